What follows belongs to an exercise in optimizing a design on an open flow for small area, a short achievable clock period and few clock cycles; a production flow would make more cautious choices.
In this exercise RTL edits were held to simulation tests only and were not proved equivalent to the original.
Runs are listed by start time; runs that overlapped did not see each other's results, and the first one shown may already differ from the original design.
Some runs may be left out. An edit can pass the tests and still lose a function that they never use.
No activity file was given, so power comes from the tool's default toggle rates.

$ cat flow/run.sh
#!/bin/bash
# synth_recipe.tcl (not shown) runs the flow's synth.tcl, then flattens the netlist and writes it again
# the make line also repeats each setting of config.mk as NAME=value (left out here)
make -C /OpenROAD-flow-scripts/flow DESIGN_CONFIG=/design/flow/config.mk WORK_HOME=/design/flow/orfs CLKGATE_MAP_FILE= SYNTH_SCRIPT=/design/flow/synth_recipe.tcl finish
$ cat flow/config.mk
export PLATFORM = sky130hd
export DESIGN_NAME = cpu_cache
export DESIGN_NICKNAME = cpu_cache
export VERILOG_FILES = /design/flow/design.v
export SDC_FILE = /design/flow/constraint.sdc
export NUM_CORES = 8
export LEC_CHECK = 0
export CAP_MARGIN = 20
export CORE_MARGIN = 2
export CORE_UTILIZATION = 40
export SLEW_MARGIN = 20
$ cat flow/constraint.sdc
create_clock -name core_clock -period 11.0 [get_ports {clk}]
set_input_delay 2.2000 -clock core_clock [delete_from_list [all_inputs] [get_ports {clk}]]
set_output_delay 2.2000 -clock core_clock [all_outputs]
set_load 0.01 [all_outputs]
$ cat flow/design.v
module alu (Opcode, read1, ALUinput, FuncCode, Bcond, ALUresult, Reset_N);
	input [16-1:0] read1;
	input [16-1:0] ALUinput;
	input [5:0] FuncCode;
    input [3:0] Opcode;
    input Reset_N;
	output [16-1:0] ALUresult;
    output Bcond;
	reg [16-1:0] ALUresult;
    reg Bcond;
    reg [16-1:0] zeroextended;
	always @(*) begin
        ALUresult = 0;
        Bcond = 0;
        zeroextended = 0;
        case(Opcode)
            4'd15:
            begin
                case (FuncCode)
                    3'b000: ALUresult = read1+ALUinput;
                    3'b001: ALUresult = read1-ALUinput;                      	
                    3'b100: ALUresult = ~read1;  
                    3'b010: ALUresult = (read1&ALUinput);  
                    3'b011: ALUresult = read1|ALUinput;  
                    3'b110: ALUresult = read1<<1;  
                    3'b111: ALUresult = $signed(read1)>>>1;  
                    3'b101: ALUresult = ~read1+1;  
                    default: ALUresult=-1;
                endcase
            end
            4'd4: begin
                ALUresult = read1+ALUinput;
            end
            4'd5: begin
                zeroextended[7:0] = ALUinput[7:0];
                ALUresult = read1|zeroextended;
            end
            4'd6: ALUresult = ALUinput<<8;
            4'd7: ALUresult = read1+ALUinput;		  
            4'd8: ALUresult = read1+ALUinput;		
            4'd0: Bcond = (read1 != ALUinput)? 1 : 0;
            4'd1: Bcond = (read1 == ALUinput)? 1 : 0;
            4'd2: Bcond = ($signed(read1) > 0)? 1: 0;
            4'd3: Bcond = ($signed(read1) < 0)? 1: 0;
        endcase
    end
endmodule
module control (Instruction, Reset_N, Opcode, RegDst, Jump, Branch, MemRead, MemtoReg, MemWrite, ALUSrc, RegWrite, FuncCode, isStall,isFlush,isFlushID,isHalted,cacheHit1,cacheHit2,writeToData);
    input [16-1:0] Instruction;
    input Reset_N;
    input isStall;
    input [1:0]isFlush;
	output [3:0] Opcode;
    output RegDst;
    output Jump;
    output MemRead;
    output MemtoReg;
    output MemWrite;
    output ALUSrc;
    output RegWrite;
    output [5:0] FuncCode;
    input [1:0] isFlushID;
    output reg isHalted;
    output reg Branch;
    input cacheHit1;
    input cacheHit2;
    input writeToData;
    wire [3:0] Opcode;
    reg RegDst;
    reg Jump;
    reg MemRead;
    reg MemtoReg;
    reg MemWrite; 
    reg ALUSrc;
    reg RegWrite;
    wire [5:0] FuncCode;
    assign Opcode = Instruction[15:12];
    assign FuncCode = Instruction[5:0];
    always @(*) begin
        RegDst=0;
        Jump=0;
        Branch=0;
        MemRead=0;
        MemtoReg=0;
        MemWrite=0;
        ALUSrc=0;
        RegWrite=0;
        isHalted=0;
        if(Reset_N && !isFlushID && cacheHit1!=0 && cacheHit2!=0&&writeToData==0) begin
            if(Opcode == 4'd15) begin
                if(FuncCode==6'd29) isHalted=1;
                if((FuncCode != 6'd28) &&(FuncCode != 6'd29) && (FuncCode != 6'd25)) begin
                RegDst = 1;
                if(isStall==0) RegWrite = 1;
                end
            end
            if((Opcode == 4'd4)||(Opcode == 4'd5)||(Opcode == 4'd6)) begin
                ALUSrc = 1;
                if(isStall==0) RegWrite = 1;
            end
            if(Opcode ==4'd7) begin
                MemRead = 1;
                ALUSrc = 1;
                if(isStall==0) RegWrite = 1;
                MemtoReg = 1;
            end
            if(Opcode ==4'd8) begin
                if(isStall==0) MemWrite = 1;
                ALUSrc = 1;
            end
            if((Opcode == 4'd0)||(Opcode == 4'd1)||(Opcode == 4'd2)||(Opcode == 4'd3)) begin
                Branch = 1;
            end
            if(Opcode == 4'd9) begin
                Jump = 1;
            end
            if(Opcode == 4'd10) begin
                Jump = 1;
                if(isStall==0) RegWrite = 1;
            end
        end
    end    
endmodule
module datapath(Instruction, Opcode, RegDst, Jump, Branch, MemRead, MemtoReg, MemWrite, ALUSrc, RegWrite, Reset_N,PC,PC_EX,clk,forwardBMEM,realData,FuncCode,
isStall,isFlush,PC_NEXT,MemReadMEM,MemWriteMEM,ALUresultMEM,output_port_reg,PC_PRED_EX,num_inst_reg,isFlushID,is_halted_reg,isHalted,BranchEX,BcondEX,JumpEX,cacheHit1,cacheHit2,writeToData);
input clk;
input [15:0] Instruction;
input [3:0] Opcode;
input RegDst;
input Jump;
input Branch;
input MemRead;
input MemtoReg;
input MemWrite;
input ALUSrc;  
input RegWrite;
input Reset_N;
input [15:0] realData;
input [5:0] FuncCode;
input [15:0] PC;
input [15:0] PC_EX;
input [15:0] PC_PRED_EX;
output reg [1:0] isFlushID;
output reg [15:0] forwardBMEM;
output reg isStall;
output reg [1:0] isFlush;
output reg [15:0] PC_NEXT;
output MemReadMEM;
output MemWriteMEM;
output [15:0] ALUresultMEM;
output reg [15:0] output_port_reg;
output reg [15:0] num_inst_reg;
output reg is_halted_reg;
input isHalted;
output reg BranchEX;
output BcondEX;
output JumpEX;
input cacheHit1;
input cacheHit2;
input writeToData;
wire [16-1:0] writedata;
wire [1:0] rs;
wire [1:0] rt;
wire [1:0] rd;
wire [7:0] imm;
wire [11:0] target;
wire [16-1:0] read1;
wire [16-1:0] read2;
wire [16-1:0] forwardA;
wire [16-1:0] forwardB;
wire [16-1:0] ALUresultEX;
wire [16-1:0] ALUinput2;
wire [15:0] realData;
wire [15:0] extended;
wire BcondEX;
wire isJRL;
wire isJPR;
wire isJAL;
reg [1:0] rsEX;
reg [1:0] rtEX;
reg [1:0] rdEX;
reg RegWriteEX;
reg RegDstEX;
reg MemReadEX;
reg MemWriteEX;
reg MemtoRegEX;
reg isJRLEX;
reg isJPREX;
reg isJALEX;
reg ALUSrcEX;
reg [7:0] immEX;
reg JumpEX;
reg [3:0] OpcodeEX;
reg [11:0]targetEX;
reg [5:0] FuncCodeEX;
reg [1:0] isFlushEX;
reg isHaltedEX;
reg [15:0] read1EX;
reg [15:0] read2EX;
reg wasStallEX;
reg [1:0] rsMEM;
reg [1:0] rtMEM;
reg [1:0] rdMEM;
reg RegWriteMEM;
reg RegDstMEM;
reg MemReadMEM;
reg MemWriteMEM;
reg MemtoRegMEM;
reg [15:0] ALUresultMEM;
reg isJRLMEM;
reg isJPRMEM;
reg isJALMEM;
reg [15:0] PC_MEM;
reg [1:0] isFlushMEM;
reg wasStallMEM;
reg isHaltedMEM;
reg wwdMEM;
reg [15:0]wwdDataMEM;
reg [1:0] rsWB;
reg [1:0] rtWB;
reg [1:0] rdWB;
reg RegWriteWB;
reg RegDstWB;
reg MemtoRegWB;
reg [15:0] ALUresultWB;
reg isJRLWB;
reg isJPRWB;
reg isJALWB;
reg [15:0] PC_WB;
reg [1:0] isFlushWB;
reg wwdWB;
reg wasStallWB;
reg isHaltedWB;
reg [15:0] wwdDataWB;
assign rs = Instruction[11:10];
assign rt = Instruction[9:8];
assign rd = (isJRL||isJAL)? 2: Instruction[7:6];
assign imm = Instruction[7:0];
assign extended = {{8{immEX[7]}},immEX[7:0]};  
assign target = Instruction[11:0];
assign writedata = MemtoRegWB? realData: ((isJRLWB||isJALWB)? PC_WB+1: ALUresultWB);
assign isJRL = ((Opcode==4'd15)&&(FuncCode == 6'd26))? 1:0;
assign isJPR = ((Opcode==4'd15)&&(FuncCode == 6'd25))? 1:0;
assign isJAL = (Opcode==4'd10)? 1:0;
assign ALUinput2 = (ALUSrcEX==1)? extended: forwardB;
Forwarding forwardunitA(rsEX, rdMEM, rdWB, read1EX, ALUresultMEM, writedata, RegWriteMEM, RegWriteWB, forwardA,isFlushMEM,isFlushWB,isJALMEM,isJRLMEM,PC_MEM);
Forwarding forwardunitB(rtEX, rdMEM, rdWB, read2EX, ALUresultMEM, writedata, RegWriteMEM, RegWriteWB, forwardB,isFlushMEM,isFlushWB,isJALMEM,isJRLMEM,PC_MEM);
register Register(rs,rt,rtWB,rdWB, writedata, RegWriteWB, read1, read2, Reset_N, RegDstWB,clk,isJPRWB,isJRLWB,isJALWB);
alu Alu(OpcodeEX, forwardA, ALUinput2, FuncCodeEX, BcondEX, ALUresultEX, Reset_N);
always @(posedge clk) begin 
    if(!Reset_N) begin
        read1EX<=0;
        read2EX<=0;
        num_inst_reg<=0;
        output_port_reg<=0;
        is_halted_reg<=0;
        isFlushID<=2;
        rsEX<=0;
        rtEX<=0;
        rdEX<=0;
        RegWriteEX<=0;
        RegDstEX<=0;
        MemReadEX<=0;
        MemWriteEX<=0;
        MemtoRegEX<=0;
        isJRLEX<=0;
        isJPREX<=0;
        isJALEX<=0;
        ALUSrcEX<=0;
        immEX<=0;
        targetEX<=0;
        FuncCodeEX<=0;
        JumpEX<=0;
        OpcodeEX<=0;
        isFlushEX<=2;
        isHaltedEX<=0;
        wasStallEX<=0;
        BranchEX<=0;
        wwdMEM<=0;
        rsMEM<=0;
        rtMEM<=0;
        rdMEM<=0;
        RegWriteMEM<=0;
        RegDstMEM<=0;
        MemReadMEM<=0;
        MemWriteMEM<=0;
        MemtoRegMEM<=0;
        ALUresultMEM<=0;
        isJRLMEM<=0;
        isJPRMEM<=0;
        isJALMEM<=0;
        PC_MEM<=0;
        forwardBMEM<=0;
        isFlushMEM<=2;
        wasStallMEM<=0;
        isHaltedMEM<=0;
        wwdDataMEM<=0;
        rsWB<=0;
        rtWB<=0;
        rdWB<=0;
        RegWriteWB<=0;
        RegDstWB<=0;
        MemtoRegWB<=0;
        ALUresultWB<=0;
        isJRLWB<=0;
        isJPRWB<=0;
        isJALWB<=0;
        PC_WB<=0;
        isFlushWB<=2;
        wwdWB<=0;
        wasStallWB<=0;
        isHaltedWB<=0;
        wwdDataWB<=0;
    end
    else begin
    if(cacheHit1!=0&&cacheHit2!=0&&writeToData==0) begin
        if(isFlush) begin
        read1EX<=0;
        read2EX<=0;
        rsEX<=0;
        rtEX<=0;
        rdEX<=0;
        RegWriteEX<=0;
        RegDstEX<=0;
        MemReadEX<=0;
        MemWriteEX<=0;
        MemtoRegEX<=0;
        isJRLEX<=0;
        isJPREX<=0;
        isJALEX<=0;
        ALUSrcEX<=0;
        immEX<=0;
        targetEX<=0;
        FuncCodeEX<=0;
        JumpEX<=0;
        OpcodeEX<=0;
        isFlushEX<=1;
        isFlushID<=1;
        isHaltedEX<=0;
        BranchEX<=0;
        end
        else begin
        read1EX<=read1;
        read2EX<=read2;
        rsEX<=rs;
        rtEX<=rt;
        if(RegDst==1) rdEX<=rd;
        else if (isJAL||isJRL) rdEX<=2;
        else rdEX<=rt;
        if(isStall) wasStallEX<=1;
        else wasStallEX<=0;
        RegWriteEX<=RegWrite;
        RegDstEX<=RegDst;
        MemReadEX<=MemRead;
        MemWriteEX<=MemWrite;
        MemtoRegEX<=MemtoReg;
        isJRLEX<=isJRL;
        isJPREX<=isJPR;
        isJALEX<=isJAL;
        ALUSrcEX<=ALUSrc;
        immEX<=imm;
        targetEX<=target;
        FuncCodeEX<=FuncCode;
        OpcodeEX<=Opcode;
        JumpEX<=Jump && !isStall;
        isFlushEX<=isFlushID;
        isFlushID<=isFlush;
        isHaltedEX<=isHalted;
        BranchEX<=Branch && !isStall;
        end
        if(OpcodeEX == 4'd15 && FuncCodeEX==6'd28)begin
            wwdMEM<=1;
            wwdDataMEM<=forwardA;
        end
        else wwdMEM<=0;
        rsMEM<=rsEX;
        rtMEM<=rtEX;
        rdMEM<=rdEX;
        RegWriteMEM<=RegWriteEX;
        RegDstMEM<=RegDstEX;
        MemReadMEM<=MemReadEX;
        MemWriteMEM<=MemWriteEX;
        MemtoRegMEM<=MemtoRegEX;
        ALUresultMEM<=ALUresultEX;
        isJRLMEM<=isJRLEX;
        isJPRMEM<=isJPREX;
        isJALMEM<=isJALEX;
        PC_MEM<=PC_EX;
        forwardBMEM<=forwardB;
        isFlushMEM<=isFlushEX;
        isHaltedMEM<=isHaltedEX;
        wasStallMEM<=wasStallEX;
        rsWB<=rsMEM;
        rtWB<=rtMEM;
        rdWB<=rdMEM;
        RegWriteWB<=RegWriteMEM;
        RegDstWB<=RegDstMEM;
        MemtoRegWB<=MemtoRegMEM;
        ALUresultWB<=ALUresultMEM;
        isJRLWB<=isJRLMEM;
        isJPRWB<=isJPRMEM;
        isJALWB<=isJALMEM;
        PC_WB<=PC_MEM;
        isFlushWB<=isFlushMEM;
        wwdWB<=wwdMEM;
        wasStallWB<=wasStallMEM;
        isHaltedWB<=isHaltedMEM;
        wwdDataWB<=wwdDataMEM;
        if(isFlushWB==0 && wasStallWB==0) begin
        num_inst_reg<=num_inst_reg+1;
        if(isHaltedWB) is_halted_reg<=1;
        if(wwdWB) output_port_reg<=wwdDataWB;
        end
    end
    end
end
always @(*) begin
    isStall = 0;
    if(!Reset_N) begin
    PC_NEXT = 0;
    isFlush = 2;
    end
    else begin
    if(JumpEX) begin
    PC_NEXT = targetEX;    
    end
    else if (BcondEX) begin
    PC_NEXT = PC_EX + (extended+1);
    end
    else if (isJRLEX||isJPREX) PC_NEXT = forwardA;
    else PC_NEXT = PC_EX+1;
    end
    if(PC_NEXT!=PC_PRED_EX && isFlushID!=2 && isFlushEX==0 && wasStallEX==0) isFlush = 1;
    else isFlush = 0;
    if((wasStallEX==0) && (isFlushEX==0))begin
        if((rs==rdEX)&&(MemReadEX==1)) isStall = 1;
        if(Opcode==4'd15) begin
            if((FuncCode==6'd0)||(FuncCode==6'd1)||(FuncCode==6'd2)||(FuncCode==6'd3))begin
                if((rt==rdEX)&&(MemReadEX==1)) isStall = 1;    
            end
        end
        else if((Opcode!=4'd2) && (Opcode!=4'd3) && (Opcode!=4'd9) && (Opcode!=4'd10)) begin
                if((rt==rdEX)&&(MemReadEX==1)) isStall = 1;  
        end
        else if((Opcode==4'd9) || (Opcode==4'd10)) isStall = 0;
    end
    else isStall = 0;
end
endmodule
module Forwarding (rs, rdMEM, rdWB, read, ALUresultMEM, writedata,RegWriteMEM,RegWriteWB,out,isFlushMEM,isFlushWB,isJALMEM,isJRLMEM,PC_MEM);
    input [1:0] rs;
    input [1:0] rdMEM;
    input [1:0] rdWB;
    input [15:0] read;
    input [15:0] ALUresultMEM;
    input [15:0] writedata;
    input RegWriteMEM;
    input RegWriteWB;
    input [1:0]isFlushMEM;
    input [1:0]isFlushWB;
    input isJALMEM;
    input isJRLMEM;
    input [15:0] PC_MEM;
    output reg [15:0] out;
    always @(*) begin
        if((rs==rdMEM) && (RegWriteMEM==1) && (isFlushMEM==0))begin
           if(isJALMEM||isJRLMEM) out = PC_MEM+1;
           else out = ALUresultMEM;
        end
        else if((rs==rdWB) && (RegWriteWB==1) && (isFlushWB==0)) out = writedata;
        else out =read;
    end
endmodule
module MUX (in0, in1, in2, in3, sel, out);
    input [16-1:0] in0;
    input [16-1:0] in1;
    input [16-1:0] in2;
    input [16-1:0] in3;
    input [1:0] sel;
    output reg [16-1:0] out;
    always @(*) begin
        case (sel)
            0: out = in0;
            1: out = in1;
            2: out = in2;
            3: out = in3;
        endcase
    end
endmodule
module register(rs,rt,rtWB,rdWB, writedata, RegWrite, read1, read2, Reset_N, RegDst,clk, isJPR,isJRL,isJAL);
    input clk;
    input [1:0] rs;
    input [1:0] rt;
    input [1:0] rdWB;
    input [1:0] rtWB;
    input [16-1:0]writedata;
    input Reset_N;
    input RegWrite;
    input RegDst;
    input isJPR;
    input isJRL;
    input isJAL;
    output [16-1:0] read1;
    output [16-1:0] read2;
    reg [16-1:0] innerReg0;
    reg [16-1:0] innerReg1;
    reg [16-1:0] innerReg2;
    reg [16-1:0] innerReg3;
    wire [16-1:0] read1;
    wire [16-1:0] read2;
    always @(negedge clk) begin
        if(!Reset_N) begin
            innerReg0 <= 0;
            innerReg1 <= 0;
            innerReg2 <= 0;
            innerReg3 <= 0;
        end
        if((RegWrite==1) && (RegDst==1)) begin
            if(isJRL==1) innerReg2 <= writedata;
            else begin
            case (rdWB)
                0: innerReg0 <= writedata;
                1: innerReg1 <= writedata;
                2: innerReg2 <= writedata;
                3: innerReg3 <= writedata; 
            endcase
            end
        end
        if((RegWrite==1) && (RegDst==0)) begin
            if(isJAL==1) innerReg2 <= writedata;
            else begin
            case (rtWB)
                0: innerReg0 <= writedata;
                1: innerReg1 <= writedata;
                2: innerReg2 <= writedata;
                3: innerReg3 <= writedata; 
            endcase
            end
        end
    end
    MUX muxRS (innerReg0, innerReg1, innerReg2, innerReg3, rs, read1);
    MUX muxRT (innerReg0, innerReg1, innerReg2, innerReg3, rt, read2);
endmodule
module cpu(Clk, Reset_N, readC1, address1, cacheData1, readC2, writeC2, address2, cacheData2, num_inst, output_port, is_halted, cacheHit1,cacheHit2, writeCacheData,writeToData);
	input Clk;
	wire Clk;
	input Reset_N;
	wire Reset_N;
	output readC1;
	wire readC1;
	output [16-1:0] address1;
	wire [16-1:0] address1;
	output readC2;
	wire readC2;
	output writeC2;
	wire writeC2;
	output [16-1:0] address2;
	wire [16-1:0] address2;
	input [16-1:0] cacheData1;
	wire [16-1:0] cacheData1;
	input [16-1:0] cacheData2;
	wire [16-1:0] cacheData2;
	output wire [15:0] writeCacheData;
	output [16-1:0] num_inst;
	wire [16-1:0] num_inst;
	output [16-1:0] output_port;
	wire [16-1:0] output_port;
	output is_halted;
	wire is_halted;
	input cacheHit1;
	input cacheHit2;
	input writeToData;
	reg [15:0] Instruction;
	reg [15:0] realData;
	wire [15:0] num_inst_reg;
	wire [15:0] PC_PRED;
	reg [15:0] PC;
	reg [15:0] PC_EX;
	reg [15:0] PC_ID;
	reg [15:0] PC_PRED_EX;
	reg [15:0] PC_PRED_ID;
	wire [3:0]Opcode;
	wire RegDst;
	wire Jump;
	wire Branch;
	wire MemRead;
	wire MemtoReg;
	wire MemWrite;
	wire ALUSrc;
	wire RegWrite;
	wire [15:0] forwardBMEM;
	wire [5:0]FuncCode;
	wire isStall;
	wire [1:0] isFlush;
	wire [15:0]PC_NEXT;
	wire MemReadMEM;
	wire MemWriteMEM;
	wire [15:0] ALUresultMEM;
	wire [15:0] forwardA;
	wire is_halted_reg;
	wire [15:0]output_port_reg;
	reg [15:0] address1_reg;
	wire [1:0] isFlushID;
	wire isHalted;
	wire BranchEX;
	wire BcondEX;
	wire JumpEX;
	PCPred pcpred(PC,PC_PRED,Reset_N,PC_EX,PC_NEXT,BcondEX,JumpEX,BranchEX,Clk);
	datapath datapathA (Instruction, Opcode, RegDst, Jump, Branch, MemRead, MemtoReg, MemWrite, ALUSrc, RegWrite, Reset_N,PC,PC_EX,Clk,forwardBMEM,realData,FuncCode,
	isStall,isFlush,PC_NEXT,MemReadMEM,MemWriteMEM,ALUresultMEM,output_port_reg,PC_PRED_EX,num_inst_reg,isFlushID,is_halted_reg,isHalted,BranchEX,BcondEX,JumpEX,cacheHit1,cacheHit2,writeToData);
	control controlA (Instruction, Reset_N, Opcode, RegDst, Jump, Branch, MemRead, MemtoReg, MemWrite, ALUSrc, RegWrite, FuncCode, isStall,isFlush,isFlushID,isHalted,cacheHit1,cacheHit2,writeToData);
	assign num_inst = num_inst_reg;
	assign readC1 = (!isStall&&cacheHit1!=0&&cacheHit2!=0&&writeToData==0);
	assign readC2 = (MemReadMEM);
	assign writeC2 = (MemWriteMEM);
	assign address2 = ALUresultMEM;
	assign writeCacheData = MemWriteMEM? forwardBMEM:0;
	assign address1 = address1_reg;
	assign is_halted = is_halted_reg;
	assign output_port = output_port_reg;
	always @(posedge Clk) begin
		if(Reset_N==0) begin
			Instruction <=0;
			realData <=0;
			PC<=0;
			PC_EX<=0;
			PC_PRED_EX<=0;
			address1_reg<=0;
		end
		else begin
			if(isStall==0 && cacheHit1!=0&&cacheHit2!=0&&writeToData==0) begin		
				Instruction <= cacheData1;
				if(isFlush!=1) begin
					address1_reg <= PC_PRED;
					PC <= PC_PRED;
				end
				else begin
					address1_reg<=PC_NEXT;
					PC <= PC_NEXT;
				end
				PC_ID<=PC;
				PC_EX<=PC_ID;
				PC_PRED_ID<=PC_PRED;
				PC_PRED_EX<=PC_PRED_ID;
			end
			if(MemReadMEM==1&&cacheHit1!=0&&cacheHit2!=0&&writeToData==0) realData <= cacheData2;
		end
	end
endmodule
module PCPred(PC,out,Reset_N,UpdatePC,UpdatePred,Bcond,Jump,Branch,clk);
	input [15:0] PC;
	input Reset_N;
	input [15:0] UpdatePC;
	input [15:0] UpdatePred;
	input Bcond;
	input Jump;
	input Branch;
	input clk;
	output reg [15:0] out;
	reg [2:0] State;
	reg [15:0] PCentry[0:7];
	reg [15:0] Predentry[0:7];
	reg valid[0:7];
	integer i;
	always @(*) begin
		if(!Reset_N) out = 0;
		else if(PCentry[PC[2:0]]==PC && valid[PC[2:0]] && (State==2 || State==3)) out = Predentry[PC[2:0]];
		else out = PC+1;
	end
	always @(posedge clk) begin
		if(!Reset_N) begin
			for(i=0;i<8;i=i+1) begin
				PCentry[i] <= 0;
				Predentry[i] <= 0;
				valid[i] <= 0;
			end
			State <= 3;
		end
		else if(Jump||Branch) begin
			if(Branch) begin
			case (State) 
				0: begin
					if(Bcond) State <= 1;
					else State <= 0; 
				end
				1: begin
					if(Bcond) State <= 3;
					else State <= 0; 	
				end
				2: begin
					if(Bcond) State <= 3;
					else State <= 0; 
				end
				3: begin
					if(Bcond) State <= 3;
					else State <= 2; 
				end				
			endcase
			end
			PCentry[UpdatePC[2:0]] <= UpdatePC;
			Predentry[UpdatePC[2:0]] <= UpdatePred;
			valid[UpdatePC[2:0]] <= 1;
		end	
	end
endmodule
module cache (Clk,Reset_N,readC1,readC2,writeC2, address1, address2, writeCacheData,
instData00, instData01, instData10, instData11, memData00, memData01, memData10, memData11, instReady, memReadReady, memWriteReady,
cacheHit1, cacheHit2, cacheData1, cacheData2, readM1, readM2, writeM2, writeToData,
evicted2_00, evicted2_01, evicted2_10, evicted2_11,evicted2_address);
input Clk;
input Reset_N;
input readC1;
input readC2;
input writeC2;
input [15:0] address1;
input [15:0] address2;
input [15:0] writeCacheData;
input [15:0] instData00;
input [15:0] instData01;
input [15:0] instData10;
input [15:0] instData11;
input [15:0] memData00;
input [15:0] memData01;
input [15:0] memData10;
input [15:0] memData11;
input [1:0] instReady;
input [1:0] memReadReady;
input [1:0] memWriteReady;
output reg cacheHit1;
output reg cacheHit2;
output reg [15:0] cacheData1;
output reg [15:0] cacheData2;
output reg writeToData;
output reg readM1;
output reg readM2;
output reg writeM2;
output reg[15:0] evicted2_00;
output reg[15:0] evicted2_01;
output reg[15:0] evicted2_10;
output reg[15:0] evicted2_11;
output reg [15:0] evicted2_address;
reg [15:0] Iway0_data[0:1][0:3];
reg [15:0] Iway1_data[0:1][0:3];
reg [15:0] Dway0_data[0:1][0:3];
reg [15:0] Dway1_data[0:1][0:3];
reg [12:0] Iway0_tag[0:1];
reg [12:0] Iway1_tag[0:1];
reg [12:0] Dway0_tag[0:1];
reg [12:0] Dway1_tag[0:1];
reg Iway0_valid[0:1];
reg Iway1_valid[0:1];
reg ILRU[0:1];
reg Dway0_valid[0:1];
reg Dway1_valid[0:1];
reg Dway0_dirty[0:1];
reg Dway1_dirty[0:1];
reg DLRU[0:1];
reg fill2_way; 
integer i,j;
always @(negedge Clk) begin
    if(!Reset_N) begin
        for(i=0;i<2;i=i+1) begin
            for(j=0;j<4;j=j+1)begin
                Iway0_data[i][j] <= 0;
                Iway1_data[i][j] <= 0;
                Dway0_data[i][j] <= 0;
                Dway1_data[i][j] <= 0;
            end
            Iway0_tag[i] <= 0;
            Iway1_tag[i] <= 0;
            Iway0_valid[i] <= 0;
            Iway1_valid[i] <= 0;
            ILRU[i] <= 0;
            Dway0_tag[i] <= 0;
            Dway1_tag[i] <= 0;
            Dway0_valid[i] <= 0;
            Dway1_valid[i] <= 0;
            Dway0_dirty[i] <= 0;
            Dway1_dirty[i] <= 0;
            DLRU[i] <= 0;
        end
        cacheData1<=0;
        cacheData2<=0;
        evicted2_address<=0;
        cacheHit1<=1;
        cacheHit2<=1;
        readM1<=0;
        readM2<=0;
        writeM2<=0;
        evicted2_00<=0;
        evicted2_01<=0;
        evicted2_10<=0;
        evicted2_11<=0;
        writeToData<=0;
        fill2_way<=0;
    end
    else begin
        if(readC1) begin
            if(Iway0_tag[address1[2]] == address1[15:3] && Iway0_valid[address1[2]]) begin
                cacheHit1 <=1;
                cacheData1 <= Iway0_data[address1[2]][address1[1:0]];
                ILRU[address1[2]] <= 1;
            end
            else if(Iway1_tag[address1[2]] == address1[15:3] && Iway1_valid[address1[2]])begin
                cacheHit1 <=1;
                cacheData1 <= Iway1_data[address1[2]][address1[1:0]];
                ILRU[address1[2]] <= 0;
            end
            else begin  
                cacheHit1<=0;
                readM1<=1;
            end
        end
        if(readC2 && cacheHit2 && !writeToData) begin
            if(Dway0_tag[address2[2]] == address2[15:3] && Dway0_valid[address2[2]]) begin
                cacheHit2 <= 1;
                cacheData2 <= Dway0_data[address2[2]][address2[1:0]];
                DLRU[address2[2]] <= 1;
            end
            else if(Dway1_tag[address2[2]] == address2[15:3] && Dway1_valid[address2[2]])begin
                cacheHit2 <=1;
                cacheData2 <= Dway1_data[address2[2]][address2[1:0]];
                DLRU[address2[2]] <= 0;
            end
            else begin  
                cacheHit2<=0;
                fill2_way <= !Dway0_valid[address2[2]] ? 1'b0 : !Dway1_valid[address2[2]] ? 1'b1 : DLRU[address2[2]];
                if(DLRU[address2[2]]==0 && Dway0_dirty[address2[2]] && Dway0_valid[address2[2]]) begin  
                   evicted2_00 <= Dway0_data[address2[2]][0];
                   evicted2_01 <= Dway0_data[address2[2]][1];
                   evicted2_10 <= Dway0_data[address2[2]][2];
                   evicted2_11 <= Dway0_data[address2[2]][3];
                   writeM2<=1;
                   evicted2_address <= {Dway0_tag[address2[2]], address2[2], 2'b00};
                   writeToData<=1;
                   fill2_way<=0;
                   DLRU[address2[2]] <=1;                   
                end
                else if(DLRU[address2[2]]==1 && Dway1_dirty[address2[2]] && Dway1_valid[address2[2]]) begin  
                   evicted2_00 <= Dway1_data[address2[2]][0];
                   evicted2_01 <= Dway1_data[address2[2]][1];
                   evicted2_10 <= Dway1_data[address2[2]][2];
                   evicted2_11 <= Dway1_data[address2[2]][3];
                   writeM2<=1;
                   evicted2_address <= {Dway1_tag[address2[2]], address2[2], 2'b00};
                   writeToData<=1;
                   fill2_way<=1;
                   DLRU[address2[2]] <=0;                       
                end
                readM2 <= 1;
            end    
        end
        else if (writeC2 && cacheHit2 && !writeToData) begin
            if(Dway0_tag[address2[2]] == address2[15:3] && Dway0_valid[address2[2]]) begin
                cacheHit2 <= 1;
                Dway0_data[address2[2]][address2[1:0]] <= writeCacheData;
                DLRU[address2[2]] <= 1;
                Dway0_dirty[address2[2]]<=1;
            end
            else if(Dway1_tag[address2[2]] == address2[15:3] && Dway1_valid[address2[2]])begin
                cacheHit2 <=1;
                Dway1_data[address2[2]][address2[1:0]] <= writeCacheData;
                DLRU[address2[2]] <= 0;
                Dway1_dirty[address2[2]]<=1;
            end
            else begin
                cacheHit2<=0;
                fill2_way <= !Dway0_valid[address2[2]] ? 1'b0 : !Dway1_valid[address2[2]] ? 1'b1 : DLRU[address2[2]];
                if(DLRU[address2[2]]==0 && Dway0_dirty[address2[2]] && Dway0_valid[address2[2]]) begin  
                   evicted2_00 <= Dway0_data[address2[2]][0];
                   evicted2_01 <= Dway0_data[address2[2]][1];
                   evicted2_10 <= Dway0_data[address2[2]][2];
                   evicted2_11 <= Dway0_data[address2[2]][3];
                   evicted2_address <= {Dway0_tag[address2[2]], address2[2], 2'b00};                   
                   writeM2<=1;
                   writeToData<=1;
                   fill2_way<=0;
                   DLRU[address2[2]]<=1;                   
                end
                else if(DLRU[address2[2]]==1 && Dway1_dirty[address2[2]] && Dway1_valid[address2[2]]) begin  
                   evicted2_00 <= Dway1_data[address2[2]][0];
                   evicted2_01 <= Dway1_data[address2[2]][1];
                   evicted2_10 <= Dway1_data[address2[2]][2];
                   evicted2_11 <= Dway1_data[address2[2]][3];
                   evicted2_address <= {Dway1_tag[address2[2]], address2[2], 2'b00};                   
                   writeM2<=1;
                   writeToData<=1;
                   fill2_way<=1;
                   DLRU[address2[2]]<=0;                   
                end
                readM2<=1;
            end
        end
        if(instReady==1) begin
            if(Iway0_valid[address1[2]]==0) begin
                Iway0_data[address1[2]][0] <= instData00;
                Iway0_data[address1[2]][1] <= instData01;
                Iway0_data[address1[2]][2] <= instData10;
                Iway0_data[address1[2]][3] <= instData11;
                Iway0_tag[address1[2]] <= address1[15:3];
                Iway0_valid[address1[2]] <=1;
            end
            else begin
                Iway1_data[address1[2]][0] <= instData00;
                Iway1_data[address1[2]][1] <= instData01;
                Iway1_data[address1[2]][2] <= instData10;
                Iway1_data[address1[2]][3] <= instData11;
                Iway1_tag[address1[2]] <= address1[15:3];
                Iway1_valid[address1[2]] <=1;
            end
            case (address1[1:0])
                0:cacheData1<=instData00; 
                1:cacheData1<=instData01;
                2:cacheData1<=instData10;
                3:cacheData1<=instData11;
            endcase
            cacheHit1<=1;
            readM1<=0;
        end
        if(memReadReady==1) begin
            if(fill2_way==0) begin
                Dway0_data[address2[2]][0] <= memData00;
                Dway0_data[address2[2]][1] <= memData01;
                Dway0_data[address2[2]][2] <= memData10;
                Dway0_data[address2[2]][3] <= memData11;
                Dway0_tag[address2[2]] <= address2[15:3];
                Dway0_valid[address2[2]] <=1;
                Dway0_dirty[address2[2]] <=0;
            end
            else begin
                Dway1_data[address2[2]][0] <= memData00;
                Dway1_data[address2[2]][1] <= memData01;
                Dway1_data[address2[2]][2] <= memData10;
                Dway1_data[address2[2]][3] <= memData11;
                Dway1_tag[address2[2]] <= address2[15:3];
                Dway1_valid[address2[2]] <=1;
                Dway1_dirty[address2[2]] <=0;
            end
            if(readC2) begin
                case (address2[1:0])
                    0:cacheData2<=memData00; 
                    1:cacheData2<=memData01;
                    2:cacheData2<=memData10;
                    3:cacheData2<=memData11;
                endcase
            end
            else if(writeC2) begin
                if(fill2_way==0) begin
                    Dway0_data[address2[2]][address2[1:0]] <= writeCacheData;
                    Dway0_dirty[address2[2]] <= 1;
                end
                else begin
                    Dway1_data[address2[2]][address2[1:0]] <= writeCacheData;
                    Dway1_dirty[address2[2]] <= 1;
                end
            end
            cacheHit2<=1;
            readM2<=0;
        end
        if(memWriteReady==1) begin
            writeM2<=0;
            writeToData<=0;
        end
    end
end
endmodule
module cpu_cache (
	input clk,
	input reset_n,
	output readM1,
	output [15:0] address1,
	input [15:0] instData00,
	input [15:0] instData01,
	input [15:0] instData10,
	input [15:0] instData11,
	input [1:0] instReady,
	output readM2,
	output writeM2,
	output [15:0] address2,
	input [15:0] memData00,
	input [15:0] memData01,
	input [15:0] memData10,
	input [15:0] memData11,
	input [1:0] memReadReady,
	input [1:0] memWriteReady,
	output [15:0] evicted2_address,
	output [15:0] evicted2_00,
	output [15:0] evicted2_01,
	output [15:0] evicted2_10,
	output [15:0] evicted2_11,
	output [15:0] num_inst,
	output [15:0] output_port,
	output is_halted
);
	wire readC1, readC2, writeC2;
	wire [15:0] cacheData1, cacheData2, writeCacheData;
	wire cacheHit1, cacheHit2, writeToData;
	cpu UUT (clk, reset_n, readC1, address1, cacheData1, readC2, writeC2, address2, cacheData2,
		num_inst, output_port, is_halted, cacheHit1, cacheHit2, writeCacheData, writeToData);
	cache cacheA (clk, reset_n, readC1, readC2, writeC2, address1, address2, writeCacheData,
		instData00, instData01, instData10, instData11, memData00, memData01, memData10, memData11,
		instReady, memReadReady, memWriteReady,
		cacheHit1, cacheHit2, cacheData1, cacheData2, readM1, readM2, writeM2, writeToData,
		evicted2_00, evicted2_01, evicted2_10, evicted2_11, evicted2_address);
endmodule
==> out/metrics.cfg, run 1 <==
[synth]
ys_top_cells_by_area = edfxtp_1, dfxtp_1, mux4_2
synth.most_common_cell = nand2_1
synth_warnings = 9
yosys.area.top_type = edfxtp_1
synth_flop_cell = edfxtp_1
netlist_area_um2 = 71500
async_flop_share_pct = 0
synth_top_family_by_area = simple AND/OR/NAND/NOR gates
synth_fa_ha_area_share_pct = 1.36
ys_seq_area_share_pct = 52.8
syn_area_per_cell_um2 = 10.9
ys_seq_elements = 1432
synth.area.mux_share_pct = 13.2
synthSimpleGateAreaFrac_pct = 15.5
synth_cell_type_count = 99
synth-compound-area-share_pct = 11.4
synth_xor_area_share_pct = 2.23
synth-edff-count = 904
synthCells = 6531
synthTopCellsByCount = nand2_1, edfxtp_1, dfxtp_1, clkbuf_1, nor2_1
netlist.area_leader.share_pct = 38.0

[die]
fp.dieH_um = 427
start_util_pct = 40.1
num_io_pins = 284
coreArea_um2 = 178000
die_w_um = 427
num_rows = 155
dieArea_um2 = 182000

[global_routing]
overflow = 0
grt_use_total_pct = 26.1
grt_pass1_vias = 56600
grt_pass1_wl_mm = 358
antenna_found_initial = 0
grt_max_degree = 164

[timing]
slew_viol_final = 0
slew_headroom_pct = 19.4
hold_viol = 0
setup_tns_ps = 0
clock_skew_ps = 67.5
setup_viol = 0
worstMarginPinSlew_ps = 1190
rsz0062_at_grt = false

[power]
ir_drop_mv = 0.133
power.density_nw_per_um2 = 165
total_power_w = 0.0141
p_leak_nw = 32.8

[setup_path]
path_max_fanout = 58
worstSetupStartpoint = UUT.datapathA.ALUresultMEM[2]$_SDFFE_PN0P_
r2r-start = UUT.datapathA.ALUresultMEM[2]$_SDFFE_PN0P_
crit_path_start_kind = register
path_cells = mux2i_1 -> xnor2_1 -> nor4_1 -> nand4_1 -> nand2b_1 -> buf_4 -> o21a_1 -> nor2_1 -> nand2_1 -> nand3b_1 -> buf_4
crit_arrival_ps = 4810
path_delay_family = simple AND/OR/NAND/NOR gates
slowest_delay_ps = 880
crit_path_frequent_cell = buf_4
end_kind = register
crit_type = register to register
worstPathRequired_ps = 5970
path_buf_inv = 2
critPathSlowestCell = dfxtp_4

[flow_run]
cap_violations = 0

[cts]
clk_path_buf_depth = 3
path_clk_slew_ps = 50
h-tree-depth = 4
hold_buffers = 0
cts_setup_buffers = 0
cts.sinks = 1432
cts-buffers-inserted = 163
cts_resized = 0
clockRootBuffer = clkbuf_16
clock_latency_ps = 840
cts_tree = built

[outcome]
status = complete, no violations

[finish]
utilization_pct = 48.0
area_delta_synth_final_pct = 19.6
drive_gt1_share_pct = 11.8
nNetsFinal = 7659

[placement]
place.gp.congestion = 0.977
port_buffers = 281
post-dp-hpwl_mm = 164

[detailed_routing]
wl_per_cell_um = 24.3
drc = 0
dr.pass1.iters = 8
drtAntennaViolNets = 0
drtIter0Drc = 6460
viasPerCell = 5.76
totalWireLength_mm = 241
vias = 57300

[worst_hold_path]
hold_class = register to register
hold_start = cacheA.evicted2_00[12]$_SDFFE_NN0P_

final cells by class:
| cell class | instances | area [um2] |
|---|---|---|
| Clock inverter | 917 | 4060 |
| Fill cell | 16300 | 92600 |
| Timing Repair Buffer | 479 | 4400 |
| Multi-Input combinational cell | 4451 | 31500 |
| Antenna cell | 1 | 2.50 |
| Clock buffer | 196 | 4420 |
| Tap cell | 2355 | 2950 |
| Sequential cell | 1432 | 37700 |
| Inverter | 109 | 417 |
worst register-to-register path, stage by stage (launching register included):
cell      delay, ps
dfxtp_4         880
mux2i_1         450
xnor2_1         130
nor4_1          340
nand4_1         270
nand2b_1        240
buf_4           230
o21a_1          230
nor2_1          500
nand2_1         200
nand3b_1        240
buf_4           290
report_power, final:
group | internal [W] | switching [W]
Combinational | 0.000499 | 0.000752
Sequential | 0.00593 | 0.000186
Clock | 0.00360 | 0.00312
Total | 0.0100 | 0.00405
layer usage:
metal  GRT usage [%]  vias to the layer above  part of all wire (%)  wire length (um)
li1                -                    25700                     -                 -
met1            33.4                    28200                    40             95700
met2            41.4                     2849                    47            113000
met3            6.04                      479                   8.6             20800
met4            13.2                        0                   4.7             11500
met5               0                        -                     0                 0
cell families (layout without fill, tap and decap cells):
group,Yosys count,count (layout)
XOR/XNOR,182,182
AO/OA/AOI/OAI,1298,1298
AND/OR/NAND/NOR,2360,2360
buffers and inverters,661,1701
other,1,15
adder cells (fa/ha/maj),76,76
flip-flops,1432,1432
multiplexers,521,521
per-stage QoR:
| step | hold WS [ps] | cell area [um2] | worst slack (ps) | instances |
|---|---|---|---|---|
| 2_1_floorplan | 418 | 71500 | 187 | 6544 |
| 3_3_place_gp | 433 | 76900 | 569 | 8825 |
| 3_5_place_dp | 432 | 77000 | 509 | 8825 |
| 4_1_cts | 449 | 85400 | 1270 | 9937 |
| 5_1_grt | 463 | 85400 | 889 | 9939 |
| 6_report | 446 | 85400 | 1170 | 9940 |
worst paths after layout:
kind	depth (start not counted)	slack, ps	to
max reg2reg	11	1170	cacheA.Dway1_data[7][11]$_DFFE_NP_
min	2	450	cacheA.evicted2_00[12]$_SDFFE_NN0P_
min reg2reg	2	450	cacheA.evicted2_00[12]$_SDFFE_NN0P_
max	11	1170	cacheA.Dway1_data[7][11]$_DFFE_NP_
cell usage in the layout, fill, tap and decap left out, drive strengths merged, types with 28 or more instances in the layout:
cell	n
a2bb2oi	53
xnor2	121
inv	949
nand2	991
o21ai	416
buf	197
nand3	121
dfxtp	528
and2	375
o22ai	31
clkinv	35
mux2i	170
nor2	441
a22oi	34
a21oi	397
mux4	336
clkbuf	198
clkdlybuf4s50	280
ha	73
nor4	39
nor3	76
a211oi	90
nand2b	29
edfxtp	904
and3	135
a32o	32
clkinvlp	28
xor2	61
nand4	41
Testbench counts, summed over its fixed seeds: cycles 393,617.
==> inputs of run 2 (changes only) <==
==> flow/design.v (replaced) <==
module cpu_cache (
	input clk,
	input reset_n,
	output readM1,
	output [15:0] address1,
	input [15:0] instData00,
	input [15:0] instData01,
	input [15:0] instData10,
	input [15:0] instData11,
	input [1:0] instReady,
	output readM2,
	output writeM2,
	output [15:0] address2,
	input [15:0] memData00,
	input [15:0] memData01,
	input [15:0] memData10,
	input [15:0] memData11,
	input [1:0] memReadReady,
	input [1:0] memWriteReady,
	output [15:0] evicted2_address,
	output [15:0] evicted2_00,
	output [15:0] evicted2_01,
	output [15:0] evicted2_10,
	output [15:0] evicted2_11,
	output reg [15:0] num_inst,
	output reg [15:0] output_port,
	output reg is_halted
);
	reg [1:0] st1, st2r, st2w;
	always @(posedge clk) begin
		st1 <= instReady;
		st2r <= memReadReady;
		st2w <= memWriteReady;
	end
	wire idle1 = (st1 == 2'd2);
	wire idle2r = (st2r == 2'd2);
	wire idle2w = (st2w == 2'd2);
	wire wbusy = (st2w == 2'd0);
	wire rdy1 = (instReady == 2'd1);
	wire rdy2 = (memReadReady == 2'd1);
	reg [15:0] pc;
	reg id_v;
	reg [15:0] id_ins;
	reg [15:0] id_pcn;
	reg mem_v, mem_wen, mem_ld, mem_st, mem_wwd, mem_hlt;
	reg [1:0] mem_rd;
	reg [15:0] mem_res;
	reg [15:0] mem_sd;
	reg [15:0] rf0, rf1, rf2, rf3;
	reg [13:0] tagI;      
	reg hasI;             
	reg vI;               
	reg [13:0] tagS;
	reg vS;
	reg [15:0] iS0, iS1, iS2, iS3;
	wire [13:0] pcb = pc[15:2];
	wire mS = vS & (tagS == pcb);
	wire mI = hasI & (tagI == pcb);
	wire ihit = mS | (mI & (vI | rdy1));
	reg [15:0] wS, wI;
	always @(*) begin
		case (pc[1:0])
			2'd0: begin wS = iS0; wI = instData00; end
			2'd1: begin wS = iS1; wI = instData01; end
			2'd2: begin wS = iS2; wI = instData10; end
			default: begin wS = iS3; wI = instData11; end
		endcase
	end
	wire [15:0] fetched = mS ? wS : wI;
	wire [3:0] id_op = id_ins[15:12];
	wire [5:0] id_fn = id_ins[5:0];
	wire id_flow = id_v & ((id_op == 4'd9) | (id_op == 4'd10) |
		((id_op == 4'd15) & ((id_fn == 6'd25) | (id_fn == 6'd26) | (id_fn == 6'd29))) |
		((id_op[3:2] == 2'b00) & id_ins[7]));
	wire [13:0] pfb = pcb + 14'd1;
	wire demand = ~mS & ~mI & ~id_flow;
	wire pf = ~demand & ~id_flow & (mS | (mI & vI)) &
		~(vS & (tagS == pfb)) & ~(hasI & (tagI == pfb));
	assign readM1 = demand | pf;
	assign address1 = demand ? pc : {pfb, 2'b00};
	wire take1 = readM1 & idle1;
	always @(posedge clk) begin
		if (!reset_n) begin
			hasI <= 1'b0;
			vI <= 1'b0;
			vS <= 1'b0;
		end else if (take1) begin
			tagI <= address1[15:2];
			hasI <= 1'b1;
			vI <= 1'b0;
			if (vI & ~mS) begin
				vS <= 1'b1;
				tagS <= tagI;
				iS0 <= instData00;
				iS1 <= instData01;
				iS2 <= instData10;
				iS3 <= instData11;
			end
		end else if (hasI & rdy1) begin
			vI <= 1'b1;
		end
	end
	wire [3:0] op = id_op;
	wire [1:0] rs = id_ins[11:10];
	wire [1:0] rt = id_ins[9:8];
	wire [1:0] rd = id_ins[7:6];
	wire [5:0] fn = id_fn;
	wire [7:0] imm = id_ins[7:0];
	wire [15:0] simm = {{8{imm[7]}}, imm};
	wire isR = (op == 4'd15);
	wire isAlu = isR & (fn[5:3] == 3'd0);
	wire isJPR = isR & (fn == 6'd25);
	wire isJRL = isR & (fn == 6'd26);
	wire isWWD = isR & (fn == 6'd28);
	wire isHLT = isR & (fn == 6'd29);
	wire isADI = (op == 4'd4);
	wire isORI = (op == 4'd5);
	wire isLHI = (op == 4'd6);
	wire isLWD = (op == 4'd7);
	wire isSWD = (op == 4'd8);
	wire isBr = (op[3:2] == 2'b00);
	wire isJMP = (op == 4'd9);
	wire isJAL = (op == 4'd10);
	wire uses_rs = ~(isLHI | isJMP | isJAL | (op == 4'd11) | (op == 4'd12) | (op == 4'd13) | (op == 4'd14));
	wire uses_rt = (isAlu & (fn[2:1] == 2'b00)) | (isAlu & (fn[2:1] == 2'b01)) | isSWD | (op == 4'd0) | (op == 4'd1);
	reg [15:0] rfa, rfb;
	always @(*) begin
		case (rs)
			2'd0: rfa = rf0;
			2'd1: rfa = rf1;
			2'd2: rfa = rf2;
			default: rfa = rf3;
		endcase
		case (rt)
			2'd0: rfb = rf0;
			2'd1: rfb = rf1;
			2'd2: rfb = rf2;
			default: rfb = rf3;
		endcase
	end
	wire fwd_ok = mem_v & mem_wen & ~mem_ld;
	wire [15:0] a = (fwd_ok & (mem_rd == rs)) ? mem_res : rfa;
	wire [15:0] b = (fwd_ok & (mem_rd == rt)) ? mem_res : rfb;
	wire luse = mem_v & mem_ld & ((uses_rs & (mem_rd == rs)) | (uses_rt & (mem_rd == rt)));
	wire aSub = isAlu & (fn[2:0] == 3'd1);
	wire aTcp = isAlu & (fn[2:0] == 3'd5);
	wire useImm = ~isR;
	wire [15:0] ax = aTcp ? ~a : a;
	wire [15:0] ay = useImm ? simm : (aSub ? ~b : (aTcp ? 16'd0 : b));
	wire [15:0] sum = ax + ay + {15'd0, aSub | aTcp};
	reg [15:0] res;
	always @(*) begin
		if (isAlu) begin
			case (fn[2:0])
				3'd2: res = a & b;
				3'd3: res = a | b;
				3'd4: res = ~a;
				3'd6: res = {a[14:0], 1'b0};
				3'd7: res = {a[15], a[15:1]};
				default: res = sum;
			endcase
		end else if (isORI) res = a | {8'd0, imm};
		else if (isLHI) res = {imm, 8'd0};
		else if (isJAL | isJRL) res = id_pcn;
		else if (isWWD) res = a;
		else res = sum;
	end
	wire a_eq_b = (a == b);
	wire a_zero = (a == 16'd0);
	reg bcond;
	always @(*) begin
		case (op[1:0])
			2'd0: bcond = ~a_eq_b;
			2'd1: bcond = a_eq_b;
			2'd2: bcond = ~a[15] & ~a_zero;
			default: bcond = a[15];
		endcase
	end
	wire [15:0] btarget = id_pcn + simm;
	wire taken = (isBr & bcond) | isJMP | isJAL | isJPR | isJRL;
	wire [15:0] target = isBr ? btarget : ((isJMP | isJAL) ? {4'd0, id_ins[11:0]} : a);
	wire wen = isAlu | isADI | isORI | isLHI | isLWD | isJAL | isJRL;
	wire [1:0] wrd = (isJAL | isJRL) ? 2'd2 : (isR ? rd : rt);
	reg [13:0] tagR;      
	reg hasR;
	reg vR;               
	reg [13:0] tagD;      
	reg vD, dirtyD;
	reg [15:0] dS0, dS1, dS2, dS3;
	wire [13:0] ab = mem_res[15:2];
	wire [1:0] aw = mem_res[1:0];
	wire hD = vD & (tagD == ab);
	wire mR = hasR & (tagR == ab);
	wire rok = vR | rdy2;
	wire memop = mem_v & (mem_ld | mem_st);
	wire st_wb = mem_v & mem_st & ~hD & vD & dirtyD;       
	assign writeM2 = st_wb & idle2w;
	assign evicted2_address = {tagD, 2'b00};
	assign evicted2_00 = dS0;
	assign evicted2_01 = dS1;
	assign evicted2_10 = dS2;
	assign evicted2_11 = dS3;
	wire st_alloc = mem_v & mem_st & ~hD & mR & rok & (~(vD & dirtyD) | idle2w);
	assign readM2 = memop & ~hD & ~mR & ~wbusy;
	assign address2 = mem_res;
	wire take2 = readM2 & idle2r;
	reg [15:0] wD, wR;
	always @(*) begin
		case (aw)
			2'd0: begin wD = dS0; wR = memData00; end
			2'd1: begin wD = dS1; wR = memData01; end
			2'd2: begin wD = dS2; wR = memData10; end
			default: begin wD = dS3; wR = memData11; end
		endcase
	end
	wire [15:0] ldata = hD ? wD : wR;
	wire mem_done = ~mem_v | (mem_ld ? (hD | (mR & rok)) : (mem_st ? (hD | st_alloc) : 1'b1));
	wire mem_stall = ~mem_done;
	wire retire = mem_v & mem_done & ~is_halted;
	always @(posedge clk) begin
		if (!reset_n) begin
			hasR <= 1'b0;
			vR <= 1'b0;
			vD <= 1'b0;
			dirtyD <= 1'b0;
		end else begin
			if (take2) begin
				tagR <= ab;
				hasR <= 1'b1;
				vR <= 1'b0;
			end else if (hasR & rdy2) begin
				vR <= 1'b1;
			end
			if (writeM2) dirtyD <= 1'b0;
			if (mem_v & mem_st & hD) begin
				dirtyD <= 1'b1;
				case (aw)
					2'd0: dS0 <= mem_sd;
					2'd1: dS1 <= mem_sd;
					2'd2: dS2 <= mem_sd;
					default: dS3 <= mem_sd;
				endcase
			end else if (st_alloc) begin
				vD <= 1'b1;
				dirtyD <= 1'b1;
				tagD <= ab;
				dS0 <= (aw == 2'd0) ? mem_sd : memData00;
				dS1 <= (aw == 2'd1) ? mem_sd : memData01;
				dS2 <= (aw == 2'd2) ? mem_sd : memData10;
				dS3 <= (aw == 2'd3) ? mem_sd : memData11;
			end
		end
	end
	wire ex_fire = id_v & ~mem_stall & ~luse;
	wire redirect = ex_fire & taken;
	wire id_free = ~id_v | ex_fire;
	always @(posedge clk) begin
		if (!reset_n) begin
			pc <= 16'd0;
			id_v <= 1'b0;
			mem_v <= 1'b0;
			num_inst <= 16'd0;
			output_port <= 16'd0;
			is_halted <= 1'b0;
			rf0 <= 16'd0;
			rf1 <= 16'd0;
			rf2 <= 16'd0;
			rf3 <= 16'd0;
		end else begin
			if (redirect) begin
				pc <= target;
				id_v <= 1'b0;
			end else if (id_free) begin
				id_v <= ihit;
				id_ins <= fetched;
				id_pcn <= pc + 16'd1;
				if (ihit) pc <= pc + 16'd1;
			end
			if (~mem_stall) begin
				mem_v <= ex_fire;
				mem_wen <= wen;
				mem_ld <= isLWD;
				mem_st <= isSWD;
				mem_wwd <= isWWD;
				mem_hlt <= isHLT;
				mem_rd <= wrd;
				mem_res <= res;
				mem_sd <= b;
			end
			if (retire) begin
				num_inst <= num_inst + 16'd1;
				if (mem_wwd) output_port <= mem_res;
				if (mem_hlt) is_halted <= 1'b1;
			end
			if (mem_v & mem_done & mem_wen) begin
				case (mem_rd)
					2'd0: rf0 <= mem_ld ? ldata : mem_res;
					2'd1: rf1 <= mem_ld ? ldata : mem_res;
					2'd2: rf2 <= mem_ld ? ldata : mem_res;
					default: rf3 <= mem_ld ? ldata : mem_res;
				endcase
			end
		end
	end
endmodule
==> run 2 against run 1 <==
- still clean
- power fell by 75%
- hold slack improved by 28 ps
- sequential power fell by 74%
- clock skew fell by 39 ps
- synthesized cell count fell by 69%
- utilization rose by 1.4 points
- highest routed layer unchanged
==> out/metrics.cfg, run 2 <==
[outcome]
status = complete, no violations

[setup_path]
rrSetupSlack_ps = 5200
path_delay_family = simple AND/OR/NAND/NOR gates
path_buf_inv = 1
path_max_fanout = 13
worstPathRequired_ps = 8800
r2r-end = mem_res[14]$_DFFE_PP_
worstSetupStartpoint = pc[3]$_SDFFE_PN0P_
r2r-start = id_ins[1]$_DFFE_PP_
path_cells = ha_1 -> nand3_1 -> nor4_1 -> xor2_1 -> nand4_1 -> a2111oi_0 -> a221o_2 -> nor2b_1 -> clkdlybuf4s50_1
crit_type = register to primary output
r2r_cells = 17
slowest_delay_ps = 950
crit_path_start_kind = register
crit_arrival_ps = 4700
critPathSlowestCell = nor4_1
end_kind = primary output

[finish]
area_delta_synth_final_pct = 22.3
nNetsFinal = 2465
final_area_um2 = 27800
layout_common_cells = clkdlybuf4s50_1, edfxtp_1, nor2_1
layout_commonest_cell = clkdlybuf4s50_1
antenna_cells = 0
drive_gt1_share_pct = 16.7
fin_cells = 3066

[die]
start_util_pct = 40.4
num_rows = 87
die_w_um = 242
dieArea_um2 = 58800
coreArea_um2 = 56300
num_io_pins = 284
fp.dieH_um = 242

[cts]
cts.sinks = 383
hold_buffers = 0
cts_resized = 0
cts_tree = built
path_clk_slew_ps = 60
cts_setup_buffers = 0
clockRootBuffer = clkbuf_16
cts-buffers-inserted = 44
h-tree-depth = 2
clock_latency_ps = 590
clk_path_buf_depth = 3

[synth]
yosys.area.top_type = edfxtp_1
synthSimpleGateAreaFrac_pct = 11.5
synth_flop_cell = edfxtp_1
synth.most_common_cell = edfxtp_1
synth_cell_type_count = 88
synth.area.mux_share_pct = 15.6
synth_warnings = 1
netlist.area_leader.share_pct = 33.7
netlist_area_um2 = 22700
synthCells = 2043
synth-edff-count = 255
syn_area_per_cell_um2 = 11.1
synth_fa_ha_area_share_pct = 3.12
synth_xor_area_share_pct = 6.28
synth_top_family_by_area = multiplexers
async_flop_share_pct = 0
ys_seq_area_share_pct = 44.9
synth-compound-area-share_pct = 14.3
synthTopCellsByCount = edfxtp_1, nor2_1, dfxtp_1, xnor2_1, nand2_1
ys_top_cells_by_area = edfxtp_1, dfxtp_1, mux4_2
ys_seq_elements = 383

[timing]
setup_tns_ps = 0
slew_headroom_pct = 20.9
slew_viol_final = 0
min_period_ps = 6900
worstMarginPinSlew_ps = 1180
fmax_mhz = 145
clock_skew_ps = 28.2
post-route-period-util_pct = 62.7
setup_viol = 0
rsz0062_at_grt = false
hold_viol = 0

[global_routing]
grt_pass1_wl_mm = 114
antenna_found_initial = 0
grt_pass1_vias = 18000
overflow = 0
grt_max_degree = 85
grt_use_total_pct = 25.2

[placement]
place_inst = 2981
place.gp.congestion = 1.02
port_buffers = 281
post-dp-hpwl_mm = 54.7
place_area_um2 = 26300

[detailed_routing]
totalWireLength_mm = 75.8
vias = 18300
drc = 0
wl_per_cell_um = 24.7
viasPerCell = 5.98
drtAntennaViolNets = 0
dr.pass1.iters = 9
drtIter0Drc = 1806

[power]
p_leak_nw = 10.1
ir_drop_mv = 0.112
power.density_nw_per_um2 = 125

[worst_hold_path]
hold_class = register to register
holdPathEnd = tagS[10]$_DFFE_PP_
hold_start = tagI[10]$_DFFE_PP_
hold_depth = 0

[flow_run]
cap_violations = 0

==> run 2: layout make-up <==
type | count | area (um2)
clock buffers | 61 | 1250
clock inverters | 21 | 244
fillers | 5133 | 28500
inverters | 75 | 282
multi-input cells | 1435 | 11600
flip-flops and latches | 383 | 10200
well taps | 756 | 946
repair buffers | 335 | 3240
==> run 2: report_power, final <==
group / total (W) / internal (W) / switching (W)
sequential: 0.00158 / 0.00156 / 0.0000227
combinational: 0.000380 / 0.000174 / 0.000206
clock: 0.00153 / 0.000913 / 0.000614
total: 0.00349 / 0.00264 / 0.000843
==> run 2: logic make-up (layout without fill, tap and decap cells) <==
kind of cell | after synthesis | in the layout
simple gates | 531 | 531
other cells | 1 | 2
fa+ha+maj | 55 | 55
mux | 239 | 239
xor+xnor | 163 | 163
buf+inv | 226 | 492
flops | 383 | 383
compound gates | 445 | 445
==> run 2: through the flow <==
stage                     hold WS [ps]  setup WS [ps]  utilization, %  power, W
after floorplan                    444           5540               -   0.00182
after global placement             452           4720            46.7   0.00198
after detailed placement           463           4640            46.7   0.00198
after CTS                          477           4000            49.3   0.00352
after global routing               482           3740            49.4   0.00360
final                              475           4100            49.4   0.00349
==> run 2: worst max-delay path by stage <==
stage                                     end  slack [ps]  cells past startpoint
after floorplan           id_ins[0]$_DFFE_PP_        5540                      9
after global placement                 readM1        4720                      9
after detailed placement               readM1        4640                      9
after CTS                              readM1        4000                      9
after global routing                   readM1        3740                      9
final                                  readM1        4100                      9
==> run 2: routing by layer <==
layer	vias to the layer above	share of wire, %	wire, um	track usage (%)
met4	0	3.2	2460	8.28
met1	9089	44	33100	34.8
met2	819	46	34900	40.6
li1	8287	-	-	-
met5	-	0	0	0
met3	125	7.0	5320	3.84
Testbench counts for the RTL of run 2, summed over its fixed seeds: cycles 259,322.
==> inputs of run 3 (changes only) <==
==> flow/design.v (replaced) <==
module cpu_cache (
	input clk,
	input reset_n,
	output readM1,
	output [15:0] address1,
	input [15:0] instData00,
	input [15:0] instData01,
	input [15:0] instData10,
	input [15:0] instData11,
	input [1:0] instReady,
	output readM2,
	output writeM2,
	output [15:0] address2,
	input [15:0] memData00,
	input [15:0] memData01,
	input [15:0] memData10,
	input [15:0] memData11,
	input [1:0] memReadReady,
	input [1:0] memWriteReady,
	output [15:0] evicted2_address,
	output [15:0] evicted2_00,
	output [15:0] evicted2_01,
	output [15:0] evicted2_10,
	output [15:0] evicted2_11,
	output reg [15:0] num_inst,
	output reg [15:0] output_port,
	output reg is_halted
);
	function flow;
		input [15:0] w;
		flow = (w[15:12] == 4'd9) | (w[15:12] == 4'd10) |
			((w[15:12] == 4'd15) & ((w[5:0] == 6'd25) | (w[5:0] == 6'd26) | (w[5:0] == 6'd29))) |
			((w[15:14] == 2'b00) & w[7]);
	endfunction
	function reads;
		input [15:0] w;
		input [1:0] r;
		reads = ((w[11:10] == r) & ~((w[15:12] == 4'd6) | (w[15:12] == 4'd9) | (w[15:12] == 4'd10) |
				(w[15:12] == 4'd11) | (w[15:12] == 4'd12) | (w[15:12] == 4'd13) | (w[15:12] == 4'd14))) |
			((w[9:8] == r) & (((w[15:12] == 4'd15) & (w[5:2] == 4'd0)) | (w[15:12] == 4'd8) |
				(w[15:12] == 4'd0) | (w[15:12] == 4'd1)));
	endfunction
	function sumeq;
		input [15:0] x, y;
		input [13:0] k;
		reg [14:0] r;
		reg c2;
		integer i;
		begin
			c2 = (x[1] & y[1]) | ((x[1] ^ y[1]) & x[0] & y[0]);
			r = {1'b0, x[15:2] ^ y[15:2] ^ k};
			sumeq = (r[0] == c2);
			for (i = 0; i < 13; i = i + 1)
				sumeq = sumeq & (r[i + 1] == ((x[i + 2] & y[i + 2]) | ((x[i + 2] ^ y[i + 2]) & r[i])));
		end
	endfunction
	reg [1:0] st1, st2r, st2w;
	always @(posedge clk) begin
		st1 <= instReady;
		st2r <= memReadReady;
		st2w <= memWriteReady;
	end
	wire idle1 = (st1 == 2'd2);
	wire idle2r = (st2r == 2'd2);
	wire rdy1 = (instReady == 2'd1);
	wire rdy2 = (memReadReady == 2'd1);
	reg [15:0] pc;
	reg id_v;
	reg [15:0] id_ins;
	reg fa, fb;           
	reg [3:0] ra, rb;     
	reg luse;             
	reg mem_v, mem_fw, mem_ld, mem_st, mem_wwd, mem_hlt;
	reg [1:0] mem_rd;
	reg [15:0] mem_res;
	reg [15:0] mem_sd;
	reg mem_hD, mem_mR;   
	reg [15:0] rf0, rf1, rf2, rf3;
	reg [13:0] tagI;      
	reg hasI;             
	reg vI;               
	reg [3:0] flI;        
	reg [13:0] tagS;
	reg vS;
	reg [15:0] iS0, iS1, iS2, iS3;
	reg [3:0] flS;
	reg rq1;              
	reg [15:0] a1;        
	reg rq2;              
	reg wq;               
	reg [13:0] tagR;      
	reg hasR;
	reg vR;               
	reg [13:0] tagD;      
	reg vD, dirtyD;
	reg [15:0] dS0, dS1, dS2, dS3;
	wire [13:0] pcb = pc[15:2];
	wire mS = vS & (tagS == pcb);
	wire mI = hasI & (tagI == pcb);
	wire ihit = mS | (mI & (vI | rdy1));
	reg [15:0] wS, wI;
	always @(*) begin
		case (pc[1:0])
			2'd0: begin wS = iS0; wI = instData00; end
			2'd1: begin wS = iS1; wI = instData01; end
			2'd2: begin wS = iS2; wI = instData10; end
			default: begin wS = iS3; wI = instData11; end
		endcase
	end
	wire [15:0] fetched = mS ? wS : wI;
	wire [3:0] flcur = mS ? flS : flI;
	wire fetched_fl = (mS | vI) & flcur[pc[1:0]];
	assign readM1 = rq1;
	assign address1 = a1;
	wire take1 = rq1 & idle1;
	wire copy = take1 & vI & ~mS;
	wire [3:0] op = id_ins[15:12];
	wire [1:0] rs = id_ins[11:10];
	wire [1:0] rt = id_ins[9:8];
	wire [1:0] rd = id_ins[7:6];
	wire [5:0] fn = id_ins[5:0];
	wire [7:0] imm = id_ins[7:0];
	wire [15:0] simm = {{8{imm[7]}}, imm};
	wire isR = (op == 4'd15);
	wire isAlu = isR & (fn[5:3] == 3'd0);
	wire isJPR = isR & (fn == 6'd25);
	wire isJRL = isR & (fn == 6'd26);
	wire isWWD = isR & (fn == 6'd28);
	wire isHLT = isR & (fn == 6'd29);
	wire isADI = (op == 4'd4);
	wire isORI = (op == 4'd5);
	wire isLHI = (op == 4'd6);
	wire isLWD = (op == 4'd7);
	wire isSWD = (op == 4'd8);
	wire isBr = (op[3:2] == 2'b00);
	wire isJMP = (op == 4'd9);
	wire isJAL = (op == 4'd10);
	wire [15:0] rfa = ({16{ra[3]}} & rf3) | ({16{ra[2]}} & rf2) | ({16{ra[1]}} & rf1) | ({16{ra[0]}} & rf0);
	wire [15:0] rfb = ({16{rb[3]}} & rf3) | ({16{rb[2]}} & rf2) | ({16{rb[1]}} & rf1) | ({16{rb[0]}} & rf0);
	wire [15:0] a = fa ? mem_res : rfa;
	wire [15:0] b = fb ? mem_res : rfb;
	wire [15:0] addr;
	add16 u_addr (.x(a), .y(simm), .ci(1'b0), .s(addr));
	wire aSub = fn[2:0] == 3'd1;
	wire aTcp = fn[2:0] == 3'd5;
	wire [15:0] ax = aTcp ? 16'd0 : a;
	wire [15:0] ay = aTcp ? a : b;
	wire [15:0] asum;
	add16 u_asum (.x(ax), .y((aSub | aTcp) ? ~ay : ay), .ci(aSub | aTcp), .s(asum));
	reg [15:0] other;
	always @(*) begin
		if (isAlu) begin
			case (fn[2:0])
				3'd2: other = a & b;
				3'd3: other = a | b;
				3'd4: other = ~a;
				3'd6: other = {a[14:0], 1'b0};
				default: other = {a[15], a[15:1]};
			endcase
		end else if (isORI) other = a | {8'd0, imm};
		else if (isLHI) other = {imm, 8'd0};
		else if (isWWD) other = a;
		else other = pc;     
	end
	wire selAddr = isADI | isLWD | isSWD;
	wire selSum = isAlu & ((fn[2:0] == 3'd0) | aSub | aTcp);
	wire [15:0] res = selAddr ? addr : (selSum ? asum : other);
	wire a_eq_b = (a == b);
	wire a_zero = (a == 16'd0);
	reg bcond;
	always @(*) begin
		case (op[1:0])
			2'd0: bcond = ~a_eq_b;
			2'd1: bcond = a_eq_b;
			2'd2: bcond = ~a[15] & ~a_zero;
			default: bcond = a[15];
		endcase
	end
	wire [15:0] btarget;
	add16 u_btarget (.x(pc), .y(simm), .ci(1'b0), .s(btarget));
	wire taken = (isBr & bcond) | isJMP | isJAL | isJPR | isJRL;
	wire [15:0] target = isBr ? btarget : ((isJMP | isJAL) ? {4'd0, id_ins[11:0]} : a);
	wire wen = isAlu | isADI | isORI | isLHI | isLWD | isJAL | isJRL;
	wire ex_fw = wen & ~isLWD;
	wire [1:0] wrd = (isJAL | isJRL) ? 2'd2 : (isR ? rd : rt);
	wire [13:0] ab = mem_res[15:2];
	wire [1:0] aw = mem_res[1:0];
	wire rok = vR | rdy2;
	assign readM2 = rq2;
	assign writeM2 = wq;
	assign address2 = mem_res;
	assign evicted2_address = {tagD, 2'b00};
	assign evicted2_00 = dS0;
	assign evicted2_01 = dS1;
	assign evicted2_10 = dS2;
	assign evicted2_11 = dS3;
	wire take2 = rq2 & idle2r;
	wire st_hit = mem_v & mem_st & mem_hD;
	wire st_alloc = mem_v & mem_st & ~mem_hD & mem_mR & rok & (~(vD & dirtyD) | wq);
	reg [15:0] wD, wR;
	always @(*) begin
		case (aw)
			2'd0: begin wD = dS0; wR = memData00; end
			2'd1: begin wD = dS1; wR = memData01; end
			2'd2: begin wD = dS2; wR = memData10; end
			default: begin wD = dS3; wR = memData11; end
		endcase
	end
	wire [15:0] ldata = mem_hD ? wD : wR;
	wire mem_done = ~mem_v | (mem_ld ? (mem_hD | (mem_mR & rok)) : (mem_st ? (mem_hD | st_alloc) : 1'b1));
	wire mem_stall = ~mem_done;
	wire retire = mem_v & mem_done & ~is_halted;
	wire wb_en = mem_v & mem_done & (mem_fw | mem_ld);
	wire [13:0] tagR_n = take2 ? ab : tagR;
	wire hasR_n = hasR | take2;
	wire dirtyD_n = st_hit | st_alloc | (dirtyD & ~wq);
	wire ex_go = id_v & ~luse;              
	wire ex_fire = ex_go & ~mem_stall;
	wire redirect = ex_fire & taken;
	wire hold = id_v & ~ex_fire;            
	wire adv = ihit & ~hold & ~redirect;    
	wire [15:0] pc_inc = pc + 16'd1;
	wire [15:0] pc_n = redirect ? target : (adv ? pc_inc : pc);
	wire id_v_n = hold | (ihit & ~redirect);
	wire [15:0] id_ins_n = adv ? fetched : id_ins;
	wire faS = mem_v & mem_fw & (mem_rd == (id_v ? rs : fetched[11:10]));
	wire fbS = mem_v & mem_fw & (mem_rd == (id_v ? rt : fetched[9:8]));
	wire luS = mem_v & mem_ld & (id_v ? reads(id_ins, mem_rd) : reads(fetched, mem_rd));
	wire faG = ex_go & ex_fw & (wrd == fetched[11:10]);
	wire fbG = ex_go & ex_fw & (wrd == fetched[9:8]);
	wire luG = ex_go & isLWD & reads(fetched, wrd);
	wire fa_n = mem_stall ? faS : faG;
	wire fb_n = mem_stall ? fbS : fbG;
	wire luse_n = mem_stall ? luS : luG;
	wire [3:0] ra_n = hold ? ra : (4'd1 << fetched[11:10]);
	wire [3:0] rb_n = hold ? rb : (4'd1 << fetched[9:8]);
	wire hDg_old = vD & sumeq(a, simm, tagD);
	wire mRg = hasR_n & sumeq(a, simm, tagR_n);
	wire hDg = st_alloc ? mRg : hDg_old;     
	wire memG = ex_go & (isLWD | isSWD);
	wire hD_n = mem_stall ? mem_hD : hDg;
	wire mR_n = mem_stall ? (mem_mR | take2) : mRg;
	wire rq2S = mem_v & (mem_ld | mem_st) & ~mem_hD & ~mem_mR & ~take2;
	wire rq2G = memG & ~hDg & ~mRg;
	wire rq2_n = (memWriteReady != 2'd0) & (mem_stall ? rq2S : rq2G);
	wire wqS = mem_v & mem_st & ~mem_hD & vD & dirtyD & ~wq;
	wire wqG = ex_go & isSWD & ~hDg & (vD | st_alloc) & dirtyD_n;
	wire wq_n = (memWriteReady == 2'd2) & (mem_stall ? wqS : wqG);
	wire [13:0] pfb = pcb + 14'd1;
	wire m_nxt = (vS & (tagS == pfb)) | (hasI & (tagI == pfb));
	wire m_cur = mS | mI;
	wire [13:0] tb = target[15:2];
	wire m_tgt = (vS & (tagS == tb)) | (hasI & (tagI == tb));
	wire demR = ~m_tgt;
	wire demA = ~((pc[1:0] == 2'd3) ? m_nxt : m_cur) & ~fetched_fl;
	wire demH = ~m_cur & ~(id_v & flow(id_ins));
	wire demE = ~m_cur;
	wire dem_n = redirect ? demR : (adv ? demA : (hold ? demH : demE));
	wire [3:0] ahead = {1'b1, pc[1:0] != 2'd3, ~pc[1], pc[1:0] == 2'd0};
	wire pf = ~take1 & ~(id_v & flow(id_ins)) & (mS | (mI & vI)) & ~|(flcur & ahead) & ~m_nxt;
	wire [15:0] pfa = {pfb, 2'b00};
	wire [15:0] a1R = demR ? target : pfa;
	wire [15:0] a1A = demA ? pc_inc : pfa;
	wire [15:0] a1H = (hold ? demH : demE) ? pc : pfa;
	wire [15:0] a1_n = redirect ? a1R : (adv ? a1A : a1H);
	always @(posedge clk) begin
		if (!reset_n) begin
			pc <= 16'd0;
			id_v <= 1'b0;
			fa <= 1'b0;
			fb <= 1'b0;
			ra <= 4'd0;
			rb <= 4'd0;
			luse <= 1'b0;
			mem_v <= 1'b0;
			num_inst <= 16'd0;
			output_port <= 16'd0;
			is_halted <= 1'b0;
			rf0 <= 16'd0;
			rf1 <= 16'd0;
			rf2 <= 16'd0;
			rf3 <= 16'd0;
			hasI <= 1'b0;
			vI <= 1'b0;
			vS <= 1'b0;
			rq1 <= 1'b1;
			a1 <= 16'd0;
			rq2 <= 1'b0;
			wq <= 1'b0;
			hasR <= 1'b0;
			vR <= 1'b0;
			vD <= 1'b0;
			dirtyD <= 1'b0;
			mem_hD <= 1'b0;
			mem_mR <= 1'b0;
		end else begin
			if (take1) begin
				tagI <= a1[15:2];
				hasI <= 1'b1;
				vI <= 1'b0;
			end else if (hasI & rdy1) begin
				vI <= 1'b1;
			end
			if (hasI & rdy1) flI <= {flow(instData11), flow(instData10), flow(instData01), flow(instData00)};
			if (copy) begin
				tagS <= tagI;
				vS <= 1'b1;
				flS <= flI;
				iS0 <= instData00;
				iS1 <= instData01;
				iS2 <= instData10;
				iS3 <= instData11;
			end
			rq1 <= dem_n | pf;
			a1 <= a1_n;
			pc <= pc_n;
			id_v <= id_v_n;
			id_ins <= id_ins_n;
			fa <= fa_n;
			fb <= fb_n;
			ra <= ra_n;
			rb <= rb_n;
			luse <= luse_n;
			if (~mem_stall) begin
				mem_v <= ex_fire;
				mem_fw <= ex_fw;
				mem_ld <= isLWD;
				mem_st <= isSWD;
				mem_wwd <= isWWD;
				mem_hlt <= isHLT;
				mem_rd <= wrd;
				mem_res <= res;
				mem_sd <= b;
			end
			mem_hD <= hD_n;
			mem_mR <= mR_n;
			rq2 <= rq2_n;
			wq <= wq_n;
			tagR <= tagR_n;
			hasR <= hasR_n;
			if (take2) vR <= 1'b0;
			else if (hasR & rdy2) vR <= 1'b1;
			dirtyD <= dirtyD_n;
			if (st_hit) begin
				case (aw)
					2'd0: dS0 <= mem_sd;
					2'd1: dS1 <= mem_sd;
					2'd2: dS2 <= mem_sd;
					default: dS3 <= mem_sd;
				endcase
			end else if (st_alloc) begin
				vD <= 1'b1;
				tagD <= ab;
				dS0 <= (aw == 2'd0) ? mem_sd : memData00;
				dS1 <= (aw == 2'd1) ? mem_sd : memData01;
				dS2 <= (aw == 2'd2) ? mem_sd : memData10;
				dS3 <= (aw == 2'd3) ? mem_sd : memData11;
			end
			if (retire) begin
				num_inst <= num_inst + 16'd1;
				if (mem_wwd) output_port <= mem_res;
				if (mem_hlt) is_halted <= 1'b1;
			end
			if (wb_en) begin
				case (mem_rd)
					2'd0: rf0 <= mem_ld ? ldata : mem_res;
					2'd1: rf1 <= mem_ld ? ldata : mem_res;
					2'd2: rf2 <= mem_ld ? ldata : mem_res;
					default: rf3 <= mem_ld ? ldata : mem_res;
				endcase
			end
		end
	end
endmodule
module add16 (
	input [15:0] x,
	input [15:0] y,
	input ci,
	output [15:0] s
);
	wire [15:0] p0 = x ^ y;
	wire [15:0] g0 = x & y;
	wire [15:0] g1, p1, g2, p2, g3, p3, g4;
	wire [15:0] gi = {g0[15:1], g0[0] | (p0[0] & ci)};
	genvar i;
	generate
		for (i = 0; i < 16; i = i + 1) begin : l1
			if (i >= 1) begin
				assign g1[i] = gi[i] | (p0[i] & gi[i - 1]);
				assign p1[i] = p0[i] & p0[i - 1];
			end else begin
				assign g1[i] = gi[i];
				assign p1[i] = p0[i];
			end
		end
		for (i = 0; i < 16; i = i + 1) begin : l2
			if (i >= 2) begin
				assign g2[i] = g1[i] | (p1[i] & g1[i - 2]);
				assign p2[i] = p1[i] & p1[i - 2];
			end else begin
				assign g2[i] = g1[i];
				assign p2[i] = p1[i];
			end
		end
		for (i = 0; i < 16; i = i + 1) begin : l3
			if (i >= 4) begin
				assign g3[i] = g2[i] | (p2[i] & g2[i - 4]);
				assign p3[i] = p2[i] & p2[i - 4];
			end else begin
				assign g3[i] = g2[i];
				assign p3[i] = p2[i];
			end
		end
		for (i = 0; i < 16; i = i + 1) begin : l4
			if (i >= 8) begin
				assign g4[i] = g3[i] | (p3[i] & g3[i - 8]);
			end else begin
				assign g4[i] = g3[i];
			end
		end
	endgenerate
	assign s = p0 ^ {g4[14:0], ci};
endmodule
==> flow/flow/run.sh (new file) <==
#!/bin/bash
# The standard layout (standard.sh), with three changes to how it is made:
#  - ports are buffered with sky130_fd_sc_hd__buf_1 instead of the delay buffer
#    that buffer_ports picks by default,
#  - timing repair aims for 7 ns of setup slack (the SDC is unchanged),
#  - the clock tree clusters up to 25 sinks within 80 um.
# The make output goes to flow.log in this folder; ORFS keeps each step's log
# under orfs/logs.
set -euo pipefail
bash standard.sh \
  "BUFFER_PORTS_ARGS=-buffer_cell sky130_fd_sc_hd__buf_1" \
  SETUP_SLACK_MARGIN=7 \
  CTS_CLUSTER_SIZE=25 \
  CTS_CLUSTER_DIAMETER=80 \
  finish > flow.log 2>&1
==> flow/standard.sh (new file) <==
#!/bin/bash
# synth_recipe.tcl (not shown) runs the flow's synth.tcl, then flattens the netlist and writes it again
# the make line also repeats each setting of config.mk as NAME=value (left out here)
make -C /OpenROAD-flow-scripts/flow DESIGN_CONFIG=/design/flow/config.mk WORK_HOME=/design/flow/orfs CLKGATE_MAP_FILE= SYNTH_SCRIPT=/design/flow/synth_recipe.tcl "${@:-finish}"
removed: flow/run.sh
==> run 3 against run 2 <==
- largest cell class unchanged
- critical path depth is 7 higher
- maximum frequency is 65% higher
- utilization is 0.33 points lower
- routed wire length is 52% higher
- critical path type is now register to register
- highest routed layer is now met5
==> out/metrics.cfg, run 3 <==
[finish]
nNetsFinal = 3461
layout_commonest_cell = nand2_1
regArea_um2 = 10600
drive_gt1_share_pct = 19.9
final_area_um2 = 32900
fillers = 6262
layout_common_cells = nand2_1, buf_1, edfxtp_1
utilization_pct = 49.1
multiInputGateArea_um2 = 16400
area_delta_synth_final_pct = 22.1

[timing]
slew_headroom_pct = 23.6
fmax_mhz = 240
hold_viol = 0
clock_skew_ps = 21.4
post-route-period-util_pct = 37.9
min_period_ps = 4170
worstMarginPinSlew_ps = 1140
hold_slack_ps = 454
setup_viol = 0
setup_tns_ps = 0
slew_viol_final = 0
rsz0062_at_grt = true

[power]
power.density_nw_per_um2 = 93.5
p_leak_nw = 11.6
ir_drop_mv = 0.106

[global_routing]
overflow = 0
grt_max_degree = 83
antenna_found_initial = 3
grt_pass1_vias = 24700
grt_use_total_pct = 31.8
grt_pass1_wl_mm = 166

[synth]
netlist_area_um2 = 26900
synth_warnings = 1
synth.most_common_cell = nand2_1
synthTopCellsByCount = nand2_1, a21oi_1, edfxtp_1, nor2_1, clkbuf_1
ys_top_cells_by_area = edfxtp_1, dfxtp_1, a21oi_1
synthCells = 2879
netlist.area_leader.share_pct = 27.6
syn_area_per_cell_um2 = 9.35
synth-edff-count = 247
synth_flop_cell = edfxtp_1
ys_seq_area_share_pct = 39.3
async_flop_share_pct = 0
ys_seq_elements = 405
yosys.area.top_type = edfxtp_1
synth_cell_type_count = 98

[die]
die_w_um = 263
num_rows = 95
fp.dieH_um = 263
dieArea_um2 = 69400
coreArea_um2 = 66900
num_io_pins = 284
start_util_pct = 40.2

[detailed_routing]
viasPerCell = 6.29
drc = 0
dr.pass1.iters = 7
wl_per_cell_um = 28.0
drtAntennaViolNets = 0
totalWireLength_mm = 115
vias = 25800
drtIter0Drc = 2968

[setup_path]
worstPathRequired_ps = 11550
crit_path_start_kind = register
crit_arrival_ps = 4720
path_max_fanout = 4
crit_type = register to register
end_kind = register

[placement]
port_buffers = 281
post-dp-hpwl_mm = 80.9
place_area_um2 = 28900
place.gp.congestion = 1.02

[cts]
path_clk_slew_ps = 90
clock_latency_ps = 630
clk_path_buf_depth = 3
hold_buffers = 0
clockRootBuffer = clkbuf_16
cts_tree = built
h-tree-depth = 1
cts-buffers-inserted = 30
cts.sinks = 405

[outcome]
status = complete, no violations

[worst_hold_path]
hold_class = register to register

[flow_run]
cap_violations = 0

## run 3: path summary, 6_finish.rpt
kind | from | end | slack, ps | cells after the start
setup reg to reg | id_ins[0]$_DFFE_PP_ | a1[7]$_SDFF_PN0_ | 6830 | 16
setup / recovery | id_ins[0]$_DFFE_PP_ | a1[7]$_SDFF_PN0_ | 6830 | 16
hold / removal | a1[10]$_SDFF_PN0_ | tagI[8]$_DFFE_PP_ | 450 | 0
hold reg to reg | a1[10]$_SDFF_PN0_ | tagI[8]$_DFFE_PP_ | 450 | 0
## run 3: cell families after synthesis
group	share of synthesized area [%]
other	0.0139
xor gates and xnor gates	6.92
muxes	7.95
adders and majority gates	6.34
buffers and inverters	4.76
DFF	39.3
and+or+nand+nor	16.1
AOI/OAI and AO/OA	18.6
## run 3: final cells by class
type                            instances  share of cell area [%]
Antenna cell                            3                  0.0228
Clock buffer                           30                    2.28
Clock inverter                         26                    1.06
Inverter                              108                    1.39
Multi-Input combinational cell       2160                    50.0
Sequential cell                       405                    32.3
Tap cell                              873                    3.32
Timing Repair Buffer                  501                    9.60
## run 3: per-stage QoR
stage          instances  power [W]  setup WS, ps
2_1_floorplan       2880    0.00176          6820
3_3_place_gp        3895    0.00184          5730
3_5_place_dp        3895    0.00184          5620
4_1_cts             4051    0.00309          6800
5_1_grt             4103    0.00316          6700
6_report            4106    0.00307          6830
## run 3: worst max-delay path, cell delays in order, from the launching register on
cell and delay, ps:
edfxtp_1 440, buf_12 160, ha_4 150, fa_2 390, a211o_4 380, o21ai_4 120, nor4_1 90, nand2b_1 200
a2111oi_4 230, o2111ai_2 180, or4_4 620, a2bb2oi_4 210, mux2i_4 220, buf_12 160, buf_12 120, mux2_4 310
o22ai_2 130
## run 3: metal layers
metal | share of wire [%] | GRT usage [%] | up-vias
li1 | - | - | 11300
met1 | 40 | 42.0 | 12700
met2 | 46 | 51.3 | 1482
met3 | 9.1 | 5.28 | 313
met4 | 5.3 | 14.5 | 2
met5 | 0.011 | 0 | -
## run 3: power by group
part / switching (W) / internal [W]
clock: 0.000692 / 0.000558
sequential: 0.0000203 / 0.00162
combinational: 0.000113 / 0.0000729
total: 0.000826 / 0.00225
## run 3: what timing repair did
item / in CTS / in global routing
endpoints found under the setup margin: 158 / 165
cloned: 10 / 1
gates resized for setup: 193 / 133
pin swaps: 61 / 59
setup buffers: 90 / 51
Testbench counts for the RTL of run 3, summed over its fixed seeds: cycles 251,425.
==> inputs of run 4 (changes only) <==
--- a/flow/design.v
+++ b/flow/design.v
@@ -142,11 +142,9 @@
 	wire [15:0] addr;
 	add16 u_addr (.x(a), .y(simm), .ci(1'b0), .s(addr));
 	wire aSub = fn[2:0] == 3'd1;
-	wire aTcp = fn[2:0] == 3'd5;
-	wire [15:0] ax = aTcp ? 16'd0 : a;
-	wire [15:0] ay = aTcp ? a : b;
 	wire [15:0] asum;
-	add16 u_asum (.x(ax), .y((aSub | aTcp) ? ~ay : ay), .ci(aSub | aTcp), .s(asum));
+	add16 u_asum (.x(a), .y(b ^ {16{aSub}}), .ci(aSub), .s(asum));
+	wire [15:0] neg = ~a + 16'd1;
 	reg [15:0] other;
 	always @(*) begin
 		if (isAlu) begin
@@ -154,6 +152,7 @@
 				3'd2: other = a & b;
 				3'd3: other = a | b;
 				3'd4: other = ~a;
+				3'd5: other = neg;
 				3'd6: other = {a[14:0], 1'b0};
 				default: other = {a[15], a[15:1]};
 			endcase
@@ -163,8 +162,9 @@
 		else other = pc;     
 	end
 	wire selAddr = isADI | isLWD | isSWD;
-	wire selSum = isAlu & ((fn[2:0] == 3'd0) | aSub | aTcp);
-	wire [15:0] res = selAddr ? addr : (selSum ? asum : other);
+	wire selSum = isAlu & ((fn[2:0] == 3'd0) | aSub);
+	wire selOther = ~selAddr & ~selSum;
+	wire [15:0] res = ({16{selAddr}} & addr) | ({16{selSum}} & asum) | ({16{selOther}} & other);
 	wire a_eq_b = (a == b);
 	wire a_zero = (a == 16'd0);
 	reg bcond;
@@ -196,7 +196,8 @@
 	assign evicted2_11 = dS3;
 	wire take2 = rq2 & idle2r;
 	wire st_hit = mem_v & mem_st & mem_hD;
-	wire st_alloc = mem_v & mem_st & ~mem_hD & mem_mR & rok & (~(vD & dirtyD) | wq);
+	wire st_fill = mem_v & mem_st & ~mem_hD & mem_mR & (~(vD & dirtyD) | wq);    
+	wire st_alloc = st_fill & rok;                                                 
 	reg [15:0] wD, wR;
 	always @(*) begin
 		case (aw)
@@ -210,7 +211,7 @@
 	wire mem_done = ~mem_v | (mem_ld ? (mem_hD | (mem_mR & rok)) : (mem_st ? (mem_hD | st_alloc) : 1'b1));
 	wire mem_stall = ~mem_done;
 	wire retire = mem_v & mem_done & ~is_halted;
-	wire wb_en = mem_v & mem_done & (mem_fw | mem_ld);
+	wire wb_en = mem_v & (mem_fw | mem_ld);
 	wire [13:0] tagR_n = take2 ? ab : tagR;
 	wire hasR_n = hasR | take2;
 	wire dirtyD_n = st_hit | st_alloc | (dirtyD & ~wq);
@@ -249,20 +250,18 @@
 	wire [13:0] pfb = pcb + 14'd1;
 	wire m_nxt = (vS & (tagS == pfb)) | (hasI & (tagI == pfb));
 	wire m_cur = mS | mI;
-	wire [13:0] tb = target[15:2];
-	wire m_tgt = (vS & (tagS == tb)) | (hasI & (tagI == tb));
+	wire [13:0] tk = (isJMP | isJAL) ? {4'd0, id_ins[11:2]} : a[15:2];
+	wire m_tgtS = vS & (isBr ? sumeq(pc, simm, tagS) : (tagS == tk));
+	wire m_tgtI = hasI & (isBr ? sumeq(pc, simm, tagI) : (tagI == tk));
+	wire m_tgt = m_tgtS | m_tgtI;
 	wire demR = ~m_tgt;
 	wire demA = ~((pc[1:0] == 2'd3) ? m_nxt : m_cur) & ~fetched_fl;
 	wire demH = ~m_cur & ~(id_v & flow(id_ins));
 	wire demE = ~m_cur;
 	wire dem_n = redirect ? demR : (adv ? demA : (hold ? demH : demE));
 	wire [3:0] ahead = {1'b1, pc[1:0] != 2'd3, ~pc[1], pc[1:0] == 2'd0};
-	wire pf = ~take1 & ~(id_v & flow(id_ins)) & (mS | (mI & vI)) & ~|(flcur & ahead) & ~m_nxt;
-	wire [15:0] pfa = {pfb, 2'b00};
-	wire [15:0] a1R = demR ? target : pfa;
-	wire [15:0] a1A = demA ? pc_inc : pfa;
-	wire [15:0] a1H = (hold ? demH : demE) ? pc : pfa;
-	wire [15:0] a1_n = redirect ? a1R : (adv ? a1A : a1H);
+	wire pf = ~take1 & ~(id_v & (flow(id_ins) | isBr)) & (mS | (mI & vI)) & ~|(flcur & ahead) & ~m_nxt;
+	wire [15:0] a1_n = pf ? {pfb, 2'b00} : pc_n;
 	always @(posedge clk) begin
 		if (!reset_n) begin
 			pc <= 16'd0;
@@ -341,6 +340,10 @@
 			if (take2) vR <= 1'b0;
 			else if (hasR & rdy2) vR <= 1'b1;
 			dirtyD <= dirtyD_n;
+			if (st_alloc) begin
+				vD <= 1'b1;
+				tagD <= ab;
+			end
 			if (st_hit) begin
 				case (aw)
 					2'd0: dS0 <= mem_sd;
@@ -348,9 +351,7 @@
 					2'd2: dS2 <= mem_sd;
 					default: dS3 <= mem_sd;
 				endcase
-			end else if (st_alloc) begin
-				vD <= 1'b1;
-				tagD <= ab;
+			end else if (st_fill) begin
 				dS0 <= (aw == 2'd0) ? mem_sd : memData00;
 				dS1 <= (aw == 2'd1) ? mem_sd : memData01;
 				dS2 <= (aw == 2'd2) ? mem_sd : memData10;
==> flow/flow/run.sh (replaced) <==
#!/bin/bash
# The standard layout (standard.sh), with three changes to how it is made:
#  - ports are buffered with sky130_fd_sc_hd__buf_1 instead of the delay buffer
#    that buffer_ports picks by default,
#  - timing repair aims for 7.5 ns of setup slack (the SDC is unchanged),
#  - the clock tree clusters up to 25 sinks within 80 um.
# The make output goes to flow.log in this folder; ORFS keeps each step's log
# under orfs/logs.
set -euo pipefail
bash standard.sh \
  "BUFFER_PORTS_ARGS=-buffer_cell sky130_fd_sc_hd__buf_1" \
  SETUP_SLACK_MARGIN=7.5 \
  CTS_CLUSTER_SIZE=25 \
  CTS_CLUSTER_DIAMETER=80 \
  finish > flow.log 2>&1
==> run 4 against run 3 <==
- routed wire length is 0.79% lower
- highest routed layer unchanged
- sequential power is essentially flat
- still clean on timing, DRC and antenna
- design area up 1.3%
- hold slack improved by 5.1 ps
- clock skew rose by 10 ps
- non-clock buffer count grew 37
- clock power barely moved
- first-iteration DRC count grew 20%
- power is 0.11% lower
- die area decreased by 0.55%
- via count fell by 0.43%
- register-to-register slack got worse by 90 ps
==> out/metrics.cfg, run 4 <==
[cts]
cts_tree = built
h-tree-depth = 1
cts-buffers-inserted = 29
clock_latency_ps = 640
hold_buffers = 0
clockRootBuffer = clkbuf_16
path_clk_slew_ps = 100
cts.sinks = 405
clk_path_buf_depth = 3

[timing]
hold_viol = 0
fmax_mhz = 235
rsz0062_at_grt = true
clock_skew_ps = 31.8
min_period_ps = 4260
slew_viol_final = 0
finalWorstSetupSlack_ps = 6740
slew_headroom_pct = 24.3
post-route-period-util_pct = 38.7
worstMarginPinSlew_ps = 1130
setup_viol = 0
setup_tns_ps = 0

[global_routing]
grt_pass1_wl_mm = 166
antenna_found_initial = 3
grt_pass1_vias = 24800
overflow = 0
grt_max_degree = 68
grt_use_total_pct = 31.7

[synth]
syn_area_per_cell_um2 = 9.63
async_flop_share_pct = 0
ys_top_cells_by_area = edfxtp_1, dfxtp_1, xnor2_1
netlist.area_leader.share_pct = 27.7
ys_seq_elements = 405
synthCells = 2778
synth.most_common_cell = nand2_1
synth_cell_type_count = 96
yosys.area.top_type = edfxtp_1
synth-edff-count = 247
ys_seq_area_share_pct = 39.5
synthTopCellsByCount = nand2_1, edfxtp_1, a21oi_1, nor2_1, xnor2_1
synth_warnings = 1
netlist_area_um2 = 26800
synth_flop_cell = edfxtp_1

[setup_path]
critical_path_depth = 18
crit_path_start_kind = register
worstPathRequired_ps = 11520
crit_type = register to register
path_cells = buf_8 -> a22o_1 -> nor2_2 -> a21boi_1 -> buf_4 -> ha_4 -> nor4_4 -> nand4_1 -> xor2_2 -> a21oi_2 -> or4b_4 -> o32ai_4 -> buf_12 -> nand2_8 -> buf_4 -> buf_6 -> o21a_1 -> o311a_1
slowest_delay_ps = 490
critPathSlowestCell = or4b_4
path_buf_inv = 5
path_max_fanout = 7
r2r_cells = 18
crit_arrival_ps = 4780
path_delay_family = simple AND/OR/NAND/NOR gates
crit_path_frequent_cell = buf_4
end_kind = register

[power]
power.density_nw_per_um2 = 92.2
p_leak_nw = 11.9
ir_drop_mv = 0.112

[placement]
place.gp.congestion = 0.998
post-dp-hpwl_mm = 78.5
pre_cts_ws_ps = 5400
port_buffers = 281

[flow_run]
cap_violations = 0

[finish]
layout_commonest_cell = nand2_1
layout_common_cells = nand2_1, buf_1, edfxtp_1
antenna_cells = 0
drive_gt1_share_pct = 22.1
fillers = 6065
area_delta_synth_final_pct = 24.4
nNetsFinal = 3459

[detailed_routing]
dr.pass1.iters = 7
drc = 0
vias = 25700
drtAntennaViolNets = 0
viasPerCell = 6.33
wl_per_cell_um = 28.1
drtIter0Drc = 3552
totalWireLength_mm = 114

[worst_hold_path]
hold_class = register to register
hold_depth = 0

[die]
fp.dieH_um = 263
num_io_pins = 284
coreArea_um2 = 66000
start_util_pct = 40.6
die_w_um = 263
num_rows = 94
dieArea_um2 = 69000

[outcome]
status = complete, no violations

## run 4: cell type report
| type | count | area [um2] | share of cell area, % |
|---|---|---|---|
| clock buffer | 32 | 737 | 2.21 |
| clock inverter | 21 | 299 | 0.898 |
| inverter | 118 | 542 | 1.63 |
| multi-input combinational | 2081 | 16400 | 49.2 |
| sequential | 405 | 10600 | 31.9 |
| tap | 864 | 1080 | 3.25 |
| timing repair buffer | 538 | 3580 | 10.8 |
| timing repair inverter | 4 | 42.5 | 0.128 |
## run 4: through the flow
step / hold WS, ps / utilization (%) / cell area [um2] / total power, W / cells
2_1_floorplan: 421 / - / 27100 / 0.00177 / 2779
3_3_place_gp: 437 / 43.6 / 28800 / 0.00184 / 3797
3_5_place_dp: 436 / 43.6 / 28800 / 0.00184 / 3797
4_1_cts: 459 / 49.0 / 32400 / 0.00307 / 4016
5_1_grt: 478 / 50.5 / 33300 / 0.00314 / 4063
6_report: 459 / 50.5 / 33300 / 0.00307 / 4063
## run 4: cell families (layout without fill, tap and decap cells)
| kind of cell | count (synthesis) | count (layout) | share of synthesized area, % |
|---|---|---|---|
| muxes | 151 | 151 | 7.62 |
| buffers and inverters | 297 | 713 | 4.49 |
| DFF | 405 | 405 | 39.5 |
| xor gates and xnor gates | 237 | 237 | 7.89 |
| adders and majority gates | 146 | 146 | 8.37 |
| other | 1 | 2 | 0.0140 |
| AOI/OAI and AO/OA | 692 | 692 | 17.2 |
| and+or+nand+nor | 849 | 853 | 14.9 |
## run 4: worst paths after layout
kind                                     endpoint          startpoint  slack (ps)
worst max-delay path            a1[11]$_SDFF_PN0_  ra[3]$_SDFFE_PN0N_        6740
worst min-delay path             flS[0]$_DFFE_PP_    flI[0]$_DFFE_PP_         460
worst max register to register  a1[11]$_SDFF_PN0_  ra[3]$_SDFFE_PN0N_        6740
worst min register to register   flS[0]$_DFFE_PP_    flI[0]$_DFFE_PP_         460
## run 4: layer usage
metal / vias up / routed length, um / track usage (%)
met5: - / 8 / 0
met4: 2 / 6610 / 14.0
met3: 361 / 11900 / 5.93
met2: 1697 / 50500 / 49.7
met1: 12600 / 45200 / 42.7
li1: 11000 / - / -
## run 4: report_power, final
group          switching [W]  leakage, nW  internal, W  total, W
sequential         0.0000218         3.58      0.00162   0.00164
combinational       0.000123         7.81    0.0000833  0.000206
clock               0.000687        0.492     0.000538   0.00123
## run 4: repair_timing
action	4_1_cts	5_1_grt
setup endpoints to repair	322	200
setup buffers	159	42
resized for setup	270	128
cloned	7	5
pin swaps	58	67
Testbench counts for the RTL of run 4, summed over its fixed seeds: cycles 252,199.
==> inputs of run 5 (changes only) <==
--- a/flow/design.v
+++ b/flow/design.v
@@ -94,6 +94,8 @@
 	reg [13:0] tagD;      
 	reg vD, dirtyD;
 	reg [15:0] dS0, dS1, dS2, dS3;
+	reg pk;               
+	reg [1:0] pk_w;       
 	wire [13:0] pcb = pc[15:2];
 	wire mS = vS & (tagS == pcb);
 	wire mI = hasI & (tagI == pcb);
@@ -195,9 +197,12 @@
 	assign evicted2_10 = dS2;
 	assign evicted2_11 = dS3;
 	wire take2 = rq2 & idle2r;
-	wire st_hit = mem_v & mem_st & mem_hD;
-	wire st_fill = mem_v & mem_st & ~mem_hD & mem_mR & (~(vD & dirtyD) | wq);    
-	wire st_alloc = st_fill & rok;                                                 
+	wire st_hit = mem_v & mem_st & mem_hD & ~pk;
+	wire okW = ~(vD & dirtyD) | wq;            
+	wire st_fill = mem_v & mem_st & ~mem_hD & mem_mR & okW & ~pk;    
+	wire st_alloc = st_fill & rok;                                   
+	wire park = mem_v & mem_st & ~mem_hD & ~pk & okW & (take2 | (mem_mR & ~rok));
+	wire pk_alloc = pk & rok;
 	reg [15:0] wD, wR;
 	always @(*) begin
 		case (aw)
@@ -208,13 +213,14 @@
 		endcase
 	end
 	wire [15:0] ldata = mem_hD ? wD : wR;
-	wire mem_done = ~mem_v | (mem_ld ? (mem_hD | (mem_mR & rok)) : (mem_st ? (mem_hD | st_alloc) : 1'b1));
+	wire mem_done = ~mem_v | (mem_ld ? (~pk & (mem_hD | (mem_mR & rok))) : (mem_st ? (~pk & (mem_hD | st_alloc | park)) : 1'b1));
 	wire mem_stall = ~mem_done;
 	wire retire = mem_v & mem_done & ~is_halted;
 	wire wb_en = mem_v & (mem_fw | mem_ld);
 	wire [13:0] tagR_n = take2 ? ab : tagR;
 	wire hasR_n = hasR | take2;
-	wire dirtyD_n = st_hit | st_alloc | (dirtyD & ~wq);
+	wire dirtyD_n = st_hit | st_alloc | pk_alloc | (dirtyD & ~wq);
+	wire pk_n = (pk & ~pk_alloc) | park;
 	wire ex_go = id_v & ~luse;              
 	wire ex_fire = ex_go & ~mem_stall;
 	wire redirect = ex_fire & taken;
@@ -237,13 +243,13 @@
 	wire [3:0] rb_n = hold ? rb : (4'd1 << fetched[9:8]);
 	wire hDg_old = vD & sumeq(a, simm, tagD);
 	wire mRg = hasR_n & sumeq(a, simm, tagR_n);
-	wire hDg = st_alloc ? mRg : hDg_old;     
+	wire hDg = (st_alloc | pk_alloc) ? mRg : hDg_old;     
 	wire memG = ex_go & (isLWD | isSWD);
-	wire hD_n = mem_stall ? mem_hD : hDg;
+	wire hD_n = mem_stall ? (pk_alloc ? mem_mR : mem_hD) : hDg;
 	wire mR_n = mem_stall ? (mem_mR | take2) : mRg;
 	wire rq2S = mem_v & (mem_ld | mem_st) & ~mem_hD & ~mem_mR & ~take2;
 	wire rq2G = memG & ~hDg & ~mRg;
-	wire rq2_n = (memWriteReady != 2'd0) & (mem_stall ? rq2S : rq2G);
+	wire rq2_n = (memWriteReady != 2'd0) & ~pk_n & (mem_stall ? rq2S : rq2G);
 	wire wqS = mem_v & mem_st & ~mem_hD & vD & dirtyD & ~wq;
 	wire wqG = ex_go & isSWD & ~hDg & (vD | st_alloc) & dirtyD_n;
 	wire wq_n = (memWriteReady == 2'd2) & (mem_stall ? wqS : wqG);
@@ -290,6 +296,7 @@
 			vR <= 1'b0;
 			vD <= 1'b0;
 			dirtyD <= 1'b0;
+			pk <= 1'b0;
 			mem_hD <= 1'b0;
 			mem_mR <= 1'b0;
 		end else begin
@@ -343,8 +350,13 @@
 			if (st_alloc) begin
 				vD <= 1'b1;
 				tagD <= ab;
+			end else if (pk_alloc) begin
+				vD <= 1'b1;
+				tagD <= tagR;
 			end
-			if (st_hit) begin
+			pk <= pk_n;
+			if (park) pk_w <= aw;
+			if (st_hit | park) begin
 				case (aw)
 					2'd0: dS0 <= mem_sd;
 					2'd1: dS1 <= mem_sd;
@@ -356,6 +368,11 @@
 				dS1 <= (aw == 2'd1) ? mem_sd : memData01;
 				dS2 <= (aw == 2'd2) ? mem_sd : memData10;
 				dS3 <= (aw == 2'd3) ? mem_sd : memData11;
+			end else if (pk) begin
+				if (pk_w != 2'd0) dS0 <= memData00;
+				if (pk_w != 2'd1) dS1 <= memData01;
+				if (pk_w != 2'd2) dS2 <= memData10;
+				if (pk_w != 2'd3) dS3 <= memData11;
 			end
 			if (retire) begin
 				num_inst <= num_inst + 16'd1;
==> run 5 against run 4 <==
- still clean on timing, DRC and antenna
- global-route usage fell by 1.0 points
- routed wire length barely moved
- maximum frequency rose by 6.1%
- count of clock-buffer cells in the layout did not move
- clock power barely moved
- clock skew rose by 7.0 ps
- power rose by 0.61%
- critical path type unchanged
- largest power group unchanged
- highest routed layer unchanged
==> out/metrics.cfg, run 5 <==
[synth]
netlist_area_um2 = 27600
async_flop_share_pct = 0
yosys.area.top_type = edfxtp_1
netlist.area_leader.share_pct = 27.1
ys_top_cells_by_area = edfxtp_1, dfxtp_1, xnor2_1
synthTopCellsByCount = nand2_1, edfxtp_1, nor2_1, a21oi_1, xnor2_1
ys_seq_elements = 408
synth_warnings = 1
synth_cell_type_count = 98
synth.most_common_cell = nand2_1
synth-edff-count = 249
synth_flop_cell = edfxtp_1
syn_area_per_cell_um2 = 9.63
ys_seq_area_share_pct = 38.6
synthCells = 2869

[die]
dieArea_um2 = 71200
coreArea_um2 = 68500
die_w_um = 267
fp.dieH_um = 267
num_rows = 96
start_util_pct = 40.4
num_io_pins = 284

[timing]
hold_viol = 0
setup_tns_ps = 0
clock_skew_ps = 38.8
slew_viol_final = 0
fmax_mhz = 249
hold_slack_ps = 461
slew_headroom_pct = 14.6
post-route-period-util_pct = 36.5
setup_viol = 0
rsz0062_at_grt = true
min_period_ps = 4020
worstMarginPinSlew_ps = 1280

[cts]
h-tree-depth = 1
cts.sinks = 408
path_clk_slew_ps = 100
cts-buffers-inserted = 28
cts_tree = built
clockRootBuffer = clkbuf_16
clk_path_buf_depth = 3
clock_latency_ps = 640
hold_buffers = 0

[setup_path]
crit_type = register to register
worstPathRequired_ps = 11510
path_max_fanout = 6
path_delay_family = simple AND/OR/NAND/NOR gates
path_buf_inv = 4
crit_path_frequent_cell = buf_8
crit_path_start_kind = register
critPathSlowestCell = fa_1
end_kind = register
slowest_delay_ps = 560
crit_arrival_ps = 4530
path_cells = buf_12 -> buf_8 -> a22o_1 -> o31a_1 -> buf_8 -> inv_1 -> fa_1 -> xnor2_1 -> nor4_1 -> nand3_1 -> or4_1 -> o21ai_1 -> nor3_1 -> a31oi_1 -> nor2_1

[flow_run]
cap_violations = 0

[global_routing]
overflow = 0
grt_use_total_pct = 30.7
grt_pass1_wl_mm = 165
antenna_found_initial = 3
grt_pass1_vias = 25200
grt_max_degree = 110

[placement]
post-dp-hpwl_mm = 78.1
place_area_um2 = 29700
place.gp.congestion = 0.962
port_buffers = 281

[finish]
area_delta_synth_final_pct = 26.8
layout_commonest_cell = nand2_1
layout_common_cells = nand2_1, buf_1, edfxtp_1
drive_gt1_share_pct = 23.4
regArea_um2 = 10700
fillers = 6199
multiInputGateArea_um2 = 17400
nNetsFinal = 3579
final_area_um2 = 35000

[detailed_routing]
drc = 0
dr.pass1.iters = 9
vias = 26100
drtAntennaViolNets = 0
totalWireLength_mm = 114
viasPerCell = 6.22
drtIter0Drc = 3042
wl_per_cell_um = 27.2

[power]
ir_drop_mv = 0.162
power.density_nw_per_um2 = 88.1
p_leak_nw = 12.9

[outcome]
status = complete, no violations

[worst_hold_path]
hold_class = register to register

## run 5: cell count changes after synthesis, sizes merged, moves of 14 or more
cell | previous run | this run
a21oi | 236 | 186
a22o | 9 | 23
o221ai | 25 | 11
clkbuf | 125 | 145
nand3 | 66 | 95
o211ai | 10 | 27
mux2 | 71 | 96
nor2 | 195 | 221
## run 5: power breakdown
group          leakage, nW  switching (W)  internal (W)
clock                0.495       0.000655      0.000564
combinational         8.78       0.000124     0.0000966
sequential            3.60      0.0000200       0.00163
total                 12.9       0.000800       0.00229
## run 5: metrics by stage
stage | total power [W] | util (%) | std cells | setup WS [ps]
finish | 0.00309 | 51.2 | 4203 | 6980
CTS | 0.00308 | 49.2 | 4142 | 7130
global placement | 0.00185 | 43.4 | 3890 | 5650
detailed placement | 0.00185 | 43.4 | 3890 | 5680
floorplan | 0.00178 | - | 2870 | 6860
global route | 0.00316 | 51.2 | 4203 | 6870
## run 5: per-layer routing
metal	vias up	global-route usage, %	wire length (um)
li1	11400	-	-
met1	12800	39.0	43500
met2	1559	50.2	53200
met3	391	4.36	9730
met4	2	17.2	7820
met5	-	0	12
## run 5: layout make-up
class	instances	area share [%]
Timing Repair inverter	1	0.0214
Multi-Input combinational cell	2160	49.7
Tap cell	882	3.15
Sequential cell	408	30.5
Antenna cell	2	0.0143
Timing Repair Buffer	585	12.4
Clock buffer	32	2.07
Inverter	113	1.31
Clock inverter	20	0.868
## run 5: kinds of logic after synthesis
family          Yosys count  share of synthesized area, %
other cells               1                        0.0136
fa+ha+maj               146                          8.11
buf+inv                 307                          4.42
flops                   408                          38.6
simple gates            906                          15.7
xor+xnor                249                          8.16
compound gates          665                          16.2
mux                     187                          8.87
## run 5: path summary, 6_finish.rpt
kind	startpoint	to	slack, ps	cells past startpoint
max	ra[3]$_SDFFE_PN0N_	rq2$_SDFF_PN0_	6980	15
min	output_port[13]$_SDFFE_PN0P_	output_port[13]$_SDFFE_PN0P_	460	2
max reg2reg	ra[3]$_SDFFE_PN0N_	rq2$_SDFF_PN0_	6980	15
min reg2reg	output_port[13]$_SDFFE_PN0P_	output_port[13]$_SDFFE_PN0P_	460	2
## run 5: what timing repair did
item / in CTS / in global routing
resized for setup: 275 / 195
cloned: 11 / 8
pin swaps: 86 / 82
hold endpoints to repair: 0 / 0
buffers inserted: 189 / 51
setup endpoints to repair: 369 / 297
## run 5: tightest hold or removal path, stage by stage, from the launching register on
cell and delay, ps:
dfxtp_1 330, nand2_2 60, a21oi_2 40
Testbench counts for the RTL of run 5, summed over its fixed seeds: cycles 243,786.
==> inputs of run 6 (changes only) <==
--- a/flow/design.v
+++ b/flow/design.v
@@ -40,20 +40,6 @@
 			((w[9:8] == r) & (((w[15:12] == 4'd15) & (w[5:2] == 4'd0)) | (w[15:12] == 4'd8) |
 				(w[15:12] == 4'd0) | (w[15:12] == 4'd1)));
 	endfunction
-	function sumeq;
-		input [15:0] x, y;
-		input [13:0] k;
-		reg [14:0] r;
-		reg c2;
-		integer i;
-		begin
-			c2 = (x[1] & y[1]) | ((x[1] ^ y[1]) & x[0] & y[0]);
-			r = {1'b0, x[15:2] ^ y[15:2] ^ k};
-			sumeq = (r[0] == c2);
-			for (i = 0; i < 13; i = i + 1)
-				sumeq = sumeq & (r[i + 1] == ((x[i + 2] & y[i + 2]) | ((x[i + 2] ^ y[i + 2]) & r[i])));
-		end
-	endfunction
 	reg [1:0] st1, st2r, st2w;
 	always @(posedge clk) begin
 		st1 <= instReady;
@@ -241,8 +227,8 @@
 	wire luse_n = mem_stall ? luS : luG;
 	wire [3:0] ra_n = hold ? ra : (4'd1 << fetched[11:10]);
 	wire [3:0] rb_n = hold ? rb : (4'd1 << fetched[9:8]);
-	wire hDg_old = vD & sumeq(a, simm, tagD);
-	wire mRg = hasR_n & sumeq(a, simm, tagR_n);
+	wire hDg_old = vD & (addr[15:2] == tagD);
+	wire mRg = hasR_n & (addr[15:2] == tagR_n);
 	wire hDg = (st_alloc | pk_alloc) ? mRg : hDg_old;     
 	wire memG = ex_go & (isLWD | isSWD);
 	wire hD_n = mem_stall ? (pk_alloc ? mem_mR : mem_hD) : hDg;
@@ -256,9 +242,9 @@
 	wire [13:0] pfb = pcb + 14'd1;
 	wire m_nxt = (vS & (tagS == pfb)) | (hasI & (tagI == pfb));
 	wire m_cur = mS | mI;
-	wire [13:0] tk = (isJMP | isJAL) ? {4'd0, id_ins[11:2]} : a[15:2];
-	wire m_tgtS = vS & (isBr ? sumeq(pc, simm, tagS) : (tagS == tk));
-	wire m_tgtI = hasI & (isBr ? sumeq(pc, simm, tagI) : (tagI == tk));
+	wire [13:0] tk = isBr ? btarget[15:2] : (isJMP | isJAL) ? {4'd0, id_ins[11:2]} : a[15:2];
+	wire m_tgtS = vS & (tagS == tk);
+	wire m_tgtI = hasI & (tagI == tk);
 	wire m_tgt = m_tgtS | m_tgtI;
 	wire demR = ~m_tgt;
 	wire demA = ~((pc[1:0] == 2'd3) ? m_nxt : m_cur) & ~fetched_fl;
==> flow/flow/run.sh (replaced) <==
#!/bin/bash
# The standard layout (standard.sh), with three changes to how it is made:
#  - ports are buffered with sky130_fd_sc_hd__buf_1 instead of the delay buffer
#    that buffer_ports picks by default,
#  - timing repair aims for 7 ns of setup slack (the SDC is unchanged),
#  - the clock tree clusters up to 25 sinks within 80 um.
# The make output goes to flow.log in this folder; ORFS keeps each step's log
# under orfs/logs.
set -euo pipefail
bash standard.sh \
  "BUFFER_PORTS_ARGS=-buffer_cell sky130_fd_sc_hd__buf_1" \
  SETUP_SLACK_MARGIN=7 \
  CTS_CLUSTER_SIZE=25 \
  CTS_CLUSTER_DIAMETER=80 \
  finish > flow.log 2>&1
==> run 6 against run 5 <==
- sequential share of layout area up 4.0 points
- hold slack worse by 23 ps
- first-iteration DRC count down 3.7%
- die area down 5.5%
- sequential power about the same
- power down 2.2%
- synthesized cell count down 1.8%
- count of clock-buffer cells in the layout unchanged
- largest power group unchanged
==> out/metrics.cfg, run 6 <==
[detailed_routing]
drtAntennaViolNets = 0
wl_per_cell_um = 25.8
dr_wl_met3_mm = 8.30
viasPerCell = 6.26
totalWireLength_mm = 102
top_layer_used = met4
dr.pass1.iters = 9
vias = 24800
drt-met1-wl_mm = 40.4
drtIter0Drc = 2930
wl_met2_mm = 48.1
drc = 0

[timing]
min_period_ps = 4190
slew_headroom_pct = 27.2
setup_tns_ps = 0
setup_viol = 0
fmax_mhz = 239
post-route-period-util_pct = 38.1
rsz0062_at_grt = true
worstMarginPinSlew_ps = 1090
slew_viol_final = 0
finalWorstSetupSlack_ps = 6810
hold_viol = 0
clock_skew_ps = 37.3

[setup_path]
slowest_delay_ps = 520
crit_type = register to register
critPathSlowestCell = or4_4
crit_path_start_kind = register
end_kind = register
worstPathRequired_ps = 11480
r2r-start = ra[0]$_SDFFE_PN0N_
path_max_fanout = 6
r2r-end = pc[15]$_SDFF_PN0_
path_cells = buf_6 -> a222oi_1 -> a2bb2oi_4 -> buf_12 -> buf_4 -> buf_4 -> or4_4 -> nor3_4 -> a41o_2 -> a31oi_4 -> or4_4 -> or3_4 -> xnor2_2 -> nand2_1 -> a21oi_2
crit_arrival_ps = 4670
worstSetupStartpoint = ra[0]$_SDFFE_PN0N_
r2r_cells = 15
crit_path_end = pc[15]$_SDFF_PN0_
rrSetupSlack_ps = 6810

[die]
coreArea_um2 = 64500
die_w_um = 259
start_util_pct = 40.5
fp.dieH_um = 259
dieArea_um2 = 67300
num_io_pins = 284
num_rows = 93

[synth]
ys_top_cells_by_area = edfxtp_1, dfxtp_1, nand2_1
netlist.area_leader.share_pct = 28.7
synth_flop_cell = edfxtp_1
synthCells = 2817
synthTopCellsByCount = nand2_1, edfxtp_1, a21oi_1, nor2_1, clkbuf_1
async_flop_share_pct = 0
synth_warnings = 1
yosys.area.top_type = edfxtp_1
ys_seq_area_share_pct = 40.9
synth-edff-count = 249
synth_cell_type_count = 90
ys_seq_elements = 408
netlist_area_um2 = 26100
syn_area_per_cell_um2 = 9.26
synth.most_common_cell = nand2_1

[global_routing]
overflow = 0
grt_pass1_vias = 24100
grt_max_degree = 131
grt_use_total_pct = 29.3
grt_pass1_wl_mm = 151
antenna_found_initial = 1

[cts]
path_clk_slew_ps = 90
cts-buffers-inserted = 28
clock_latency_ps = 630
clockRootBuffer = clkbuf_16
h-tree-depth = 1
cts.sinks = 408
hold_buffers = 0
cts_tree = built
clk_path_buf_depth = 3

[placement]
pre_cts_ws_ps = 5680
place.gp.congestion = 0.999
post-dp-hpwl_mm = 72.8
place_inst = 3809
port_buffers = 281
place_area_um2 = 28100

[flow_run]
cap_violations = 0

[finish]
drive_gt1_share_pct = 16.8
area_delta_synth_final_pct = 18.9
layout_commonest_cell = nand2_1
nNetsFinal = 3312
layout_common_cells = nand2_1, buf_1, edfxtp_1
utilization_pct = 48.1
fin_cells = 3960
final_area_um2 = 31000
fillers = 6195

[worst_hold_path]
hold_depth = 0
hold_start = a1[9]$_SDFF_PN0_
hold_class = register to register

[power]
ir_drop_mv = 0.116
power.density_nw_per_um2 = 97.3
p_leak_nw = 11.0

[outcome]
status = complete, no violations

-- run 6: cell count changes after synthesis, moves of 18 or more --
cell,previous run,this run
nand2_1,318,343
fa_1,55,3
a21oi_1,186,226
xnor2_1,173,139
nor3_1,44,63
a22oi_1,57,75
-- run 6: cells by family (layout without fill, tap and decap cells) --
kind of cell	after synthesis	in the layout	share of synthesized area, %
flip-flops	408	408	40.9
buffers and inverters	307	592	4.53
adder cells (fa/ha/maj)	94	94	4.59
AO/OA/AOI/OAI	735	735	18.6
multiplexers	161	161	7.98
AND/OR/NAND/NOR	907	908	16.3
XOR/XNOR	204	204	7.06
other	1	3	0.0144
-- run 6: layer usage --
layer | up-vias | track usage, %
li1 | 11000 | -
met1 | 12200 | 38.3
met2 | 1360 | 48.2
met3 | 259 | 3.57
met4 | 0 | 14.1
met5 | - | 0
-- run 6: through the flow --
stage / total power (W) / hold slack (ps)
3_5_place_dp: 0.00184 / 421
6_report: 0.00302 / 438
2_1_floorplan: 0.00177 / 424
5_1_grt: 0.00310 / 463
4_1_cts: 0.00303 / 446
3_3_place_gp: 0.00183 / 417
-- run 6: timing repair --
action	4_1_cts	5_1_grt
cloned	3	1
setup endpoints to repair	259	142
pin swaps	40	49
gates resized for setup	147	105
buffers inserted	62	32
-- run 6: worst min path at each step --
stage                     slack, ps                 to
after floorplan                 420  tagS[1]$_DFFE_PP_
after global placement          420  tagI[2]$_DFFE_PP_
after detailed placement        420  tagI[7]$_DFFE_PP_
after CTS                       450  tagI[7]$_DFFE_PP_
after global routing            460  tagI[4]$_DFFE_PP_
final                           440  tagI[7]$_DFFE_PP_
-- run 6: layout make-up --
cell class / instances / area, um2 / share of cell area (%)
diodes: 1 / 2.50 / 0.00806
clock buffers: 32 / 758 / 2.44
clock inverters: 20 / 250 / 0.806
inverters: 112 / 473 / 1.52
multi-input cells: 2104 / 15400 / 49.5
flip-flops and latches: 408 / 10700 / 34.5
well taps: 855 / 1070 / 3.45
repair buffers: 428 / 2420 / 7.79
-- run 6: report_power, final --
part | switching (W) | total (W) | leakage [nW] | internal, W
Sequential | 0.0000229 | 0.00165 | 3.60 | 0.00163
Combinational | 0.000101 | 0.000167 | 6.95 | 0.0000661
Clock | 0.000661 | 0.00120 | 0.495 | 0.000542
-- run 6: critical path, delay by kind of cell, from the launching register on --
kind | cells | cell delay (ps)
and+or+nand+nor | 5 | 1820
DFF | 1 | 380
AOI/OAI and AO/OA | 5 | 1160
xor gates and xnor gates | 1 | 140
buffers and inverters | 4 | 530
Testbench counts for the RTL of run 6, summed over its fixed seeds: cycles 243,786.
==> inputs of run 7 (changes only) <==
==> flow/flow/run.sh (replaced) <==
#!/bin/bash
# The standard layout (standard.sh), with three changes to how it is made:
#  - ports are buffered with sky130_fd_sc_hd__buf_1 instead of the delay buffer
#    that buffer_ports picks by default,
#  - timing repair aims for 7.5 ns of setup slack (the SDC is unchanged),
#  - the clock tree clusters up to 25 sinks within 80 um.
# The make output goes to flow.log in this folder; ORFS keeps each step's log
# under orfs/logs.
set -euo pipefail
bash standard.sh \
  "BUFFER_PORTS_ARGS=-buffer_cell sky130_fd_sc_hd__buf_1" \
  SETUP_SLACK_MARGIN=7.5 \
  CTS_CLUSTER_SIZE=25 \
  CTS_CLUSTER_DIAMETER=80 \
  finish > flow.log 2>&1
==> run 7 against run 6 <==
- utilization is 4.5 points higher
- sequential power hardly changed
- maximum frequency is 0.63% higher
- design area is 9.3% higher
- hold slack better by 9.4 ps
- critical path type unchanged
- cell count is 3.7% higher
- die area stayed put
==> out/metrics.cfg, run 7 <==
[synth]
netlist.area_leader.share_pct = 28.7
async_flop_share_pct = 0
synth.most_common_cell = nand2_1
ys_seq_area_share_pct = 40.9
synthCells = 2817
netlist_area_um2 = 26100
synth-edff-count = 249
synthTopCellsByCount = nand2_1, edfxtp_1, a21oi_1, nor2_1, clkbuf_1
syn_area_per_cell_um2 = 9.26
synth_cell_type_count = 90
synth_warnings = 1
synth_flop_cell = edfxtp_1
ys_seq_elements = 408
yosys.area.top_type = edfxtp_1
ys_top_cells_by_area = edfxtp_1, dfxtp_1, nand2_1

[timing]
slew_headroom_pct = 29.7
min_period_ps = 4170
post-route-period-util_pct = 37.9
clock_skew_ps = 29.3
fmax_mhz = 240
hold_viol = 0
slew_viol_final = 0
worstMarginPinSlew_ps = 1050
rsz0062_at_grt = true
hold_slack_ps = 447
setup_tns_ps = 0
setup_viol = 0

[setup_path]
end_kind = register
worstPathRequired_ps = 11530
crit_path_frequent_cell = buf_6
path_buf_inv = 5
path_cells = buf_8 -> a222oi_1 -> a2bb2oi_4 -> buf_6 -> buf_6 -> buf_6 -> or4_4 -> nor3_4 -> buf_4 -> a41o_4 -> a31oi_4 -> or4_4 -> or3_4 -> mux2i_1 -> o21a_1
path_max_fanout = 8
slowest_delay_ps = 510
crit_arrival_ps = 4690
crit_type = register to register
rrSetupSlack_ps = 6830
critPathSlowestCell = or4_4
crit_path_start_kind = register
path_delay_family = simple AND/OR/NAND/NOR gates

[global_routing]
grt_max_degree = 132
overflow = 0
grt_use_total_pct = 30.9
grt_pass1_wl_mm = 159
grt_pass1_vias = 24900
antenna_found_initial = 1

[placement]
place.gp.congestion = 1.02
port_buffers = 281
post-dp-hpwl_mm = 74.4

[die]
die_w_um = 259
dieArea_um2 = 67300
fp.dieH_um = 259
num_rows = 93
num_io_pins = 284
coreArea_um2 = 64500
start_util_pct = 40.5

[cts]
clk_path_buf_depth = 3
clock_latency_ps = 650
hold_buffers = 0
cts.sinks = 408
cts-buffers-inserted = 30
path_clk_slew_ps = 100
h-tree-depth = 1
clockRootBuffer = clkbuf_16
cts_tree = built

[power]
ir_drop_mv = 0.115
power.density_nw_per_um2 = 93.5
p_leak_nw = 12.5

[detailed_routing]
vias = 25900
dr.pass1.iters = 9
drtIter0Drc = 3201
totalWireLength_mm = 109
wl_per_cell_um = 26.6
drc = 0
drtAntennaViolNets = 0
viasPerCell = 6.30

[finish]
area_delta_synth_final_pct = 30.0
drive_gt1_share_pct = 24.1
layout_commonest_cell = nand2_1
nNetsFinal = 3458
antenna_cells = 0
layout_common_cells = nand2_1, buf_1, edfxtp_1

[outcome]
status = complete, no violations

[flow_run]
cap_violations = 0

[worst_hold_path]
hold_class = register to register

==> run 7: cell counts after synthesis <==
Identical to the previous run, type by type.
==> run 7: layout make-up <==
type,instances,area [um2]
multi-input cells,2107,16400
well taps,855,1070
repair buffers,569,4140
inverters,112,473
clock inverters,21,325
clock buffers,35,855
fillers,5746,30500
flip-flops and latches,408,10700
==> run 7: worst paths after layout <==
check / depth (start not counted) / startpoint / endpoint
max: 15 / ra[1]$_SDFFE_PN0N_ / a1[15]$_SDFF_PN0_
min: 0 / a1[13]$_SDFF_PN0_ / tagI[11]$_DFFE_PP_
max reg2reg: 15 / ra[1]$_SDFFE_PN0N_ / a1[15]$_SDFF_PN0_
min reg2reg: 0 / a1[13]$_SDFF_PN0_ / tagI[11]$_DFFE_PP_
==> run 7: repair_timing <==
action	4_1_cts	5_1_grt
pin swaps	75	68
gates cloned	13	4
setup endpoints to repair	370	359
setup buffers	149	69
gates resized for setup	268	211
==> run 7: through the flow <==
step                      worst slack [ps]  utilization (%)  std cells  total power (W)  cell area, um2
after detailed placement              5550             44.5       3816          0.00185           28700
after global placement                5750             44.5       3816          0.00185           28700
after global routing                  6760             52.6       4107          0.00325           33900
after floorplan                       5600                -       2818          0.00178           27100
final                                 6830             52.6       4107          0.00317           33900
after CTS                             6880             50.3       4034          0.00316           32500
==> run 7: power breakdown <==
part           switching, W  internal (W)
registers         0.0000166       0.00163
clock network      0.000687      0.000630
logic              0.000120     0.0000911
==> run 7: cells by family (layout without fill, tap and decap cells) <==
family / after synthesis / in the layout / synth area share (%)
AND/OR/NAND/NOR: 907 / 911 / 16.3
AO/OA/AOI/OAI: 735 / 735 / 18.6
flip-flops: 408 / 408 / 40.9
buffers and inverters: 307 / 737 / 4.53
XOR/XNOR: 204 / 204 / 7.06
multiplexers: 161 / 161 / 7.98
adder cells (fa/ha/maj): 94 / 94 / 4.59
other: 1 / 2 / 0.0144
==> run 7: per-layer routing <==
metal / global-route usage, % / up-vias / wire (um)
li1: - / 11300 / -
met1: 40.2 / 12700 / 42900
met2: 49.9 / 1521 / 50400
met3: 4.50 / 346 / 9350
met4: 15.7 / 2 / 6610
met5: 0 / - / 14
==> inputs of run 8 (changes only) <==
==> flow/flow/run.sh (replaced) <==
#!/bin/bash
# The standard layout (standard.sh), with three changes to how it is made:
#  - ports are buffered with sky130_fd_sc_hd__buf_1 instead of the delay buffer
#    that buffer_ports picks by default,
#  - timing repair aims for 6 ns of setup slack (the SDC is unchanged),
#  - the clock tree clusters up to 25 sinks within 80 um.
# The make output goes to flow.log in this folder; ORFS keeps each step's log
# under orfs/logs.
set -euo pipefail
bash standard.sh \
  "BUFFER_PORTS_ARGS=-buffer_cell sky130_fd_sc_hd__buf_1" \
  SETUP_SLACK_MARGIN=6 \
  CTS_CLUSTER_SIZE=25 \
  CTS_CLUSTER_DIAMETER=80 \
  finish > flow.log 2>&1
==> run 8 against run 7 <==
- still clean
- count of clock-buffer cells in the layout down 1
- die area unchanged
- hold slack worse by 6.3 ps
- clock skew up 1.1 ps
- sequential power about the same
==> out/metrics.cfg, run 8 <==
[timing]
post-route-period-util_pct = 43.3
worstMarginPinSlew_ps = 1080
rsz0062_at_grt = true
hold_slack_ps = 441
slew_viol_final = 0
fmax_mhz = 210
setup_tns_ps = 0
hold_viol = 0
clock_skew_ps = 30.4
slew_headroom_pct = 28.1
min_period_ps = 4760
setup_viol = 0

[synth]
async_flop_share_pct = 0
syn_area_per_cell_um2 = 9.26
yosys.area.top_type = edfxtp_1
synthTopCellsByCount = nand2_1, edfxtp_1, a21oi_1, nor2_1, clkbuf_1
synth-edff-count = 249
synth_flop_cell = edfxtp_1
synth.most_common_cell = nand2_1
synthCells = 2817
netlist_area_um2 = 26100
synth_warnings = 1
netlist.area_leader.share_pct = 28.7
ys_seq_elements = 408
ys_top_cells_by_area = edfxtp_1, dfxtp_1, nand2_1
ys_seq_area_share_pct = 40.9
synth_cell_type_count = 90

[detailed_routing]
top_layer_used = met5
vias = 24000
wl_per_cell_um = 25.5
dr_wl_met3_mm = 7.29
drtIter0Drc = 3041
drc = 0
dr.pass1.iters = 7
drtAntennaViolNets = 0
drt-met1-wl_mm = 40.7
totalWireLength_mm = 98.8
wl_met2_mm = 46.0
viasPerCell = 6.19

[cts]
clk_path_buf_depth = 3
clockRootBuffer = clkbuf_16
clock_latency_ps = 650
path_clk_slew_ps = 90
cts-buffers-inserted = 29
h-tree-depth = 1
cts.sinks = 408
cts_tree = built

[finish]
drive_gt1_share_pct = 9.71
nNetsFinal = 3225
area_delta_synth_final_pct = 12.0
multiInputGateArea_um2 = 14400
antenna_cells = 0
regArea_um2 = 10700
fillers = 6350
utilization_pct = 45.3
fin_cells = 3873
layout_common_cells = nand2_1, buf_1, edfxtp_1
layout_commonest_cell = nand2_1

[placement]
place.gp.congestion = 0.993
port_buffers = 281
place_inst = 3814
post-dp-hpwl_mm = 72.7

[setup_path]
crit_arrival_ps = 5090
rrSetupSlack_ps = 6240
crit_path_end = mem_res[14]$_DFFE_PP_
path_max_fanout = 39
end_kind = register
crit_path_start_kind = register
r2r-start = id_ins[0]$_DFFE_PP_
crit_type = register to register
r2r-end = mem_res[14]$_DFFE_PP_
r2r_cells = 17
worstPathRequired_ps = 11330
worstSetupStartpoint = id_ins[0]$_DFFE_PP_

[die]
num_io_pins = 284
dieArea_um2 = 67300
num_rows = 93
start_util_pct = 40.5
die_w_um = 259
fp.dieH_um = 259
coreArea_um2 = 64500

[global_routing]
overflow = 0
grt_pass1_vias = 23200
grt_use_total_pct = 28.5
grt_max_degree = 131
antenna_found_initial = 1
grt_pass1_wl_mm = 148

[flow_run]
cap_violations = 0

[outcome]
status = complete, no violations

[power]
p_leak_nw = 10.3
ir_drop_mv = 0.127
power.density_nw_per_um2 = 104

[worst_hold_path]
hold_class = register to register

run 8: cell counts after synthesis:
No cell type changed its count.
run 8: worst max-delay path, cell delays in order (launching register included):
cell and delay, ps:
edfxtp_1 360, buf_6 300, clkinvlp_4 180, nor3_2 180
buf_4 320, xnor2_1 160, fa_1 470, a21o_1 210
a21oi_1 230, o21bai_1 100, a21oi_1 270, nor2b_1 90
o21a_1 190, o31a_1 290, o41ai_2 290, o21ai_0 200
xnor2_1 320, o221ai_1 220
run 8: cell families after synthesis:
logic type / count (synthesis) / share of synthesized area, %
AOI/OAI and AO/OA: 735 / 18.6
xor gates and xnor gates: 204 / 7.06
adders and majority gates: 94 / 4.59
buffers and inverters: 307 / 4.53
DFF: 408 / 40.9
muxes: 161 / 7.98
other: 1 / 0.0144
and+or+nand+nor: 907 / 16.3
run 8: where the power goes:
part / leakage [nW] / total, W / switching, W / internal [W]
Combinational: 6.22 / 0.000152 / 0.0000936 / 0.0000587
Sequential: 3.59 / 0.00165 / 0.0000245 / 0.00163
Clock: 0.508 / 0.00123 / 0.000681 / 0.000549
run 8: worst min-delay path by stage:
stage	from	to	slack, ps	depth (start not counted)
finish	a1[9]$_SDFF_PN0_	tagI[7]$_DFFE_PP_	440	0
global route	a1[9]$_SDFF_PN0_	tagI[7]$_DFFE_PP_	460	0
CTS	a1[11]$_SDFF_PN0_	tagI[9]$_DFFE_PP_	450	0
detailed placement	a1[8]$_SDFF_PN0_	tagI[6]$_DFFE_PP_	420	0
global placement	a1[2]$_SDFF_PN0_	tagI[0]$_DFFE_PP_	420	0
floorplan	tagI[1]$_DFFE_PP_	tagS[1]$_DFFE_PP_	420	0
run 8: timing repair:
| action | CTS | global route |
|---|---|---|
| hold buffers | 0 | 0 |
| gates resized for setup | 20 | 21 |
| setup buffers | 2 | 3 |
| endpoints found under the setup margin | 22 | 15 |
run 8: per-layer routing:
metal	vias up	global-route usage [%]
li1	10800	-
met1	11700	37.8
met2	1226	47.1
met3	209	3.41
met4	2	11.9
met5	-	0
run 8: cell type report:
type | instances | area share, %
sequential | 408 | 36.5
clock buffer | 34 | 2.58
multi-input combinational | 2103 | 49.4
inverter | 112 | 1.53
timing repair buffer | 341 | 5.22
tap | 855 | 3.66
clock inverter | 20 | 1.08
run 8: through the flow:
stage                     setup slack, ps  power (W)  instance area [um2]
after floorplan                      5600    0.00176                26200
after global placement               5070    0.00183                28000
after detailed placement             4920    0.00184                28000
after CTS                            6030    0.00306                29100
after global routing                 5980    0.00312                29200
final                                6240    0.00304                29200
==> inputs of run 9 (changes only) <==
==> flow/flow/run.sh (replaced) <==
#!/bin/bash
# The standard layout (standard.sh), with three changes to how it is made:
#  - ports are buffered with sky130_fd_sc_hd__buf_1 instead of the delay buffer
#    that buffer_ports picks by default,
#  - timing repair aims for 6.5 ns of setup slack (the SDC is unchanged),
#  - the clock tree clusters up to 25 sinks within 80 um.
# The make output goes to flow.log in this folder; ORFS keeps each step's log
# under orfs/logs.
set -euo pipefail
bash standard.sh \
  "BUFFER_PORTS_ARGS=-buffer_cell sky130_fd_sc_hd__buf_1" \
  SETUP_SLACK_MARGIN=6.5 \
  CTS_CLUSTER_SIZE=25 \
  CTS_CLUSTER_DIAMETER=80 \
  finish > flow.log 2>&1
==> run 9 against run 8 <==
- register-to-register slack gained 350 ps
- first-iteration DRC count decreased by 13%
- utilization is 0.73 points higher
- global-route usage rose by 0.15 points
- still clean on timing, DRC and antenna
- die area unchanged
- synthesized cell count unchanged
- largest power group unchanged
- hold slack lost 3.0 ps
- clock skew is 6.3 ps lower
- sequential cell count is the same
- power fell by 1.6%
- highest routed layer is now met4
==> out/metrics.cfg, run 9 <==
[synth]
synth_warnings = 1
ys_top_cells_by_area = edfxtp_1, dfxtp_1, nand2_1
syn_area_per_cell_um2 = 9.26
synthCells = 2817
netlist.area_leader.share_pct = 28.7
ys_seq_area_share_pct = 40.9
async_flop_share_pct = 0
synth_top_family_by_area = compound AO/OA/AOI/OAI gates
synth.most_common_cell = nand2_1
synth-compound-area-share_pct = 18.6
synth-edff-count = 249
synth_cell_type_count = 90
netlist_area_um2 = 26100
synthSimpleGateAreaFrac_pct = 16.3
yosys.area.top_type = edfxtp_1
synth_fa_ha_area_share_pct = 4.59
ys_seq_elements = 408
synth_xor_area_share_pct = 7.06
synth.area.mux_share_pct = 7.98
synthTopCellsByCount = nand2_1, edfxtp_1, a21oi_1, nor2_1, clkbuf_1
synth_flop_cell = edfxtp_1

[global_routing]
grt_max_degree = 131
antenna_found_initial = 1
grt_use_total_pct = 28.7
overflow = 0
grt_pass1_vias = 23300
grt_pass1_wl_mm = 149

[timing]
slew_viol_final = 0
slew_headroom_pct = 28.3
min_period_ps = 4410
fmax_mhz = 227
worstMarginPinSlew_ps = 1070
post-route-period-util_pct = 40.0
setup_viol = 0
setup_tns_ps = 0
rsz0062_at_grt = true
hold_viol = 0
clock_skew_ps = 24.1

[setup_path]
worstPathRequired_ps = 11550
crit_path_end = pc[15]$_SDFF_PN0_
r2r_cells = 17
crit_arrival_ps = 4960
r2r-end = pc[15]$_SDFF_PN0_
r2r-start = ra[1]$_SDFFE_PN0N_
rrSetupSlack_ps = 6590
crit_type = register to register
end_kind = register
crit_path_start_kind = register
path_max_fanout = 17
worstSetupStartpoint = ra[1]$_SDFFE_PN0N_

[die]
die_w_um = 259
start_util_pct = 40.5
num_io_pins = 284
fp.dieH_um = 259
coreArea_um2 = 64500
num_rows = 93
dieArea_um2 = 67300

[detailed_routing]
totalWireLength_mm = 99.7
dr.pass1.iters = 6
dr_wl_met3_mm = 7.17
drt-met1-wl_mm = 41.0
viasPerCell = 6.20
drtAntennaViolNets = 0
wl_per_cell_um = 25.5
drtIter0Drc = 2645
top_layer_used = met4
vias = 24200
wl_met2_mm = 46.9
drc = 0

[finish]
drive_gt1_share_pct = 11.5
layout_common_cells = nand2_1, buf_1, edfxtp_1
layout_commonest_cell = nand2_1
multiInputGateArea_um2 = 14600
area_delta_synth_final_pct = 13.8
utilization_pct = 46.1
fin_cells = 3902
nNetsFinal = 3255
fillers = 6230
antenna_cells = 0
regArea_um2 = 10700

[power]
power.density_nw_per_um2 = 101
p_leak_nw = 10.5
ir_drop_mv = 0.136

[cts]
path_clk_slew_ps = 90
h-tree-depth = 1
cts_tree = built
clock_latency_ps = 630
clk_path_buf_depth = 3
cts.sinks = 408
cts-buffers-inserted = 28
clockRootBuffer = clkbuf_16
hold_buffers = 0

[worst_hold_path]
hold_class = register to register

[flow_run]
cap_violations = 0

[placement]
post-dp-hpwl_mm = 72.2
place.gp.congestion = 0.966
port_buffers = 281
place_inst = 3817

[outcome]
status = complete, no violations

-- run 9: cell types whose count changed in the layout (fill, tap and decap cells not counted), sizes merged --
cell	change
clkinv	-4
buf	+30
clkbuf	+1
clkinvlp	+2
-- run 9: critical path, stage by stage, from the launching register on --
cell	delay (ps)
dfxtp_4	440
a22oi_1	230
nand3_1	110
o21ai_1	120
buf_6	240
clkinvlp_4	230
ha_1	370
nor4_4	240
nand4_1	270
xnor2_1	220
o21ai_0	160
a21oi_1	230
a31oi_1	190
or4_4	560
or3_4	380
xnor2_1	140
nand2_1	80
a21oi_2	130
-- run 9: worst min-delay path by stage --
stage	startpoint	end	slack, ps	cells after the start
final	a1[13]$_SDFF_PN0_	tagI[11]$_DFFE_PP_	440	0
after global routing	a1[13]$_SDFF_PN0_	tagI[11]$_DFFE_PP_	450	0
after CTS	a1[7]$_SDFF_PN0_	tagI[5]$_DFFE_PP_	440	0
after detailed placement	a1[7]$_SDFF_PN0_	tagI[5]$_DFFE_PP_	410	0
after global placement	a1[7]$_SDFF_PN0_	tagI[5]$_DFFE_PP_	420	0
after floorplan	tagI[1]$_DFFE_PP_	tagS[1]$_DFFE_PP_	420	0
-- run 9: per-stage QoR --
stage	hold WS [ps]	area [um2]	setup slack [ps]	total power [W]
floorplan	424	26200	5600	0.00176
global placement	416	28000	5100	0.00184
detailed placement	413	28000	4890	0.00184
CTS	444	29300	6510	0.00300
global route	448	29700	6450	0.00307
finish	438	29700	6590	0.00299
-- run 9: area by class of cell --
cell class	instances	area share (%)
clock inverter	18	0.792
tap	855	3.60
inverter	112	1.55
sequential	408	36.0
timing repair buffer	372	6.23
clock buffer	34	2.54
multi-input combinational	2103	49.3
-- run 9: kinds of logic (layout without fill, tap and decap cells) --
group | after synthesis | after routing
flip-flops | 408 | 408
AND/OR/NAND/NOR | 907 | 907
multiplexers | 161 | 161
XOR/XNOR | 204 | 204
other | 1 | 2
buffers and inverters | 307 | 536
AO/OA/AOI/OAI | 735 | 735
adder cells (fa/ha/maj) | 94 | 94
-- run 9: power breakdown --
group | internal, W | switching, W | total [W]
clock | 0.000534 | 0.000643 | 0.00118
combinational | 0.0000615 | 0.000100 | 0.000161
sequential | 0.00163 | 0.0000219 | 0.00165
total | 0.00222 | 0.000764 | 0.00299
-- run 9: metal layers --
layer	up-vias	track usage, %
li1	10800	-
met1	11900	38.1
met2	1222	47.8
met3	189	2.81
met4	0	11.7
met5	-	0
-- run 9: repair_timing --
action	CTS	global route
gates resized for setup	49	52
buffers inserted	10	21
endpoints found under the setup margin	85	30
gates cloned	0	1
pin swaps	3	9
==> inputs of run 10 (changes only) <==
==> flow/flow/run.sh (replaced) <==
#!/bin/bash
# The standard layout (standard.sh), with three changes to how it is made:
#  - ports are buffered with sky130_fd_sc_hd__buf_1 instead of the delay buffer
#    that buffer_ports picks by default,
#  - timing repair aims for 7.25 ns of setup slack (the SDC is unchanged),
#  - the clock tree clusters up to 25 sinks within 80 um.
# The make output goes to flow.log in this folder; ORFS keeps each step's log
# under orfs/logs.
set -euo pipefail
bash standard.sh \
  "BUFFER_PORTS_ARGS=-buffer_cell sky130_fd_sc_hd__buf_1" \
  SETUP_SLACK_MARGIN=7.25 \
  CTS_CLUSTER_SIZE=25 \
  CTS_CLUSTER_DIAMETER=80 \
  finish > flow.log 2>&1
==> run 10 against run 9 <==
- count of clock-buffer cells in the layout down 4
- clock power about the same
- design area up 9.1%
- power increased by 2.0%
- routed wire length is 4.7% higher
- hold slack is essentially flat
- first-iteration DRC count increased by 18%
- combinational power rose by 17%
- largest cell class unchanged
- largest power group unchanged
==> out/metrics.cfg, run 10 <==
[outcome]
status = complete, no violations

[global_routing]
grt_use_total_pct = 29.6
overflow = 0
grt_max_degree = 131
grt_pass1_vias = 24000
grt_pass1_wl_mm = 153
antenna_found_initial = 0

[setup_path]
path_cells = buf_12 -> buf_8 -> a22o_1 -> o31a_1 -> buf_6 -> ha_4 -> nor4_4 -> nand4_1 -> xnor2_1 -> o21ai_2 -> a21oi_2 -> a31oi_4 -> or4_4 -> or3_4 -> xnor2_1 -> nand2_1 -> a21oi_2
r2r-start = ra[0]$_SDFFE_PN0N_
worstPathRequired_ps = 11560
slowest_delay_ps = 480
critPathSlowestCell = or4_4
rrSetupSlack_ps = 6840
r2r-end = pc[15]$_SDFF_PN0_
crit_arrival_ps = 4730
crit_type = register to register
crit_path_start_kind = register
end_kind = register
path_max_fanout = 9
r2r_cells = 17

[finish]
layout_commonest_cell = nand2_1
drive_gt1_share_pct = 20.4
multiInputGateArea_um2 = 16000
regArea_um2 = 10700
antenna_cells = 0
fillers = 6000
nNetsFinal = 3377
layout_common_cells = nand2_1, buf_1, edfxtp_1
fin_cells = 4024
area_delta_synth_final_pct = 24.2

[detailed_routing]
viasPerCell = 6.23
dr.pass1.iters = 8
drc = 0
totalWireLength_mm = 104
vias = 25100
wl_per_cell_um = 25.9
drtIter0Drc = 3122
drtAntennaViolNets = 0

[cts]
h-tree-depth = 1
clock_latency_ps = 660
path_clk_slew_ps = 90
clk_path_buf_depth = 3
clockRootBuffer = clkbuf_16
cts.sinks = 408
cts_tree = built
cts-buffers-inserted = 29

[power]
comb_power_share_pct = 6.2
p_leak_nw = 11.8
switching_share_pct = 26.5
p_int_w = 0.00224
total_power_w = 0.00305
p_sw_w = 0.000806
clkPwrFrac_pct = 39.8
power.density_nw_per_um2 = 94.0
ir_drop_mv = 0.125
pwr-share-seq_pct = 54.0

[timing]
setup_viol = 0
min_period_ps = 4160
slew_viol_final = 0
clock_skew_ps = 42.8
worstMarginPinSlew_ps = 1160
fmax_mhz = 240
hold_viol = 0
slew_headroom_pct = 22.6
setup_tns_ps = 0
hold_slack_ps = 438
rsz0062_at_grt = true
post-route-period-util_pct = 37.9

[synth]
synth_cell_type_count = 90
synth.most_common_cell = nand2_1
synth_flop_cell = edfxtp_1
synthTopCellsByCount = nand2_1, edfxtp_1, a21oi_1, nor2_1, clkbuf_1
ys_top_cells_by_area = edfxtp_1, dfxtp_1, nand2_1
netlist.area_leader.share_pct = 28.7
syn_area_per_cell_um2 = 9.26
ys_seq_area_share_pct = 40.9
synth_warnings = 1
async_flop_share_pct = 0
synthCells = 2817
yosys.area.top_type = edfxtp_1
ys_seq_elements = 408
synth-edff-count = 249
netlist_area_um2 = 26100

[die]
num_rows = 93
num_io_pins = 284
dieArea_um2 = 67300
die_w_um = 259
coreArea_um2 = 64500
fp.dieH_um = 259
start_util_pct = 40.5

[placement]
post-dp-hpwl_mm = 73.5
place.gp.congestion = 0.983
place_inst = 3815
port_buffers = 281

[worst_hold_path]
hold_depth = 0
hold_class = register to register
holdPathEnd = tagI[6]$_DFFE_PP_
hold_start = a1[8]$_SDFF_PN0_

[flow_run]
cap_violations = 0

run 10: repair_timing:
item | 4_1_cts | 5_1_grt
hold buffers | 0 | 0
pin swaps | 53 | 58
endpoints found under the setup margin | 311 | 183
gates resized for setup | 207 | 133
buffers inserted | 88 | 57
cloned | 8 | 3
run 10: cell families (layout without fill, tap and decap cells):
logic type,Yosys count,count (layout),synth area share (%)
AOI/OAI and AO/OA,735,735,18.6
xor gates and xnor gates,204,204,7.06
adders and majority gates,94,94,4.59
buffers and inverters,307,655,4.53
DFF,408,408,40.9
muxes,161,161,7.98
other,1,2,0.0144
and+or+nand+nor,907,910,16.3
run 10: worst max-delay path by stage:
stage                                     from                 to
after floorplan                        reset_n   flS[0]$_DFFE_PP_
after global placement    mem_res[1]$_DFFE_PP_  pc[15]$_SDFF_PN0_
after detailed placement  mem_res[1]$_DFFE_PP_  pc[15]$_SDFF_PN0_
after CTS                      memReadReady[1]  pc[15]$_SDFF_PN0_
after global routing        ra[0]$_SDFFE_PN0N_  pc[15]$_SDFF_PN0_
final                       ra[0]$_SDFFE_PN0N_  pc[15]$_SDFF_PN0_
run 10: power groups by stage:
stage	registers (W)	logic [W]	clock network (W)
after global routing	0.00165	0.000200	0.00128
after global placement	0.00168	0.000163	0
after CTS	0.00165	0.000183	0.00123
after detailed placement	0.00168	0.000167	0
final	0.00165	0.000189	0.00121
after floorplan	0.00167	0.000101	0
run 10: layout make-up:
cell class | instances | area share, %
clock inverter | 23 | 1.00
clock buffer | 30 | 2.25
inverter | 112 | 1.46
multi-input combinational | 2106 | 49.3
timing repair buffer | 490 | 9.68
tap | 855 | 3.30
sequential | 408 | 33.0
run 10: critical path: cells and delay by family (launching register included):
family,cells,cell delay [ps]
simple gates,5,1590
compound gates,6,1070
buf+inv,3,440
xor+xnor,2,420
flops,1,340
fa+ha+maj,1,220
run 10: metal layers:
metal	share of wire (%)	GRT usage [%]	vias up
li1	-	-	11100
met1	40	38.9	12200
met2	46	48.4	1419
met3	8.3	3.52	295
met4	6.0	14.4	0
met5	0	0	-
run 10: stage by stage:
step | cell area, um2 | setup WS, ps | utilization, %
6_report | 32400 | 6840 | 50.3
3_5_place_dp | 28500 | 5680 | 44.2
3_3_place_gp | 28500 | 5610 | 44.2
5_1_grt | 32400 | 6790 | 50.3
2_1_floorplan | 27000 | 5600 | -
4_1_cts | 31400 | 6950 | 48.7
==> inputs of run 11 (changes only) <==
==> flow/flow/run.sh (replaced) <==
#!/bin/bash
# The standard layout (standard.sh), with three changes to how it is made:
#  - ports are buffered with sky130_fd_sc_hd__buf_1 instead of the delay buffer
#    that buffer_ports picks by default,
#  - timing repair aims for 7 ns of setup slack (the SDC is unchanged),
#  - the clock tree clusters up to 25 sinks within 80 um,
#  - the core is sized for 50% utilization.
# The make output goes to flow.log in this folder; ORFS keeps each step's log
# under orfs/logs.
set -euo pipefail
bash standard.sh \
  "BUFFER_PORTS_ARGS=-buffer_cell sky130_fd_sc_hd__buf_1" \
  SETUP_SLACK_MARGIN=7 \
  CTS_CLUSTER_SIZE=25 \
  CORE_UTILIZATION=50 \
  CTS_CLUSTER_DIAMETER=80 \
  finish > flow.log 2>&1
==> run 11 against run 10 <==
- synthesized area unchanged
- utilization increased by 11 points
- hold slack worse by 2.8 ps
- worst setup slack worse by 150 ps
- power rose by 0.78%
- cell count is 4.9% lower
- via count fell by 0.78%
- sequential cell count is the same
- register-to-register slack worse by 150 ps
- die area is 20% lower
- clock power increased by 4%
- non-clock buffer count shrank 27
- critical path type unchanged
- largest cell class unchanged
==> out/metrics.cfg, run 11 <==
[timing]
clock_skew_ps = 29.2
worstMarginPinSlew_ps = 1060
slew_viol_final = 0
setup_viol = 0
setup_tns_ps = 0
slew_headroom_pct = 29.4
fmax_mhz = 232
post-route-period-util_pct = 39.2
hold_viol = 0
min_period_ps = 4310
rsz0062_at_grt = true

[detailed_routing]
drc = 0
drtAntennaViolNets = 0
vias = 24900
viasPerCell = 6.50
totalWireLength_mm = 98.6
drtIter0Drc = 2942
dr.pass1.iters = 6
wl_per_cell_um = 25.8

[setup_path]
path_delay_family = simple AND/OR/NAND/NOR gates
critical_path_depth = 18
r2r-start = ra[1]$_SDFFE_PN0N_
path_max_fanout = 8
crit_arrival_ps = 4880
worstPathRequired_ps = 11570
slowest_delay_ps = 490
path_buf_inv = 4
critPathSlowestCell = or4_4
path_cells = buf_6 -> buf_6 -> buf_12 -> a22oi_1 -> a31oi_1 -> buf_4 -> ha_1 -> nor4_4 -> nand4_1 -> xnor2_1 -> o21ai_2 -> a21oi_2 -> a31oi_4 -> or4_4 -> or3_4 -> xnor2_2 -> nand2_1 -> a21oi_2
end_kind = register
crit_type = register to register
crit_path_start_kind = register
r2r_cells = 18
worstSetupStartpoint = ra[1]$_SDFFE_PN0N_

[finish]
nNetsFinal = 3351
layout_common_cells = nand2_1, buf_1, edfxtp_1
antenna_cells = 0
fillers = 4461
area_delta_synth_final_pct = 20.2
layout_commonest_cell = nand2_1
drive_gt1_share_pct = 18.1

[global_routing]
overflow = 0
grt_pass1_wl_mm = 145
grt_max_degree = 80
antenna_found_initial = 0
grt_use_total_pct = 35.0
grt_pass1_vias = 23600

[synth]
netlist.area_leader.share_pct = 28.7
yosys.area.top_type = edfxtp_1
synthCells = 2817
synthTopCellsByCount = nand2_1, edfxtp_1, a21oi_1, nor2_1, clkbuf_1
ys_seq_area_share_pct = 40.9
synth.most_common_cell = nand2_1
syn_area_per_cell_um2 = 9.26
synth_warnings = 1
async_flop_share_pct = 0
ys_top_cells_by_area = edfxtp_1, dfxtp_1, nand2_1
ys_seq_elements = 408
synth_cell_type_count = 90
synth_flop_cell = edfxtp_1
synth-edff-count = 249
netlist_area_um2 = 26100

[cts]
hold_buffers = 0
cts-buffers-inserted = 30
cts_tree = built
clockRootBuffer = clkbuf_16
path_clk_slew_ps = 100
clock_latency_ps = 630
clk_path_buf_depth = 3
h-tree-depth = 1
cts.sinks = 408

[die]
start_util_pct = 50.8
coreArea_um2 = 51400
die_w_um = 232
num_io_pins = 284
fp.dieH_um = 232
dieArea_um2 = 54000
num_rows = 83

[placement]
place.gp.congestion = 0.991
post-dp-hpwl_mm = 69.3
port_buffers = 281

[worst_hold_path]
hold_depth = 0
hold_start = a1[14]$_SDFF_PN0_
hold_class = register to register

[flow_run]
cap_violations = 0

[power]
ir_drop_mv = 0.134
total_power_w = 0.00307
p_leak_nw = 11.3
power.density_nw_per_um2 = 97.9

[outcome]
status = complete, no violations

-- run 11: cell types whose count changed in the layout (fill, tap and decap cells not counted), moves of 6 or more --
cell / change
mux2_2: +52
mux2_4: -52
buf_6: -20
buf_4: -7
a21oi_1: +6
inv_12: +6
-- run 11: through the flow --
| stage | utilization, % | worst slack (ps) | hold slack (ps) | instance area [um2] | cells |
|---|---|---|---|---|---|
| after floorplan | - | 5600 | 424 | 26500 | 2818 |
| after global placement | 54.4 | 5800 | 414 | 27900 | 3637 |
| after detailed placement | 54.4 | 5730 | 413 | 28000 | 3637 |
| after CTS | 58.4 | 6750 | 436 | 30000 | 3747 |
| after global routing | 61.0 | 6640 | 443 | 31400 | 3825 |
| final | 61.0 | 6690 | 435 | 31400 | 3825 |
-- run 11: what timing repair did --
item,4_1_cts,5_1_grt
cloned,3,5
setup endpoints to repair,261,146
pin swaps,25,74
setup buffers,51,73
gates resized for setup,129,136
-- run 11: cell families after synthesis --
kind of cell	after synthesis	synth area share, %
AOI/OAI and AO/OA	735	18.6
other	1	0.0144
adders and majority gates	94	4.59
and+or+nand+nor	907	16.3
muxes	161	7.98
buffers and inverters	307	4.53
xor gates and xnor gates	204	7.06
DFF	408	40.9
-- run 11: final timing paths --
| check | end | slack, ps |
|---|---|---|
| worst min-delay path | tagI[12]$_DFFE_PP_ | 440 |
| worst min register to register | tagI[12]$_DFFE_PP_ | 440 |
| worst max register to register | pc[15]$_SDFF_PN0_ | 6690 |
| worst max-delay path | pc[15]$_SDFF_PN0_ | 6690 |
-- run 11: report_power, final --
| group | internal (W) | total, W | leakage [nW] | switching [W] |
|---|---|---|---|---|
| Sequential | 0.00163 | 0.00165 | 3.60 | 0.0000222 |
| Clock | 0.000571 | 0.00126 | 0.537 | 0.000685 |
| Combinational | 0.0000669 | 0.000166 | 7.16 | 0.0000992 |
-- run 11: final cells by class --
cell class,instances,area (um2),share of cell area (%)
clock buffers,32,779,2.49
clock inverters,24,323,1.03
inverters,112,478,1.52
multi-input cells,2105,15400,49.2
flip-flops and latches,408,10700,34.1
well taps,680,851,2.71
repair buffers,463,2770,8.85
repair inverters,1,7.51,0.0239
-- run 11: routing by layer --
metal	vias to the layer above	GRT usage (%)	routed length [um]
met5	-	0	0
met4	0	15.9	5320
met3	266	4.71	8360
met2	1416	57.2	46100
met1	12100	46.1	38800
li1	11100	-	-
==> inputs of run 12 (changes only) <==
--- a/flow/design.v
+++ b/flow/design.v
@@ -62,6 +62,7 @@
 	reg [15:0] mem_sd;
 	reg mem_hD, mem_mR;   
 	reg [15:0] rf0, rf1, rf2, rf3;
+	reg [3:0] rv;          
 	reg [13:0] tagI;      
 	reg hasI;             
 	reg vI;               
@@ -123,8 +124,10 @@
 	wire isBr = (op[3:2] == 2'b00);
 	wire isJMP = (op == 4'd9);
 	wire isJAL = (op == 4'd10);
-	wire [15:0] rfa = ({16{ra[3]}} & rf3) | ({16{ra[2]}} & rf2) | ({16{ra[1]}} & rf1) | ({16{ra[0]}} & rf0);
-	wire [15:0] rfb = ({16{rb[3]}} & rf3) | ({16{rb[2]}} & rf2) | ({16{rb[1]}} & rf1) | ({16{rb[0]}} & rf0);
+	wire [3:0] rae = ra & rv;
+	wire [3:0] rbe = rb & rv;
+	wire [15:0] rfa = ({16{rae[3]}} & rf3) | ({16{rae[2]}} & rf2) | ({16{rae[1]}} & rf1) | ({16{rae[0]}} & rf0);
+	wire [15:0] rfb = ({16{rbe[3]}} & rf3) | ({16{rbe[2]}} & rf2) | ({16{rbe[1]}} & rf1) | ({16{rbe[0]}} & rf0);
 	wire [15:0] a = fa ? mem_res : rfa;
 	wire [15:0] b = fb ? mem_res : rfb;
 	wire [15:0] addr;
@@ -267,10 +270,7 @@
 			num_inst <= 16'd0;
 			output_port <= 16'd0;
 			is_halted <= 1'b0;
-			rf0 <= 16'd0;
-			rf1 <= 16'd0;
-			rf2 <= 16'd0;
-			rf3 <= 16'd0;
+			rv <= 4'd0;
 			hasI <= 1'b0;
 			vI <= 1'b0;
 			vS <= 1'b0;
@@ -365,14 +365,17 @@
 				if (mem_wwd) output_port <= mem_res;
 				if (mem_hlt) is_halted <= 1'b1;
 			end
-			if (wb_en) begin
-				case (mem_rd)
-					2'd0: rf0 <= mem_ld ? ldata : mem_res;
-					2'd1: rf1 <= mem_ld ? ldata : mem_res;
-					2'd2: rf2 <= mem_ld ? ldata : mem_res;
-					default: rf3 <= mem_ld ? ldata : mem_res;
-				endcase
-			end
+			if (wb_en) rv[mem_rd] <= 1'b1;
+		end
+	end
+	always @(posedge clk) begin
+		if (wb_en) begin
+			case (mem_rd)
+				2'd0: rf0 <= mem_ld ? ldata : mem_res;
+				2'd1: rf1 <= mem_ld ? ldata : mem_res;
+				2'd2: rf2 <= mem_ld ? ldata : mem_res;
+				default: rf3 <= mem_ld ? ldata : mem_res;
+			endcase
 		end
 	end
 endmodule
==> flow/flow/run.sh (replaced) <==
#!/bin/bash
# The standard layout (standard.sh), with three changes to how it is made:
#  - ports are buffered with sky130_fd_sc_hd__buf_1 instead of the delay buffer
#    that buffer_ports picks by default,
#  - timing repair aims for 7 ns of setup slack (the SDC is unchanged),
#  - the clock tree clusters up to 25 sinks within 80 um.
# The make output goes to flow.log in this folder; ORFS keeps each step's log
# under orfs/logs.
set -euo pipefail
bash standard.sh \
  "BUFFER_PORTS_ARGS=-buffer_cell sky130_fd_sc_hd__buf_1" \
  SETUP_SLACK_MARGIN=7 \
  CTS_CLUSTER_SIZE=25 \
  CTS_CLUSTER_DIAMETER=80 \
  finish > flow.log 2>&1
==> run 12 against run 11 <==
- still clean on timing, DRC and antenna
- sequential cell count up 4
- design area is 3.8% higher
- sequential power grew 3%
- die area increased by 30%
- largest cell class unchanged
==> out/metrics.cfg, run 12 <==
[cts]
clock_latency_ps = 630
cts.sinks = 412
h-tree-depth = 1
cts_tree = built
path_clk_slew_ps = 100
hold_buffers = 0
cts-buffers-inserted = 29
clockRootBuffer = clkbuf_16
clk_path_buf_depth = 3

[synth]
ys_top_cells_by_area = edfxtp_1, dfxtp_1, ha_1
netlist_area_um2 = 27200
synth_flop_cell = edfxtp_1
synth_cell_type_count = 110
yosys.area.top_type = edfxtp_1
synthTopCellsByCount = edfxtp_1, nor2_1, nand2_1, a21oi_1, nand3_1
ys_seq_area_share_pct = 41.8
ys_seq_elements = 412
synth.most_common_cell = edfxtp_1
synth-edff-count = 313
netlist.area_leader.share_pct = 34.5
async_flop_share_pct = 0
syn_area_per_cell_um2 = 10.0
synthCells = 2724
synth_warnings = 1

[detailed_routing]
drtIter0Drc = 3419
wl_per_cell_um = 27.4
drtAntennaViolNets = 0
totalWireLength_mm = 108
viasPerCell = 6.37
dr.pass1.iters = 8
vias = 25100
drc = 0

[setup_path]
worstPathRequired_ps = 11520
crit_type = register to register
end_kind = register
slowest_delay_ps = 530
path_cells = buf_6 -> buf_4 -> nand3_1 -> nand4_1 -> mux2_4 -> clkinvlp_4 -> ha_1 -> or2_2 -> a21o_1 -> o211ai_1 -> nor2b_4 -> xnor3_1 -> a311oi_2 -> nand4_1 -> or4b_4 -> o211ai_1 -> o32ai_1
path_max_fanout = 7
crit_path_start_kind = register
crit_arrival_ps = 4600
critPathSlowestCell = or4b_4

[global_routing]
overflow = 0
grt_pass1_wl_mm = 157
grt_max_degree = 47
grt_use_total_pct = 29.2
grt_pass1_vias = 24000
antenna_found_initial = 1

[placement]
place.gp.congestion = 1.04
pre_cts_ws_ps = 5870
post-dp-hpwl_mm = 76.1
port_buffers = 281

[power]
pwr-share-seq_pct = 55.4
p_leak_nw = 11.7
p_sw_w = 0.000785
comb_power_share_pct = 5.5
switching_share_pct = 25.6
clkPwrFrac_pct = 39.1
p_int_w = 0.00228
ir_drop_mv = 0.107
power.density_nw_per_um2 = 94.1

[finish]
area_delta_synth_final_pct = 19.5
layout_common_cells = edfxtp_1, buf_1, nand2_1
drive_gt1_share_pct = 19.6
layout_commonest_cell = edfxtp_1
nNetsFinal = 3275

[die]
dieArea_um2 = 70200
num_io_pins = 284
start_util_pct = 40.5
die_w_um = 265
coreArea_um2 = 67300
num_rows = 95
fp.dieH_um = 265

[timing]
setup_viol = 0
slew_viol_final = 0
worstMarginPinSlew_ps = 1040
setup_tns_ps = 0
fmax_mhz = 245
slew_headroom_pct = 30.6
rsz0062_at_grt = true
hold_viol = 0
min_period_ps = 4080
finalWorstSetupSlack_ps = 6920
post-route-period-util_pct = 37.1
clock_skew_ps = 31.1

[flow_run]
cap_violations = 0

[worst_hold_path]
hold_class = register to register

[outcome]
status = complete, no violations

## run 12: logic make-up after synthesis
family                     after synthesis  synth area share (%)
adders and majority gates               94                  4.40
and+or+nand+nor                        875                  16.4
muxes                                  186                  8.81
buffers and inverters                  283                  4.31
other                                    1                0.0138
AOI/OAI and AO/OA                      667                  16.8
DFF                                    412                  41.8
xor gates and xnor gates               206                  7.51
## run 12: timing repair
item	in CTS	in global routing
pin swaps	38	41
setup endpoints to repair	213	157
setup buffers	88	51
gates cloned	4	6
gates resized for setup	158	114
## run 12: metal layers
layer	track usage [%]	part of all wire [%]
met1	38.8	40
met2	47.1	46
met3	4.74	9.1
met4	12.5	4.9
met5	0	0
## run 12: critical path: cells and delay by family (launching register included)
| kind | cells | cell delay [ps] |
|---|---|---|
| buffers and inverters | 3 | 360 |
| XOR/XNOR | 1 | 270 |
| multiplexers | 1 | 400 |
| AO/OA/AOI/OAI | 5 | 860 |
| adder cells (fa/ha/maj) | 1 | 230 |
| AND/OR/NAND/NOR | 6 | 1490 |
| flip-flops | 1 | 380 |
## run 12: final timing paths
| path | startpoint | to | slack (ps) | cells past startpoint |
|---|---|---|---|---|
| worst max-delay path | rv[2]$_SDFFE_PN0P_ | wq$_SDFF_PN0_ | 6920 | 17 |
| worst min-delay path | a1[7]$_SDFF_PN0_ | tagI[5]$_DFFE_PP_ | 440 | 0 |
| worst max register to register | rv[2]$_SDFFE_PN0P_ | wq$_SDFF_PN0_ | 6920 | 17 |
| worst min register to register | a1[7]$_SDFF_PN0_ | tagI[5]$_DFFE_PP_ | 440 | 0 |
## run 12: cell type report
cell class	instances	area (um2)
multi-input combinational	2032	15800
timing repair inverter	2	12.5
antenna	1	2.50
inverter	98	435
sequential	412	11400
timing repair buffer	470	2810
clock buffer	32	737
fill	6214	34700
tap	873	1090
clock inverter	21	285
## run 12: power groups by stage
stage	Clock (W)	Sequential, W	Combinational [W]
detailed placement	0	0.00174	0.000150
global placement	0	0.00174	0.000146
global route	0.00127	0.00170	0.000180
floorplan	0	0.00172	0.0000899
CTS	0.00122	0.00170	0.000161
finish	0.00120	0.00170	0.000168
## run 12: stage by stage
stage	instance area (um2)	std cells	total power, W	hold slack [ps]	utilization [%]
after floorplan	27500	2725	0.00181	424	-
after global placement	29100	3738	0.00188	427	43.3
after detailed placement	29200	3738	0.00189	418	43.3
after CTS	31600	3883	0.00308	439	46.9
after global routing	32600	3941	0.00315	464	48.4
final	32600	3941	0.00306	442	48.4
Testbench counts for the RTL of run 12, summed over its fixed seeds: cycles 243,786.
==> inputs of run 13 (changes only) <==
--- a/flow/design.v
+++ b/flow/design.v
@@ -62,7 +62,6 @@
 	reg [15:0] mem_sd;
 	reg mem_hD, mem_mR;   
 	reg [15:0] rf0, rf1, rf2, rf3;
-	reg [3:0] rv;          
 	reg [13:0] tagI;      
 	reg hasI;             
 	reg vI;               
@@ -124,10 +123,8 @@
 	wire isBr = (op[3:2] == 2'b00);
 	wire isJMP = (op == 4'd9);
 	wire isJAL = (op == 4'd10);
-	wire [3:0] rae = ra & rv;
-	wire [3:0] rbe = rb & rv;
-	wire [15:0] rfa = ({16{rae[3]}} & rf3) | ({16{rae[2]}} & rf2) | ({16{rae[1]}} & rf1) | ({16{rae[0]}} & rf0);
-	wire [15:0] rfb = ({16{rbe[3]}} & rf3) | ({16{rbe[2]}} & rf2) | ({16{rbe[1]}} & rf1) | ({16{rbe[0]}} & rf0);
+	wire [15:0] rfa = ({16{ra[3]}} & rf3) | ({16{ra[2]}} & rf2) | ({16{ra[1]}} & rf1) | ({16{ra[0]}} & rf0);
+	wire [15:0] rfb = ({16{rb[3]}} & rf3) | ({16{rb[2]}} & rf2) | ({16{rb[1]}} & rf1) | ({16{rb[0]}} & rf0);
 	wire [15:0] a = fa ? mem_res : rfa;
 	wire [15:0] b = fb ? mem_res : rfb;
 	wire [15:0] addr;
@@ -270,7 +267,10 @@
 			num_inst <= 16'd0;
 			output_port <= 16'd0;
 			is_halted <= 1'b0;
-			rv <= 4'd0;
+			rf0 <= 16'd0;
+			rf1 <= 16'd0;
+			rf2 <= 16'd0;
+			rf3 <= 16'd0;
 			hasI <= 1'b0;
 			vI <= 1'b0;
 			vS <= 1'b0;
@@ -365,17 +365,14 @@
 				if (mem_wwd) output_port <= mem_res;
 				if (mem_hlt) is_halted <= 1'b1;
 			end
-			if (wb_en) rv[mem_rd] <= 1'b1;
-		end
-	end
-	always @(posedge clk) begin
-		if (wb_en) begin
-			case (mem_rd)
-				2'd0: rf0 <= mem_ld ? ldata : mem_res;
-				2'd1: rf1 <= mem_ld ? ldata : mem_res;
-				2'd2: rf2 <= mem_ld ? ldata : mem_res;
-				default: rf3 <= mem_ld ? ldata : mem_res;
-			endcase
+			if (wb_en) begin
+				case (mem_rd)
+					2'd0: rf0 <= mem_ld ? ldata : mem_res;
+					2'd1: rf1 <= mem_ld ? ldata : mem_res;
+					2'd2: rf2 <= mem_ld ? ldata : mem_res;
+					default: rf3 <= mem_ld ? ldata : mem_res;
+				endcase
+			end
 		end
 	end
 endmodule
==> flow/flow/run.sh (replaced) <==
#!/bin/bash
# The standard layout (standard.sh), with three changes to how it is made:
#  - ports are buffered with sky130_fd_sc_hd__buf_1 instead of the delay buffer
#    that buffer_ports picks by default,
#  - timing repair aims for 7 ns of setup slack (the SDC is unchanged),
#  - the clock tree clusters up to 25 sinks within 80 um,
#  - timing repair works on the worst 30% of the failing endpoints.
# The make output goes to flow.log in this folder; ORFS keeps each step's log
# under orfs/logs.
set -euo pipefail
bash standard.sh \
  "BUFFER_PORTS_ARGS=-buffer_cell sky130_fd_sc_hd__buf_1" \
  SETUP_SLACK_MARGIN=7 \
  CTS_CLUSTER_SIZE=25 \
  TNS_END_PERCENT=30 \
  CTS_CLUSTER_DIAMETER=80 \
  finish > flow.log 2>&1
==> run 13 against run 12 <==
- synthesized area shrank 4.2%
- routed wire length is 3.6% lower
- die area fell by 4.2%
- design area down 3.4%
- combinational power increased by 5%
- critical path type is now primary input to register
- largest cell class unchanged
- highest routed layer is now met5
==> out/metrics.cfg, run 13 <==
[timing]
setup_viol = 0
setup_tns_ps = 0
fmax_mhz = 237
slew_viol_final = 0
post-route-period-util_pct = 38.3
hold_viol = 0
slew_headroom_pct = 26.3
clock_skew_ps = 42.7
rsz0062_at_grt = true
min_period_ps = 4210
worstMarginPinSlew_ps = 1100
finalWorstSetupSlack_ps = 6790

[synth]
synth_cell_type_count = 90
synthCells = 2817
synthTopCellsByCount = nand2_1, edfxtp_1, a21oi_1, nor2_1, clkbuf_1
ys_seq_area_share_pct = 40.9
netlist.area_leader.share_pct = 28.7
ys_top_cells_by_area = edfxtp_1, dfxtp_1, nand2_1
yosys.area.top_type = edfxtp_1
async_flop_share_pct = 0
synth.most_common_cell = nand2_1
synth_flop_cell = edfxtp_1
syn_area_per_cell_um2 = 9.26
netlist_area_um2 = 26100
ys_seq_elements = 408
synth_warnings = 1
synth-edff-count = 249

[finish]
drive_gt1_share_pct = 17.9
layout_commonest_cell = nand2_1
fin_cells = 4002
layout_common_cells = nand2_1, buf_1, edfxtp_1
utilization_pct = 48.8
final_area_um2 = 31400
nNetsFinal = 3353
area_delta_synth_final_pct = 20.5

[detailed_routing]
wl_per_cell_um = 26.0
vias = 25100
dr.pass1.iters = 9
drt-met1-wl_mm = 42.1
drc = 0
totalWireLength_mm = 104
wl_met2_mm = 48.4
viasPerCell = 6.26
dr_wl_met3_mm = 8.16
drtAntennaViolNets = 0
top_layer_used = met5
drtIter0Drc = 3251

[cts]
path_clk_slew_ps = 80
cts.sinks = 408
clk_path_buf_depth = 3
cts-buffers-inserted = 27
hold_buffers = 0
clockRootBuffer = clkbuf_16
clock_latency_ps = 640
cts_tree = built
h-tree-depth = 1

[die]
coreArea_um2 = 64500
num_rows = 93
dieArea_um2 = 67300
num_io_pins = 284
die_w_um = 259
start_util_pct = 40.5
fp.dieH_um = 259

[global_routing]
grt_max_degree = 131
antenna_found_initial = 3
grt_pass1_wl_mm = 154
grt_use_total_pct = 29.6
grt_pass1_vias = 24400
overflow = 0

[power]
p_leak_nw = 11.3
ir_drop_mv = 0.123
power.density_nw_per_um2 = 95.4

[placement]
place.gp.congestion = 0.996
post-dp-hpwl_mm = 72.5
port_buffers = 281
place_area_um2 = 28100
pre_cts_ws_ps = 4920
place_inst = 3821

[setup_path]
crit_type = primary input to register
crit_arrival_ps = 4750
crit_path_start_kind = primary input
end_kind = register
path_max_fanout = 3
worstPathRequired_ps = 11530

[flow_run]
cap_violations = 0

[worst_hold_path]
hold_class = register to register

[outcome]
status = complete, no violations

## run 13: cell count changes after synthesis, sizes merged, moves of 23 or more
cell,delta
clkbuf,+52
a22oi,+36
dfxtp,+60
nand2,+153
edfxtp,-64
a31oi,+23
nand4,-38
a21oi,+51
nand3,-68
buf,-42
## run 13: repair_timing
| item | in CTS | in global routing |
|---|---|---|
| pin swaps | 34 | 44 |
| buffers inserted | 60 | 59 |
| gates cloned | 6 | 3 |
| endpoints found under the setup margin | 238 | 181 |
| gates resized for setup | 158 | 124 |
## run 13: logic make-up after synthesis
family	synth area share [%]
compound gates	18.6
mux	7.98
flops	40.9
simple gates	16.3
buf+inv	4.53
other cells	0.0144
xor+xnor	7.06
fa+ha+maj	4.59
## run 13: final timing paths
path / startpoint / end / slack [ps] / cells past startpoint
hold / removal: a1[5]$_SDFF_PN0_ / tagI[3]$_DFFE_PP_ / 440 / 0
hold reg to reg: a1[5]$_SDFF_PN0_ / tagI[3]$_DFFE_PP_ / 440 / 0
setup reg to reg: ra[3]$_SDFFE_PN0N_ / pc[15]$_SDFF_PN0_ / 6820 / 16
setup / recovery: memReadReady[0] / pc[15]$_SDFF_PN0_ / 6790 / 12
## run 13: final cells by class
cell class	instances	area, um2
Fill cell	6082	33000
Multi-Input combinational cell	2103	15300
Sequential cell	408	10700
Timing Repair Buffer	471	2900
Tap cell	855	1070
Clock buffer	31	712
Inverter	112	467
Clock inverter	19	270
Antenna cell	3	7.51
## run 13: critical path: stages
cell and delay (ps):
buf_6 70, nor2b_4 170, o211ai_1 120, o311a_1 220, o221a_4 270, nor3_4 280, a31oi_4 170, or4_4 490
or3_4 380, xnor2_2 150, nand2_1 80, a21oi_2 120
## run 13: power by group
part / switching, W / internal [W]
clock network: 0.000642 / 0.000534
logic: 0.000106 / 0.0000708
registers: 0.0000182 / 0.00163
## run 13: metal layers
layer  global-route usage (%)  vias to the layer above
li1                         -                    11100
met1                     38.8                    12400
met2                     48.3                     1360
met3                     4.25                      254
met4                     13.8                        4
met5                        0                        -
## run 13: per-stage QoR
stage	hold WS, ps	power, W
2_1_floorplan	424	0.00176
3_3_place_gp	419	0.00183
3_5_place_dp	412	0.00184
4_1_cts	440	0.00301
5_1_grt	449	0.00308
6_report	437	0.00300
Testbench counts for the RTL of run 13, summed over its fixed seeds: cycles 243,786.
==> inputs of run 14 (changes only) <==
--- a/flow/design.v
+++ b/flow/design.v
@@ -62,6 +62,7 @@
 	reg [15:0] mem_sd;
 	reg mem_hD, mem_mR;   
 	reg [15:0] rf0, rf1, rf2, rf3;
+	reg [3:0] rv;          
 	reg [13:0] tagI;      
 	reg hasI;             
 	reg vI;               
@@ -123,8 +124,10 @@
 	wire isBr = (op[3:2] == 2'b00);
 	wire isJMP = (op == 4'd9);
 	wire isJAL = (op == 4'd10);
-	wire [15:0] rfa = ({16{ra[3]}} & rf3) | ({16{ra[2]}} & rf2) | ({16{ra[1]}} & rf1) | ({16{ra[0]}} & rf0);
-	wire [15:0] rfb = ({16{rb[3]}} & rf3) | ({16{rb[2]}} & rf2) | ({16{rb[1]}} & rf1) | ({16{rb[0]}} & rf0);
+	wire [3:0] rae = ra & rv;
+	wire [3:0] rbe = rb & rv;
+	wire [15:0] rfa = ({16{rae[3]}} & rf3) | ({16{rae[2]}} & rf2) | ({16{rae[1]}} & rf1) | ({16{rae[0]}} & rf0);
+	wire [15:0] rfb = ({16{rbe[3]}} & rf3) | ({16{rbe[2]}} & rf2) | ({16{rbe[1]}} & rf1) | ({16{rbe[0]}} & rf0);
 	wire [15:0] a = fa ? mem_res : rfa;
 	wire [15:0] b = fb ? mem_res : rfb;
 	wire [15:0] addr;
@@ -267,10 +270,7 @@
 			num_inst <= 16'd0;
 			output_port <= 16'd0;
 			is_halted <= 1'b0;
-			rf0 <= 16'd0;
-			rf1 <= 16'd0;
-			rf2 <= 16'd0;
-			rf3 <= 16'd0;
+			rv <= 4'd0;
 			hasI <= 1'b0;
 			vI <= 1'b0;
 			vS <= 1'b0;
@@ -365,14 +365,17 @@
 				if (mem_wwd) output_port <= mem_res;
 				if (mem_hlt) is_halted <= 1'b1;
 			end
-			if (wb_en) begin
-				case (mem_rd)
-					2'd0: rf0 <= mem_ld ? ldata : mem_res;
-					2'd1: rf1 <= mem_ld ? ldata : mem_res;
-					2'd2: rf2 <= mem_ld ? ldata : mem_res;
-					default: rf3 <= mem_ld ? ldata : mem_res;
-				endcase
-			end
+			if (wb_en) rv[mem_rd] <= 1'b1;
+		end
+	end
+	always @(posedge clk) begin
+		if (wb_en) begin
+			case (mem_rd)
+				2'd0: rf0 <= mem_ld ? ldata : mem_res;
+				2'd1: rf1 <= mem_ld ? ldata : mem_res;
+				2'd2: rf2 <= mem_ld ? ldata : mem_res;
+				default: rf3 <= mem_ld ? ldata : mem_res;
+			endcase
 		end
 	end
 endmodule
==> run 14 against run 13 <==
- count of clock-buffer cells in the layout stayed put
- clock skew decreased by 11 ps
- power is 0.50% higher
- synthesized area up 4.4%
- worst setup slack improved by 41 ps
- sequential power up 3%
- highest routed layer unchanged
- sequential share of layout area grew 1.4 points
- largest power group unchanged
- sequential cell count up 4
==> out/metrics.cfg, run 14 <==
[timing]
min_period_ps = 4170
worstMarginPinSlew_ps = 1140
rsz0062_at_grt = true
post-route-period-util_pct = 37.9
slew_viol_final = 0
setup_tns_ps = 0
clock_skew_ps = 31.6
setup_viol = 0
slew_headroom_pct = 23.8
fmax_mhz = 240
hold_slack_ps = 439
hold_viol = 0
finalWorstSetupSlack_ps = 6830

[die]
coreArea_um2 = 67300
die_w_um = 265
start_util_pct = 40.5
num_rows = 95
dieArea_um2 = 70200
fp.dieH_um = 265
num_io_pins = 284

[detailed_routing]
viasPerCell = 6.37
drtIter0Drc = 3115
drtAntennaViolNets = 0
dr.pass1.iters = 9
drc = 0
vias = 25100
wl_per_cell_um = 26.9
totalWireLength_mm = 106

[power]
power.density_nw_per_um2 = 93.4
total_power_w = 0.00301
p_leak_nw = 11.6
ir_drop_mv = 0.0858

[worst_hold_path]
holdPathEnd = tagI[12]$_DFFE_PP_
hold_class = register to register
hold_start = a1[14]$_SDFF_PN0_
hold_depth = 0

[synth]
netlist.area_leader.share_pct = 34.5
synthTopCellsByCount = edfxtp_1, nor2_1, nand2_1, a21oi_1, nand3_1
synthCells = 2724
async_flop_share_pct = 0
ys_top_cells_by_area = edfxtp_1, dfxtp_1, ha_1
synth_cell_type_count = 110
ys_seq_elements = 412
synth.most_common_cell = edfxtp_1
synth_flop_cell = edfxtp_1
synth_warnings = 1
syn_area_per_cell_um2 = 10.0
ys_seq_area_share_pct = 41.8
yosys.area.top_type = edfxtp_1
synth-edff-count = 313
netlist_area_um2 = 27200

[setup_path]
slowest_delay_ps = 520
rrSetupSlack_ps = 6830
crit_type = register to register
r2r_cells = 16
end_kind = register
worstPathRequired_ps = 11500
crit_path_start_kind = register
path_max_fanout = 7
critPathSlowestCell = or4b_4
path_cells = buf_6 -> nand3_1 -> nand4_1 -> mux2_4 -> buf_4 -> ha_1 -> nor4b_1 -> a31oi_1 -> nand4_1 -> nor4_2 -> nand4_1 -> nor4b_2 -> nand4_1 -> or4b_4 -> o211ai_1 -> o32ai_1
r2r-start = ra[0]$_SDFFE_PN0N_
crit_arrival_ps = 4670
crit_path_frequent_cell = nand4_1
r2r-end = wq$_SDFF_PN0_

[cts]
cts.sinks = 412
clk_path_buf_depth = 3
hold_buffers = 0
clock_latency_ps = 620
path_clk_slew_ps = 100
cts-buffers-inserted = 27
h-tree-depth = 1
clockRootBuffer = clkbuf_16
cts_tree = built

[placement]
place_inst = 3740
port_buffers = 281
pre_cts_ws_ps = 5610
place.gp.congestion = 1.03
post-dp-hpwl_mm = 75.5

[outcome]
status = complete, no violations

[global_routing]
grt_max_degree = 47
overflow = 0
antenna_found_initial = 4
grt_pass1_wl_mm = 153
grt_pass1_vias = 23500
grt_use_total_pct = 28.6

[flow_run]
cap_violations = 0

[finish]
layout_common_cells = edfxtp_1, buf_1, nor2_1, nand2_1, a21oi_1
nNetsFinal = 3274
fillers = 6363
layout_commonest_cell = edfxtp_1
fin_cells = 3940
drive_gt1_share_pct = 18.4
area_delta_synth_final_pct = 18.5

run 14: cells by family after synthesis:
kind of cell | count (synthesis) | share of synthesized area (%)
AND/OR/NAND/NOR | 875 | 16.4
AO/OA/AOI/OAI | 667 | 16.8
flip-flops | 412 | 41.8
buffers and inverters | 283 | 4.31
XOR/XNOR | 206 | 7.51
multiplexers | 186 | 8.81
adder cells (fa/ha/maj) | 94 | 4.40
other | 1 | 0.0138
run 14: cell type report:
cell class,instances,area [um2],share of cell area (%)
clock buffers,31,701,2.17
well taps,873,1090,3.38
inverters,98,430,1.33
multi-input cells,2032,15600,48.3
repair buffers,473,2790,8.64
diodes,2,5.00,0.0155
flip-flops and latches,412,11400,35.4
clock inverters,19,255,0.791
run 14: stage by stage:
stage	utilization (%)	area, um2
3_5_place_dp	43.3	29100
4_1_cts	46.1	31000
2_1_floorplan	-	27400
3_3_place_gp	43.3	29100
5_1_grt	48.0	32300
6_report	48.0	32300
run 14: power by group:
group          switching, W  internal (W)  leakage [nW]
Sequential        0.0000183       0.00168          3.69
Combinational      0.000100     0.0000662          7.43
Clock              0.000630      0.000521         0.465
Total              0.000749       0.00227          11.6
run 14: worst max-delay path by stage:
stage / startpoint / to / slack (ps) / depth (start not counted)
floorplan: memReadReady[0] / wq$_SDFF_PN0_ / 6820 / 10
global placement: mem_res[1]$_DFFE_PP_ / wq$_SDFF_PN0_ / 5760 / 15
detailed placement: mem_res[1]$_DFFE_PP_ / mem_hD$_SDFFE_PN0P_ / 5610 / 15
CTS: reset_n / iS3[6]$_DFFE_PP_ / 6760 / 4
global route: ra[2]$_SDFFE_PN0N_ / mem_hD$_SDFFE_PN0P_ / 6780 / 17
finish: ra[0]$_SDFFE_PN0N_ / wq$_SDFF_PN0_ / 6830 / 16
run 14: worst max-delay path: cells and delay by family (launching register included):
kind	cells	cell delay, ps
AOI/OAI and AO/OA	3	480
adders and majority gates	1	390
buffers and inverters	2	300
DFF	1	390
muxes	1	430
and+or+nand+nor	9	2060
run 14: routing by layer:
layer  routed length (um)  global-route usage, %  up-vias
li1                     -                      -    11000
met1                42800                   38.3    12300
met2                48300                   46.1     1516
met3                 9480                   3.92      281
met4                 5440                   13.0        2
met5                   11                      0        -
run 14: timing repair:
item,in CTS,in global routing
cloned,4,2
resized for setup,140,82
pin swaps,22,45
endpoints found under the hold margin,0,0
endpoints found under the setup margin,250,229
buffers inserted,45,94
Testbench counts for the RTL of run 14, summed over its fixed seeds: cycles 243,786.
==> inputs of run 15 (changes only) <==
--- a/flow/design.v
+++ b/flow/design.v
@@ -62,7 +62,6 @@
 	reg [15:0] mem_sd;
 	reg mem_hD, mem_mR;   
 	reg [15:0] rf0, rf1, rf2, rf3;
-	reg [3:0] rv;          
 	reg [13:0] tagI;      
 	reg hasI;             
 	reg vI;               
@@ -124,10 +123,8 @@
 	wire isBr = (op[3:2] == 2'b00);
 	wire isJMP = (op == 4'd9);
 	wire isJAL = (op == 4'd10);
-	wire [3:0] rae = ra & rv;
-	wire [3:0] rbe = rb & rv;
-	wire [15:0] rfa = ({16{rae[3]}} & rf3) | ({16{rae[2]}} & rf2) | ({16{rae[1]}} & rf1) | ({16{rae[0]}} & rf0);
-	wire [15:0] rfb = ({16{rbe[3]}} & rf3) | ({16{rbe[2]}} & rf2) | ({16{rbe[1]}} & rf1) | ({16{rbe[0]}} & rf0);
+	wire [15:0] rfa = ({16{ra[3]}} & rf3) | ({16{ra[2]}} & rf2) | ({16{ra[1]}} & rf1) | ({16{ra[0]}} & rf0);
+	wire [15:0] rfb = ({16{rb[3]}} & rf3) | ({16{rb[2]}} & rf2) | ({16{rb[1]}} & rf1) | ({16{rb[0]}} & rf0);
 	wire [15:0] a = fa ? mem_res : rfa;
 	wire [15:0] b = fb ? mem_res : rfb;
 	wire [15:0] addr;
@@ -270,7 +267,10 @@
 			num_inst <= 16'd0;
 			output_port <= 16'd0;
 			is_halted <= 1'b0;
-			rv <= 4'd0;
+			rf0 <= 16'd0;
+			rf1 <= 16'd0;
+			rf2 <= 16'd0;
+			rf3 <= 16'd0;
 			hasI <= 1'b0;
 			vI <= 1'b0;
 			vS <= 1'b0;
@@ -365,17 +365,14 @@
 				if (mem_wwd) output_port <= mem_res;
 				if (mem_hlt) is_halted <= 1'b1;
 			end
-			if (wb_en) rv[mem_rd] <= 1'b1;
-		end
-	end
-	always @(posedge clk) begin
-		if (wb_en) begin
-			case (mem_rd)
-				2'd0: rf0 <= mem_ld ? ldata : mem_res;
-				2'd1: rf1 <= mem_ld ? ldata : mem_res;
-				2'd2: rf2 <= mem_ld ? ldata : mem_res;
-				default: rf3 <= mem_ld ? ldata : mem_res;
-			endcase
+			if (wb_en) begin
+				case (mem_rd)
+					2'd0: rf0 <= mem_ld ? ldata : mem_res;
+					2'd1: rf1 <= mem_ld ? ldata : mem_res;
+					2'd2: rf2 <= mem_ld ? ldata : mem_res;
+					default: rf3 <= mem_ld ? ldata : mem_res;
+				endcase
+			end
 		end
 	end
 endmodule
==> flow/flow/run.sh (replaced) <==
#!/bin/bash
# The standard layout (standard.sh), with three changes to how it is made:
#  - ports are buffered with sky130_fd_sc_hd__buf_1 instead of the delay buffer
#    that buffer_ports picks by default,
#  - timing repair aims for 7 ns of setup slack (the SDC is unchanged),
#  - the clock tree clusters up to 25 sinks within 70 um.
# The make output goes to flow.log in this folder; ORFS keeps each step's log
# under orfs/logs.
set -euo pipefail
bash standard.sh \
  "BUFFER_PORTS_ARGS=-buffer_cell sky130_fd_sc_hd__buf_1" \
  SETUP_SLACK_MARGIN=7 \
  CTS_CLUSTER_SIZE=25 \
  CTS_CLUSTER_DIAMETER=70 \
  finish > flow.log 2>&1
==> run 15 against run 14 <==
- worst setup slack improved by 45 ps
- register-to-register slack gained 50 ps
- sequential power is 3% lower
- critical path depth shrank 1
- critical path type unchanged
- largest cell class unchanged
==> out/metrics.cfg, run 15 <==
[finish]
final_area_um2 = 31400
layout_commonest_cell = nand2_1
layout_common_cells = nand2_1, buf_1, edfxtp_1
fin_cells = 3976
drive_gt1_share_pct = 17.4
area_delta_synth_final_pct = 20.3
nNetsFinal = 3321

[flow_run]
cap_violations = 0

[synth]
synth_cell_type_count = 90
synthCells = 2817
synth-edff-count = 249
netlist.area_leader.share_pct = 28.7
ys_top_cells_by_area = edfxtp_1, dfxtp_1, nand2_1
syn_area_per_cell_um2 = 9.26
async_flop_share_pct = 0
ys_seq_elements = 408
synthTopCellsByCount = nand2_1, edfxtp_1, a21oi_1, nor2_1, clkbuf_1
netlist_area_um2 = 26100
ys_seq_area_share_pct = 40.9
synth_warnings = 1
synth_flop_cell = edfxtp_1
yosys.area.top_type = edfxtp_1
synth.most_common_cell = nand2_1

[timing]
setup_viol = 0
hold_slack_ps = 432
min_period_ps = 4120
fmax_mhz = 242
worstMarginPinSlew_ps = 1150
finalWorstSetupSlack_ps = 6880
post-route-period-util_pct = 37.5
slew_viol_final = 0
slew_headroom_pct = 23.6
hold_viol = 0
setup_tns_ps = 0
clock_skew_ps = 37.8
rsz0062_at_grt = true

[setup_path]
crit_arrival_ps = 4560
critPathSlowestCell = or4_4
critical_path_depth = 15
worstPathRequired_ps = 11440
crit_path_start_kind = register
path_delay_family = simple AND/OR/NAND/NOR gates
end_kind = register
path_max_fanout = 17
slowest_delay_ps = 500
crit_path_frequent_cell = a21oi_2
path_buf_inv = 1
path_cells = a22o_1 -> o31a_1 -> buf_4 -> ha_1 -> nor4_4 -> nand4_1 -> xnor2_1 -> o21ai_1 -> a21oi_2 -> a31oi_4 -> or4_4 -> or3_4 -> xnor2_2 -> nand2_1 -> a21oi_2
r2r_cells = 15
crit_type = register to register

[detailed_routing]
wl_per_cell_um = 25.9
drtIter0Drc = 3090
viasPerCell = 6.24
totalWireLength_mm = 103
vias = 24800
drtAntennaViolNets = 0
drc = 0
dr.pass1.iters = 7

[global_routing]
grt_pass1_vias = 24200
gr-usage-met3_pct = 4.22
grt.met2_usage_pct = 48.3
grt_use_total_pct = 29.6
grtUsageMet1_pct = 38.4
overflow = 0
grt_max_degree = 131
antenna_found_initial = 1
grt_pass1_wl_mm = 152
top_usage_layer = met2

[cts]
path_clk_slew_ps = 80
cts.sinks = 408
h-tree-depth = 2
cts_tree = built
clock_latency_ps = 610
clockRootBuffer = clkbuf_16
hold_buffers = 0
clk_path_buf_depth = 3
cts-buffers-inserted = 36

[die]
fp.dieH_um = 259
dieArea_um2 = 67300
coreArea_um2 = 64500
die_w_um = 259
start_util_pct = 40.5
num_io_pins = 284
num_rows = 93

[worst_hold_path]
hold_depth = 0
hold_class = register to register

[placement]
place.gp.congestion = 0.999
port_buffers = 281
post-dp-hpwl_mm = 72.8
place_inst = 3809
pre_cts_ws_ps = 5680
place_area_um2 = 28100

[power]
p_leak_nw = 11.2
power.density_nw_per_um2 = 103
ir_drop_mv = 0.0977

[outcome]
status = complete, no violations

==> run 15: final cells by class <==
type | count | area (um2)
Inverter | 112 | 465
Clock buffer | 39 | 935
Antenna cell | 2 | 5.00
Clock inverter | 27 | 357
Timing Repair Buffer | 429 | 2450
Sequential cell | 408 | 10700
Fill cell | 6168 | 33100
Multi-Input combinational cell | 2104 | 15400
Tap cell | 855 | 1070
==> run 15: logic make-up (layout without fill, tap and decap cells) <==
kind of cell	after synthesis	count (layout)	synth area share, %
and+or+nand+nor	907	908	16.3
AOI/OAI and AO/OA	735	735	18.6
DFF	408	408	40.9
buffers and inverters	307	607	4.53
xor gates and xnor gates	204	204	7.06
muxes	161	161	7.98
adders and majority gates	94	94	4.59
other	1	4	0.0144
==> run 15: what timing repair did <==
action / in CTS / in global routing
hold endpoints to repair: 0 / 0
gates resized for setup: 158 / 111
cloned: 3 / 2
buffers inserted: 65 / 29
endpoints found under the setup margin: 260 / 136
pin swaps: 46 / 41
==> run 15: path summary, 6_finish.rpt <==
kind	from	to	slack, ps
setup / recovery	ra[1]$_SDFFE_PN0N_	pc[15]$_SDFF_PN0_	6880
hold / removal	a1[9]$_SDFF_PN0_	tagI[7]$_DFFE_PP_	430
setup reg to reg	ra[1]$_SDFFE_PN0N_	pc[15]$_SDFF_PN0_	6880
hold reg to reg	a1[9]$_SDFF_PN0_	tagI[7]$_DFFE_PP_	430
==> run 15: per-stage QoR <==
stage | power, W | util [%]
CTS | 0.00323 | 47.6
global route | 0.00330 | 48.7
finish | 0.00322 | 48.7
detailed placement | 0.00184 | 43.7
floorplan | 0.00177 | -
global placement | 0.00183 | 43.7
==> run 15: power by group <==
group          total (W)  internal [W]  switching (W)
combinational   0.000165     0.0000651       0.000100
clock            0.00141      0.000692       0.000714
sequential       0.00165       0.00163      0.0000238
==> run 15: worst reg2reg max path: cells and delay by family (launching register included) <==
family          cells  cell delay (ps)
simple gates        5             1580
flops               1              430
buf+inv             1              210
fa+ha+maj           1              360
xor+xnor            2              390
compound gates      6             1020
==> run 15: per-layer routing <==
layer  part of all wire, %  wire, um
met2                    47     48200
met5                     0         0
met3                   7.8      8070
met4                   5.4      5580
met1                    40     41000
Testbench counts for the RTL of run 15, summed over its fixed seeds: cycles 243,786.
==> inputs of run 16 (changes only) <==
--- a/flow/design.v
+++ b/flow/design.v
@@ -127,11 +127,9 @@
 	wire [15:0] rfb = ({16{rb[3]}} & rf3) | ({16{rb[2]}} & rf2) | ({16{rb[1]}} & rf1) | ({16{rb[0]}} & rf0);
 	wire [15:0] a = fa ? mem_res : rfa;
 	wire [15:0] b = fb ? mem_res : rfb;
+	wire aSub = isR & (fn[2:0] == 3'd1);
 	wire [15:0] addr;
-	add16 u_addr (.x(a), .y(simm), .ci(1'b0), .s(addr));
-	wire aSub = fn[2:0] == 3'd1;
-	wire [15:0] asum;
-	add16 u_asum (.x(a), .y(b ^ {16{aSub}}), .ci(aSub), .s(asum));
+	add16 u_addr (.x(a), .y(isR ? (b ^ {16{aSub}}) : simm), .ci(aSub), .s(addr));
 	wire [15:0] neg = ~a + 16'd1;
 	reg [15:0] other;
 	always @(*) begin
@@ -149,10 +147,8 @@
 		else if (isWWD) other = a;
 		else other = pc;     
 	end
-	wire selAddr = isADI | isLWD | isSWD;
-	wire selSum = isAlu & ((fn[2:0] == 3'd0) | aSub);
-	wire selOther = ~selAddr & ~selSum;
-	wire [15:0] res = ({16{selAddr}} & addr) | ({16{selSum}} & asum) | ({16{selOther}} & other);
+	wire selAddr = isADI | isLWD | isSWD | (isAlu & ((fn[2:0] == 3'd0) | (fn[2:0] == 3'd1)));
+	wire [15:0] res = selAddr ? addr : other;
 	wire a_eq_b = (a == b);
 	wire a_zero = (a == 16'd0);
 	reg bcond;
==> flow/flow/run.sh (replaced) <==
#!/bin/bash
# The standard layout (standard.sh), with three changes to how it is made:
#  - ports are buffered with sky130_fd_sc_hd__buf_1 instead of the delay buffer
#    that buffer_ports picks by default,
#  - timing repair aims for 6.8 ns of setup slack (the SDC is unchanged),
#  - the clock tree clusters up to 25 sinks within 70 um.
# The make output goes to flow.log in this folder; ORFS keeps each step's log
# under orfs/logs.
set -euo pipefail
bash standard.sh \
  "BUFFER_PORTS_ARGS=-buffer_cell sky130_fd_sc_hd__buf_1" \
  SETUP_SLACK_MARGIN=6.8 \
  CTS_CLUSTER_SIZE=25 \
  CTS_CLUSTER_DIAMETER=70 \
  finish > flow.log 2>&1
==> run 16 against run 15 <==
- still clean on timing, DRC and antenna
- global-route usage down 1.4 points
- power down 3.8%
- synthesized cell count down 5.9%
- count of clock-buffer cells in the layout down 5
- combinational power about the same
==> out/metrics.cfg, run 16 <==
[outcome]
status = complete, no violations

[die]
die_w_um = 257
coreArea_um2 = 63100
fp.dieH_um = 257
dieArea_um2 = 65800
num_rows = 92
start_util_pct = 40.4
num_io_pins = 284

[setup_path]
rrSetupSlack_ps = 6770
crit_arrival_ps = 4800
crit_path_start_kind = register
r2r-end = rq2$_SDFF_PN0_
r2r-start = ra[0]$_SDFFE_PN0N_
crit_type = register to register
r2r_cells = 15
path_max_fanout = 14
worstPathRequired_ps = 11570
end_kind = register

[synth]
netlist.area_leader.share_pct = 29.3
ys_seq_elements = 408
synthTopCellsByCount = nand2_1, edfxtp_1, a21oi_1, nor2_1, dfxtp_1
synth_warnings = 1
synth.most_common_cell = nand2_1
netlist_area_um2 = 25500
synth-edff-count = 249
synth_cell_type_count = 93
ys_seq_area_share_pct = 41.8
yosys.area.top_type = edfxtp_1
syn_area_per_cell_um2 = 9.62
synthCells = 2652
async_flop_share_pct = 0
ys_top_cells_by_area = edfxtp_1, dfxtp_1, nand2_1
synth_flop_cell = edfxtp_1

[timing]
clock_skew_ps = 27.1
hold_viol = 0
slew_viol_final = 0
slew_headroom_pct = 31.5
rsz0062_at_grt = true
worstMarginPinSlew_ps = 1020
min_period_ps = 4230
setup_tns_ps = 0
fmax_mhz = 236
setup_viol = 0
post-route-period-util_pct = 38.5

[detailed_routing]
viasPerCell = 6.18
vias = 23300
drtAntennaViolNets = 0
drc = 0
totalWireLength_mm = 96.7
drtIter0Drc = 2460
wl_per_cell_um = 25.6
dr.pass1.iters = 6

[global_routing]
grt_pass1_wl_mm = 143
grt_max_degree = 76
antenna_found_initial = 0
grt_use_total_pct = 28.2
grt_pass1_vias = 22400
overflow = 0

[placement]
post-dp-hpwl_mm = 67.9
port_buffers = 281
place.gp.congestion = 0.971

[cts]
cts.sinks = 408
path_clk_slew_ps = 90
clock_latency_ps = 640
hold_buffers = 0
clockRootBuffer = clkbuf_16
cts-buffers-inserted = 31
clk_path_buf_depth = 3
cts_tree = built
h-tree-depth = 1

[finish]
antenna_cells = 0
area_delta_synth_final_pct = 16.4
drive_gt1_share_pct = 13.9
layout_common_cells = nand2_1, buf_1, edfxtp_1
fillers = 6049
layout_commonest_cell = nand2_1
nNetsFinal = 3108

[flow_run]
cap_violations = 0

[worst_hold_path]
hold_class = register to register
holdPathEnd = tagI[12]$_DFFE_PP_
hold_start = a1[14]$_SDFF_PN0_
hold_depth = 0

[power]
ir_drop_mv = 0.134
p_leak_nw = 10.4
power.density_nw_per_um2 = 104
total_power_w = 0.00310

## run 16: changes by cell type in the layout (fill, tap and decap cells not counted), moves of 16 or more
| cell | previous run | this run |
|---|---|---|
| a211oi_1 | 13 | 36 |
| nor2_1 | 191 | 170 |
| xor2_1 | 59 | 86 |
| xnor2_1 | 131 | 98 |
| nand2_1 | 330 | 304 |
| buf_4 | 112 | 91 |
| mux4_2 | 29 | 45 |
| nor3_1 | 54 | 38 |
## run 16: worst max-delay path, stage by stage, from the launching register on
cell and delay (ps):
dfxtp_1 360, buf_6 170, a22o_1 200, o31a_1 350, fa_2 390, fa_2 380, a21o_4 240, a221o_1 290
a211o_1 330, a31o_2 270, a21oi_4 180, xor2_2 180, xor2_1 80, and4b_2 270, or3_1 330, a21oi_1 140
## run 16: cell families (layout without fill, tap and decap cells)
| logic type | after synthesis | count (layout) | share of synthesized area, % |
|---|---|---|---|
| adder cells (fa/ha/maj) | 71 | 71 | 3.57 |
| AND/OR/NAND/NOR | 812 | 812 | 15.1 |
| AO/OA/AOI/OAI | 703 | 704 | 18.5 |
| multiplexers | 168 | 168 | 9.20 |
| other | 1 | 2 | 0.0147 |
| XOR/XNOR | 196 | 196 | 7.12 |
| buffers and inverters | 293 | 564 | 4.62 |
| flip-flops | 408 | 408 | 41.8 |
## run 16: metrics by stage
step                util [%]  instances  hold slack (ps)  worst slack [ps]  instance area, um2
global route            47.1       3771              464              6570               29700
global placement        43.4       3639              417              5740               27400
detailed placement      43.4       3640              421              5650               27400
CTS                     46.6       3763              442              6620               29400
floorplan                  -       2653              424              6770               25700
finish                  47.1       3771              439              6770               29700
## run 16: area by class of cell
cell class	count	area (um2)	share of cell area, %
clock buffer	34	808	2.72
timing repair buffer	398	2230	7.50
timing repair inverter	1	7.51	0.0253
inverter	108	414	1.40
sequential	408	10700	36.0
tap	846	1060	3.57
multi-input combinational	1953	14100	47.7
clock inverter	23	340	1.15
## run 16: worst max path at each step
stage                             from                  end  depth (start not counted)
floorplan              memReadReady[0]  id_ins[0]$_DFFE_PP_                          7
global placement               reset_n    iS0[11]$_DFFE_PP_                          6
detailed placement             reset_n    iS2[11]$_DFFE_PP_                          6
CTS                 rb[0]$_SDFFE_PN0N_       rq2$_SDFF_PN0_                         17
global route        rb[0]$_SDFFE_PN0N_        wq$_SDFF_PN0_                         17
finish              ra[0]$_SDFFE_PN0N_       rq2$_SDFF_PN0_                         15
## run 16: timing repair
action / CTS / global route
endpoints found under the setup margin: 128 / 74
gates resized for setup: 54 / 46
pin swaps: 4 / 8
cloned: 6 / 0
buffers inserted: 60 / 6
## run 16: routing by layer
metal / up-vias / track usage (%) / share of wire [%]
li1: 10400 / - / -
met2: 1382 / 45.4 / 45
met4: 0 / 13.3 / 5.7
met1: 11300 / 36.8 / 40
met3: 258 / 4.97 / 9.0
met5: - / 0 / 0
## run 16: report_power, final
part	total, W	internal [W]	leakage, nW	switching, W
registers	0.00165	0.00163	3.59	0.0000200
logic	0.000165	0.0000668	6.31	0.0000984
clock network	0.00129	0.000592	0.549	0.000695
Testbench counts for the RTL of run 16, summed over its fixed seeds: cycles 243,786.
==> inputs of run 17 (changes only) <==
==> flow/flow/run.sh (replaced) <==
#!/bin/bash
# The standard layout (standard.sh), with three changes to how it is made:
#  - ports are buffered with sky130_fd_sc_hd__buf_1 instead of the delay buffer
#    that buffer_ports picks by default,
#  - timing repair aims for 6.8 ns of setup slack (the SDC is unchanged),
#  - the clock tree clusters up to 25 sinks within 75 um.
# The make output goes to flow.log in this folder; ORFS keeps each step's log
# under orfs/logs.
set -euo pipefail
bash standard.sh \
  "BUFFER_PORTS_ARGS=-buffer_cell sky130_fd_sc_hd__buf_1" \
  SETUP_SLACK_MARGIN=6.8 \
  CTS_CLUSTER_SIZE=25 \
  CTS_CLUSTER_DIAMETER=75 \
  finish > flow.log 2>&1
==> run 17 against run 16 <==
- still clean on timing, DRC and antenna
- global-route usage is essentially flat
- clock power is essentially flat
- non-clock buffer count grew 1
- die area is the same
- sequential power is essentially flat
- power shrank 0.17%
- maximum frequency grew 0.11%
- sequential share of layout area is essentially flat
- critical path type unchanged
==> out/metrics.cfg, run 17 <==
[detailed_routing]
dr_wl_met3_mm = 8.21
drc = 0
totalWireLength_mm = 96.8
wl_per_cell_um = 25.7
top_layer_used = met5
dr.pass1.iters = 6
wl_met2_mm = 44.2
drtAntennaViolNets = 0
vias = 23400
drtIter0Drc = 2673
viasPerCell = 6.20
drt-met1-wl_mm = 39.0

[finish]
layout_common_cells = nand2_1, buf_1, edfxtp_1
drive_gt1_share_pct = 14.0
multiInputGateArea_um2 = 14200
area_delta_synth_final_pct = 16.3
nNetsFinal = 3109
regArea_um2 = 10700
fillers = 6060
layout_commonest_cell = nand2_1

[synth]
synth.most_common_cell = nand2_1
ys_top_cells_by_area = edfxtp_1, dfxtp_1, nand2_1
netlist_area_um2 = 25500
synth_flop_cell = edfxtp_1
yosys.area.top_type = edfxtp_1
ys_seq_area_share_pct = 41.8
synth-edff-count = 249
synthCells = 2652
synthTopCellsByCount = nand2_1, edfxtp_1, a21oi_1, nor2_1, dfxtp_1
syn_area_per_cell_um2 = 9.62
ys_seq_elements = 408
async_flop_share_pct = 0
netlist.area_leader.share_pct = 29.3
synth_cell_type_count = 93
synth_warnings = 1

[timing]
min_period_ps = 4230
worstMarginPinSlew_ps = 999
post-route-period-util_pct = 38.4
setup_viol = 0
rsz0062_at_grt = true
hold_slack_ps = 437
hold_viol = 0
setup_tns_ps = 0
slew_viol_final = 0
fmax_mhz = 237
clock_skew_ps = 25.8
slew_headroom_pct = 33.2

[power]
ir_drop_mv = 0.134
power.density_nw_per_um2 = 104
p_leak_nw = 10.5

[setup_path]
crit_type = register to register
r2r_cells = 15
path_max_fanout = 14
worstPathRequired_ps = 11570
end_kind = register
crit_path_start_kind = register
crit_arrival_ps = 4800

[placement]
port_buffers = 281
post-dp-hpwl_mm = 67.9
place.gp.congestion = 0.971

[die]
start_util_pct = 40.4
num_rows = 92
num_io_pins = 284
coreArea_um2 = 63100
dieArea_um2 = 65800
die_w_um = 257
fp.dieH_um = 257

[flow_run]
cap_violations = 0

[cts]
clock_latency_ps = 640
clockRootBuffer = clkbuf_16
clk_path_buf_depth = 3
cts-buffers-inserted = 31
hold_buffers = 0
path_clk_slew_ps = 100
h-tree-depth = 1
cts_tree = built
cts.sinks = 408

[global_routing]
grt_pass1_wl_mm = 143
grt_use_total_pct = 28.3
antenna_found_initial = 1
grt_pass1_vias = 22500
grt_max_degree = 76
overflow = 0

[worst_hold_path]
hold_depth = 0
hold_class = register to register

[outcome]
status = complete, no violations

[run 17: cell counts after synthesis]
Identical to the previous run, type by type.
[run 17: critical path, stage by stage (launching register included)]
cell and delay [ps]:
dfxtp_1 360, buf_6 170, a22o_1 200, o31a_1 350
fa_2 390, fa_2 380, a21o_4 240, a221o_1 290
a211o_1 330, a31o_2 270, a21oi_4 180, xor2_2 180
xor2_1 80, and4b_2 270, or3_1 330, a21oi_1 140
[run 17: power breakdown]
part           switching [W]  internal [W]
Combinational      0.0000988     0.0000668
Clock               0.000704      0.000577
Sequential         0.0000201       0.00163
Total               0.000823       0.00227
[run 17: final timing paths]
check | slack [ps] | start | endpoint
worst min-delay path | 440 | a1[14]$_SDFF_PN0_ | tagI[12]$_DFFE_PP_
worst max register to register | 6770 | ra[0]$_SDFFE_PN0N_ | rq2$_SDFF_PN0_
worst min register to register | 440 | a1[14]$_SDFF_PN0_ | tagI[12]$_DFFE_PP_
worst max-delay path | 6770 | ra[0]$_SDFFE_PN0N_ | rq2$_SDFF_PN0_
[run 17: per-stage QoR]
stage               worst slack (ps)  instances  total power, W  area [um2]  util, %
finish                          6770       3773         0.00309       29700     47.0
global route                    6570       3772         0.00318       29700     47.0
CTS                             6620       3763         0.00312       29400     46.6
detailed placement              5650       3640         0.00184       27400     43.4
global placement                5740       3639         0.00183       27400     43.4
floorplan                       6770       2653         0.00176       25700        -
[run 17: layer usage]
metal | up-vias | track usage (%)
met1 | 11500 | 37.1
met3 | 242 | 4.56
met4 | 2 | 13.3
met2 | 1288 | 45.5
met5 | - | 0
li1 | 10400 | -
[run 17: what timing repair did]
| item | in CTS | in global routing |
|---|---|---|
| pin swaps | 4 | 9 |
| cloned | 6 | 0 |
| resized for setup | 54 | 48 |
| buffers inserted | 60 | 6 |
| endpoints found under the setup margin | 127 | 73 |
[run 17: layout make-up]
cell class	count	share of cell area, %
diodes	1	0.00843
multi-input cells	1953	47.7
repair buffers	399	7.49
flip-flops and latches	408	36.0
repair inverters	1	0.0253
inverters	108	1.39
clock inverters	25	1.18
well taps	846	3.57
clock buffers	32	2.63
[run 17: cell families after synthesis]
kind of cell | share of synthesized area (%)
AOI/OAI and AO/OA | 18.5
adders and majority gates | 3.57
muxes | 9.20
DFF | 41.8
xor gates and xnor gates | 7.12
and+or+nand+nor | 15.1
other | 0.0147
buffers and inverters | 4.62
==> inputs of run 18 (changes only) <==
==> flow/flow/run.sh (replaced) <==
#!/bin/bash
# The standard layout (standard.sh), with four changes to how it is made:
#  - ports are buffered with sky130_fd_sc_hd__buf_1 instead of the delay buffer
#    that buffer_ports picks by default,
#  - timing repair aims for 6.8 ns of setup slack (the SDC is unchanged),
#  - the clock tree clusters up to 25 sinks within 70 um,
#  - repair_design aims 5% (not 20%) below the library's max-slew limits.
# The make output goes to flow.log in this folder; ORFS keeps each step's log
# under orfs/logs.
set -euo pipefail
bash standard.sh \
  "BUFFER_PORTS_ARGS=-buffer_cell sky130_fd_sc_hd__buf_1" \
  SETUP_SLACK_MARGIN=6.8 \
  CTS_CLUSTER_SIZE=25 \
  CTS_CLUSTER_DIAMETER=70 \
  SLEW_MARGIN=5 \
  finish > flow.log 2>&1
==> run 18 against run 17 <==
- cell count rose by 0.16%
- highest routed layer unchanged
- hold slack lost 3.4 ps
- routed wire length decreased by 0.35%
- non-clock buffer count unchanged
- global-route usage rose by 0.083 points
- largest power group unchanged
- synthesized area is the same
- register-to-register slack improved by 30 ps
- sequential cell count unchanged
==> out/metrics.cfg, run 18 <==
[timing]
worstMarginPinSlew_ps = 980
min_period_ps = 4200
clock_skew_ps = 49.0
setup_tns_ps = 0
finalWorstSetupSlack_ps = 6800
slew_viol_final = 0
setup_viol = 0
slew_headroom_pct = 34.4
fmax_mhz = 238
hold_viol = 0
post-route-period-util_pct = 38.2
rsz0062_at_grt = true

[setup_path]
r2r_cells = 16
crit_arrival_ps = 4720
crit_type = register to register
crit_path_start_kind = register
end_kind = register
r2r-start = mem_res[0]$_DFFE_PP_
worstPathRequired_ps = 11520
r2r-end = rq2$_SDFF_PN0_
rrSetupSlack_ps = 6800
path_max_fanout = 3

[finish]
drive_gt1_share_pct = 14.5
layout_commonest_cell = nand2_1
nNetsFinal = 3113
area_delta_synth_final_pct = 17.1
fin_cells = 3779
layout_common_cells = nand2_1, buf_1, edfxtp_1
antenna_cells = 0

[worst_hold_path]
holdPathEnd = tagI[12]$_DFFE_PP_
hold_class = register to register
hold_start = a1[14]$_SDFF_PN0_
hold_depth = 0

[flow_run]
cap_violations = 0

[cts]
cts-buffers-inserted = 35
cts_tree = built
clockRootBuffer = clkbuf_16
hold_buffers = 0
clock_latency_ps = 610
path_clk_slew_ps = 90
cts.sinks = 408
clk_path_buf_depth = 3
h-tree-depth = 2

[synth]
synthSimpleGateAreaFrac_pct = 15.1
synth.area.mux_share_pct = 9.20
async_flop_share_pct = 0
synth-compound-area-share_pct = 18.5
synthCells = 2652
syn_area_per_cell_um2 = 9.62
netlist.area_leader.share_pct = 29.3
yosys.area.top_type = edfxtp_1
synth_top_family_by_area = compound AO/OA/AOI/OAI gates
ys_top_cells_by_area = edfxtp_1, dfxtp_1, nand2_1
ys_seq_elements = 408
synth_flop_cell = edfxtp_1
synth_xor_area_share_pct = 7.12
synth_fa_ha_area_share_pct = 3.57
synth.most_common_cell = nand2_1
synth_warnings = 1
synthTopCellsByCount = nand2_1, edfxtp_1, a21oi_1, nor2_1, dfxtp_1
synth-edff-count = 249
synth_cell_type_count = 93
netlist_area_um2 = 25500
ys_seq_area_share_pct = 41.8

[global_routing]
grt_pass1_wl_mm = 144
grt_pass1_vias = 22500
grt_max_degree = 76
antenna_found_initial = 1
overflow = 0
grt_use_total_pct = 28.3

[die]
num_rows = 92
dieArea_um2 = 65800
coreArea_um2 = 63100
start_util_pct = 40.4
fp.dieH_um = 257
die_w_um = 257
num_io_pins = 284

[detailed_routing]
totalWireLength_mm = 96.5
dr.pass1.iters = 11
viasPerCell = 6.23
drc = 0
drtIter0Drc = 2710
drtAntennaViolNets = 0
wl_per_cell_um = 25.5
vias = 23500

[power]
total_power_w = 0.00323
power.density_nw_per_um2 = 108
ir_drop_mv = 0.134
p_leak_nw = 10.5

[placement]
pre_cts_ws_ps = 5650
post-dp-hpwl_mm = 67.9
place_inst = 3641
port_buffers = 281
place.gp.congestion = 0.971

[outcome]
status = complete, no violations

## run 18: cell types whose count changed in the layout (fill, tap and decap cells not counted), moves of 2 or more
cell,previous run,this run
buf_6,9,1
buf_4,93,100
buf_8,1,5
clkbuf_16,31,35
inv_6,3,7
a211oi_1,36,33
a211oi_2,3,6
buf_12,11,8
clkbuf_8,0,2
clkinv_4,3,1
inv_4,3,1
xnor2_1,98,96
xnor2_2,2,4
## run 18: area by class of cell
class | count | area [um2]
sequential | 408 | 10700
timing repair inverter | 1 | 7.51
multi-input combinational | 1953 | 14200
clock buffer | 38 | 907
inverter | 108 | 412
fill | 6078 | 33200
clock inverter | 26 | 388
timing repair buffer | 399 | 2180
tap | 846 | 1060
## run 18: where the power goes
group	total, W	internal [W]	switching, W
sequential	0.00165	0.00163	0.0000196
combinational	0.000164	0.0000652	0.0000991
clock	0.00141	0.000688	0.000725
## run 18: kinds of logic after synthesis
logic type / count (synthesis)
AOI/OAI and AO/OA: 703
xor gates and xnor gates: 196
adders and majority gates: 71
buffers and inverters: 293
DFF: 408
muxes: 168
other: 1
and+or+nand+nor: 812
## run 18: worst max-delay path by stage
stage | slack (ps) | startpoint | to
3_3_place_gp | 5740 | reset_n | iS0[11]$_DFFE_PP_
3_5_place_dp | 5650 | reset_n | iS0[8]$_DFFE_PP_
2_1_floorplan | 6770 | memReadReady[0] | id_ins[0]$_DFFE_PP_
6_report | 6800 | mem_res[0]$_DFFE_PP_ | rq2$_SDFF_PN0_
4_1_cts | 6680 | id_ins[2]$_DFFE_PP_ | mem_hD$_SDFFE_PN0P_
5_1_grt | 6650 | rb[3]$_SDFFE_PN0N_ | mem_hD$_SDFFE_PN0P_
## run 18: worst max-delay path, stage by stage, from the launching register on
cell      delay [ps]
edfxtp_1         440
buf_12           160
o21a_4           210
xor2_2           160
o21ai_1          130
fa_2             400
fa_2             390
a21o_4           250
a221o_1          290
a211o_1          290
a31o_2           270
a21oi_4          160
xor2_2           180
xor2_1            80
and4b_1          220
or3_1            350
a21oi_1          150
## run 18: through the flow
| step | hold slack (ps) | area, um2 | util, % |
|---|---|---|---|
| after floorplan | 424 | 25700 | - |
| after global placement | 417 | 27400 | 43.4 |
| after detailed placement | 422 | 27400 | 43.4 |
| after CTS | 439 | 29500 | 46.7 |
| after global routing | 453 | 29900 | 47.3 |
| final | 434 | 29900 | 47.3 |
## run 18: metal layers
layer | part of all wire (%) | GRT usage [%] | wire (um) | up-vias
li1 | - | - | - | 10400
met1 | 41 | 37.8 | 39200 | 11500
met2 | 45 | 44.8 | 43700 | 1384
met3 | 8.7 | 4.46 | 8390 | 274
met4 | 5.4 | 14.0 | 5180 | 2
met5 | 0.0083 | 0 | 8 | -
## run 18: timing repair
| item | 4_1_cts | 5_1_grt |
|---|---|---|
| resized for setup | 59 | 49 |
| cloned | 6 | 0 |
| setup endpoints to repair | 134 | 77 |
| pin swaps | 18 | 11 |
| setup buffers | 53 | 13 |
==> inputs of run 19 (changes only) <==
==> flow/flow/run.sh (replaced) <==
#!/bin/bash
# The standard layout (standard.sh), with four changes to how it is made:
#  - ports are buffered with sky130_fd_sc_hd__buf_1 instead of the delay buffer
#    that buffer_ports picks by default,
#  - timing repair aims for 6.8 ns of setup slack (the SDC is unchanged),
#  - the clock tree clusters up to 25 sinks within 80 um,
#  - repair_design aims 5% (not 20%) below the library's max-slew limits.
# The make output goes to flow.log in this folder; ORFS keeps each step's log
# under orfs/logs.
set -euo pipefail
bash standard.sh \
  "BUFFER_PORTS_ARGS=-buffer_cell sky130_fd_sc_hd__buf_1" \
  SETUP_SLACK_MARGIN=6.8 \
  CTS_CLUSTER_SIZE=25 \
  CTS_CLUSTER_DIAMETER=80 \
  SLEW_MARGIN=5 \
  finish > flow.log 2>&1
==> run 19 against run 18 <==
- still clean on timing, DRC and antenna
- sequential power about the same
- combinational power about the same
- power is 4.6% lower
- clock skew shrank 24 ps
- routed wire length is essentially flat
- sequential cell count is the same
- die area unchanged
- synthesized cell count unchanged
- register-to-register slack hardly changed
==> out/metrics.cfg, run 19 <==
[finish]
utilization_pct = 47.2
area_delta_synth_final_pct = 16.6
fillers = 6072
regArea_um2 = 10700
antenna_cells = 0
multiInputGateArea_um2 = 14200
layout_commonest_cell = nand2_1
layout_common_cells = nand2_1, buf_1, edfxtp_1
final_area_um2 = 29700
drive_gt1_share_pct = 14.3
nNetsFinal = 3112

[detailed_routing]
totalWireLength_mm = 96.4
viasPerCell = 6.20
wl_per_cell_um = 25.5
drc = 0
drtIter0Drc = 2610
dr.pass1.iters = 6
drtAntennaViolNets = 0
vias = 23400

[power]
ir_drop_mv = 0.127
p_sw_w = 0.000799
p_int_w = 0.00228
pwr-share-seq_pct = 53.5
clkPwrFrac_pct = 41.1
p_leak_nw = 10.5
switching_share_pct = 26.0
comb_power_share_pct = 5.4
power.density_nw_per_um2 = 103

[global_routing]
grtUsageMet1_pct = 37.7
top_usage_layer = met2
grt.met2_usage_pct = 45.5
overflow = 0
grt_use_total_pct = 28.2
antenna_found_initial = 0
gr-usage-met3_pct = 3.98
grt_pass1_vias = 22400
grt_pass1_wl_mm = 143
grt_max_degree = 76

[setup_path]
crit_arrival_ps = 4760
path_buf_inv = 1
worstPathRequired_ps = 11570
critPathSlowestCell = fa_2
r2r-end = rq2$_SDFF_PN0_
end_kind = register
crit_path_start_kind = register
critical_path_depth = 15
crit_path_frequent_cell = fa_2
crit_type = register to register
worstSetupStartpoint = ra[0]$_SDFFE_PN0N_
path_max_fanout = 14
path_delay_family = compound AO/OA/AOI/OAI gates
slowest_delay_ps = 390
path_cells = buf_4 -> a22o_1 -> o31a_1 -> fa_2 -> fa_2 -> a21o_4 -> a221o_1 -> a211o_1 -> a31o_2 -> a21oi_4 -> xor2_2 -> xor2_1 -> and4b_1 -> or3_1 -> a21oi_1
r2r-start = ra[0]$_SDFFE_PN0N_
r2r_cells = 15
rrSetupSlack_ps = 6810

[die]
fp.dieH_um = 257
dieArea_um2 = 65800
coreArea_um2 = 63100
die_w_um = 257
num_rows = 92
start_util_pct = 40.4
num_io_pins = 284

[cts]
clock_latency_ps = 640
clockRootBuffer = clkbuf_16
cts_tree = built
h-tree-depth = 1
path_clk_slew_ps = 90
hold_buffers = 0
clk_path_buf_depth = 3
cts.sinks = 408
cts-buffers-inserted = 30

[synth]
syn_area_per_cell_um2 = 9.62
synth.area.mux_share_pct = 9.20
ys_top_cells_by_area = edfxtp_1, dfxtp_1, nand2_1
synth_top_family_by_area = compound AO/OA/AOI/OAI gates
synth.most_common_cell = nand2_1
synth_flop_cell = edfxtp_1
synthCells = 2652
yosys.area.top_type = edfxtp_1
synthTopCellsByCount = nand2_1, edfxtp_1, a21oi_1, nor2_1, dfxtp_1
netlist.area_leader.share_pct = 29.3
synth_warnings = 1
async_flop_share_pct = 0
netlist_area_um2 = 25500
ys_seq_elements = 408
synth_xor_area_share_pct = 7.12
synth-edff-count = 249
synth_fa_ha_area_share_pct = 3.57
synthSimpleGateAreaFrac_pct = 15.1
synth_cell_type_count = 93
synth-compound-area-share_pct = 18.5
ys_seq_area_share_pct = 41.8

[timing]
clock_skew_ps = 25.1
min_period_ps = 4190
worstMarginPinSlew_ps = 1020
rsz0062_at_grt = true
slew_viol_final = 0
setup_viol = 0
hold_viol = 0
fmax_mhz = 238
slew_headroom_pct = 31.4
setup_tns_ps = 0
post-route-period-util_pct = 38.1

[worst_hold_path]
hold_start = a1[14]$_SDFF_PN0_
hold_class = register to register
holdPathEnd = tagI[12]$_DFFE_PP_
hold_depth = 0

[flow_run]
cap_violations = 0

[placement]
post-dp-hpwl_mm = 67.9
place.gp.congestion = 0.971
place_area_um2 = 27400
port_buffers = 281

[outcome]
status = complete, no violations

-- run 19: cell counts after synthesis --
Identical to the previous run, type by type.
-- run 19: routing by layer --
| metal | vias to the layer above | share of wire, % |
|---|---|---|
| li1 | 10400 | - |
| met1 | 11500 | 41 |
| met2 | 1277 | 46 |
| met3 | 245 | 8.4 |
| met4 | 0 | 5.1 |
| met5 | - | 0 |
-- run 19: worst max-delay path by stage --
stage / to / slack, ps
6_report: rq2$_SDFF_PN0_ / 6810
5_1_grt: mem_hD$_SDFFE_PN0P_ / 6640
4_1_cts: mem_hD$_SDFFE_PN0P_ / 6690
3_5_place_dp: iS0[8]$_DFFE_PP_ / 5650
3_3_place_gp: iS0[11]$_DFFE_PP_ / 5740
2_1_floorplan: id_ins[0]$_DFFE_PP_ / 6770
-- run 19: worst register-to-register path, cell delays in order, from the launching register on --
cell     delay, ps
dfxtp_1        350
buf_4          210
a22o_1         220
o31a_1         320
fa_2           400
fa_2           390
a21o_4         230
a221o_1        290
a211o_1        290
a31o_2         270
a21oi_4        160
xor2_2         190
xor2_1          90
and4b_1        220
or3_1          350
a21oi_1        150
-- run 19: timing repair --
action                                  4_1_cts  5_1_grt
gates cloned                                  6        0
resized for setup                            58       54
buffers inserted                             59       10
endpoints found under the setup margin      127       79
pin swaps                                    15        8
-- run 19: metrics by stage --
step	cells	power, W	hold slack, ps	worst slack [ps]
2_1_floorplan	2653	0.00176	424	6770
3_3_place_gp	3639	0.00183	417	5740
3_5_place_dp	3641	0.00184	422	5650
4_1_cts	3762	0.00309	441	6690
5_1_grt	3775	0.00316	457	6640
6_report	3775	0.00308	436	6810
-- run 19: logic make-up after synthesis --
group,after synthesis
and+or+nand+nor,812
other,1
adders and majority gates,71
muxes,168
DFF,408
buffers and inverters,293
xor gates and xnor gates,196
AOI/OAI and AO/OA,703
-- run 19: layout make-up --
cell class	count	share of cell area, %
well taps	846	3.56
clock inverters	22	0.950
multi-input cells	1953	47.9
inverters	108	1.39
repair inverters	1	0.0252
repair buffers	403	7.54
flip-flops and latches	408	35.9
clock buffers	34	2.75
-- run 19: power by group through the flow --
stage                     Clock [W]  Sequential (W)  Combinational [W]
final                       0.00126         0.00165           0.000165
after CTS                   0.00129         0.00165           0.000162
after floorplan                   0         0.00167          0.0000913
after global placement            0         0.00169           0.000145
after global routing        0.00134         0.00165           0.000176
after detailed placement          0         0.00169           0.000149

==> what the ideal ports hide <==
How much do the figures lean on ideal ports? The routed layouts below were timed once more, with nothing changed but the port constraints. Step 1 assumes that a clkbuf_16 drives the clock port and a buf_2 every other input. Step 2 also shifts input and output timing later by t, the mid clock arrival at the registers, as if the neighbouring blocks saw the same clock. a / b / c = ideal / step 1 / step 2; a / b = the first two.
run	shift t [ns]	setup WS [ns]	worst setup path at the end	latest minus earliest clock arrival (ns)	worst register clock-pin slew, ns
run 2	0.638	4.102 / 4.041 / 4.679	register to output	0.028 / 0.028	0.07 / 0.07
run 3	0.687	6.828 / 6.828 / 6.290	input to register	0.026 / 0.026	0.10 / 0.10
run 4	0.686	6.738 / 6.738 / 6.215	input to register	0.037 / 0.036	0.10 / 0.10
run 5	0.689	6.981 / 6.981 / 6.382	input to register	0.039 / 0.039	0.11 / 0.11
run 6	0.679	6.808 / 6.808 / 6.163	input to register	0.037 / 0.037	0.10 / 0.10
run 7	0.696	6.835 / 6.835 / 6.182	input to register	0.030 / 0.031	0.10 / 0.10
run 8	0.692	6.242 / 6.242 / 5.583	input to register	0.035 / 0.036	0.11 / 0.11
run 9	0.672	6.595 / 6.595 / 5.951	input to register	0.038 / 0.038	0.11 / 0.11
run 10	0.693	6.836 / 6.836 / 6.369	input to register	0.043 / 0.042	0.10 / 0.10
run 11	0.675	6.686 / 6.686 / 6.190	input to register	0.029 / 0.029	0.10 / 0.10
run 12	0.682	6.922 / 6.922 / 6.347	input to register	0.031 / 0.031	0.10 / 0.10
run 13	0.684	6.789 / 6.815 / 6.131	input to register	0.043 / 0.044	0.11 / 0.11
run 14	0.667	6.830 / 6.830 / 6.234	input to register	0.033 / 0.033	0.10 / 0.10
run 15	0.647	6.875 / 6.875 / 6.269	input to register	0.041 / 0.041	0.09 / 0.09
run 16	0.683	6.769 / 6.769 / 6.293	input to register	0.029 / 0.029	0.10 / 0.10
run 17	0.692	6.773 / 6.773 / 6.312	input to register	0.029 / 0.029	0.10 / 0.10
run 18	0.645	6.803 / 6.803 / 6.360	input to register	0.053 / 0.053	0.10 / 0.10
run 19	0.686	6.807 / 6.807 / 6.327	input to register	0.025 / 0.025	0.10 / 0.10
After both steps setup and hold are still met in every run listed. For run 8, which loses most, drivers alone change the setup slack by 0.000 ns; drivers and shift together by -0.659 ns.
